From an optimization exercise on the open Yosys and OpenROAD flow, aimed at small area; shortcuts taken in it are not production practice.
In this exercise RTL edits were held to simulation tests only and were not proved equivalent to the original.
Runs are listed by start time; runs that overlapped did not see each other's results, and the first one shown may already differ from the original design.
The series may have gaps, and a smaller design here may also do less where the tests do not look.

[flow/run.sh]
#!/bin/bash
# synth_recipe.tcl (not shown) runs the flow's synth.tcl, then flattens the netlist and writes it again
# the make line also repeats each setting of config.mk as NAME=value (left out here)
make -C /OpenROAD-flow-scripts/flow DESIGN_CONFIG=/design/flow/config.mk WORK_HOME=/design/flow/orfs CLKGATE_MAP_FILE= SYNTH_SCRIPT=/design/flow/synth_recipe.tcl finish
[flow/config.mk]
export PLATFORM = sky130hd
export DESIGN_NAME = butterfly
export DESIGN_NICKNAME = butterfly
export VERILOG_FILES = /design/flow/design.v
export SDC_FILE = /design/flow/constraint.sdc
export NUM_CORES = 4
export LEC_CHECK = 0
export ABC_AREA = 1
export CAP_MARGIN = 20
export CORE_MARGIN = 2
export CORE_UTILIZATION = 40
export SLEW_MARGIN = 20
export SYNTH_HIERARCHICAL = 1
export SYNTH_MINIMUM_KEEP_SIZE = 0
[flow/constraint.sdc]
create_clock -name core_clock -period 7.0 [get_ports {clk_data}]
set_input_delay 1.4000 -clock core_clock [delete_from_list [all_inputs] [get_ports {clk_data}]]
set_output_delay 1.4000 -clock core_clock [all_outputs]
set_load 0.01 [all_outputs]
[flow/design.v]
`timescale 1ns / 1ps
module mult_butterfly (
    input CLK,
    input signed [15: 0] A,
    input signed [15: 0] B,
    output signed [31: 0] P
    );
    localparam STAGES = 8;
    reg signed [15: 0] a_r;
    reg signed [15: 0] b_r;
    reg signed [31: 0] p_r [0: STAGES - 2];
    integer i;
    always @(posedge CLK) begin
        a_r <= A;
        b_r <= B;
        p_r[0] <= a_r * b_r;
        for (i = 1; i <= STAGES - 2; i = i + 1) begin
            p_r[i] <= p_r[i-1];
        end
    end
    assign P = p_r[STAGES - 2];
endmodule
module butterfly #(
    parameter DATA_WIDTH = 16
)(
    input clk_data,
    input rst,
    input en,
    input signed [DATA_WIDTH - 1: 0] xp_real,
    input signed [DATA_WIDTH - 1: 0] xp_imag,
    input signed [DATA_WIDTH - 1: 0] xq_real,
    input signed [DATA_WIDTH - 1: 0] xq_imag,
    input signed [DATA_WIDTH - 1: 0] factor_real,
    input signed [DATA_WIDTH - 1: 0] factor_imag,
    output valid,
    output signed [DATA_WIDTH - 1: 0] yp_real,
    output signed [DATA_WIDTH - 1: 0] yp_imag,
    output signed [DATA_WIDTH - 1: 0] yq_real,
    output signed [DATA_WIDTH - 1: 0] yq_imag
    );
    wire fr_one0 = factor_real[0] ^ 1'b0;
    wire fr_two0 = (factor_real[1] & ~factor_real[0] & ~1'b0) | (~factor_real[1] & factor_real[0] & 1'b0);
    wire fr_neg0 = factor_real[1];
    wire pp1 = (fr_one0 & xq_real[0]) ^ fr_neg0;
    wire pp2 = ((fr_one0 & xq_real[1]) | (fr_two0 & xq_real[0])) ^ fr_neg0;
    wire pp3 = ((fr_one0 & xq_real[2]) | (fr_two0 & xq_real[1])) ^ fr_neg0;
    wire pp4 = ((fr_one0 & xq_real[3]) | (fr_two0 & xq_real[2])) ^ fr_neg0;
    wire pp5 = ((fr_one0 & xq_real[4]) | (fr_two0 & xq_real[3])) ^ fr_neg0;
    wire pp6 = ((fr_one0 & xq_real[5]) | (fr_two0 & xq_real[4])) ^ fr_neg0;
    wire pp7 = ((fr_one0 & xq_real[6]) | (fr_two0 & xq_real[5])) ^ fr_neg0;
    wire pp8 = ((fr_one0 & xq_real[7]) | (fr_two0 & xq_real[6])) ^ fr_neg0;
    wire pp9 = ((fr_one0 & xq_real[8]) | (fr_two0 & xq_real[7])) ^ fr_neg0;
    wire pp10 = ((fr_one0 & xq_real[9]) | (fr_two0 & xq_real[8])) ^ fr_neg0;
    wire pp11 = ((fr_one0 & xq_real[10]) | (fr_two0 & xq_real[9])) ^ fr_neg0;
    wire pp12 = ((fr_one0 & xq_real[11]) | (fr_two0 & xq_real[10])) ^ fr_neg0;
    wire pp13 = ((fr_one0 & xq_real[12]) | (fr_two0 & xq_real[11])) ^ fr_neg0;
    wire pp14 = ((fr_one0 & xq_real[13]) | (fr_two0 & xq_real[12])) ^ fr_neg0;
    wire pp15 = ((fr_one0 & xq_real[14]) | (fr_two0 & xq_real[13])) ^ fr_neg0;
    wire pp16 = ((fr_one0 & xq_real[15]) | (fr_two0 & xq_real[14])) ^ fr_neg0;
    wire pp17 = ((fr_one0 & xq_real[15]) | (fr_two0 & xq_real[15])) ^ fr_neg0;
    wire ppn18 = ~pp17;
    wire fr_one1 = factor_real[2] ^ factor_real[1];
    wire fr_two1 = (factor_real[3] & ~factor_real[2] & ~factor_real[1]) | (~factor_real[3] & factor_real[2] & factor_real[1]);
    wire fr_neg1 = factor_real[3];
    wire pp19 = (fr_one1 & xq_real[0]) ^ fr_neg1;
    wire pp20 = ((fr_one1 & xq_real[1]) | (fr_two1 & xq_real[0])) ^ fr_neg1;
    wire pp21 = ((fr_one1 & xq_real[2]) | (fr_two1 & xq_real[1])) ^ fr_neg1;
    wire pp22 = ((fr_one1 & xq_real[3]) | (fr_two1 & xq_real[2])) ^ fr_neg1;
    wire pp23 = ((fr_one1 & xq_real[4]) | (fr_two1 & xq_real[3])) ^ fr_neg1;
    wire pp24 = ((fr_one1 & xq_real[5]) | (fr_two1 & xq_real[4])) ^ fr_neg1;
    wire pp25 = ((fr_one1 & xq_real[6]) | (fr_two1 & xq_real[5])) ^ fr_neg1;
    wire pp26 = ((fr_one1 & xq_real[7]) | (fr_two1 & xq_real[6])) ^ fr_neg1;
    wire pp27 = ((fr_one1 & xq_real[8]) | (fr_two1 & xq_real[7])) ^ fr_neg1;
    wire pp28 = ((fr_one1 & xq_real[9]) | (fr_two1 & xq_real[8])) ^ fr_neg1;
    wire pp29 = ((fr_one1 & xq_real[10]) | (fr_two1 & xq_real[9])) ^ fr_neg1;
    wire pp30 = ((fr_one1 & xq_real[11]) | (fr_two1 & xq_real[10])) ^ fr_neg1;
    wire pp31 = ((fr_one1 & xq_real[12]) | (fr_two1 & xq_real[11])) ^ fr_neg1;
    wire pp32 = ((fr_one1 & xq_real[13]) | (fr_two1 & xq_real[12])) ^ fr_neg1;
    wire pp33 = ((fr_one1 & xq_real[14]) | (fr_two1 & xq_real[13])) ^ fr_neg1;
    wire pp34 = ((fr_one1 & xq_real[15]) | (fr_two1 & xq_real[14])) ^ fr_neg1;
    wire pp35 = ((fr_one1 & xq_real[15]) | (fr_two1 & xq_real[15])) ^ fr_neg1;
    wire ppn36 = ~pp35;
    wire fr_one2 = factor_real[4] ^ factor_real[3];
    wire fr_two2 = (factor_real[5] & ~factor_real[4] & ~factor_real[3]) | (~factor_real[5] & factor_real[4] & factor_real[3]);
    wire fr_neg2 = factor_real[5];
    wire pp37 = (fr_one2 & xq_real[0]) ^ fr_neg2;
    wire pp38 = ((fr_one2 & xq_real[1]) | (fr_two2 & xq_real[0])) ^ fr_neg2;
    wire pp39 = ((fr_one2 & xq_real[2]) | (fr_two2 & xq_real[1])) ^ fr_neg2;
    wire pp40 = ((fr_one2 & xq_real[3]) | (fr_two2 & xq_real[2])) ^ fr_neg2;
    wire pp41 = ((fr_one2 & xq_real[4]) | (fr_two2 & xq_real[3])) ^ fr_neg2;
    wire pp42 = ((fr_one2 & xq_real[5]) | (fr_two2 & xq_real[4])) ^ fr_neg2;
    wire pp43 = ((fr_one2 & xq_real[6]) | (fr_two2 & xq_real[5])) ^ fr_neg2;
    wire pp44 = ((fr_one2 & xq_real[7]) | (fr_two2 & xq_real[6])) ^ fr_neg2;
    wire pp45 = ((fr_one2 & xq_real[8]) | (fr_two2 & xq_real[7])) ^ fr_neg2;
    wire pp46 = ((fr_one2 & xq_real[9]) | (fr_two2 & xq_real[8])) ^ fr_neg2;
    wire pp47 = ((fr_one2 & xq_real[10]) | (fr_two2 & xq_real[9])) ^ fr_neg2;
    wire pp48 = ((fr_one2 & xq_real[11]) | (fr_two2 & xq_real[10])) ^ fr_neg2;
    wire pp49 = ((fr_one2 & xq_real[12]) | (fr_two2 & xq_real[11])) ^ fr_neg2;
    wire pp50 = ((fr_one2 & xq_real[13]) | (fr_two2 & xq_real[12])) ^ fr_neg2;
    wire pp51 = ((fr_one2 & xq_real[14]) | (fr_two2 & xq_real[13])) ^ fr_neg2;
    wire pp52 = ((fr_one2 & xq_real[15]) | (fr_two2 & xq_real[14])) ^ fr_neg2;
    wire pp53 = ((fr_one2 & xq_real[15]) | (fr_two2 & xq_real[15])) ^ fr_neg2;
    wire ppn54 = ~pp53;
    wire fr_one3 = factor_real[6] ^ factor_real[5];
    wire fr_two3 = (factor_real[7] & ~factor_real[6] & ~factor_real[5]) | (~factor_real[7] & factor_real[6] & factor_real[5]);
    wire fr_neg3 = factor_real[7];
    wire pp55 = (fr_one3 & xq_real[0]) ^ fr_neg3;
    wire pp56 = ((fr_one3 & xq_real[1]) | (fr_two3 & xq_real[0])) ^ fr_neg3;
    wire pp57 = ((fr_one3 & xq_real[2]) | (fr_two3 & xq_real[1])) ^ fr_neg3;
    wire pp58 = ((fr_one3 & xq_real[3]) | (fr_two3 & xq_real[2])) ^ fr_neg3;
    wire pp59 = ((fr_one3 & xq_real[4]) | (fr_two3 & xq_real[3])) ^ fr_neg3;
    wire pp60 = ((fr_one3 & xq_real[5]) | (fr_two3 & xq_real[4])) ^ fr_neg3;
    wire pp61 = ((fr_one3 & xq_real[6]) | (fr_two3 & xq_real[5])) ^ fr_neg3;
    wire pp62 = ((fr_one3 & xq_real[7]) | (fr_two3 & xq_real[6])) ^ fr_neg3;
    wire pp63 = ((fr_one3 & xq_real[8]) | (fr_two3 & xq_real[7])) ^ fr_neg3;
    wire pp64 = ((fr_one3 & xq_real[9]) | (fr_two3 & xq_real[8])) ^ fr_neg3;
    wire pp65 = ((fr_one3 & xq_real[10]) | (fr_two3 & xq_real[9])) ^ fr_neg3;
    wire pp66 = ((fr_one3 & xq_real[11]) | (fr_two3 & xq_real[10])) ^ fr_neg3;
    wire pp67 = ((fr_one3 & xq_real[12]) | (fr_two3 & xq_real[11])) ^ fr_neg3;
    wire pp68 = ((fr_one3 & xq_real[13]) | (fr_two3 & xq_real[12])) ^ fr_neg3;
    wire pp69 = ((fr_one3 & xq_real[14]) | (fr_two3 & xq_real[13])) ^ fr_neg3;
    wire pp70 = ((fr_one3 & xq_real[15]) | (fr_two3 & xq_real[14])) ^ fr_neg3;
    wire pp71 = ((fr_one3 & xq_real[15]) | (fr_two3 & xq_real[15])) ^ fr_neg3;
    wire ppn72 = ~pp71;
    wire fr_one4 = factor_real[8] ^ factor_real[7];
    wire fr_two4 = (factor_real[9] & ~factor_real[8] & ~factor_real[7]) | (~factor_real[9] & factor_real[8] & factor_real[7]);
    wire fr_neg4 = factor_real[9];
    wire pp73 = (fr_one4 & xq_real[0]) ^ fr_neg4;
    wire pp74 = ((fr_one4 & xq_real[1]) | (fr_two4 & xq_real[0])) ^ fr_neg4;
    wire pp75 = ((fr_one4 & xq_real[2]) | (fr_two4 & xq_real[1])) ^ fr_neg4;
    wire pp76 = ((fr_one4 & xq_real[3]) | (fr_two4 & xq_real[2])) ^ fr_neg4;
    wire pp77 = ((fr_one4 & xq_real[4]) | (fr_two4 & xq_real[3])) ^ fr_neg4;
    wire pp78 = ((fr_one4 & xq_real[5]) | (fr_two4 & xq_real[4])) ^ fr_neg4;
    wire pp79 = ((fr_one4 & xq_real[6]) | (fr_two4 & xq_real[5])) ^ fr_neg4;
    wire pp80 = ((fr_one4 & xq_real[7]) | (fr_two4 & xq_real[6])) ^ fr_neg4;
    wire pp81 = ((fr_one4 & xq_real[8]) | (fr_two4 & xq_real[7])) ^ fr_neg4;
    wire pp82 = ((fr_one4 & xq_real[9]) | (fr_two4 & xq_real[8])) ^ fr_neg4;
    wire pp83 = ((fr_one4 & xq_real[10]) | (fr_two4 & xq_real[9])) ^ fr_neg4;
    wire pp84 = ((fr_one4 & xq_real[11]) | (fr_two4 & xq_real[10])) ^ fr_neg4;
    wire pp85 = ((fr_one4 & xq_real[12]) | (fr_two4 & xq_real[11])) ^ fr_neg4;
    wire pp86 = ((fr_one4 & xq_real[13]) | (fr_two4 & xq_real[12])) ^ fr_neg4;
    wire pp87 = ((fr_one4 & xq_real[14]) | (fr_two4 & xq_real[13])) ^ fr_neg4;
    wire pp88 = ((fr_one4 & xq_real[15]) | (fr_two4 & xq_real[14])) ^ fr_neg4;
    wire pp89 = ((fr_one4 & xq_real[15]) | (fr_two4 & xq_real[15])) ^ fr_neg4;
    wire ppn90 = ~pp89;
    wire fr_one5 = factor_real[10] ^ factor_real[9];
    wire fr_two5 = (factor_real[11] & ~factor_real[10] & ~factor_real[9]) | (~factor_real[11] & factor_real[10] & factor_real[9]);
    wire fr_neg5 = factor_real[11];
    wire pp91 = (fr_one5 & xq_real[0]) ^ fr_neg5;
    wire pp92 = ((fr_one5 & xq_real[1]) | (fr_two5 & xq_real[0])) ^ fr_neg5;
    wire pp93 = ((fr_one5 & xq_real[2]) | (fr_two5 & xq_real[1])) ^ fr_neg5;
    wire pp94 = ((fr_one5 & xq_real[3]) | (fr_two5 & xq_real[2])) ^ fr_neg5;
    wire pp95 = ((fr_one5 & xq_real[4]) | (fr_two5 & xq_real[3])) ^ fr_neg5;
    wire pp96 = ((fr_one5 & xq_real[5]) | (fr_two5 & xq_real[4])) ^ fr_neg5;
    wire pp97 = ((fr_one5 & xq_real[6]) | (fr_two5 & xq_real[5])) ^ fr_neg5;
    wire pp98 = ((fr_one5 & xq_real[7]) | (fr_two5 & xq_real[6])) ^ fr_neg5;
    wire pp99 = ((fr_one5 & xq_real[8]) | (fr_two5 & xq_real[7])) ^ fr_neg5;
    wire pp100 = ((fr_one5 & xq_real[9]) | (fr_two5 & xq_real[8])) ^ fr_neg5;
    wire pp101 = ((fr_one5 & xq_real[10]) | (fr_two5 & xq_real[9])) ^ fr_neg5;
    wire pp102 = ((fr_one5 & xq_real[11]) | (fr_two5 & xq_real[10])) ^ fr_neg5;
    wire pp103 = ((fr_one5 & xq_real[12]) | (fr_two5 & xq_real[11])) ^ fr_neg5;
    wire pp104 = ((fr_one5 & xq_real[13]) | (fr_two5 & xq_real[12])) ^ fr_neg5;
    wire pp105 = ((fr_one5 & xq_real[14]) | (fr_two5 & xq_real[13])) ^ fr_neg5;
    wire pp106 = ((fr_one5 & xq_real[15]) | (fr_two5 & xq_real[14])) ^ fr_neg5;
    wire pp107 = ((fr_one5 & xq_real[15]) | (fr_two5 & xq_real[15])) ^ fr_neg5;
    wire ppn108 = ~pp107;
    wire fr_one6 = factor_real[12] ^ factor_real[11];
    wire fr_two6 = (factor_real[13] & ~factor_real[12] & ~factor_real[11]) | (~factor_real[13] & factor_real[12] & factor_real[11]);
    wire fr_neg6 = factor_real[13];
    wire pp109 = (fr_one6 & xq_real[0]) ^ fr_neg6;
    wire pp110 = ((fr_one6 & xq_real[1]) | (fr_two6 & xq_real[0])) ^ fr_neg6;
    wire pp111 = ((fr_one6 & xq_real[2]) | (fr_two6 & xq_real[1])) ^ fr_neg6;
    wire pp112 = ((fr_one6 & xq_real[3]) | (fr_two6 & xq_real[2])) ^ fr_neg6;
    wire pp113 = ((fr_one6 & xq_real[4]) | (fr_two6 & xq_real[3])) ^ fr_neg6;
    wire pp114 = ((fr_one6 & xq_real[5]) | (fr_two6 & xq_real[4])) ^ fr_neg6;
    wire pp115 = ((fr_one6 & xq_real[6]) | (fr_two6 & xq_real[5])) ^ fr_neg6;
    wire pp116 = ((fr_one6 & xq_real[7]) | (fr_two6 & xq_real[6])) ^ fr_neg6;
    wire pp117 = ((fr_one6 & xq_real[8]) | (fr_two6 & xq_real[7])) ^ fr_neg6;
    wire pp118 = ((fr_one6 & xq_real[9]) | (fr_two6 & xq_real[8])) ^ fr_neg6;
    wire pp119 = ((fr_one6 & xq_real[10]) | (fr_two6 & xq_real[9])) ^ fr_neg6;
    wire pp120 = ((fr_one6 & xq_real[11]) | (fr_two6 & xq_real[10])) ^ fr_neg6;
    wire pp121 = ((fr_one6 & xq_real[12]) | (fr_two6 & xq_real[11])) ^ fr_neg6;
    wire pp122 = ((fr_one6 & xq_real[13]) | (fr_two6 & xq_real[12])) ^ fr_neg6;
    wire pp123 = ((fr_one6 & xq_real[14]) | (fr_two6 & xq_real[13])) ^ fr_neg6;
    wire pp124 = ((fr_one6 & xq_real[15]) | (fr_two6 & xq_real[14])) ^ fr_neg6;
    wire pp125 = ((fr_one6 & xq_real[15]) | (fr_two6 & xq_real[15])) ^ fr_neg6;
    wire ppn126 = ~pp125;
    wire fr_one7 = factor_real[14] ^ factor_real[13];
    wire fr_two7 = (factor_real[15] & ~factor_real[14] & ~factor_real[13]) | (~factor_real[15] & factor_real[14] & factor_real[13]);
    wire fr_neg7 = factor_real[15];
    wire pp127 = (fr_one7 & xq_real[0]) ^ fr_neg7;
    wire pp128 = ((fr_one7 & xq_real[1]) | (fr_two7 & xq_real[0])) ^ fr_neg7;
    wire pp129 = ((fr_one7 & xq_real[2]) | (fr_two7 & xq_real[1])) ^ fr_neg7;
    wire pp130 = ((fr_one7 & xq_real[3]) | (fr_two7 & xq_real[2])) ^ fr_neg7;
    wire pp131 = ((fr_one7 & xq_real[4]) | (fr_two7 & xq_real[3])) ^ fr_neg7;
    wire pp132 = ((fr_one7 & xq_real[5]) | (fr_two7 & xq_real[4])) ^ fr_neg7;
    wire pp133 = ((fr_one7 & xq_real[6]) | (fr_two7 & xq_real[5])) ^ fr_neg7;
    wire pp134 = ((fr_one7 & xq_real[7]) | (fr_two7 & xq_real[6])) ^ fr_neg7;
    wire pp135 = ((fr_one7 & xq_real[8]) | (fr_two7 & xq_real[7])) ^ fr_neg7;
    wire pp136 = ((fr_one7 & xq_real[9]) | (fr_two7 & xq_real[8])) ^ fr_neg7;
    wire pp137 = ((fr_one7 & xq_real[10]) | (fr_two7 & xq_real[9])) ^ fr_neg7;
    wire pp138 = ((fr_one7 & xq_real[11]) | (fr_two7 & xq_real[10])) ^ fr_neg7;
    wire pp139 = ((fr_one7 & xq_real[12]) | (fr_two7 & xq_real[11])) ^ fr_neg7;
    wire pp140 = ((fr_one7 & xq_real[13]) | (fr_two7 & xq_real[12])) ^ fr_neg7;
    wire pp141 = ((fr_one7 & xq_real[14]) | (fr_two7 & xq_real[13])) ^ fr_neg7;
    wire pp142 = ((fr_one7 & xq_real[15]) | (fr_two7 & xq_real[14])) ^ fr_neg7;
    wire pp143 = ((fr_one7 & xq_real[15]) | (fr_two7 & xq_real[15])) ^ fr_neg7;
    wire ppn144 = ~pp143;
    wire fin_one0 = factor_imag[0] ^ 1'b0;
    wire fin_two0 = (factor_imag[1] & ~factor_imag[0] & ~1'b0) | (~factor_imag[1] & factor_imag[0] & 1'b0);
    wire fin_neg0 = ~factor_imag[1];
    wire pp145 = (fin_one0 & xq_imag[0]) ^ fin_neg0;
    wire pp146 = ((fin_one0 & xq_imag[1]) | (fin_two0 & xq_imag[0])) ^ fin_neg0;
    wire pp147 = ((fin_one0 & xq_imag[2]) | (fin_two0 & xq_imag[1])) ^ fin_neg0;
    wire pp148 = ((fin_one0 & xq_imag[3]) | (fin_two0 & xq_imag[2])) ^ fin_neg0;
    wire pp149 = ((fin_one0 & xq_imag[4]) | (fin_two0 & xq_imag[3])) ^ fin_neg0;
    wire pp150 = ((fin_one0 & xq_imag[5]) | (fin_two0 & xq_imag[4])) ^ fin_neg0;
    wire pp151 = ((fin_one0 & xq_imag[6]) | (fin_two0 & xq_imag[5])) ^ fin_neg0;
    wire pp152 = ((fin_one0 & xq_imag[7]) | (fin_two0 & xq_imag[6])) ^ fin_neg0;
    wire pp153 = ((fin_one0 & xq_imag[8]) | (fin_two0 & xq_imag[7])) ^ fin_neg0;
    wire pp154 = ((fin_one0 & xq_imag[9]) | (fin_two0 & xq_imag[8])) ^ fin_neg0;
    wire pp155 = ((fin_one0 & xq_imag[10]) | (fin_two0 & xq_imag[9])) ^ fin_neg0;
    wire pp156 = ((fin_one0 & xq_imag[11]) | (fin_two0 & xq_imag[10])) ^ fin_neg0;
    wire pp157 = ((fin_one0 & xq_imag[12]) | (fin_two0 & xq_imag[11])) ^ fin_neg0;
    wire pp158 = ((fin_one0 & xq_imag[13]) | (fin_two0 & xq_imag[12])) ^ fin_neg0;
    wire pp159 = ((fin_one0 & xq_imag[14]) | (fin_two0 & xq_imag[13])) ^ fin_neg0;
    wire pp160 = ((fin_one0 & xq_imag[15]) | (fin_two0 & xq_imag[14])) ^ fin_neg0;
    wire pp161 = ((fin_one0 & xq_imag[15]) | (fin_two0 & xq_imag[15])) ^ fin_neg0;
    wire ppn162 = ~pp161;
    wire fin_one1 = factor_imag[2] ^ factor_imag[1];
    wire fin_two1 = (factor_imag[3] & ~factor_imag[2] & ~factor_imag[1]) | (~factor_imag[3] & factor_imag[2] & factor_imag[1]);
    wire fin_neg1 = ~factor_imag[3];
    wire pp163 = (fin_one1 & xq_imag[0]) ^ fin_neg1;
    wire pp164 = ((fin_one1 & xq_imag[1]) | (fin_two1 & xq_imag[0])) ^ fin_neg1;
    wire pp165 = ((fin_one1 & xq_imag[2]) | (fin_two1 & xq_imag[1])) ^ fin_neg1;
    wire pp166 = ((fin_one1 & xq_imag[3]) | (fin_two1 & xq_imag[2])) ^ fin_neg1;
    wire pp167 = ((fin_one1 & xq_imag[4]) | (fin_two1 & xq_imag[3])) ^ fin_neg1;
    wire pp168 = ((fin_one1 & xq_imag[5]) | (fin_two1 & xq_imag[4])) ^ fin_neg1;
    wire pp169 = ((fin_one1 & xq_imag[6]) | (fin_two1 & xq_imag[5])) ^ fin_neg1;
    wire pp170 = ((fin_one1 & xq_imag[7]) | (fin_two1 & xq_imag[6])) ^ fin_neg1;
    wire pp171 = ((fin_one1 & xq_imag[8]) | (fin_two1 & xq_imag[7])) ^ fin_neg1;
    wire pp172 = ((fin_one1 & xq_imag[9]) | (fin_two1 & xq_imag[8])) ^ fin_neg1;
    wire pp173 = ((fin_one1 & xq_imag[10]) | (fin_two1 & xq_imag[9])) ^ fin_neg1;
    wire pp174 = ((fin_one1 & xq_imag[11]) | (fin_two1 & xq_imag[10])) ^ fin_neg1;
    wire pp175 = ((fin_one1 & xq_imag[12]) | (fin_two1 & xq_imag[11])) ^ fin_neg1;
    wire pp176 = ((fin_one1 & xq_imag[13]) | (fin_two1 & xq_imag[12])) ^ fin_neg1;
    wire pp177 = ((fin_one1 & xq_imag[14]) | (fin_two1 & xq_imag[13])) ^ fin_neg1;
    wire pp178 = ((fin_one1 & xq_imag[15]) | (fin_two1 & xq_imag[14])) ^ fin_neg1;
    wire pp179 = ((fin_one1 & xq_imag[15]) | (fin_two1 & xq_imag[15])) ^ fin_neg1;
    wire ppn180 = ~pp179;
    wire fin_one2 = factor_imag[4] ^ factor_imag[3];
    wire fin_two2 = (factor_imag[5] & ~factor_imag[4] & ~factor_imag[3]) | (~factor_imag[5] & factor_imag[4] & factor_imag[3]);
    wire fin_neg2 = ~factor_imag[5];
    wire pp181 = (fin_one2 & xq_imag[0]) ^ fin_neg2;
    wire pp182 = ((fin_one2 & xq_imag[1]) | (fin_two2 & xq_imag[0])) ^ fin_neg2;
    wire pp183 = ((fin_one2 & xq_imag[2]) | (fin_two2 & xq_imag[1])) ^ fin_neg2;
    wire pp184 = ((fin_one2 & xq_imag[3]) | (fin_two2 & xq_imag[2])) ^ fin_neg2;
    wire pp185 = ((fin_one2 & xq_imag[4]) | (fin_two2 & xq_imag[3])) ^ fin_neg2;
    wire pp186 = ((fin_one2 & xq_imag[5]) | (fin_two2 & xq_imag[4])) ^ fin_neg2;
    wire pp187 = ((fin_one2 & xq_imag[6]) | (fin_two2 & xq_imag[5])) ^ fin_neg2;
    wire pp188 = ((fin_one2 & xq_imag[7]) | (fin_two2 & xq_imag[6])) ^ fin_neg2;
    wire pp189 = ((fin_one2 & xq_imag[8]) | (fin_two2 & xq_imag[7])) ^ fin_neg2;
    wire pp190 = ((fin_one2 & xq_imag[9]) | (fin_two2 & xq_imag[8])) ^ fin_neg2;
    wire pp191 = ((fin_one2 & xq_imag[10]) | (fin_two2 & xq_imag[9])) ^ fin_neg2;
    wire pp192 = ((fin_one2 & xq_imag[11]) | (fin_two2 & xq_imag[10])) ^ fin_neg2;
    wire pp193 = ((fin_one2 & xq_imag[12]) | (fin_two2 & xq_imag[11])) ^ fin_neg2;
    wire pp194 = ((fin_one2 & xq_imag[13]) | (fin_two2 & xq_imag[12])) ^ fin_neg2;
    wire pp195 = ((fin_one2 & xq_imag[14]) | (fin_two2 & xq_imag[13])) ^ fin_neg2;
    wire pp196 = ((fin_one2 & xq_imag[15]) | (fin_two2 & xq_imag[14])) ^ fin_neg2;
    wire pp197 = ((fin_one2 & xq_imag[15]) | (fin_two2 & xq_imag[15])) ^ fin_neg2;
    wire ppn198 = ~pp197;
    wire fin_one3 = factor_imag[6] ^ factor_imag[5];
    wire fin_two3 = (factor_imag[7] & ~factor_imag[6] & ~factor_imag[5]) | (~factor_imag[7] & factor_imag[6] & factor_imag[5]);
    wire fin_neg3 = ~factor_imag[7];
    wire pp199 = (fin_one3 & xq_imag[0]) ^ fin_neg3;
    wire pp200 = ((fin_one3 & xq_imag[1]) | (fin_two3 & xq_imag[0])) ^ fin_neg3;
    wire pp201 = ((fin_one3 & xq_imag[2]) | (fin_two3 & xq_imag[1])) ^ fin_neg3;
    wire pp202 = ((fin_one3 & xq_imag[3]) | (fin_two3 & xq_imag[2])) ^ fin_neg3;
    wire pp203 = ((fin_one3 & xq_imag[4]) | (fin_two3 & xq_imag[3])) ^ fin_neg3;
    wire pp204 = ((fin_one3 & xq_imag[5]) | (fin_two3 & xq_imag[4])) ^ fin_neg3;
    wire pp205 = ((fin_one3 & xq_imag[6]) | (fin_two3 & xq_imag[5])) ^ fin_neg3;
    wire pp206 = ((fin_one3 & xq_imag[7]) | (fin_two3 & xq_imag[6])) ^ fin_neg3;
    wire pp207 = ((fin_one3 & xq_imag[8]) | (fin_two3 & xq_imag[7])) ^ fin_neg3;
    wire pp208 = ((fin_one3 & xq_imag[9]) | (fin_two3 & xq_imag[8])) ^ fin_neg3;
    wire pp209 = ((fin_one3 & xq_imag[10]) | (fin_two3 & xq_imag[9])) ^ fin_neg3;
    wire pp210 = ((fin_one3 & xq_imag[11]) | (fin_two3 & xq_imag[10])) ^ fin_neg3;
    wire pp211 = ((fin_one3 & xq_imag[12]) | (fin_two3 & xq_imag[11])) ^ fin_neg3;
    wire pp212 = ((fin_one3 & xq_imag[13]) | (fin_two3 & xq_imag[12])) ^ fin_neg3;
    wire pp213 = ((fin_one3 & xq_imag[14]) | (fin_two3 & xq_imag[13])) ^ fin_neg3;
    wire pp214 = ((fin_one3 & xq_imag[15]) | (fin_two3 & xq_imag[14])) ^ fin_neg3;
    wire pp215 = ((fin_one3 & xq_imag[15]) | (fin_two3 & xq_imag[15])) ^ fin_neg3;
    wire ppn216 = ~pp215;
    wire fin_one4 = factor_imag[8] ^ factor_imag[7];
    wire fin_two4 = (factor_imag[9] & ~factor_imag[8] & ~factor_imag[7]) | (~factor_imag[9] & factor_imag[8] & factor_imag[7]);
    wire fin_neg4 = ~factor_imag[9];
    wire pp217 = (fin_one4 & xq_imag[0]) ^ fin_neg4;
    wire pp218 = ((fin_one4 & xq_imag[1]) | (fin_two4 & xq_imag[0])) ^ fin_neg4;
    wire pp219 = ((fin_one4 & xq_imag[2]) | (fin_two4 & xq_imag[1])) ^ fin_neg4;
    wire pp220 = ((fin_one4 & xq_imag[3]) | (fin_two4 & xq_imag[2])) ^ fin_neg4;
    wire pp221 = ((fin_one4 & xq_imag[4]) | (fin_two4 & xq_imag[3])) ^ fin_neg4;
    wire pp222 = ((fin_one4 & xq_imag[5]) | (fin_two4 & xq_imag[4])) ^ fin_neg4;
    wire pp223 = ((fin_one4 & xq_imag[6]) | (fin_two4 & xq_imag[5])) ^ fin_neg4;
    wire pp224 = ((fin_one4 & xq_imag[7]) | (fin_two4 & xq_imag[6])) ^ fin_neg4;
    wire pp225 = ((fin_one4 & xq_imag[8]) | (fin_two4 & xq_imag[7])) ^ fin_neg4;
    wire pp226 = ((fin_one4 & xq_imag[9]) | (fin_two4 & xq_imag[8])) ^ fin_neg4;
    wire pp227 = ((fin_one4 & xq_imag[10]) | (fin_two4 & xq_imag[9])) ^ fin_neg4;
    wire pp228 = ((fin_one4 & xq_imag[11]) | (fin_two4 & xq_imag[10])) ^ fin_neg4;
    wire pp229 = ((fin_one4 & xq_imag[12]) | (fin_two4 & xq_imag[11])) ^ fin_neg4;
    wire pp230 = ((fin_one4 & xq_imag[13]) | (fin_two4 & xq_imag[12])) ^ fin_neg4;
    wire pp231 = ((fin_one4 & xq_imag[14]) | (fin_two4 & xq_imag[13])) ^ fin_neg4;
    wire pp232 = ((fin_one4 & xq_imag[15]) | (fin_two4 & xq_imag[14])) ^ fin_neg4;
    wire pp233 = ((fin_one4 & xq_imag[15]) | (fin_two4 & xq_imag[15])) ^ fin_neg4;
    wire ppn234 = ~pp233;
    wire fin_one5 = factor_imag[10] ^ factor_imag[9];
    wire fin_two5 = (factor_imag[11] & ~factor_imag[10] & ~factor_imag[9]) | (~factor_imag[11] & factor_imag[10] & factor_imag[9]);
    wire fin_neg5 = ~factor_imag[11];
    wire pp235 = (fin_one5 & xq_imag[0]) ^ fin_neg5;
    wire pp236 = ((fin_one5 & xq_imag[1]) | (fin_two5 & xq_imag[0])) ^ fin_neg5;
    wire pp237 = ((fin_one5 & xq_imag[2]) | (fin_two5 & xq_imag[1])) ^ fin_neg5;
    wire pp238 = ((fin_one5 & xq_imag[3]) | (fin_two5 & xq_imag[2])) ^ fin_neg5;
    wire pp239 = ((fin_one5 & xq_imag[4]) | (fin_two5 & xq_imag[3])) ^ fin_neg5;
    wire pp240 = ((fin_one5 & xq_imag[5]) | (fin_two5 & xq_imag[4])) ^ fin_neg5;
    wire pp241 = ((fin_one5 & xq_imag[6]) | (fin_two5 & xq_imag[5])) ^ fin_neg5;
    wire pp242 = ((fin_one5 & xq_imag[7]) | (fin_two5 & xq_imag[6])) ^ fin_neg5;
    wire pp243 = ((fin_one5 & xq_imag[8]) | (fin_two5 & xq_imag[7])) ^ fin_neg5;
    wire pp244 = ((fin_one5 & xq_imag[9]) | (fin_two5 & xq_imag[8])) ^ fin_neg5;
    wire pp245 = ((fin_one5 & xq_imag[10]) | (fin_two5 & xq_imag[9])) ^ fin_neg5;
    wire pp246 = ((fin_one5 & xq_imag[11]) | (fin_two5 & xq_imag[10])) ^ fin_neg5;
    wire pp247 = ((fin_one5 & xq_imag[12]) | (fin_two5 & xq_imag[11])) ^ fin_neg5;
    wire pp248 = ((fin_one5 & xq_imag[13]) | (fin_two5 & xq_imag[12])) ^ fin_neg5;
    wire pp249 = ((fin_one5 & xq_imag[14]) | (fin_two5 & xq_imag[13])) ^ fin_neg5;
    wire pp250 = ((fin_one5 & xq_imag[15]) | (fin_two5 & xq_imag[14])) ^ fin_neg5;
    wire pp251 = ((fin_one5 & xq_imag[15]) | (fin_two5 & xq_imag[15])) ^ fin_neg5;
    wire ppn252 = ~pp251;
    wire fin_one6 = factor_imag[12] ^ factor_imag[11];
    wire fin_two6 = (factor_imag[13] & ~factor_imag[12] & ~factor_imag[11]) | (~factor_imag[13] & factor_imag[12] & factor_imag[11]);
    wire fin_neg6 = ~factor_imag[13];
    wire pp253 = (fin_one6 & xq_imag[0]) ^ fin_neg6;
    wire pp254 = ((fin_one6 & xq_imag[1]) | (fin_two6 & xq_imag[0])) ^ fin_neg6;
    wire pp255 = ((fin_one6 & xq_imag[2]) | (fin_two6 & xq_imag[1])) ^ fin_neg6;
    wire pp256 = ((fin_one6 & xq_imag[3]) | (fin_two6 & xq_imag[2])) ^ fin_neg6;
    wire pp257 = ((fin_one6 & xq_imag[4]) | (fin_two6 & xq_imag[3])) ^ fin_neg6;
    wire pp258 = ((fin_one6 & xq_imag[5]) | (fin_two6 & xq_imag[4])) ^ fin_neg6;
    wire pp259 = ((fin_one6 & xq_imag[6]) | (fin_two6 & xq_imag[5])) ^ fin_neg6;
    wire pp260 = ((fin_one6 & xq_imag[7]) | (fin_two6 & xq_imag[6])) ^ fin_neg6;
    wire pp261 = ((fin_one6 & xq_imag[8]) | (fin_two6 & xq_imag[7])) ^ fin_neg6;
    wire pp262 = ((fin_one6 & xq_imag[9]) | (fin_two6 & xq_imag[8])) ^ fin_neg6;
    wire pp263 = ((fin_one6 & xq_imag[10]) | (fin_two6 & xq_imag[9])) ^ fin_neg6;
    wire pp264 = ((fin_one6 & xq_imag[11]) | (fin_two6 & xq_imag[10])) ^ fin_neg6;
    wire pp265 = ((fin_one6 & xq_imag[12]) | (fin_two6 & xq_imag[11])) ^ fin_neg6;
    wire pp266 = ((fin_one6 & xq_imag[13]) | (fin_two6 & xq_imag[12])) ^ fin_neg6;
    wire pp267 = ((fin_one6 & xq_imag[14]) | (fin_two6 & xq_imag[13])) ^ fin_neg6;
    wire pp268 = ((fin_one6 & xq_imag[15]) | (fin_two6 & xq_imag[14])) ^ fin_neg6;
    wire pp269 = ((fin_one6 & xq_imag[15]) | (fin_two6 & xq_imag[15])) ^ fin_neg6;
    wire ppn270 = ~pp269;
    wire fin_one7 = factor_imag[14] ^ factor_imag[13];
    wire fin_two7 = (factor_imag[15] & ~factor_imag[14] & ~factor_imag[13]) | (~factor_imag[15] & factor_imag[14] & factor_imag[13]);
    wire fin_neg7 = ~factor_imag[15];
    wire pp271 = (fin_one7 & xq_imag[0]) ^ fin_neg7;
    wire pp272 = ((fin_one7 & xq_imag[1]) | (fin_two7 & xq_imag[0])) ^ fin_neg7;
    wire pp273 = ((fin_one7 & xq_imag[2]) | (fin_two7 & xq_imag[1])) ^ fin_neg7;
    wire pp274 = ((fin_one7 & xq_imag[3]) | (fin_two7 & xq_imag[2])) ^ fin_neg7;
    wire pp275 = ((fin_one7 & xq_imag[4]) | (fin_two7 & xq_imag[3])) ^ fin_neg7;
    wire pp276 = ((fin_one7 & xq_imag[5]) | (fin_two7 & xq_imag[4])) ^ fin_neg7;
    wire pp277 = ((fin_one7 & xq_imag[6]) | (fin_two7 & xq_imag[5])) ^ fin_neg7;
    wire pp278 = ((fin_one7 & xq_imag[7]) | (fin_two7 & xq_imag[6])) ^ fin_neg7;
    wire pp279 = ((fin_one7 & xq_imag[8]) | (fin_two7 & xq_imag[7])) ^ fin_neg7;
    wire pp280 = ((fin_one7 & xq_imag[9]) | (fin_two7 & xq_imag[8])) ^ fin_neg7;
    wire pp281 = ((fin_one7 & xq_imag[10]) | (fin_two7 & xq_imag[9])) ^ fin_neg7;
    wire pp282 = ((fin_one7 & xq_imag[11]) | (fin_two7 & xq_imag[10])) ^ fin_neg7;
    wire pp283 = ((fin_one7 & xq_imag[12]) | (fin_two7 & xq_imag[11])) ^ fin_neg7;
    wire pp284 = ((fin_one7 & xq_imag[13]) | (fin_two7 & xq_imag[12])) ^ fin_neg7;
    wire pp285 = ((fin_one7 & xq_imag[14]) | (fin_two7 & xq_imag[13])) ^ fin_neg7;
    wire pp286 = ((fin_one7 & xq_imag[15]) | (fin_two7 & xq_imag[14])) ^ fin_neg7;
    wire pp287 = ((fin_one7 & xq_imag[15]) | (fin_two7 & xq_imag[15])) ^ fin_neg7;
    wire ppn288 = ~pp287;
    wire xs289 = ~xp_real[15];
    wire res290, rec291;
    bfly_fa u_res290 (.a(pp1), .b(fr_neg0), .c(pp145), .s(res290), .co(rec291));
    wire res292, rec293;
    bfly_ha u_res292 (.a(pp2), .b(pp146), .s(res292), .co(rec293));
    wire res294, rec295;
    bfly_fa u_res294 (.a(pp3), .b(pp19), .c(fr_neg1), .s(res294), .co(rec295));
    wire res296, rec297;
    bfly_fa u_res296 (.a(pp147), .b(pp163), .c(fin_neg1), .s(res296), .co(rec297));
    wire res298, rec299;
    bfly_ha u_res298 (.a(rec293), .b(res294), .s(res298), .co(rec299));
    wire res300, rec301;
    bfly_fa u_res300 (.a(pp4), .b(pp20), .c(pp148), .s(res300), .co(rec301));
    wire res302, rec303;
    bfly_fa u_res302 (.a(pp164), .b(rec295), .c(rec297), .s(res302), .co(rec303));
    wire res304, rec305;
    bfly_ha u_res304 (.a(res300), .b(rec299), .s(res304), .co(rec305));
    wire res306, rec307;
    bfly_fa u_res306 (.a(pp5), .b(pp21), .c(pp37), .s(res306), .co(rec307));
    wire res308, rec309;
    bfly_fa u_res308 (.a(fr_neg2), .b(pp149), .c(pp165), .s(res308), .co(rec309));
    wire res310, rec311;
    bfly_fa u_res310 (.a(pp181), .b(fin_neg2), .c(rec301), .s(res310), .co(rec311));
    wire res312, rec313;
    bfly_fa u_res312 (.a(res306), .b(res308), .c(rec303), .s(res312), .co(rec313));
    wire res314, rec315;
    bfly_ha u_res314 (.a(res310), .b(rec305), .s(res314), .co(rec315));
    wire res316, rec317;
    bfly_fa u_res316 (.a(pp6), .b(pp22), .c(pp38), .s(res316), .co(rec317));
    wire res318, rec319;
    bfly_fa u_res318 (.a(pp150), .b(pp166), .c(pp182), .s(res318), .co(rec319));
    wire res320, rec321;
    bfly_fa u_res320 (.a(rec307), .b(rec309), .c(res316), .s(res320), .co(rec321));
    wire res322, rec323;
    bfly_fa u_res322 (.a(res318), .b(rec311), .c(res320), .s(res322), .co(rec323));
    wire res324, rec325;
    bfly_ha u_res324 (.a(rec315), .b(rec313), .s(res324), .co(rec325));
    wire res326, rec327;
    bfly_fa u_res326 (.a(pp7), .b(pp23), .c(pp39), .s(res326), .co(rec327));
    wire res328, rec329;
    bfly_fa u_res328 (.a(pp55), .b(fr_neg3), .c(pp151), .s(res328), .co(rec329));
    wire res330, rec331;
    bfly_fa u_res330 (.a(pp167), .b(pp183), .c(pp199), .s(res330), .co(rec331));
    wire res332, rec333;
    bfly_fa u_res332 (.a(fin_neg3), .b(rec317), .c(rec319), .s(res332), .co(rec333));
    wire res334, rec335;
    bfly_fa u_res334 (.a(res326), .b(res328), .c(res330), .s(res334), .co(rec335));
    wire res336, rec337;
    bfly_fa u_res336 (.a(rec321), .b(res332), .c(res334), .s(res336), .co(rec337));
    wire res338, rec339;
    bfly_ha u_res338 (.a(rec323), .b(res336), .s(res338), .co(rec339));
    wire res340, rec341;
    bfly_fa u_res340 (.a(pp8), .b(pp24), .c(pp40), .s(res340), .co(rec341));
    wire res342, rec343;
    bfly_fa u_res342 (.a(pp56), .b(pp152), .c(pp168), .s(res342), .co(rec343));
    wire res344, rec345;
    bfly_fa u_res344 (.a(pp184), .b(pp200), .c(rec327), .s(res344), .co(rec345));
    wire res346, rec347;
    bfly_fa u_res346 (.a(rec329), .b(rec331), .c(res340), .s(res346), .co(rec347));
    wire res348, rec349;
    bfly_fa u_res348 (.a(res342), .b(rec333), .c(rec335), .s(res348), .co(rec349));
    wire res350, rec351;
    bfly_fa u_res350 (.a(res344), .b(res346), .c(rec337), .s(res350), .co(rec351));
    wire res352, rec353;
    bfly_ha u_res352 (.a(res348), .b(rec339), .s(res352), .co(rec353));
    wire res354, rec355;
    bfly_fa u_res354 (.a(pp9), .b(pp25), .c(pp41), .s(res354), .co(rec355));
    wire res356, rec357;
    bfly_fa u_res356 (.a(pp57), .b(pp73), .c(fr_neg4), .s(res356), .co(rec357));
    wire res358, rec359;
    bfly_fa u_res358 (.a(pp153), .b(pp169), .c(pp185), .s(res358), .co(rec359));
    wire res360, rec361;
    bfly_fa u_res360 (.a(pp201), .b(pp217), .c(fin_neg4), .s(res360), .co(rec361));
    wire res362, rec363;
    bfly_fa u_res362 (.a(rec341), .b(rec343), .c(res354), .s(res362), .co(rec363));
    wire res364, rec365;
    bfly_fa u_res364 (.a(res356), .b(res358), .c(res360), .s(res364), .co(rec365));
    wire res366, rec367;
    bfly_fa u_res366 (.a(rec345), .b(rec347), .c(res362), .s(res366), .co(rec367));
    wire res368, rec369;
    bfly_fa u_res368 (.a(res364), .b(rec349), .c(res366), .s(res368), .co(rec369));
    wire res370, rec371;
    bfly_ha u_res370 (.a(rec351), .b(rec353), .s(res370), .co(rec371));
    wire res372, rec373;
    bfly_fa u_res372 (.a(pp10), .b(pp26), .c(pp42), .s(res372), .co(rec373));
    wire res374, rec375;
    bfly_fa u_res374 (.a(pp58), .b(pp74), .c(pp154), .s(res374), .co(rec375));
    wire res376, rec377;
    bfly_fa u_res376 (.a(pp170), .b(pp186), .c(pp202), .s(res376), .co(rec377));
    wire res378, rec379;
    bfly_fa u_res378 (.a(pp218), .b(rec355), .c(rec357), .s(res378), .co(rec379));
    wire res380, rec381;
    bfly_fa u_res380 (.a(rec359), .b(rec361), .c(res372), .s(res380), .co(rec381));
    wire res382, rec383;
    bfly_fa u_res382 (.a(res374), .b(res376), .c(rec363), .s(res382), .co(rec383));
    wire res384, rec385;
    bfly_fa u_res384 (.a(rec365), .b(res378), .c(res380), .s(res384), .co(rec385));
    wire res386, rec387;
    bfly_fa u_res386 (.a(rec367), .b(res382), .c(res384), .s(res386), .co(rec387));
    wire res388, rec389;
    bfly_ha u_res388 (.a(rec369), .b(res386), .s(res388), .co(rec389));
    wire res390, rec391;
    bfly_fa u_res390 (.a(pp11), .b(pp27), .c(pp43), .s(res390), .co(rec391));
    wire res392, rec393;
    bfly_fa u_res392 (.a(pp59), .b(pp75), .c(pp91), .s(res392), .co(rec393));
    wire res394, rec395;
    bfly_fa u_res394 (.a(fr_neg5), .b(pp155), .c(pp171), .s(res394), .co(rec395));
    wire res396, rec397;
    bfly_fa u_res396 (.a(pp187), .b(pp203), .c(pp219), .s(res396), .co(rec397));
    wire res398, rec399;
    bfly_fa u_res398 (.a(pp235), .b(fin_neg5), .c(rec373), .s(res398), .co(rec399));
    wire res400, rec401;
    bfly_fa u_res400 (.a(rec375), .b(rec377), .c(res390), .s(res400), .co(rec401));
    wire res402, rec403;
    bfly_fa u_res402 (.a(res392), .b(res394), .c(res396), .s(res402), .co(rec403));
    wire res404, rec405;
    bfly_fa u_res404 (.a(rec379), .b(rec381), .c(res398), .s(res404), .co(rec405));
    wire res406, rec407;
    bfly_fa u_res406 (.a(res400), .b(res402), .c(rec383), .s(res406), .co(rec407));
    wire res408, rec409;
    bfly_fa u_res408 (.a(rec385), .b(res404), .c(res406), .s(res408), .co(rec409));
    wire res410, rec411;
    bfly_ha u_res410 (.a(rec387), .b(rec389), .s(res410), .co(rec411));
    wire res412, rec413;
    bfly_fa u_res412 (.a(pp12), .b(pp28), .c(pp44), .s(res412), .co(rec413));
    wire res414, rec415;
    bfly_fa u_res414 (.a(pp60), .b(pp76), .c(pp92), .s(res414), .co(rec415));
    wire res416, rec417;
    bfly_fa u_res416 (.a(pp156), .b(pp172), .c(pp188), .s(res416), .co(rec417));
    wire res418, rec419;
    bfly_fa u_res418 (.a(pp204), .b(pp220), .c(pp236), .s(res418), .co(rec419));
    wire res420, rec421;
    bfly_fa u_res420 (.a(rec391), .b(rec393), .c(rec395), .s(res420), .co(rec421));
    wire res422, rec423;
    bfly_fa u_res422 (.a(rec397), .b(res412), .c(res414), .s(res422), .co(rec423));
    wire res424, rec425;
    bfly_fa u_res424 (.a(res416), .b(res418), .c(rec399), .s(res424), .co(rec425));
    wire res426, rec427;
    bfly_fa u_res426 (.a(rec401), .b(rec403), .c(res420), .s(res426), .co(rec427));
    wire res428, rec429;
    bfly_fa u_res428 (.a(res422), .b(rec405), .c(res424), .s(res428), .co(rec429));
    wire res430, rec431;
    bfly_fa u_res430 (.a(res426), .b(rec407), .c(res428), .s(res430), .co(rec431));
    wire res432, rec433;
    bfly_ha u_res432 (.a(rec409), .b(res430), .s(res432), .co(rec433));
    wire res434, rec435;
    bfly_fa u_res434 (.a(pp13), .b(pp29), .c(pp45), .s(res434), .co(rec435));
    wire res436, rec437;
    bfly_fa u_res436 (.a(pp61), .b(pp77), .c(pp93), .s(res436), .co(rec437));
    wire res438, rec439;
    bfly_fa u_res438 (.a(pp109), .b(fr_neg6), .c(pp157), .s(res438), .co(rec439));
    wire res440, rec441;
    bfly_fa u_res440 (.a(pp173), .b(pp189), .c(pp205), .s(res440), .co(rec441));
    wire res442, rec443;
    bfly_fa u_res442 (.a(pp221), .b(pp237), .c(pp253), .s(res442), .co(rec443));
    wire res444, rec445;
    bfly_fa u_res444 (.a(fin_neg6), .b(rec413), .c(rec415), .s(res444), .co(rec445));
    wire res446, rec447;
    bfly_fa u_res446 (.a(rec417), .b(rec419), .c(res434), .s(res446), .co(rec447));
    wire res448, rec449;
    bfly_fa u_res448 (.a(res436), .b(res438), .c(res440), .s(res448), .co(rec449));
    wire res450, rec451;
    bfly_fa u_res450 (.a(res442), .b(rec421), .c(rec423), .s(res450), .co(rec451));
    wire res452, rec453;
    bfly_fa u_res452 (.a(res444), .b(res446), .c(res448), .s(res452), .co(rec453));
    wire res454, rec455;
    bfly_fa u_res454 (.a(rec425), .b(rec427), .c(res450), .s(res454), .co(rec455));
    wire res456, rec457;
    bfly_fa u_res456 (.a(res452), .b(rec429), .c(res454), .s(res456), .co(rec457));
    wire res458, rec459;
    bfly_ha u_res458 (.a(rec431), .b(res456), .s(res458), .co(rec459));
    wire res460, rec461;
    bfly_fa u_res460 (.a(pp14), .b(pp30), .c(pp46), .s(res460), .co(rec461));
    wire res462, rec463;
    bfly_fa u_res462 (.a(pp62), .b(pp78), .c(pp94), .s(res462), .co(rec463));
    wire res464, rec465;
    bfly_fa u_res464 (.a(pp110), .b(pp158), .c(pp174), .s(res464), .co(rec465));
    wire res466, rec467;
    bfly_fa u_res466 (.a(pp190), .b(pp206), .c(pp222), .s(res466), .co(rec467));
    wire res468, rec469;
    bfly_fa u_res468 (.a(pp238), .b(pp254), .c(xp_real[0]), .s(res468), .co(rec469));
    wire res470, rec471;
    bfly_fa u_res470 (.a(rec435), .b(rec437), .c(rec439), .s(res470), .co(rec471));
    wire res472, rec473;
    bfly_fa u_res472 (.a(rec441), .b(rec443), .c(res460), .s(res472), .co(rec473));
    wire res474, rec475;
    bfly_fa u_res474 (.a(res462), .b(res464), .c(res466), .s(res474), .co(rec475));
    wire res476, rec477;
    bfly_fa u_res476 (.a(res468), .b(rec445), .c(rec447), .s(res476), .co(rec477));
    wire res478, rec479;
    bfly_fa u_res478 (.a(rec449), .b(res470), .c(res472), .s(res478), .co(rec479));
    wire res480, rec481;
    bfly_fa u_res480 (.a(res474), .b(rec451), .c(rec453), .s(res480), .co(rec481));
    wire res482, rec483;
    bfly_fa u_res482 (.a(res476), .b(res478), .c(rec455), .s(res482), .co(rec483));
    wire res484, rec485;
    bfly_fa u_res484 (.a(res480), .b(rec457), .c(res482), .s(res484), .co(rec485));
    wire res486, rec487;
    bfly_fa u_res486 (.a(pp15), .b(pp31), .c(pp47), .s(res486), .co(rec487));
    wire res488, rec489;
    bfly_fa u_res488 (.a(pp63), .b(pp79), .c(pp95), .s(res488), .co(rec489));
    wire res490, rec491;
    bfly_fa u_res490 (.a(pp111), .b(pp127), .c(fr_neg7), .s(res490), .co(rec491));
    wire res492, rec493;
    bfly_fa u_res492 (.a(pp159), .b(pp175), .c(pp191), .s(res492), .co(rec493));
    wire res494, rec495;
    bfly_fa u_res494 (.a(pp207), .b(pp223), .c(pp239), .s(res494), .co(rec495));
    wire res496, rec497;
    bfly_fa u_res496 (.a(pp255), .b(pp271), .c(fin_neg7), .s(res496), .co(rec497));
    wire res498, rec499;
    bfly_fa u_res498 (.a(xp_real[1]), .b(rec461), .c(rec463), .s(res498), .co(rec499));
    wire res500, rec501;
    bfly_fa u_res500 (.a(rec465), .b(rec467), .c(rec469), .s(res500), .co(rec501));
    wire res502, rec503;
    bfly_fa u_res502 (.a(res486), .b(res488), .c(res490), .s(res502), .co(rec503));
    wire res504, rec505;
    bfly_fa u_res504 (.a(res492), .b(res494), .c(res496), .s(res504), .co(rec505));
    wire res506, rec507;
    bfly_fa u_res506 (.a(rec471), .b(rec473), .c(rec475), .s(res506), .co(rec507));
    wire res508, rec509;
    bfly_fa u_res508 (.a(res498), .b(res500), .c(res502), .s(res508), .co(rec509));
    wire res510, rec511;
    bfly_fa u_res510 (.a(res504), .b(rec477), .c(rec479), .s(res510), .co(rec511));
    wire res512, rec513;
    bfly_fa u_res512 (.a(res506), .b(res508), .c(rec481), .s(res512), .co(rec513));
    wire res514, rec515;
    bfly_fa u_res514 (.a(res510), .b(rec483), .c(res512), .s(res514), .co(rec515));
    wire res516, rec517;
    bfly_fa u_res516 (.a(pp16), .b(pp32), .c(pp48), .s(res516), .co(rec517));
    wire res518, rec519;
    bfly_fa u_res518 (.a(pp64), .b(pp80), .c(pp96), .s(res518), .co(rec519));
    wire res520, rec521;
    bfly_fa u_res520 (.a(pp112), .b(pp128), .c(pp160), .s(res520), .co(rec521));
    wire res522, rec523;
    bfly_fa u_res522 (.a(pp176), .b(pp192), .c(pp208), .s(res522), .co(rec523));
    wire res524, rec525;
    bfly_fa u_res524 (.a(pp224), .b(pp240), .c(pp256), .s(res524), .co(rec525));
    wire res526, rec527;
    bfly_fa u_res526 (.a(pp272), .b(xp_real[2]), .c(rec487), .s(res526), .co(rec527));
    wire res528, rec529;
    bfly_fa u_res528 (.a(rec489), .b(rec491), .c(rec493), .s(res528), .co(rec529));
    wire res530, rec531;
    bfly_fa u_res530 (.a(rec495), .b(rec497), .c(res516), .s(res530), .co(rec531));
    wire res532, rec533;
    bfly_fa u_res532 (.a(res518), .b(res520), .c(res522), .s(res532), .co(rec533));
    wire res534, rec535;
    bfly_fa u_res534 (.a(res524), .b(rec499), .c(rec501), .s(res534), .co(rec535));
    wire res536, rec537;
    bfly_fa u_res536 (.a(rec503), .b(rec505), .c(res526), .s(res536), .co(rec537));
    wire res538, rec539;
    bfly_fa u_res538 (.a(res528), .b(res530), .c(res532), .s(res538), .co(rec539));
    wire res540, rec541;
    bfly_fa u_res540 (.a(rec507), .b(res534), .c(rec509), .s(res540), .co(rec541));
    wire res542, rec543;
    bfly_fa u_res542 (.a(res536), .b(res538), .c(rec511), .s(res542), .co(rec543));
    wire res544, rec545;
    bfly_fa u_res544 (.a(res540), .b(rec513), .c(res542), .s(res544), .co(rec545));
    wire res546, rec547;
    bfly_fa u_res546 (.a(ppn18), .b(pp33), .c(pp49), .s(res546), .co(rec547));
    wire res548, rec549;
    bfly_fa u_res548 (.a(pp65), .b(pp81), .c(pp97), .s(res548), .co(rec549));
    wire res550, rec551;
    bfly_fa u_res550 (.a(pp113), .b(pp129), .c(ppn162), .s(res550), .co(rec551));
    wire res552, rec553;
    bfly_fa u_res552 (.a(pp177), .b(pp193), .c(pp209), .s(res552), .co(rec553));
    wire res554, rec555;
    bfly_fa u_res554 (.a(pp225), .b(pp241), .c(pp257), .s(res554), .co(rec555));
    wire res556, rec557;
    bfly_fa u_res556 (.a(pp273), .b(xp_real[3]), .c(rec517), .s(res556), .co(rec557));
    wire res558, rec559;
    bfly_fa u_res558 (.a(rec519), .b(rec521), .c(rec523), .s(res558), .co(rec559));
    wire res560, rec561;
    bfly_fa u_res560 (.a(rec525), .b(res546), .c(res548), .s(res560), .co(rec561));
    wire res562, rec563;
    bfly_fa u_res562 (.a(res550), .b(res552), .c(res554), .s(res562), .co(rec563));
    wire res564, rec565;
    bfly_fa u_res564 (.a(rec527), .b(rec529), .c(rec531), .s(res564), .co(rec565));
    wire res566, rec567;
    bfly_fa u_res566 (.a(rec533), .b(res556), .c(res558), .s(res566), .co(rec567));
    wire res568, rec569;
    bfly_fa u_res568 (.a(res560), .b(res562), .c(rec535), .s(res568), .co(rec569));
    wire res570, rec571;
    bfly_fa u_res570 (.a(rec537), .b(rec539), .c(res564), .s(res570), .co(rec571));
    wire res572, rec573;
    bfly_fa u_res572 (.a(res566), .b(res568), .c(rec541), .s(res572), .co(rec573));
    wire res574, rec575;
    bfly_fa u_res574 (.a(res570), .b(rec543), .c(res572), .s(res574), .co(rec575));
    wire res576 = ~(pp34 ^ pp50);
    wire rec577 = pp34 | pp50;
    wire res578, rec579;
    bfly_fa u_res578 (.a(pp66), .b(pp82), .c(pp98), .s(res578), .co(rec579));
    wire res580, rec581;
    bfly_fa u_res580 (.a(pp114), .b(pp130), .c(pp178), .s(res580), .co(rec581));
    wire res582, rec583;
    bfly_fa u_res582 (.a(pp194), .b(pp210), .c(pp226), .s(res582), .co(rec583));
    wire res584, rec585;
    bfly_fa u_res584 (.a(pp242), .b(pp258), .c(pp274), .s(res584), .co(rec585));
    wire res586, rec587;
    bfly_fa u_res586 (.a(xp_real[4]), .b(res576), .c(rec547), .s(res586), .co(rec587));
    wire res588, rec589;
    bfly_fa u_res588 (.a(rec549), .b(rec551), .c(rec553), .s(res588), .co(rec589));
    wire res590, rec591;
    bfly_fa u_res590 (.a(rec555), .b(res578), .c(res580), .s(res590), .co(rec591));
    wire res592, rec593;
    bfly_fa u_res592 (.a(res582), .b(res584), .c(rec557), .s(res592), .co(rec593));
    wire res594, rec595;
    bfly_fa u_res594 (.a(rec559), .b(rec561), .c(rec563), .s(res594), .co(rec595));
    wire res596, rec597;
    bfly_fa u_res596 (.a(res586), .b(res588), .c(res590), .s(res596), .co(rec597));
    wire res598, rec599;
    bfly_fa u_res598 (.a(rec565), .b(rec567), .c(res592), .s(res598), .co(rec599));
    wire res600, rec601;
    bfly_fa u_res600 (.a(res594), .b(res596), .c(rec569), .s(res600), .co(rec601));
    wire res602, rec603;
    bfly_fa u_res602 (.a(rec571), .b(res598), .c(res600), .s(res602), .co(rec603));
    wire res604, rec605;
    bfly_ha u_res604 (.a(rec573), .b(res602), .s(res604), .co(rec605));
    wire res606 = ~(ppn36 ^ pp51);
    wire rec607 = ppn36 | pp51;
    wire res608, rec609;
    bfly_fa u_res608 (.a(pp67), .b(pp83), .c(pp99), .s(res608), .co(rec609));
    wire res610, rec611;
    bfly_fa u_res610 (.a(pp115), .b(pp131), .c(ppn180), .s(res610), .co(rec611));
    wire res612, rec613;
    bfly_fa u_res612 (.a(pp195), .b(pp211), .c(pp227), .s(res612), .co(rec613));
    wire res614, rec615;
    bfly_fa u_res614 (.a(pp243), .b(pp259), .c(pp275), .s(res614), .co(rec615));
    wire res616, rec617;
    bfly_fa u_res616 (.a(xp_real[5]), .b(rec577), .c(res606), .s(res616), .co(rec617));
    wire res618, rec619;
    bfly_fa u_res618 (.a(rec579), .b(rec581), .c(rec583), .s(res618), .co(rec619));
    wire res620, rec621;
    bfly_fa u_res620 (.a(rec585), .b(res608), .c(res610), .s(res620), .co(rec621));
    wire res622, rec623;
    bfly_fa u_res622 (.a(res612), .b(res614), .c(res616), .s(res622), .co(rec623));
    wire res624, rec625;
    bfly_fa u_res624 (.a(rec587), .b(rec589), .c(rec591), .s(res624), .co(rec625));
    wire res626, rec627;
    bfly_fa u_res626 (.a(res618), .b(res620), .c(res622), .s(res626), .co(rec627));
    wire res628, rec629;
    bfly_fa u_res628 (.a(rec593), .b(rec595), .c(rec597), .s(res628), .co(rec629));
    wire res630, rec631;
    bfly_fa u_res630 (.a(res624), .b(res626), .c(rec599), .s(res630), .co(rec631));
    wire res632, rec633;
    bfly_fa u_res632 (.a(res628), .b(rec601), .c(res630), .s(res632), .co(rec633));
    wire res634, rec635;
    bfly_ha u_res634 (.a(rec603), .b(res632), .s(res634), .co(rec635));
    wire res636, rec637;
    bfly_fa u_res636 (.a(pp52), .b(pp68), .c(pp84), .s(res636), .co(rec637));
    wire res638, rec639;
    bfly_fa u_res638 (.a(pp100), .b(pp116), .c(pp132), .s(res638), .co(rec639));
    wire res640, rec641;
    bfly_fa u_res640 (.a(pp196), .b(pp212), .c(pp228), .s(res640), .co(rec641));
    wire res642, rec643;
    bfly_fa u_res642 (.a(pp244), .b(pp260), .c(pp276), .s(res642), .co(rec643));
    wire res644, rec645;
    bfly_fa u_res644 (.a(xp_real[6]), .b(rec607), .c(rec609), .s(res644), .co(rec645));
    wire res646, rec647;
    bfly_fa u_res646 (.a(rec611), .b(rec613), .c(rec615), .s(res646), .co(rec647));
    wire res648, rec649;
    bfly_fa u_res648 (.a(res636), .b(res638), .c(res640), .s(res648), .co(rec649));
    wire res650, rec651;
    bfly_fa u_res650 (.a(res642), .b(rec617), .c(rec619), .s(res650), .co(rec651));
    wire res652, rec653;
    bfly_fa u_res652 (.a(rec621), .b(res644), .c(res646), .s(res652), .co(rec653));
    wire res654, rec655;
    bfly_fa u_res654 (.a(res648), .b(rec623), .c(rec625), .s(res654), .co(rec655));
    wire res656, rec657;
    bfly_fa u_res656 (.a(res650), .b(res652), .c(rec627), .s(res656), .co(rec657));
    wire res658, rec659;
    bfly_fa u_res658 (.a(rec629), .b(res654), .c(res656), .s(res658), .co(rec659));
    wire res660, rec661;
    bfly_fa u_res660 (.a(rec631), .b(res658), .c(rec633), .s(res660), .co(rec661));
    wire res662 = ~(ppn54 ^ pp69);
    wire rec663 = ppn54 | pp69;
    wire res664, rec665;
    bfly_fa u_res664 (.a(pp85), .b(pp101), .c(pp117), .s(res664), .co(rec665));
    wire res666, rec667;
    bfly_fa u_res666 (.a(pp133), .b(ppn198), .c(pp213), .s(res666), .co(rec667));
    wire res668, rec669;
    bfly_fa u_res668 (.a(pp229), .b(pp245), .c(pp261), .s(res668), .co(rec669));
    wire res670, rec671;
    bfly_fa u_res670 (.a(pp277), .b(xp_real[7]), .c(res662), .s(res670), .co(rec671));
    wire res672, rec673;
    bfly_fa u_res672 (.a(rec637), .b(rec639), .c(rec641), .s(res672), .co(rec673));
    wire res674, rec675;
    bfly_fa u_res674 (.a(rec643), .b(res664), .c(res666), .s(res674), .co(rec675));
    wire res676, rec677;
    bfly_fa u_res676 (.a(res668), .b(res670), .c(rec645), .s(res676), .co(rec677));
    wire res678, rec679;
    bfly_fa u_res678 (.a(rec647), .b(rec649), .c(res672), .s(res678), .co(rec679));
    wire res680, rec681;
    bfly_fa u_res680 (.a(res674), .b(rec651), .c(rec653), .s(res680), .co(rec681));
    wire res682, rec683;
    bfly_fa u_res682 (.a(res676), .b(res678), .c(rec655), .s(res682), .co(rec683));
    wire res684, rec685;
    bfly_fa u_res684 (.a(res680), .b(rec657), .c(res682), .s(res684), .co(rec685));
    wire res686, rec687;
    bfly_ha u_res686 (.a(rec659), .b(res684), .s(res686), .co(rec687));
    wire res688, rec689;
    bfly_fa u_res688 (.a(pp70), .b(pp86), .c(pp102), .s(res688), .co(rec689));
    wire res690, rec691;
    bfly_fa u_res690 (.a(pp118), .b(pp134), .c(pp214), .s(res690), .co(rec691));
    wire res692, rec693;
    bfly_fa u_res692 (.a(pp230), .b(pp246), .c(pp262), .s(res692), .co(rec693));
    wire res694, rec695;
    bfly_fa u_res694 (.a(pp278), .b(xp_real[8]), .c(rec663), .s(res694), .co(rec695));
    wire res696, rec697;
    bfly_fa u_res696 (.a(rec665), .b(rec667), .c(rec669), .s(res696), .co(rec697));
    wire res698, rec699;
    bfly_fa u_res698 (.a(res688), .b(res690), .c(res692), .s(res698), .co(rec699));
    wire res700, rec701;
    bfly_fa u_res700 (.a(rec671), .b(res694), .c(rec673), .s(res700), .co(rec701));
    wire res702, rec703;
    bfly_fa u_res702 (.a(rec675), .b(res696), .c(res698), .s(res702), .co(rec703));
    wire res704, rec705;
    bfly_fa u_res704 (.a(rec677), .b(rec679), .c(res700), .s(res704), .co(rec705));
    wire res706, rec707;
    bfly_fa u_res706 (.a(res702), .b(rec681), .c(res704), .s(res706), .co(rec707));
    wire res708, rec709;
    bfly_fa u_res708 (.a(rec683), .b(res706), .c(rec685), .s(res708), .co(rec709));
    wire res710 = ~(ppn72 ^ pp87);
    wire rec711 = ppn72 | pp87;
    wire res712, rec713;
    bfly_fa u_res712 (.a(pp103), .b(pp119), .c(pp135), .s(res712), .co(rec713));
    wire res714, rec715;
    bfly_fa u_res714 (.a(ppn216), .b(pp231), .c(pp247), .s(res714), .co(rec715));
    wire res716, rec717;
    bfly_fa u_res716 (.a(pp263), .b(pp279), .c(xp_real[9]), .s(res716), .co(rec717));
    wire res718, rec719;
    bfly_fa u_res718 (.a(res710), .b(rec689), .c(rec691), .s(res718), .co(rec719));
    wire res720, rec721;
    bfly_fa u_res720 (.a(rec693), .b(res712), .c(res714), .s(res720), .co(rec721));
    wire res722, rec723;
    bfly_fa u_res722 (.a(res716), .b(rec695), .c(rec697), .s(res722), .co(rec723));
    wire res724, rec725;
    bfly_fa u_res724 (.a(rec699), .b(res718), .c(res720), .s(res724), .co(rec725));
    wire res726, rec727;
    bfly_fa u_res726 (.a(rec701), .b(res722), .c(rec703), .s(res726), .co(rec727));
    wire res728, rec729;
    bfly_fa u_res728 (.a(res724), .b(rec705), .c(res726), .s(res728), .co(rec729));
    wire res730, rec731;
    bfly_ha u_res730 (.a(rec707), .b(res728), .s(res730), .co(rec731));
    wire res732, rec733;
    bfly_fa u_res732 (.a(pp88), .b(pp104), .c(pp120), .s(res732), .co(rec733));
    wire res734, rec735;
    bfly_fa u_res734 (.a(pp136), .b(pp232), .c(pp248), .s(res734), .co(rec735));
    wire res736, rec737;
    bfly_fa u_res736 (.a(pp264), .b(pp280), .c(xp_real[10]), .s(res736), .co(rec737));
    wire res738, rec739;
    bfly_fa u_res738 (.a(rec711), .b(rec713), .c(rec715), .s(res738), .co(rec739));
    wire res740, rec741;
    bfly_fa u_res740 (.a(rec717), .b(res732), .c(res734), .s(res740), .co(rec741));
    wire res742, rec743;
    bfly_fa u_res742 (.a(res736), .b(rec719), .c(rec721), .s(res742), .co(rec743));
    wire res744, rec745;
    bfly_fa u_res744 (.a(res738), .b(res740), .c(rec723), .s(res744), .co(rec745));
    wire res746, rec747;
    bfly_fa u_res746 (.a(rec725), .b(res742), .c(res744), .s(res746), .co(rec747));
    wire res748, rec749;
    bfly_fa u_res748 (.a(rec727), .b(res746), .c(rec729), .s(res748), .co(rec749));
    wire res750 = ~(ppn90 ^ pp105);
    wire rec751 = ppn90 | pp105;
    wire res752, rec753;
    bfly_fa u_res752 (.a(pp121), .b(pp137), .c(ppn234), .s(res752), .co(rec753));
    wire res754, rec755;
    bfly_fa u_res754 (.a(pp249), .b(pp265), .c(pp281), .s(res754), .co(rec755));
    wire res756, rec757;
    bfly_fa u_res756 (.a(xp_real[11]), .b(res750), .c(rec733), .s(res756), .co(rec757));
    wire res758, rec759;
    bfly_fa u_res758 (.a(rec735), .b(rec737), .c(res752), .s(res758), .co(rec759));
    wire res760, rec761;
    bfly_fa u_res760 (.a(res754), .b(rec739), .c(rec741), .s(res760), .co(rec761));
    wire res762, rec763;
    bfly_fa u_res762 (.a(res756), .b(res758), .c(rec743), .s(res762), .co(rec763));
    wire res764, rec765;
    bfly_fa u_res764 (.a(res760), .b(rec745), .c(res762), .s(res764), .co(rec765));
    wire res766, rec767;
    bfly_ha u_res766 (.a(rec747), .b(res764), .s(res766), .co(rec767));
    wire res768, rec769;
    bfly_fa u_res768 (.a(pp106), .b(pp122), .c(pp138), .s(res768), .co(rec769));
    wire res770, rec771;
    bfly_fa u_res770 (.a(pp250), .b(pp266), .c(pp282), .s(res770), .co(rec771));
    wire res772, rec773;
    bfly_fa u_res772 (.a(xp_real[12]), .b(rec751), .c(rec753), .s(res772), .co(rec773));
    wire res774, rec775;
    bfly_fa u_res774 (.a(rec755), .b(res768), .c(res770), .s(res774), .co(rec775));
    wire res776, rec777;
    bfly_fa u_res776 (.a(rec757), .b(rec759), .c(res772), .s(res776), .co(rec777));
    wire res778, rec779;
    bfly_fa u_res778 (.a(res774), .b(rec761), .c(res776), .s(res778), .co(rec779));
    wire res780, rec781;
    bfly_fa u_res780 (.a(rec763), .b(res778), .c(rec765), .s(res780), .co(rec781));
    wire res782 = ~(ppn108 ^ pp123);
    wire rec783 = ppn108 | pp123;
    wire res784, rec785;
    bfly_fa u_res784 (.a(pp139), .b(ppn252), .c(pp267), .s(res784), .co(rec785));
    wire res786, rec787;
    bfly_fa u_res786 (.a(pp283), .b(xp_real[13]), .c(res782), .s(res786), .co(rec787));
    wire res788, rec789;
    bfly_fa u_res788 (.a(rec769), .b(rec771), .c(res784), .s(res788), .co(rec789));
    wire res790, rec791;
    bfly_fa u_res790 (.a(res786), .b(rec773), .c(rec775), .s(res790), .co(rec791));
    wire res792, rec793;
    bfly_fa u_res792 (.a(res788), .b(rec777), .c(res790), .s(res792), .co(rec793));
    wire res794, rec795;
    bfly_ha u_res794 (.a(rec779), .b(res792), .s(res794), .co(rec795));
    wire res796, rec797;
    bfly_fa u_res796 (.a(pp124), .b(pp140), .c(pp268), .s(res796), .co(rec797));
    wire res798, rec799;
    bfly_fa u_res798 (.a(pp284), .b(xp_real[14]), .c(rec783), .s(res798), .co(rec799));
    wire res800, rec801;
    bfly_fa u_res800 (.a(rec785), .b(res796), .c(rec787), .s(res800), .co(rec801));
    wire res802, rec803;
    bfly_fa u_res802 (.a(res798), .b(rec789), .c(res800), .s(res802), .co(rec803));
    wire res804, rec805;
    bfly_fa u_res804 (.a(rec791), .b(res802), .c(rec793), .s(res804), .co(rec805));
    wire res806, rec807;
    bfly_fa u_res806 (.a(ppn126), .b(pp141), .c(ppn270), .s(res806), .co(rec807));
    wire res808, rec809;
    bfly_fa u_res808 (.a(pp285), .b(xs289), .c(rec797), .s(res808), .co(rec809));
    wire res810, rec811;
    bfly_fa u_res810 (.a(res806), .b(rec799), .c(res808), .s(res810), .co(rec811));
    wire res812, rec813;
    bfly_fa u_res812 (.a(rec801), .b(res810), .c(rec803), .s(res812), .co(rec813));
    wire res814, rec815;
    bfly_fa u_res814 (.a(pp142), .b(pp286), .c(rec807), .s(res814), .co(rec815));
    wire res816, rec817;
    bfly_fa u_res816 (.a(rec809), .b(res814), .c(rec811), .s(res816), .co(rec817));
    wire res818 = ~(ppn144 ^ ppn288);
    wire rec819 = ppn144 | ppn288;
    wire res820, rec821;
    bfly_ha u_res820 (.a(res818), .b(rec815), .s(res820), .co(rec821));
    wire [20:0] re_a = {1'b1, 1'b1, rec819, res820, res816, res812, rec795, res794, rec767, res766, rec731, res730, rec687, res686, rec635, rec605, rec575, rec545, rec515, rec485, rec459};
    wire [20:0] re_b = {1'b0, 1'b0, rec821, rec817, rec813, rec805, res804, rec781, res780, rec749, res748, rec709, res708, rec661, res660, res634, res604, res574, res544, res514, res484};
    wire [12:0] re_la = {rec433, rec411, res408, rec371, res368, res350, rec325, res322, res314, res302, res296, res292, fin_neg0};
    wire [12:0] re_lb = {res458, res432, res410, res388, res370, res352, res338, res324, res312, res304, res298, rec291, res290};
    wire [12:0] re_lx = re_la ^ re_lb;
    wire [12:0] re_lo = re_la | re_lb;
    wire [12:0] re_lg = re_la & re_lb;
    wire re_z = (re_lx == {re_lo[11:0], 1'b0});
    wire re_G822 = re_lg[1] | (re_lo[1] & re_lg[0]);
    wire re_P823 = re_lo[1] & re_lo[0];
    wire re_G824 = re_lg[3] | (re_lo[3] & re_lg[2]);
    wire re_P825 = re_lo[3] & re_lo[2];
    wire re_G826 = re_lg[5] | (re_lo[5] & re_lg[4]);
    wire re_P827 = re_lo[5] & re_lo[4];
    wire re_G828 = re_lg[7] | (re_lo[7] & re_lg[6]);
    wire re_P829 = re_lo[7] & re_lo[6];
    wire re_G830 = re_lg[9] | (re_lo[9] & re_lg[8]);
    wire re_P831 = re_lo[9] & re_lo[8];
    wire re_G832 = re_lg[11] | (re_lo[11] & re_lg[10]);
    wire re_P833 = re_lo[11] & re_lo[10];
    wire re_G834 = re_G824 | (re_P825 & re_G822);
    wire re_P835 = re_P825 & re_P823;
    wire re_G836 = re_G828 | (re_P829 & re_G826);
    wire re_P837 = re_P829 & re_P827;
    wire re_G838 = re_G832 | (re_P833 & re_G830);
    wire re_P839 = re_P833 & re_P831;
    wire re_G840 = re_G836 | (re_P837 & re_G834);
    wire re_P841 = re_P837 & re_P835;
    wire re_G842 = re_lg[12] | (re_lo[12] & re_G838);
    wire re_P843 = re_lo[12] & re_P839;
    wire re_G844 = re_G842 | (re_P843 & re_G840);
    wire re_P845 = re_P843 & re_P841;
    wire re_c13 = re_G844;
    wire fi_one0 = factor_imag[0] ^ 1'b0;
    wire fi_two0 = (factor_imag[1] & ~factor_imag[0] & ~1'b0) | (~factor_imag[1] & factor_imag[0] & 1'b0);
    wire fi_neg0 = factor_imag[1];
    wire pp846 = (fi_one0 & xq_real[0]) ^ fi_neg0;
    wire pp847 = ((fi_one0 & xq_real[1]) | (fi_two0 & xq_real[0])) ^ fi_neg0;
    wire pp848 = ((fi_one0 & xq_real[2]) | (fi_two0 & xq_real[1])) ^ fi_neg0;
    wire pp849 = ((fi_one0 & xq_real[3]) | (fi_two0 & xq_real[2])) ^ fi_neg0;
    wire pp850 = ((fi_one0 & xq_real[4]) | (fi_two0 & xq_real[3])) ^ fi_neg0;
    wire pp851 = ((fi_one0 & xq_real[5]) | (fi_two0 & xq_real[4])) ^ fi_neg0;
    wire pp852 = ((fi_one0 & xq_real[6]) | (fi_two0 & xq_real[5])) ^ fi_neg0;
    wire pp853 = ((fi_one0 & xq_real[7]) | (fi_two0 & xq_real[6])) ^ fi_neg0;
    wire pp854 = ((fi_one0 & xq_real[8]) | (fi_two0 & xq_real[7])) ^ fi_neg0;
    wire pp855 = ((fi_one0 & xq_real[9]) | (fi_two0 & xq_real[8])) ^ fi_neg0;
    wire pp856 = ((fi_one0 & xq_real[10]) | (fi_two0 & xq_real[9])) ^ fi_neg0;
    wire pp857 = ((fi_one0 & xq_real[11]) | (fi_two0 & xq_real[10])) ^ fi_neg0;
    wire pp858 = ((fi_one0 & xq_real[12]) | (fi_two0 & xq_real[11])) ^ fi_neg0;
    wire pp859 = ((fi_one0 & xq_real[13]) | (fi_two0 & xq_real[12])) ^ fi_neg0;
    wire pp860 = ((fi_one0 & xq_real[14]) | (fi_two0 & xq_real[13])) ^ fi_neg0;
    wire pp861 = ((fi_one0 & xq_real[15]) | (fi_two0 & xq_real[14])) ^ fi_neg0;
    wire pp862 = ((fi_one0 & xq_real[15]) | (fi_two0 & xq_real[15])) ^ fi_neg0;
    wire ppn863 = ~pp862;
    wire fi_one1 = factor_imag[2] ^ factor_imag[1];
    wire fi_two1 = (factor_imag[3] & ~factor_imag[2] & ~factor_imag[1]) | (~factor_imag[3] & factor_imag[2] & factor_imag[1]);
    wire fi_neg1 = factor_imag[3];
    wire pp864 = (fi_one1 & xq_real[0]) ^ fi_neg1;
    wire pp865 = ((fi_one1 & xq_real[1]) | (fi_two1 & xq_real[0])) ^ fi_neg1;
    wire pp866 = ((fi_one1 & xq_real[2]) | (fi_two1 & xq_real[1])) ^ fi_neg1;
    wire pp867 = ((fi_one1 & xq_real[3]) | (fi_two1 & xq_real[2])) ^ fi_neg1;
    wire pp868 = ((fi_one1 & xq_real[4]) | (fi_two1 & xq_real[3])) ^ fi_neg1;
    wire pp869 = ((fi_one1 & xq_real[5]) | (fi_two1 & xq_real[4])) ^ fi_neg1;
    wire pp870 = ((fi_one1 & xq_real[6]) | (fi_two1 & xq_real[5])) ^ fi_neg1;
    wire pp871 = ((fi_one1 & xq_real[7]) | (fi_two1 & xq_real[6])) ^ fi_neg1;
    wire pp872 = ((fi_one1 & xq_real[8]) | (fi_two1 & xq_real[7])) ^ fi_neg1;
    wire pp873 = ((fi_one1 & xq_real[9]) | (fi_two1 & xq_real[8])) ^ fi_neg1;
    wire pp874 = ((fi_one1 & xq_real[10]) | (fi_two1 & xq_real[9])) ^ fi_neg1;
    wire pp875 = ((fi_one1 & xq_real[11]) | (fi_two1 & xq_real[10])) ^ fi_neg1;
    wire pp876 = ((fi_one1 & xq_real[12]) | (fi_two1 & xq_real[11])) ^ fi_neg1;
    wire pp877 = ((fi_one1 & xq_real[13]) | (fi_two1 & xq_real[12])) ^ fi_neg1;
    wire pp878 = ((fi_one1 & xq_real[14]) | (fi_two1 & xq_real[13])) ^ fi_neg1;
    wire pp879 = ((fi_one1 & xq_real[15]) | (fi_two1 & xq_real[14])) ^ fi_neg1;
    wire pp880 = ((fi_one1 & xq_real[15]) | (fi_two1 & xq_real[15])) ^ fi_neg1;
    wire ppn881 = ~pp880;
    wire fi_one2 = factor_imag[4] ^ factor_imag[3];
    wire fi_two2 = (factor_imag[5] & ~factor_imag[4] & ~factor_imag[3]) | (~factor_imag[5] & factor_imag[4] & factor_imag[3]);
    wire fi_neg2 = factor_imag[5];
    wire pp882 = (fi_one2 & xq_real[0]) ^ fi_neg2;
    wire pp883 = ((fi_one2 & xq_real[1]) | (fi_two2 & xq_real[0])) ^ fi_neg2;
    wire pp884 = ((fi_one2 & xq_real[2]) | (fi_two2 & xq_real[1])) ^ fi_neg2;
    wire pp885 = ((fi_one2 & xq_real[3]) | (fi_two2 & xq_real[2])) ^ fi_neg2;
    wire pp886 = ((fi_one2 & xq_real[4]) | (fi_two2 & xq_real[3])) ^ fi_neg2;
    wire pp887 = ((fi_one2 & xq_real[5]) | (fi_two2 & xq_real[4])) ^ fi_neg2;
    wire pp888 = ((fi_one2 & xq_real[6]) | (fi_two2 & xq_real[5])) ^ fi_neg2;
    wire pp889 = ((fi_one2 & xq_real[7]) | (fi_two2 & xq_real[6])) ^ fi_neg2;
    wire pp890 = ((fi_one2 & xq_real[8]) | (fi_two2 & xq_real[7])) ^ fi_neg2;
    wire pp891 = ((fi_one2 & xq_real[9]) | (fi_two2 & xq_real[8])) ^ fi_neg2;
    wire pp892 = ((fi_one2 & xq_real[10]) | (fi_two2 & xq_real[9])) ^ fi_neg2;
    wire pp893 = ((fi_one2 & xq_real[11]) | (fi_two2 & xq_real[10])) ^ fi_neg2;
    wire pp894 = ((fi_one2 & xq_real[12]) | (fi_two2 & xq_real[11])) ^ fi_neg2;
    wire pp895 = ((fi_one2 & xq_real[13]) | (fi_two2 & xq_real[12])) ^ fi_neg2;
    wire pp896 = ((fi_one2 & xq_real[14]) | (fi_two2 & xq_real[13])) ^ fi_neg2;
    wire pp897 = ((fi_one2 & xq_real[15]) | (fi_two2 & xq_real[14])) ^ fi_neg2;
    wire pp898 = ((fi_one2 & xq_real[15]) | (fi_two2 & xq_real[15])) ^ fi_neg2;
    wire ppn899 = ~pp898;
    wire fi_one3 = factor_imag[6] ^ factor_imag[5];
    wire fi_two3 = (factor_imag[7] & ~factor_imag[6] & ~factor_imag[5]) | (~factor_imag[7] & factor_imag[6] & factor_imag[5]);
    wire fi_neg3 = factor_imag[7];
    wire pp900 = (fi_one3 & xq_real[0]) ^ fi_neg3;
    wire pp901 = ((fi_one3 & xq_real[1]) | (fi_two3 & xq_real[0])) ^ fi_neg3;
    wire pp902 = ((fi_one3 & xq_real[2]) | (fi_two3 & xq_real[1])) ^ fi_neg3;
    wire pp903 = ((fi_one3 & xq_real[3]) | (fi_two3 & xq_real[2])) ^ fi_neg3;
    wire pp904 = ((fi_one3 & xq_real[4]) | (fi_two3 & xq_real[3])) ^ fi_neg3;
    wire pp905 = ((fi_one3 & xq_real[5]) | (fi_two3 & xq_real[4])) ^ fi_neg3;
    wire pp906 = ((fi_one3 & xq_real[6]) | (fi_two3 & xq_real[5])) ^ fi_neg3;
    wire pp907 = ((fi_one3 & xq_real[7]) | (fi_two3 & xq_real[6])) ^ fi_neg3;
    wire pp908 = ((fi_one3 & xq_real[8]) | (fi_two3 & xq_real[7])) ^ fi_neg3;
    wire pp909 = ((fi_one3 & xq_real[9]) | (fi_two3 & xq_real[8])) ^ fi_neg3;
    wire pp910 = ((fi_one3 & xq_real[10]) | (fi_two3 & xq_real[9])) ^ fi_neg3;
    wire pp911 = ((fi_one3 & xq_real[11]) | (fi_two3 & xq_real[10])) ^ fi_neg3;
    wire pp912 = ((fi_one3 & xq_real[12]) | (fi_two3 & xq_real[11])) ^ fi_neg3;
    wire pp913 = ((fi_one3 & xq_real[13]) | (fi_two3 & xq_real[12])) ^ fi_neg3;
    wire pp914 = ((fi_one3 & xq_real[14]) | (fi_two3 & xq_real[13])) ^ fi_neg3;
    wire pp915 = ((fi_one3 & xq_real[15]) | (fi_two3 & xq_real[14])) ^ fi_neg3;
    wire pp916 = ((fi_one3 & xq_real[15]) | (fi_two3 & xq_real[15])) ^ fi_neg3;
    wire ppn917 = ~pp916;
    wire fi_one4 = factor_imag[8] ^ factor_imag[7];
    wire fi_two4 = (factor_imag[9] & ~factor_imag[8] & ~factor_imag[7]) | (~factor_imag[9] & factor_imag[8] & factor_imag[7]);
    wire fi_neg4 = factor_imag[9];
    wire pp918 = (fi_one4 & xq_real[0]) ^ fi_neg4;
    wire pp919 = ((fi_one4 & xq_real[1]) | (fi_two4 & xq_real[0])) ^ fi_neg4;
    wire pp920 = ((fi_one4 & xq_real[2]) | (fi_two4 & xq_real[1])) ^ fi_neg4;
    wire pp921 = ((fi_one4 & xq_real[3]) | (fi_two4 & xq_real[2])) ^ fi_neg4;
    wire pp922 = ((fi_one4 & xq_real[4]) | (fi_two4 & xq_real[3])) ^ fi_neg4;
    wire pp923 = ((fi_one4 & xq_real[5]) | (fi_two4 & xq_real[4])) ^ fi_neg4;
    wire pp924 = ((fi_one4 & xq_real[6]) | (fi_two4 & xq_real[5])) ^ fi_neg4;
    wire pp925 = ((fi_one4 & xq_real[7]) | (fi_two4 & xq_real[6])) ^ fi_neg4;
    wire pp926 = ((fi_one4 & xq_real[8]) | (fi_two4 & xq_real[7])) ^ fi_neg4;
    wire pp927 = ((fi_one4 & xq_real[9]) | (fi_two4 & xq_real[8])) ^ fi_neg4;
    wire pp928 = ((fi_one4 & xq_real[10]) | (fi_two4 & xq_real[9])) ^ fi_neg4;
    wire pp929 = ((fi_one4 & xq_real[11]) | (fi_two4 & xq_real[10])) ^ fi_neg4;
    wire pp930 = ((fi_one4 & xq_real[12]) | (fi_two4 & xq_real[11])) ^ fi_neg4;
    wire pp931 = ((fi_one4 & xq_real[13]) | (fi_two4 & xq_real[12])) ^ fi_neg4;
    wire pp932 = ((fi_one4 & xq_real[14]) | (fi_two4 & xq_real[13])) ^ fi_neg4;
    wire pp933 = ((fi_one4 & xq_real[15]) | (fi_two4 & xq_real[14])) ^ fi_neg4;
    wire pp934 = ((fi_one4 & xq_real[15]) | (fi_two4 & xq_real[15])) ^ fi_neg4;
    wire ppn935 = ~pp934;
    wire fi_one5 = factor_imag[10] ^ factor_imag[9];
    wire fi_two5 = (factor_imag[11] & ~factor_imag[10] & ~factor_imag[9]) | (~factor_imag[11] & factor_imag[10] & factor_imag[9]);
    wire fi_neg5 = factor_imag[11];
    wire pp936 = (fi_one5 & xq_real[0]) ^ fi_neg5;
    wire pp937 = ((fi_one5 & xq_real[1]) | (fi_two5 & xq_real[0])) ^ fi_neg5;
    wire pp938 = ((fi_one5 & xq_real[2]) | (fi_two5 & xq_real[1])) ^ fi_neg5;
    wire pp939 = ((fi_one5 & xq_real[3]) | (fi_two5 & xq_real[2])) ^ fi_neg5;
    wire pp940 = ((fi_one5 & xq_real[4]) | (fi_two5 & xq_real[3])) ^ fi_neg5;
    wire pp941 = ((fi_one5 & xq_real[5]) | (fi_two5 & xq_real[4])) ^ fi_neg5;
    wire pp942 = ((fi_one5 & xq_real[6]) | (fi_two5 & xq_real[5])) ^ fi_neg5;
    wire pp943 = ((fi_one5 & xq_real[7]) | (fi_two5 & xq_real[6])) ^ fi_neg5;
    wire pp944 = ((fi_one5 & xq_real[8]) | (fi_two5 & xq_real[7])) ^ fi_neg5;
    wire pp945 = ((fi_one5 & xq_real[9]) | (fi_two5 & xq_real[8])) ^ fi_neg5;
    wire pp946 = ((fi_one5 & xq_real[10]) | (fi_two5 & xq_real[9])) ^ fi_neg5;
    wire pp947 = ((fi_one5 & xq_real[11]) | (fi_two5 & xq_real[10])) ^ fi_neg5;
    wire pp948 = ((fi_one5 & xq_real[12]) | (fi_two5 & xq_real[11])) ^ fi_neg5;
    wire pp949 = ((fi_one5 & xq_real[13]) | (fi_two5 & xq_real[12])) ^ fi_neg5;
    wire pp950 = ((fi_one5 & xq_real[14]) | (fi_two5 & xq_real[13])) ^ fi_neg5;
    wire pp951 = ((fi_one5 & xq_real[15]) | (fi_two5 & xq_real[14])) ^ fi_neg5;
    wire pp952 = ((fi_one5 & xq_real[15]) | (fi_two5 & xq_real[15])) ^ fi_neg5;
    wire ppn953 = ~pp952;
    wire fi_one6 = factor_imag[12] ^ factor_imag[11];
    wire fi_two6 = (factor_imag[13] & ~factor_imag[12] & ~factor_imag[11]) | (~factor_imag[13] & factor_imag[12] & factor_imag[11]);
    wire fi_neg6 = factor_imag[13];
    wire pp954 = (fi_one6 & xq_real[0]) ^ fi_neg6;
    wire pp955 = ((fi_one6 & xq_real[1]) | (fi_two6 & xq_real[0])) ^ fi_neg6;
    wire pp956 = ((fi_one6 & xq_real[2]) | (fi_two6 & xq_real[1])) ^ fi_neg6;
    wire pp957 = ((fi_one6 & xq_real[3]) | (fi_two6 & xq_real[2])) ^ fi_neg6;
    wire pp958 = ((fi_one6 & xq_real[4]) | (fi_two6 & xq_real[3])) ^ fi_neg6;
    wire pp959 = ((fi_one6 & xq_real[5]) | (fi_two6 & xq_real[4])) ^ fi_neg6;
    wire pp960 = ((fi_one6 & xq_real[6]) | (fi_two6 & xq_real[5])) ^ fi_neg6;
    wire pp961 = ((fi_one6 & xq_real[7]) | (fi_two6 & xq_real[6])) ^ fi_neg6;
    wire pp962 = ((fi_one6 & xq_real[8]) | (fi_two6 & xq_real[7])) ^ fi_neg6;
    wire pp963 = ((fi_one6 & xq_real[9]) | (fi_two6 & xq_real[8])) ^ fi_neg6;
    wire pp964 = ((fi_one6 & xq_real[10]) | (fi_two6 & xq_real[9])) ^ fi_neg6;
    wire pp965 = ((fi_one6 & xq_real[11]) | (fi_two6 & xq_real[10])) ^ fi_neg6;
    wire pp966 = ((fi_one6 & xq_real[12]) | (fi_two6 & xq_real[11])) ^ fi_neg6;
    wire pp967 = ((fi_one6 & xq_real[13]) | (fi_two6 & xq_real[12])) ^ fi_neg6;
    wire pp968 = ((fi_one6 & xq_real[14]) | (fi_two6 & xq_real[13])) ^ fi_neg6;
    wire pp969 = ((fi_one6 & xq_real[15]) | (fi_two6 & xq_real[14])) ^ fi_neg6;
    wire pp970 = ((fi_one6 & xq_real[15]) | (fi_two6 & xq_real[15])) ^ fi_neg6;
    wire ppn971 = ~pp970;
    wire fi_one7 = factor_imag[14] ^ factor_imag[13];
    wire fi_two7 = (factor_imag[15] & ~factor_imag[14] & ~factor_imag[13]) | (~factor_imag[15] & factor_imag[14] & factor_imag[13]);
    wire fi_neg7 = factor_imag[15];
    wire pp972 = (fi_one7 & xq_real[0]) ^ fi_neg7;
    wire pp973 = ((fi_one7 & xq_real[1]) | (fi_two7 & xq_real[0])) ^ fi_neg7;
    wire pp974 = ((fi_one7 & xq_real[2]) | (fi_two7 & xq_real[1])) ^ fi_neg7;
    wire pp975 = ((fi_one7 & xq_real[3]) | (fi_two7 & xq_real[2])) ^ fi_neg7;
    wire pp976 = ((fi_one7 & xq_real[4]) | (fi_two7 & xq_real[3])) ^ fi_neg7;
    wire pp977 = ((fi_one7 & xq_real[5]) | (fi_two7 & xq_real[4])) ^ fi_neg7;
    wire pp978 = ((fi_one7 & xq_real[6]) | (fi_two7 & xq_real[5])) ^ fi_neg7;
    wire pp979 = ((fi_one7 & xq_real[7]) | (fi_two7 & xq_real[6])) ^ fi_neg7;
    wire pp980 = ((fi_one7 & xq_real[8]) | (fi_two7 & xq_real[7])) ^ fi_neg7;
    wire pp981 = ((fi_one7 & xq_real[9]) | (fi_two7 & xq_real[8])) ^ fi_neg7;
    wire pp982 = ((fi_one7 & xq_real[10]) | (fi_two7 & xq_real[9])) ^ fi_neg7;
    wire pp983 = ((fi_one7 & xq_real[11]) | (fi_two7 & xq_real[10])) ^ fi_neg7;
    wire pp984 = ((fi_one7 & xq_real[12]) | (fi_two7 & xq_real[11])) ^ fi_neg7;
    wire pp985 = ((fi_one7 & xq_real[13]) | (fi_two7 & xq_real[12])) ^ fi_neg7;
    wire pp986 = ((fi_one7 & xq_real[14]) | (fi_two7 & xq_real[13])) ^ fi_neg7;
    wire pp987 = ((fi_one7 & xq_real[15]) | (fi_two7 & xq_real[14])) ^ fi_neg7;
    wire pp988 = ((fi_one7 & xq_real[15]) | (fi_two7 & xq_real[15])) ^ fi_neg7;
    wire ppn989 = ~pp988;
    wire pp990 = (fr_one0 & xq_imag[0]) ^ fr_neg0;
    wire pp991 = ((fr_one0 & xq_imag[1]) | (fr_two0 & xq_imag[0])) ^ fr_neg0;
    wire pp992 = ((fr_one0 & xq_imag[2]) | (fr_two0 & xq_imag[1])) ^ fr_neg0;
    wire pp993 = ((fr_one0 & xq_imag[3]) | (fr_two0 & xq_imag[2])) ^ fr_neg0;
    wire pp994 = ((fr_one0 & xq_imag[4]) | (fr_two0 & xq_imag[3])) ^ fr_neg0;
    wire pp995 = ((fr_one0 & xq_imag[5]) | (fr_two0 & xq_imag[4])) ^ fr_neg0;
    wire pp996 = ((fr_one0 & xq_imag[6]) | (fr_two0 & xq_imag[5])) ^ fr_neg0;
    wire pp997 = ((fr_one0 & xq_imag[7]) | (fr_two0 & xq_imag[6])) ^ fr_neg0;
    wire pp998 = ((fr_one0 & xq_imag[8]) | (fr_two0 & xq_imag[7])) ^ fr_neg0;
    wire pp999 = ((fr_one0 & xq_imag[9]) | (fr_two0 & xq_imag[8])) ^ fr_neg0;
    wire pp1000 = ((fr_one0 & xq_imag[10]) | (fr_two0 & xq_imag[9])) ^ fr_neg0;
    wire pp1001 = ((fr_one0 & xq_imag[11]) | (fr_two0 & xq_imag[10])) ^ fr_neg0;
    wire pp1002 = ((fr_one0 & xq_imag[12]) | (fr_two0 & xq_imag[11])) ^ fr_neg0;
    wire pp1003 = ((fr_one0 & xq_imag[13]) | (fr_two0 & xq_imag[12])) ^ fr_neg0;
    wire pp1004 = ((fr_one0 & xq_imag[14]) | (fr_two0 & xq_imag[13])) ^ fr_neg0;
    wire pp1005 = ((fr_one0 & xq_imag[15]) | (fr_two0 & xq_imag[14])) ^ fr_neg0;
    wire pp1006 = ((fr_one0 & xq_imag[15]) | (fr_two0 & xq_imag[15])) ^ fr_neg0;
    wire ppn1007 = ~pp1006;
    wire pp1008 = (fr_one1 & xq_imag[0]) ^ fr_neg1;
    wire pp1009 = ((fr_one1 & xq_imag[1]) | (fr_two1 & xq_imag[0])) ^ fr_neg1;
    wire pp1010 = ((fr_one1 & xq_imag[2]) | (fr_two1 & xq_imag[1])) ^ fr_neg1;
    wire pp1011 = ((fr_one1 & xq_imag[3]) | (fr_two1 & xq_imag[2])) ^ fr_neg1;
    wire pp1012 = ((fr_one1 & xq_imag[4]) | (fr_two1 & xq_imag[3])) ^ fr_neg1;
    wire pp1013 = ((fr_one1 & xq_imag[5]) | (fr_two1 & xq_imag[4])) ^ fr_neg1;
    wire pp1014 = ((fr_one1 & xq_imag[6]) | (fr_two1 & xq_imag[5])) ^ fr_neg1;
    wire pp1015 = ((fr_one1 & xq_imag[7]) | (fr_two1 & xq_imag[6])) ^ fr_neg1;
    wire pp1016 = ((fr_one1 & xq_imag[8]) | (fr_two1 & xq_imag[7])) ^ fr_neg1;
    wire pp1017 = ((fr_one1 & xq_imag[9]) | (fr_two1 & xq_imag[8])) ^ fr_neg1;
    wire pp1018 = ((fr_one1 & xq_imag[10]) | (fr_two1 & xq_imag[9])) ^ fr_neg1;
    wire pp1019 = ((fr_one1 & xq_imag[11]) | (fr_two1 & xq_imag[10])) ^ fr_neg1;
    wire pp1020 = ((fr_one1 & xq_imag[12]) | (fr_two1 & xq_imag[11])) ^ fr_neg1;
    wire pp1021 = ((fr_one1 & xq_imag[13]) | (fr_two1 & xq_imag[12])) ^ fr_neg1;
    wire pp1022 = ((fr_one1 & xq_imag[14]) | (fr_two1 & xq_imag[13])) ^ fr_neg1;
    wire pp1023 = ((fr_one1 & xq_imag[15]) | (fr_two1 & xq_imag[14])) ^ fr_neg1;
    wire pp1024 = ((fr_one1 & xq_imag[15]) | (fr_two1 & xq_imag[15])) ^ fr_neg1;
    wire ppn1025 = ~pp1024;
    wire pp1026 = (fr_one2 & xq_imag[0]) ^ fr_neg2;
    wire pp1027 = ((fr_one2 & xq_imag[1]) | (fr_two2 & xq_imag[0])) ^ fr_neg2;
    wire pp1028 = ((fr_one2 & xq_imag[2]) | (fr_two2 & xq_imag[1])) ^ fr_neg2;
    wire pp1029 = ((fr_one2 & xq_imag[3]) | (fr_two2 & xq_imag[2])) ^ fr_neg2;
    wire pp1030 = ((fr_one2 & xq_imag[4]) | (fr_two2 & xq_imag[3])) ^ fr_neg2;
    wire pp1031 = ((fr_one2 & xq_imag[5]) | (fr_two2 & xq_imag[4])) ^ fr_neg2;
    wire pp1032 = ((fr_one2 & xq_imag[6]) | (fr_two2 & xq_imag[5])) ^ fr_neg2;
    wire pp1033 = ((fr_one2 & xq_imag[7]) | (fr_two2 & xq_imag[6])) ^ fr_neg2;
    wire pp1034 = ((fr_one2 & xq_imag[8]) | (fr_two2 & xq_imag[7])) ^ fr_neg2;
    wire pp1035 = ((fr_one2 & xq_imag[9]) | (fr_two2 & xq_imag[8])) ^ fr_neg2;
    wire pp1036 = ((fr_one2 & xq_imag[10]) | (fr_two2 & xq_imag[9])) ^ fr_neg2;
    wire pp1037 = ((fr_one2 & xq_imag[11]) | (fr_two2 & xq_imag[10])) ^ fr_neg2;
    wire pp1038 = ((fr_one2 & xq_imag[12]) | (fr_two2 & xq_imag[11])) ^ fr_neg2;
    wire pp1039 = ((fr_one2 & xq_imag[13]) | (fr_two2 & xq_imag[12])) ^ fr_neg2;
    wire pp1040 = ((fr_one2 & xq_imag[14]) | (fr_two2 & xq_imag[13])) ^ fr_neg2;
    wire pp1041 = ((fr_one2 & xq_imag[15]) | (fr_two2 & xq_imag[14])) ^ fr_neg2;
    wire pp1042 = ((fr_one2 & xq_imag[15]) | (fr_two2 & xq_imag[15])) ^ fr_neg2;
    wire ppn1043 = ~pp1042;
    wire pp1044 = (fr_one3 & xq_imag[0]) ^ fr_neg3;
    wire pp1045 = ((fr_one3 & xq_imag[1]) | (fr_two3 & xq_imag[0])) ^ fr_neg3;
    wire pp1046 = ((fr_one3 & xq_imag[2]) | (fr_two3 & xq_imag[1])) ^ fr_neg3;
    wire pp1047 = ((fr_one3 & xq_imag[3]) | (fr_two3 & xq_imag[2])) ^ fr_neg3;
    wire pp1048 = ((fr_one3 & xq_imag[4]) | (fr_two3 & xq_imag[3])) ^ fr_neg3;
    wire pp1049 = ((fr_one3 & xq_imag[5]) | (fr_two3 & xq_imag[4])) ^ fr_neg3;
    wire pp1050 = ((fr_one3 & xq_imag[6]) | (fr_two3 & xq_imag[5])) ^ fr_neg3;
    wire pp1051 = ((fr_one3 & xq_imag[7]) | (fr_two3 & xq_imag[6])) ^ fr_neg3;
    wire pp1052 = ((fr_one3 & xq_imag[8]) | (fr_two3 & xq_imag[7])) ^ fr_neg3;
    wire pp1053 = ((fr_one3 & xq_imag[9]) | (fr_two3 & xq_imag[8])) ^ fr_neg3;
    wire pp1054 = ((fr_one3 & xq_imag[10]) | (fr_two3 & xq_imag[9])) ^ fr_neg3;
    wire pp1055 = ((fr_one3 & xq_imag[11]) | (fr_two3 & xq_imag[10])) ^ fr_neg3;
    wire pp1056 = ((fr_one3 & xq_imag[12]) | (fr_two3 & xq_imag[11])) ^ fr_neg3;
    wire pp1057 = ((fr_one3 & xq_imag[13]) | (fr_two3 & xq_imag[12])) ^ fr_neg3;
    wire pp1058 = ((fr_one3 & xq_imag[14]) | (fr_two3 & xq_imag[13])) ^ fr_neg3;
    wire pp1059 = ((fr_one3 & xq_imag[15]) | (fr_two3 & xq_imag[14])) ^ fr_neg3;
    wire pp1060 = ((fr_one3 & xq_imag[15]) | (fr_two3 & xq_imag[15])) ^ fr_neg3;
    wire ppn1061 = ~pp1060;
    wire pp1062 = (fr_one4 & xq_imag[0]) ^ fr_neg4;
    wire pp1063 = ((fr_one4 & xq_imag[1]) | (fr_two4 & xq_imag[0])) ^ fr_neg4;
    wire pp1064 = ((fr_one4 & xq_imag[2]) | (fr_two4 & xq_imag[1])) ^ fr_neg4;
    wire pp1065 = ((fr_one4 & xq_imag[3]) | (fr_two4 & xq_imag[2])) ^ fr_neg4;
    wire pp1066 = ((fr_one4 & xq_imag[4]) | (fr_two4 & xq_imag[3])) ^ fr_neg4;
    wire pp1067 = ((fr_one4 & xq_imag[5]) | (fr_two4 & xq_imag[4])) ^ fr_neg4;
    wire pp1068 = ((fr_one4 & xq_imag[6]) | (fr_two4 & xq_imag[5])) ^ fr_neg4;
    wire pp1069 = ((fr_one4 & xq_imag[7]) | (fr_two4 & xq_imag[6])) ^ fr_neg4;
    wire pp1070 = ((fr_one4 & xq_imag[8]) | (fr_two4 & xq_imag[7])) ^ fr_neg4;
    wire pp1071 = ((fr_one4 & xq_imag[9]) | (fr_two4 & xq_imag[8])) ^ fr_neg4;
    wire pp1072 = ((fr_one4 & xq_imag[10]) | (fr_two4 & xq_imag[9])) ^ fr_neg4;
    wire pp1073 = ((fr_one4 & xq_imag[11]) | (fr_two4 & xq_imag[10])) ^ fr_neg4;
    wire pp1074 = ((fr_one4 & xq_imag[12]) | (fr_two4 & xq_imag[11])) ^ fr_neg4;
    wire pp1075 = ((fr_one4 & xq_imag[13]) | (fr_two4 & xq_imag[12])) ^ fr_neg4;
    wire pp1076 = ((fr_one4 & xq_imag[14]) | (fr_two4 & xq_imag[13])) ^ fr_neg4;
    wire pp1077 = ((fr_one4 & xq_imag[15]) | (fr_two4 & xq_imag[14])) ^ fr_neg4;
    wire pp1078 = ((fr_one4 & xq_imag[15]) | (fr_two4 & xq_imag[15])) ^ fr_neg4;
    wire ppn1079 = ~pp1078;
    wire pp1080 = (fr_one5 & xq_imag[0]) ^ fr_neg5;
    wire pp1081 = ((fr_one5 & xq_imag[1]) | (fr_two5 & xq_imag[0])) ^ fr_neg5;
    wire pp1082 = ((fr_one5 & xq_imag[2]) | (fr_two5 & xq_imag[1])) ^ fr_neg5;
    wire pp1083 = ((fr_one5 & xq_imag[3]) | (fr_two5 & xq_imag[2])) ^ fr_neg5;
    wire pp1084 = ((fr_one5 & xq_imag[4]) | (fr_two5 & xq_imag[3])) ^ fr_neg5;
    wire pp1085 = ((fr_one5 & xq_imag[5]) | (fr_two5 & xq_imag[4])) ^ fr_neg5;
    wire pp1086 = ((fr_one5 & xq_imag[6]) | (fr_two5 & xq_imag[5])) ^ fr_neg5;
    wire pp1087 = ((fr_one5 & xq_imag[7]) | (fr_two5 & xq_imag[6])) ^ fr_neg5;
    wire pp1088 = ((fr_one5 & xq_imag[8]) | (fr_two5 & xq_imag[7])) ^ fr_neg5;
    wire pp1089 = ((fr_one5 & xq_imag[9]) | (fr_two5 & xq_imag[8])) ^ fr_neg5;
    wire pp1090 = ((fr_one5 & xq_imag[10]) | (fr_two5 & xq_imag[9])) ^ fr_neg5;
    wire pp1091 = ((fr_one5 & xq_imag[11]) | (fr_two5 & xq_imag[10])) ^ fr_neg5;
    wire pp1092 = ((fr_one5 & xq_imag[12]) | (fr_two5 & xq_imag[11])) ^ fr_neg5;
    wire pp1093 = ((fr_one5 & xq_imag[13]) | (fr_two5 & xq_imag[12])) ^ fr_neg5;
    wire pp1094 = ((fr_one5 & xq_imag[14]) | (fr_two5 & xq_imag[13])) ^ fr_neg5;
    wire pp1095 = ((fr_one5 & xq_imag[15]) | (fr_two5 & xq_imag[14])) ^ fr_neg5;
    wire pp1096 = ((fr_one5 & xq_imag[15]) | (fr_two5 & xq_imag[15])) ^ fr_neg5;
    wire ppn1097 = ~pp1096;
    wire pp1098 = (fr_one6 & xq_imag[0]) ^ fr_neg6;
    wire pp1099 = ((fr_one6 & xq_imag[1]) | (fr_two6 & xq_imag[0])) ^ fr_neg6;
    wire pp1100 = ((fr_one6 & xq_imag[2]) | (fr_two6 & xq_imag[1])) ^ fr_neg6;
    wire pp1101 = ((fr_one6 & xq_imag[3]) | (fr_two6 & xq_imag[2])) ^ fr_neg6;
    wire pp1102 = ((fr_one6 & xq_imag[4]) | (fr_two6 & xq_imag[3])) ^ fr_neg6;
    wire pp1103 = ((fr_one6 & xq_imag[5]) | (fr_two6 & xq_imag[4])) ^ fr_neg6;
    wire pp1104 = ((fr_one6 & xq_imag[6]) | (fr_two6 & xq_imag[5])) ^ fr_neg6;
    wire pp1105 = ((fr_one6 & xq_imag[7]) | (fr_two6 & xq_imag[6])) ^ fr_neg6;
    wire pp1106 = ((fr_one6 & xq_imag[8]) | (fr_two6 & xq_imag[7])) ^ fr_neg6;
    wire pp1107 = ((fr_one6 & xq_imag[9]) | (fr_two6 & xq_imag[8])) ^ fr_neg6;
    wire pp1108 = ((fr_one6 & xq_imag[10]) | (fr_two6 & xq_imag[9])) ^ fr_neg6;
    wire pp1109 = ((fr_one6 & xq_imag[11]) | (fr_two6 & xq_imag[10])) ^ fr_neg6;
    wire pp1110 = ((fr_one6 & xq_imag[12]) | (fr_two6 & xq_imag[11])) ^ fr_neg6;
    wire pp1111 = ((fr_one6 & xq_imag[13]) | (fr_two6 & xq_imag[12])) ^ fr_neg6;
    wire pp1112 = ((fr_one6 & xq_imag[14]) | (fr_two6 & xq_imag[13])) ^ fr_neg6;
    wire pp1113 = ((fr_one6 & xq_imag[15]) | (fr_two6 & xq_imag[14])) ^ fr_neg6;
    wire pp1114 = ((fr_one6 & xq_imag[15]) | (fr_two6 & xq_imag[15])) ^ fr_neg6;
    wire ppn1115 = ~pp1114;
    wire pp1116 = (fr_one7 & xq_imag[0]) ^ fr_neg7;
    wire pp1117 = ((fr_one7 & xq_imag[1]) | (fr_two7 & xq_imag[0])) ^ fr_neg7;
    wire pp1118 = ((fr_one7 & xq_imag[2]) | (fr_two7 & xq_imag[1])) ^ fr_neg7;
    wire pp1119 = ((fr_one7 & xq_imag[3]) | (fr_two7 & xq_imag[2])) ^ fr_neg7;
    wire pp1120 = ((fr_one7 & xq_imag[4]) | (fr_two7 & xq_imag[3])) ^ fr_neg7;
    wire pp1121 = ((fr_one7 & xq_imag[5]) | (fr_two7 & xq_imag[4])) ^ fr_neg7;
    wire pp1122 = ((fr_one7 & xq_imag[6]) | (fr_two7 & xq_imag[5])) ^ fr_neg7;
    wire pp1123 = ((fr_one7 & xq_imag[7]) | (fr_two7 & xq_imag[6])) ^ fr_neg7;
    wire pp1124 = ((fr_one7 & xq_imag[8]) | (fr_two7 & xq_imag[7])) ^ fr_neg7;
    wire pp1125 = ((fr_one7 & xq_imag[9]) | (fr_two7 & xq_imag[8])) ^ fr_neg7;
    wire pp1126 = ((fr_one7 & xq_imag[10]) | (fr_two7 & xq_imag[9])) ^ fr_neg7;
    wire pp1127 = ((fr_one7 & xq_imag[11]) | (fr_two7 & xq_imag[10])) ^ fr_neg7;
    wire pp1128 = ((fr_one7 & xq_imag[12]) | (fr_two7 & xq_imag[11])) ^ fr_neg7;
    wire pp1129 = ((fr_one7 & xq_imag[13]) | (fr_two7 & xq_imag[12])) ^ fr_neg7;
    wire pp1130 = ((fr_one7 & xq_imag[14]) | (fr_two7 & xq_imag[13])) ^ fr_neg7;
    wire pp1131 = ((fr_one7 & xq_imag[15]) | (fr_two7 & xq_imag[14])) ^ fr_neg7;
    wire pp1132 = ((fr_one7 & xq_imag[15]) | (fr_two7 & xq_imag[15])) ^ fr_neg7;
    wire ppn1133 = ~pp1132;
    wire xs1134 = ~xp_imag[15];
    wire ims1135, imc1136;
    bfly_fa u_ims1135 (.a(pp846), .b(fi_neg0), .c(pp990), .s(ims1135), .co(imc1136));
    wire ims1137, imc1138;
    bfly_ha u_ims1137 (.a(pp847), .b(pp991), .s(ims1137), .co(imc1138));
    wire ims1139, imc1140;
    bfly_fa u_ims1139 (.a(pp848), .b(pp864), .c(fi_neg1), .s(ims1139), .co(imc1140));
    wire ims1141, imc1142;
    bfly_fa u_ims1141 (.a(pp992), .b(pp1008), .c(fr_neg1), .s(ims1141), .co(imc1142));
    wire ims1143, imc1144;
    bfly_ha u_ims1143 (.a(imc1138), .b(ims1139), .s(ims1143), .co(imc1144));
    wire ims1145, imc1146;
    bfly_fa u_ims1145 (.a(pp849), .b(pp865), .c(pp993), .s(ims1145), .co(imc1146));
    wire ims1147, imc1148;
    bfly_fa u_ims1147 (.a(pp1009), .b(imc1140), .c(imc1142), .s(ims1147), .co(imc1148));
    wire ims1149, imc1150;
    bfly_ha u_ims1149 (.a(ims1145), .b(imc1144), .s(ims1149), .co(imc1150));
    wire ims1151, imc1152;
    bfly_fa u_ims1151 (.a(pp850), .b(pp866), .c(pp882), .s(ims1151), .co(imc1152));
    wire ims1153, imc1154;
    bfly_fa u_ims1153 (.a(fi_neg2), .b(pp994), .c(pp1010), .s(ims1153), .co(imc1154));
    wire ims1155, imc1156;
    bfly_fa u_ims1155 (.a(pp1026), .b(fr_neg2), .c(imc1146), .s(ims1155), .co(imc1156));
    wire ims1157, imc1158;
    bfly_fa u_ims1157 (.a(ims1151), .b(ims1153), .c(imc1148), .s(ims1157), .co(imc1158));
    wire ims1159, imc1160;
    bfly_ha u_ims1159 (.a(ims1155), .b(imc1150), .s(ims1159), .co(imc1160));
    wire ims1161, imc1162;
    bfly_fa u_ims1161 (.a(pp851), .b(pp867), .c(pp883), .s(ims1161), .co(imc1162));
    wire ims1163, imc1164;
    bfly_fa u_ims1163 (.a(pp995), .b(pp1011), .c(pp1027), .s(ims1163), .co(imc1164));
    wire ims1165, imc1166;
    bfly_fa u_ims1165 (.a(imc1152), .b(imc1154), .c(ims1161), .s(ims1165), .co(imc1166));
    wire ims1167, imc1168;
    bfly_fa u_ims1167 (.a(ims1163), .b(imc1156), .c(ims1165), .s(ims1167), .co(imc1168));
    wire ims1169, imc1170;
    bfly_ha u_ims1169 (.a(imc1160), .b(imc1158), .s(ims1169), .co(imc1170));
    wire ims1171, imc1172;
    bfly_fa u_ims1171 (.a(pp852), .b(pp868), .c(pp884), .s(ims1171), .co(imc1172));
    wire ims1173, imc1174;
    bfly_fa u_ims1173 (.a(pp900), .b(fi_neg3), .c(pp996), .s(ims1173), .co(imc1174));
    wire ims1175, imc1176;
    bfly_fa u_ims1175 (.a(pp1012), .b(pp1028), .c(pp1044), .s(ims1175), .co(imc1176));
    wire ims1177, imc1178;
    bfly_fa u_ims1177 (.a(fr_neg3), .b(imc1162), .c(imc1164), .s(ims1177), .co(imc1178));
    wire ims1179, imc1180;
    bfly_fa u_ims1179 (.a(ims1171), .b(ims1173), .c(ims1175), .s(ims1179), .co(imc1180));
    wire ims1181, imc1182;
    bfly_fa u_ims1181 (.a(imc1166), .b(ims1177), .c(ims1179), .s(ims1181), .co(imc1182));
    wire ims1183, imc1184;
    bfly_ha u_ims1183 (.a(imc1168), .b(ims1181), .s(ims1183), .co(imc1184));
    wire ims1185, imc1186;
    bfly_fa u_ims1185 (.a(pp853), .b(pp869), .c(pp885), .s(ims1185), .co(imc1186));
    wire ims1187, imc1188;
    bfly_fa u_ims1187 (.a(pp901), .b(pp997), .c(pp1013), .s(ims1187), .co(imc1188));
    wire ims1189, imc1190;
    bfly_fa u_ims1189 (.a(pp1029), .b(pp1045), .c(imc1172), .s(ims1189), .co(imc1190));
    wire ims1191, imc1192;
    bfly_fa u_ims1191 (.a(imc1174), .b(imc1176), .c(ims1185), .s(ims1191), .co(imc1192));
    wire ims1193, imc1194;
    bfly_fa u_ims1193 (.a(ims1187), .b(imc1178), .c(imc1180), .s(ims1193), .co(imc1194));
    wire ims1195, imc1196;
    bfly_fa u_ims1195 (.a(ims1189), .b(ims1191), .c(imc1182), .s(ims1195), .co(imc1196));
    wire ims1197, imc1198;
    bfly_ha u_ims1197 (.a(ims1193), .b(imc1184), .s(ims1197), .co(imc1198));
    wire ims1199, imc1200;
    bfly_fa u_ims1199 (.a(pp854), .b(pp870), .c(pp886), .s(ims1199), .co(imc1200));
    wire ims1201, imc1202;
    bfly_fa u_ims1201 (.a(pp902), .b(pp918), .c(fi_neg4), .s(ims1201), .co(imc1202));
    wire ims1203, imc1204;
    bfly_fa u_ims1203 (.a(pp998), .b(pp1014), .c(pp1030), .s(ims1203), .co(imc1204));
    wire ims1205, imc1206;
    bfly_fa u_ims1205 (.a(pp1046), .b(pp1062), .c(fr_neg4), .s(ims1205), .co(imc1206));
    wire ims1207, imc1208;
    bfly_fa u_ims1207 (.a(imc1186), .b(imc1188), .c(ims1199), .s(ims1207), .co(imc1208));
    wire ims1209, imc1210;
    bfly_fa u_ims1209 (.a(ims1201), .b(ims1203), .c(ims1205), .s(ims1209), .co(imc1210));
    wire ims1211, imc1212;
    bfly_fa u_ims1211 (.a(imc1190), .b(imc1192), .c(ims1207), .s(ims1211), .co(imc1212));
    wire ims1213, imc1214;
    bfly_fa u_ims1213 (.a(ims1209), .b(imc1194), .c(ims1211), .s(ims1213), .co(imc1214));
    wire ims1215, imc1216;
    bfly_ha u_ims1215 (.a(imc1196), .b(imc1198), .s(ims1215), .co(imc1216));
    wire ims1217, imc1218;
    bfly_fa u_ims1217 (.a(pp855), .b(pp871), .c(pp887), .s(ims1217), .co(imc1218));
    wire ims1219, imc1220;
    bfly_fa u_ims1219 (.a(pp903), .b(pp919), .c(pp999), .s(ims1219), .co(imc1220));
    wire ims1221, imc1222;
    bfly_fa u_ims1221 (.a(pp1015), .b(pp1031), .c(pp1047), .s(ims1221), .co(imc1222));
    wire ims1223, imc1224;
    bfly_fa u_ims1223 (.a(pp1063), .b(imc1200), .c(imc1202), .s(ims1223), .co(imc1224));
    wire ims1225, imc1226;
    bfly_fa u_ims1225 (.a(imc1204), .b(imc1206), .c(ims1217), .s(ims1225), .co(imc1226));
    wire ims1227, imc1228;
    bfly_fa u_ims1227 (.a(ims1219), .b(ims1221), .c(imc1208), .s(ims1227), .co(imc1228));
    wire ims1229, imc1230;
    bfly_fa u_ims1229 (.a(imc1210), .b(ims1223), .c(ims1225), .s(ims1229), .co(imc1230));
    wire ims1231, imc1232;
    bfly_fa u_ims1231 (.a(imc1212), .b(ims1227), .c(ims1229), .s(ims1231), .co(imc1232));
    wire ims1233, imc1234;
    bfly_ha u_ims1233 (.a(imc1214), .b(ims1231), .s(ims1233), .co(imc1234));
    wire ims1235, imc1236;
    bfly_fa u_ims1235 (.a(pp856), .b(pp872), .c(pp888), .s(ims1235), .co(imc1236));
    wire ims1237, imc1238;
    bfly_fa u_ims1237 (.a(pp904), .b(pp920), .c(pp936), .s(ims1237), .co(imc1238));
    wire ims1239, imc1240;
    bfly_fa u_ims1239 (.a(fi_neg5), .b(pp1000), .c(pp1016), .s(ims1239), .co(imc1240));
    wire ims1241, imc1242;
    bfly_fa u_ims1241 (.a(pp1032), .b(pp1048), .c(pp1064), .s(ims1241), .co(imc1242));
    wire ims1243, imc1244;
    bfly_fa u_ims1243 (.a(pp1080), .b(fr_neg5), .c(imc1218), .s(ims1243), .co(imc1244));
    wire ims1245, imc1246;
    bfly_fa u_ims1245 (.a(imc1220), .b(imc1222), .c(ims1235), .s(ims1245), .co(imc1246));
    wire ims1247, imc1248;
    bfly_fa u_ims1247 (.a(ims1237), .b(ims1239), .c(ims1241), .s(ims1247), .co(imc1248));
    wire ims1249, imc1250;
    bfly_fa u_ims1249 (.a(imc1224), .b(imc1226), .c(ims1243), .s(ims1249), .co(imc1250));
    wire ims1251, imc1252;
    bfly_fa u_ims1251 (.a(ims1245), .b(ims1247), .c(imc1228), .s(ims1251), .co(imc1252));
    wire ims1253, imc1254;
    bfly_fa u_ims1253 (.a(imc1230), .b(ims1249), .c(ims1251), .s(ims1253), .co(imc1254));
    wire ims1255, imc1256;
    bfly_ha u_ims1255 (.a(imc1232), .b(imc1234), .s(ims1255), .co(imc1256));
    wire ims1257, imc1258;
    bfly_fa u_ims1257 (.a(pp857), .b(pp873), .c(pp889), .s(ims1257), .co(imc1258));
    wire ims1259, imc1260;
    bfly_fa u_ims1259 (.a(pp905), .b(pp921), .c(pp937), .s(ims1259), .co(imc1260));
    wire ims1261, imc1262;
    bfly_fa u_ims1261 (.a(pp1001), .b(pp1017), .c(pp1033), .s(ims1261), .co(imc1262));
    wire ims1263, imc1264;
    bfly_fa u_ims1263 (.a(pp1049), .b(pp1065), .c(pp1081), .s(ims1263), .co(imc1264));
    wire ims1265, imc1266;
    bfly_fa u_ims1265 (.a(imc1236), .b(imc1238), .c(imc1240), .s(ims1265), .co(imc1266));
    wire ims1267, imc1268;
    bfly_fa u_ims1267 (.a(imc1242), .b(ims1257), .c(ims1259), .s(ims1267), .co(imc1268));
    wire ims1269, imc1270;
    bfly_fa u_ims1269 (.a(ims1261), .b(ims1263), .c(imc1244), .s(ims1269), .co(imc1270));
    wire ims1271, imc1272;
    bfly_fa u_ims1271 (.a(imc1246), .b(imc1248), .c(ims1265), .s(ims1271), .co(imc1272));
    wire ims1273, imc1274;
    bfly_fa u_ims1273 (.a(ims1267), .b(imc1250), .c(ims1269), .s(ims1273), .co(imc1274));
    wire ims1275, imc1276;
    bfly_fa u_ims1275 (.a(ims1271), .b(imc1252), .c(ims1273), .s(ims1275), .co(imc1276));
    wire ims1277, imc1278;
    bfly_ha u_ims1277 (.a(imc1254), .b(ims1275), .s(ims1277), .co(imc1278));
    wire ims1279, imc1280;
    bfly_fa u_ims1279 (.a(pp858), .b(pp874), .c(pp890), .s(ims1279), .co(imc1280));
    wire ims1281, imc1282;
    bfly_fa u_ims1281 (.a(pp906), .b(pp922), .c(pp938), .s(ims1281), .co(imc1282));
    wire ims1283, imc1284;
    bfly_fa u_ims1283 (.a(pp954), .b(fi_neg6), .c(pp1002), .s(ims1283), .co(imc1284));
    wire ims1285, imc1286;
    bfly_fa u_ims1285 (.a(pp1018), .b(pp1034), .c(pp1050), .s(ims1285), .co(imc1286));
    wire ims1287, imc1288;
    bfly_fa u_ims1287 (.a(pp1066), .b(pp1082), .c(pp1098), .s(ims1287), .co(imc1288));
    wire ims1289, imc1290;
    bfly_fa u_ims1289 (.a(fr_neg6), .b(imc1258), .c(imc1260), .s(ims1289), .co(imc1290));
    wire ims1291, imc1292;
    bfly_fa u_ims1291 (.a(imc1262), .b(imc1264), .c(ims1279), .s(ims1291), .co(imc1292));
    wire ims1293, imc1294;
    bfly_fa u_ims1293 (.a(ims1281), .b(ims1283), .c(ims1285), .s(ims1293), .co(imc1294));
    wire ims1295, imc1296;
    bfly_fa u_ims1295 (.a(ims1287), .b(imc1266), .c(imc1268), .s(ims1295), .co(imc1296));
    wire ims1297, imc1298;
    bfly_fa u_ims1297 (.a(ims1289), .b(ims1291), .c(ims1293), .s(ims1297), .co(imc1298));
    wire ims1299, imc1300;
    bfly_fa u_ims1299 (.a(imc1270), .b(imc1272), .c(ims1295), .s(ims1299), .co(imc1300));
    wire ims1301, imc1302;
    bfly_fa u_ims1301 (.a(ims1297), .b(imc1274), .c(ims1299), .s(ims1301), .co(imc1302));
    wire ims1303, imc1304;
    bfly_ha u_ims1303 (.a(imc1276), .b(ims1301), .s(ims1303), .co(imc1304));
    wire ims1305, imc1306;
    bfly_fa u_ims1305 (.a(pp859), .b(pp875), .c(pp891), .s(ims1305), .co(imc1306));
    wire ims1307, imc1308;
    bfly_fa u_ims1307 (.a(pp907), .b(pp923), .c(pp939), .s(ims1307), .co(imc1308));
    wire ims1309, imc1310;
    bfly_fa u_ims1309 (.a(pp955), .b(pp1003), .c(pp1019), .s(ims1309), .co(imc1310));
    wire ims1311, imc1312;
    bfly_fa u_ims1311 (.a(pp1035), .b(pp1051), .c(pp1067), .s(ims1311), .co(imc1312));
    wire ims1313, imc1314;
    bfly_fa u_ims1313 (.a(pp1083), .b(pp1099), .c(xp_imag[0]), .s(ims1313), .co(imc1314));
    wire ims1315, imc1316;
    bfly_fa u_ims1315 (.a(imc1280), .b(imc1282), .c(imc1284), .s(ims1315), .co(imc1316));
    wire ims1317, imc1318;
    bfly_fa u_ims1317 (.a(imc1286), .b(imc1288), .c(ims1305), .s(ims1317), .co(imc1318));
    wire ims1319, imc1320;
    bfly_fa u_ims1319 (.a(ims1307), .b(ims1309), .c(ims1311), .s(ims1319), .co(imc1320));
    wire ims1321, imc1322;
    bfly_fa u_ims1321 (.a(ims1313), .b(imc1290), .c(imc1292), .s(ims1321), .co(imc1322));
    wire ims1323, imc1324;
    bfly_fa u_ims1323 (.a(imc1294), .b(ims1315), .c(ims1317), .s(ims1323), .co(imc1324));
    wire ims1325, imc1326;
    bfly_fa u_ims1325 (.a(ims1319), .b(imc1296), .c(imc1298), .s(ims1325), .co(imc1326));
    wire ims1327, imc1328;
    bfly_fa u_ims1327 (.a(ims1321), .b(ims1323), .c(imc1300), .s(ims1327), .co(imc1328));
    wire ims1329, imc1330;
    bfly_fa u_ims1329 (.a(ims1325), .b(imc1302), .c(ims1327), .s(ims1329), .co(imc1330));
    wire ims1331, imc1332;
    bfly_fa u_ims1331 (.a(pp860), .b(pp876), .c(pp892), .s(ims1331), .co(imc1332));
    wire ims1333, imc1334;
    bfly_fa u_ims1333 (.a(pp908), .b(pp924), .c(pp940), .s(ims1333), .co(imc1334));
    wire ims1335, imc1336;
    bfly_fa u_ims1335 (.a(pp956), .b(pp972), .c(fi_neg7), .s(ims1335), .co(imc1336));
    wire ims1337, imc1338;
    bfly_fa u_ims1337 (.a(pp1004), .b(pp1020), .c(pp1036), .s(ims1337), .co(imc1338));
    wire ims1339, imc1340;
    bfly_fa u_ims1339 (.a(pp1052), .b(pp1068), .c(pp1084), .s(ims1339), .co(imc1340));
    wire ims1341, imc1342;
    bfly_fa u_ims1341 (.a(pp1100), .b(pp1116), .c(fr_neg7), .s(ims1341), .co(imc1342));
    wire ims1343, imc1344;
    bfly_fa u_ims1343 (.a(xp_imag[1]), .b(imc1306), .c(imc1308), .s(ims1343), .co(imc1344));
    wire ims1345, imc1346;
    bfly_fa u_ims1345 (.a(imc1310), .b(imc1312), .c(imc1314), .s(ims1345), .co(imc1346));
    wire ims1347, imc1348;
    bfly_fa u_ims1347 (.a(ims1331), .b(ims1333), .c(ims1335), .s(ims1347), .co(imc1348));
    wire ims1349, imc1350;
    bfly_fa u_ims1349 (.a(ims1337), .b(ims1339), .c(ims1341), .s(ims1349), .co(imc1350));
    wire ims1351, imc1352;
    bfly_fa u_ims1351 (.a(imc1316), .b(imc1318), .c(imc1320), .s(ims1351), .co(imc1352));
    wire ims1353, imc1354;
    bfly_fa u_ims1353 (.a(ims1343), .b(ims1345), .c(ims1347), .s(ims1353), .co(imc1354));
    wire ims1355, imc1356;
    bfly_fa u_ims1355 (.a(ims1349), .b(imc1322), .c(imc1324), .s(ims1355), .co(imc1356));
    wire ims1357, imc1358;
    bfly_fa u_ims1357 (.a(ims1351), .b(ims1353), .c(imc1326), .s(ims1357), .co(imc1358));
    wire ims1359, imc1360;
    bfly_fa u_ims1359 (.a(ims1355), .b(imc1328), .c(ims1357), .s(ims1359), .co(imc1360));
    wire ims1361, imc1362;
    bfly_fa u_ims1361 (.a(pp861), .b(pp877), .c(pp893), .s(ims1361), .co(imc1362));
    wire ims1363, imc1364;
    bfly_fa u_ims1363 (.a(pp909), .b(pp925), .c(pp941), .s(ims1363), .co(imc1364));
    wire ims1365, imc1366;
    bfly_fa u_ims1365 (.a(pp957), .b(pp973), .c(pp1005), .s(ims1365), .co(imc1366));
    wire ims1367, imc1368;
    bfly_fa u_ims1367 (.a(pp1021), .b(pp1037), .c(pp1053), .s(ims1367), .co(imc1368));
    wire ims1369, imc1370;
    bfly_fa u_ims1369 (.a(pp1069), .b(pp1085), .c(pp1101), .s(ims1369), .co(imc1370));
    wire ims1371, imc1372;
    bfly_fa u_ims1371 (.a(pp1117), .b(xp_imag[2]), .c(imc1332), .s(ims1371), .co(imc1372));
    wire ims1373, imc1374;
    bfly_fa u_ims1373 (.a(imc1334), .b(imc1336), .c(imc1338), .s(ims1373), .co(imc1374));
    wire ims1375, imc1376;
    bfly_fa u_ims1375 (.a(imc1340), .b(imc1342), .c(ims1361), .s(ims1375), .co(imc1376));
    wire ims1377, imc1378;
    bfly_fa u_ims1377 (.a(ims1363), .b(ims1365), .c(ims1367), .s(ims1377), .co(imc1378));
    wire ims1379, imc1380;
    bfly_fa u_ims1379 (.a(ims1369), .b(imc1344), .c(imc1346), .s(ims1379), .co(imc1380));
    wire ims1381, imc1382;
    bfly_fa u_ims1381 (.a(imc1348), .b(imc1350), .c(ims1371), .s(ims1381), .co(imc1382));
    wire ims1383, imc1384;
    bfly_fa u_ims1383 (.a(ims1373), .b(ims1375), .c(ims1377), .s(ims1383), .co(imc1384));
    wire ims1385, imc1386;
    bfly_fa u_ims1385 (.a(imc1352), .b(ims1379), .c(imc1354), .s(ims1385), .co(imc1386));
    wire ims1387, imc1388;
    bfly_fa u_ims1387 (.a(ims1381), .b(ims1383), .c(imc1356), .s(ims1387), .co(imc1388));
    wire ims1389, imc1390;
    bfly_fa u_ims1389 (.a(ims1385), .b(imc1358), .c(ims1387), .s(ims1389), .co(imc1390));
    wire ims1391, imc1392;
    bfly_fa u_ims1391 (.a(ppn863), .b(pp878), .c(pp894), .s(ims1391), .co(imc1392));
    wire ims1393, imc1394;
    bfly_fa u_ims1393 (.a(pp910), .b(pp926), .c(pp942), .s(ims1393), .co(imc1394));
    wire ims1395, imc1396;
    bfly_fa u_ims1395 (.a(pp958), .b(pp974), .c(ppn1007), .s(ims1395), .co(imc1396));
    wire ims1397, imc1398;
    bfly_fa u_ims1397 (.a(pp1022), .b(pp1038), .c(pp1054), .s(ims1397), .co(imc1398));
    wire ims1399, imc1400;
    bfly_fa u_ims1399 (.a(pp1070), .b(pp1086), .c(pp1102), .s(ims1399), .co(imc1400));
    wire ims1401, imc1402;
    bfly_fa u_ims1401 (.a(pp1118), .b(xp_imag[3]), .c(imc1362), .s(ims1401), .co(imc1402));
    wire ims1403, imc1404;
    bfly_fa u_ims1403 (.a(imc1364), .b(imc1366), .c(imc1368), .s(ims1403), .co(imc1404));
    wire ims1405, imc1406;
    bfly_fa u_ims1405 (.a(imc1370), .b(ims1391), .c(ims1393), .s(ims1405), .co(imc1406));
    wire ims1407, imc1408;
    bfly_fa u_ims1407 (.a(ims1395), .b(ims1397), .c(ims1399), .s(ims1407), .co(imc1408));
    wire ims1409, imc1410;
    bfly_fa u_ims1409 (.a(imc1372), .b(imc1374), .c(imc1376), .s(ims1409), .co(imc1410));
    wire ims1411, imc1412;
    bfly_fa u_ims1411 (.a(imc1378), .b(ims1401), .c(ims1403), .s(ims1411), .co(imc1412));
    wire ims1413, imc1414;
    bfly_fa u_ims1413 (.a(ims1405), .b(ims1407), .c(imc1380), .s(ims1413), .co(imc1414));
    wire ims1415, imc1416;
    bfly_fa u_ims1415 (.a(imc1382), .b(imc1384), .c(ims1409), .s(ims1415), .co(imc1416));
    wire ims1417, imc1418;
    bfly_fa u_ims1417 (.a(ims1411), .b(ims1413), .c(imc1386), .s(ims1417), .co(imc1418));
    wire ims1419, imc1420;
    bfly_fa u_ims1419 (.a(ims1415), .b(imc1388), .c(ims1417), .s(ims1419), .co(imc1420));
    wire ims1421 = ~(pp879 ^ pp895);
    wire imc1422 = pp879 | pp895;
    wire ims1423, imc1424;
    bfly_fa u_ims1423 (.a(pp911), .b(pp927), .c(pp943), .s(ims1423), .co(imc1424));
    wire ims1425, imc1426;
    bfly_fa u_ims1425 (.a(pp959), .b(pp975), .c(pp1023), .s(ims1425), .co(imc1426));
    wire ims1427, imc1428;
    bfly_fa u_ims1427 (.a(pp1039), .b(pp1055), .c(pp1071), .s(ims1427), .co(imc1428));
    wire ims1429, imc1430;
    bfly_fa u_ims1429 (.a(pp1087), .b(pp1103), .c(pp1119), .s(ims1429), .co(imc1430));
    wire ims1431, imc1432;
    bfly_fa u_ims1431 (.a(xp_imag[4]), .b(ims1421), .c(imc1392), .s(ims1431), .co(imc1432));
    wire ims1433, imc1434;
    bfly_fa u_ims1433 (.a(imc1394), .b(imc1396), .c(imc1398), .s(ims1433), .co(imc1434));
    wire ims1435, imc1436;
    bfly_fa u_ims1435 (.a(imc1400), .b(ims1423), .c(ims1425), .s(ims1435), .co(imc1436));
    wire ims1437, imc1438;
    bfly_fa u_ims1437 (.a(ims1427), .b(ims1429), .c(imc1402), .s(ims1437), .co(imc1438));
    wire ims1439, imc1440;
    bfly_fa u_ims1439 (.a(imc1404), .b(imc1406), .c(imc1408), .s(ims1439), .co(imc1440));
    wire ims1441, imc1442;
    bfly_fa u_ims1441 (.a(ims1431), .b(ims1433), .c(ims1435), .s(ims1441), .co(imc1442));
    wire ims1443, imc1444;
    bfly_fa u_ims1443 (.a(imc1410), .b(imc1412), .c(ims1437), .s(ims1443), .co(imc1444));
    wire ims1445, imc1446;
    bfly_fa u_ims1445 (.a(ims1439), .b(ims1441), .c(imc1414), .s(ims1445), .co(imc1446));
    wire ims1447, imc1448;
    bfly_fa u_ims1447 (.a(imc1416), .b(ims1443), .c(ims1445), .s(ims1447), .co(imc1448));
    wire ims1449, imc1450;
    bfly_ha u_ims1449 (.a(imc1418), .b(ims1447), .s(ims1449), .co(imc1450));
    wire ims1451 = ~(ppn881 ^ pp896);
    wire imc1452 = ppn881 | pp896;
    wire ims1453, imc1454;
    bfly_fa u_ims1453 (.a(pp912), .b(pp928), .c(pp944), .s(ims1453), .co(imc1454));
    wire ims1455, imc1456;
    bfly_fa u_ims1455 (.a(pp960), .b(pp976), .c(ppn1025), .s(ims1455), .co(imc1456));
    wire ims1457, imc1458;
    bfly_fa u_ims1457 (.a(pp1040), .b(pp1056), .c(pp1072), .s(ims1457), .co(imc1458));
    wire ims1459, imc1460;
    bfly_fa u_ims1459 (.a(pp1088), .b(pp1104), .c(pp1120), .s(ims1459), .co(imc1460));
    wire ims1461, imc1462;
    bfly_fa u_ims1461 (.a(xp_imag[5]), .b(imc1422), .c(ims1451), .s(ims1461), .co(imc1462));
    wire ims1463, imc1464;
    bfly_fa u_ims1463 (.a(imc1424), .b(imc1426), .c(imc1428), .s(ims1463), .co(imc1464));
    wire ims1465, imc1466;
    bfly_fa u_ims1465 (.a(imc1430), .b(ims1453), .c(ims1455), .s(ims1465), .co(imc1466));
    wire ims1467, imc1468;
    bfly_fa u_ims1467 (.a(ims1457), .b(ims1459), .c(ims1461), .s(ims1467), .co(imc1468));
    wire ims1469, imc1470;
    bfly_fa u_ims1469 (.a(imc1432), .b(imc1434), .c(imc1436), .s(ims1469), .co(imc1470));
    wire ims1471, imc1472;
    bfly_fa u_ims1471 (.a(ims1463), .b(ims1465), .c(ims1467), .s(ims1471), .co(imc1472));
    wire ims1473, imc1474;
    bfly_fa u_ims1473 (.a(imc1438), .b(imc1440), .c(imc1442), .s(ims1473), .co(imc1474));
    wire ims1475, imc1476;
    bfly_fa u_ims1475 (.a(ims1469), .b(ims1471), .c(imc1444), .s(ims1475), .co(imc1476));
    wire ims1477, imc1478;
    bfly_fa u_ims1477 (.a(ims1473), .b(imc1446), .c(ims1475), .s(ims1477), .co(imc1478));
    wire ims1479, imc1480;
    bfly_ha u_ims1479 (.a(imc1448), .b(ims1477), .s(ims1479), .co(imc1480));
    wire ims1481, imc1482;
    bfly_fa u_ims1481 (.a(pp897), .b(pp913), .c(pp929), .s(ims1481), .co(imc1482));
    wire ims1483, imc1484;
    bfly_fa u_ims1483 (.a(pp945), .b(pp961), .c(pp977), .s(ims1483), .co(imc1484));
    wire ims1485, imc1486;
    bfly_fa u_ims1485 (.a(pp1041), .b(pp1057), .c(pp1073), .s(ims1485), .co(imc1486));
    wire ims1487, imc1488;
    bfly_fa u_ims1487 (.a(pp1089), .b(pp1105), .c(pp1121), .s(ims1487), .co(imc1488));
    wire ims1489, imc1490;
    bfly_fa u_ims1489 (.a(xp_imag[6]), .b(imc1452), .c(imc1454), .s(ims1489), .co(imc1490));
    wire ims1491, imc1492;
    bfly_fa u_ims1491 (.a(imc1456), .b(imc1458), .c(imc1460), .s(ims1491), .co(imc1492));
    wire ims1493, imc1494;
    bfly_fa u_ims1493 (.a(ims1481), .b(ims1483), .c(ims1485), .s(ims1493), .co(imc1494));
    wire ims1495, imc1496;
    bfly_fa u_ims1495 (.a(ims1487), .b(imc1462), .c(imc1464), .s(ims1495), .co(imc1496));
    wire ims1497, imc1498;
    bfly_fa u_ims1497 (.a(imc1466), .b(ims1489), .c(ims1491), .s(ims1497), .co(imc1498));
    wire ims1499, imc1500;
    bfly_fa u_ims1499 (.a(ims1493), .b(imc1468), .c(imc1470), .s(ims1499), .co(imc1500));
    wire ims1501, imc1502;
    bfly_fa u_ims1501 (.a(ims1495), .b(ims1497), .c(imc1472), .s(ims1501), .co(imc1502));
    wire ims1503, imc1504;
    bfly_fa u_ims1503 (.a(imc1474), .b(ims1499), .c(ims1501), .s(ims1503), .co(imc1504));
    wire ims1505, imc1506;
    bfly_fa u_ims1505 (.a(imc1476), .b(ims1503), .c(imc1478), .s(ims1505), .co(imc1506));
    wire ims1507 = ~(ppn899 ^ pp914);
    wire imc1508 = ppn899 | pp914;
    wire ims1509, imc1510;
    bfly_fa u_ims1509 (.a(pp930), .b(pp946), .c(pp962), .s(ims1509), .co(imc1510));
    wire ims1511, imc1512;
    bfly_fa u_ims1511 (.a(pp978), .b(ppn1043), .c(pp1058), .s(ims1511), .co(imc1512));
    wire ims1513, imc1514;
    bfly_fa u_ims1513 (.a(pp1074), .b(pp1090), .c(pp1106), .s(ims1513), .co(imc1514));
    wire ims1515, imc1516;
    bfly_fa u_ims1515 (.a(pp1122), .b(xp_imag[7]), .c(ims1507), .s(ims1515), .co(imc1516));
    wire ims1517, imc1518;
    bfly_fa u_ims1517 (.a(imc1482), .b(imc1484), .c(imc1486), .s(ims1517), .co(imc1518));
    wire ims1519, imc1520;
    bfly_fa u_ims1519 (.a(imc1488), .b(ims1509), .c(ims1511), .s(ims1519), .co(imc1520));
    wire ims1521, imc1522;
    bfly_fa u_ims1521 (.a(ims1513), .b(ims1515), .c(imc1490), .s(ims1521), .co(imc1522));
    wire ims1523, imc1524;
    bfly_fa u_ims1523 (.a(imc1492), .b(imc1494), .c(ims1517), .s(ims1523), .co(imc1524));
    wire ims1525, imc1526;
    bfly_fa u_ims1525 (.a(ims1519), .b(imc1496), .c(imc1498), .s(ims1525), .co(imc1526));
    wire ims1527, imc1528;
    bfly_fa u_ims1527 (.a(ims1521), .b(ims1523), .c(imc1500), .s(ims1527), .co(imc1528));
    wire ims1529, imc1530;
    bfly_fa u_ims1529 (.a(ims1525), .b(imc1502), .c(ims1527), .s(ims1529), .co(imc1530));
    wire ims1531, imc1532;
    bfly_ha u_ims1531 (.a(imc1504), .b(ims1529), .s(ims1531), .co(imc1532));
    wire ims1533, imc1534;
    bfly_fa u_ims1533 (.a(pp915), .b(pp931), .c(pp947), .s(ims1533), .co(imc1534));
    wire ims1535, imc1536;
    bfly_fa u_ims1535 (.a(pp963), .b(pp979), .c(pp1059), .s(ims1535), .co(imc1536));
    wire ims1537, imc1538;
    bfly_fa u_ims1537 (.a(pp1075), .b(pp1091), .c(pp1107), .s(ims1537), .co(imc1538));
    wire ims1539, imc1540;
    bfly_fa u_ims1539 (.a(pp1123), .b(xp_imag[8]), .c(imc1508), .s(ims1539), .co(imc1540));
    wire ims1541, imc1542;
    bfly_fa u_ims1541 (.a(imc1510), .b(imc1512), .c(imc1514), .s(ims1541), .co(imc1542));
    wire ims1543, imc1544;
    bfly_fa u_ims1543 (.a(ims1533), .b(ims1535), .c(ims1537), .s(ims1543), .co(imc1544));
    wire ims1545, imc1546;
    bfly_fa u_ims1545 (.a(imc1516), .b(ims1539), .c(imc1518), .s(ims1545), .co(imc1546));
    wire ims1547, imc1548;
    bfly_fa u_ims1547 (.a(imc1520), .b(ims1541), .c(ims1543), .s(ims1547), .co(imc1548));
    wire ims1549, imc1550;
    bfly_fa u_ims1549 (.a(imc1522), .b(imc1524), .c(ims1545), .s(ims1549), .co(imc1550));
    wire ims1551, imc1552;
    bfly_fa u_ims1551 (.a(ims1547), .b(imc1526), .c(ims1549), .s(ims1551), .co(imc1552));
    wire ims1553, imc1554;
    bfly_fa u_ims1553 (.a(imc1528), .b(ims1551), .c(imc1530), .s(ims1553), .co(imc1554));
    wire ims1555 = ~(ppn917 ^ pp932);
    wire imc1556 = ppn917 | pp932;
    wire ims1557, imc1558;
    bfly_fa u_ims1557 (.a(pp948), .b(pp964), .c(pp980), .s(ims1557), .co(imc1558));
    wire ims1559, imc1560;
    bfly_fa u_ims1559 (.a(ppn1061), .b(pp1076), .c(pp1092), .s(ims1559), .co(imc1560));
    wire ims1561, imc1562;
    bfly_fa u_ims1561 (.a(pp1108), .b(pp1124), .c(xp_imag[9]), .s(ims1561), .co(imc1562));
    wire ims1563, imc1564;
    bfly_fa u_ims1563 (.a(ims1555), .b(imc1534), .c(imc1536), .s(ims1563), .co(imc1564));
    wire ims1565, imc1566;
    bfly_fa u_ims1565 (.a(imc1538), .b(ims1557), .c(ims1559), .s(ims1565), .co(imc1566));
    wire ims1567, imc1568;
    bfly_fa u_ims1567 (.a(ims1561), .b(imc1540), .c(imc1542), .s(ims1567), .co(imc1568));
    wire ims1569, imc1570;
    bfly_fa u_ims1569 (.a(imc1544), .b(ims1563), .c(ims1565), .s(ims1569), .co(imc1570));
    wire ims1571, imc1572;
    bfly_fa u_ims1571 (.a(imc1546), .b(ims1567), .c(imc1548), .s(ims1571), .co(imc1572));
    wire ims1573, imc1574;
    bfly_fa u_ims1573 (.a(ims1569), .b(imc1550), .c(ims1571), .s(ims1573), .co(imc1574));
    wire ims1575, imc1576;
    bfly_ha u_ims1575 (.a(imc1552), .b(ims1573), .s(ims1575), .co(imc1576));
    wire ims1577, imc1578;
    bfly_fa u_ims1577 (.a(pp933), .b(pp949), .c(pp965), .s(ims1577), .co(imc1578));
    wire ims1579, imc1580;
    bfly_fa u_ims1579 (.a(pp981), .b(pp1077), .c(pp1093), .s(ims1579), .co(imc1580));
    wire ims1581, imc1582;
    bfly_fa u_ims1581 (.a(pp1109), .b(pp1125), .c(xp_imag[10]), .s(ims1581), .co(imc1582));
    wire ims1583, imc1584;
    bfly_fa u_ims1583 (.a(imc1556), .b(imc1558), .c(imc1560), .s(ims1583), .co(imc1584));
    wire ims1585, imc1586;
    bfly_fa u_ims1585 (.a(imc1562), .b(ims1577), .c(ims1579), .s(ims1585), .co(imc1586));
    wire ims1587, imc1588;
    bfly_fa u_ims1587 (.a(ims1581), .b(imc1564), .c(imc1566), .s(ims1587), .co(imc1588));
    wire ims1589, imc1590;
    bfly_fa u_ims1589 (.a(ims1583), .b(ims1585), .c(imc1568), .s(ims1589), .co(imc1590));
    wire ims1591, imc1592;
    bfly_fa u_ims1591 (.a(imc1570), .b(ims1587), .c(ims1589), .s(ims1591), .co(imc1592));
    wire ims1593, imc1594;
    bfly_fa u_ims1593 (.a(imc1572), .b(ims1591), .c(imc1574), .s(ims1593), .co(imc1594));
    wire ims1595 = ~(ppn935 ^ pp950);
    wire imc1596 = ppn935 | pp950;
    wire ims1597, imc1598;
    bfly_fa u_ims1597 (.a(pp966), .b(pp982), .c(ppn1079), .s(ims1597), .co(imc1598));
    wire ims1599, imc1600;
    bfly_fa u_ims1599 (.a(pp1094), .b(pp1110), .c(pp1126), .s(ims1599), .co(imc1600));
    wire ims1601, imc1602;
    bfly_fa u_ims1601 (.a(xp_imag[11]), .b(ims1595), .c(imc1578), .s(ims1601), .co(imc1602));
    wire ims1603, imc1604;
    bfly_fa u_ims1603 (.a(imc1580), .b(imc1582), .c(ims1597), .s(ims1603), .co(imc1604));
    wire ims1605, imc1606;
    bfly_fa u_ims1605 (.a(ims1599), .b(imc1584), .c(imc1586), .s(ims1605), .co(imc1606));
    wire ims1607, imc1608;
    bfly_fa u_ims1607 (.a(ims1601), .b(ims1603), .c(imc1588), .s(ims1607), .co(imc1608));
    wire ims1609, imc1610;
    bfly_fa u_ims1609 (.a(ims1605), .b(imc1590), .c(ims1607), .s(ims1609), .co(imc1610));
    wire ims1611, imc1612;
    bfly_ha u_ims1611 (.a(imc1592), .b(ims1609), .s(ims1611), .co(imc1612));
    wire ims1613, imc1614;
    bfly_fa u_ims1613 (.a(pp951), .b(pp967), .c(pp983), .s(ims1613), .co(imc1614));
    wire ims1615, imc1616;
    bfly_fa u_ims1615 (.a(pp1095), .b(pp1111), .c(pp1127), .s(ims1615), .co(imc1616));
    wire ims1617, imc1618;
    bfly_fa u_ims1617 (.a(xp_imag[12]), .b(imc1596), .c(imc1598), .s(ims1617), .co(imc1618));
    wire ims1619, imc1620;
    bfly_fa u_ims1619 (.a(imc1600), .b(ims1613), .c(ims1615), .s(ims1619), .co(imc1620));
    wire ims1621, imc1622;
    bfly_fa u_ims1621 (.a(imc1602), .b(imc1604), .c(ims1617), .s(ims1621), .co(imc1622));
    wire ims1623, imc1624;
    bfly_fa u_ims1623 (.a(ims1619), .b(imc1606), .c(ims1621), .s(ims1623), .co(imc1624));
    wire ims1625, imc1626;
    bfly_fa u_ims1625 (.a(imc1608), .b(ims1623), .c(imc1610), .s(ims1625), .co(imc1626));
    wire ims1627 = ~(ppn953 ^ pp968);
    wire imc1628 = ppn953 | pp968;
    wire ims1629, imc1630;
    bfly_fa u_ims1629 (.a(pp984), .b(ppn1097), .c(pp1112), .s(ims1629), .co(imc1630));
    wire ims1631, imc1632;
    bfly_fa u_ims1631 (.a(pp1128), .b(xp_imag[13]), .c(ims1627), .s(ims1631), .co(imc1632));
    wire ims1633, imc1634;
    bfly_fa u_ims1633 (.a(imc1614), .b(imc1616), .c(ims1629), .s(ims1633), .co(imc1634));
    wire ims1635, imc1636;
    bfly_fa u_ims1635 (.a(ims1631), .b(imc1618), .c(imc1620), .s(ims1635), .co(imc1636));
    wire ims1637, imc1638;
    bfly_fa u_ims1637 (.a(ims1633), .b(imc1622), .c(ims1635), .s(ims1637), .co(imc1638));
    wire ims1639, imc1640;
    bfly_ha u_ims1639 (.a(imc1624), .b(ims1637), .s(ims1639), .co(imc1640));
    wire ims1641, imc1642;
    bfly_fa u_ims1641 (.a(pp969), .b(pp985), .c(pp1113), .s(ims1641), .co(imc1642));
    wire ims1643, imc1644;
    bfly_fa u_ims1643 (.a(pp1129), .b(xp_imag[14]), .c(imc1628), .s(ims1643), .co(imc1644));
    wire ims1645, imc1646;
    bfly_fa u_ims1645 (.a(imc1630), .b(ims1641), .c(imc1632), .s(ims1645), .co(imc1646));
    wire ims1647, imc1648;
    bfly_fa u_ims1647 (.a(ims1643), .b(imc1634), .c(ims1645), .s(ims1647), .co(imc1648));
    wire ims1649, imc1650;
    bfly_fa u_ims1649 (.a(imc1636), .b(ims1647), .c(imc1638), .s(ims1649), .co(imc1650));
    wire ims1651, imc1652;
    bfly_fa u_ims1651 (.a(ppn971), .b(pp986), .c(ppn1115), .s(ims1651), .co(imc1652));
    wire ims1653, imc1654;
    bfly_fa u_ims1653 (.a(pp1130), .b(xs1134), .c(imc1642), .s(ims1653), .co(imc1654));
    wire ims1655, imc1656;
    bfly_fa u_ims1655 (.a(ims1651), .b(imc1644), .c(ims1653), .s(ims1655), .co(imc1656));
    wire ims1657, imc1658;
    bfly_fa u_ims1657 (.a(imc1646), .b(ims1655), .c(imc1648), .s(ims1657), .co(imc1658));
    wire ims1659, imc1660;
    bfly_fa u_ims1659 (.a(pp987), .b(pp1131), .c(imc1652), .s(ims1659), .co(imc1660));
    wire ims1661, imc1662;
    bfly_fa u_ims1661 (.a(imc1654), .b(ims1659), .c(imc1656), .s(ims1661), .co(imc1662));
    wire ims1663 = ~(ppn989 ^ ppn1133);
    wire imc1664 = ppn989 | ppn1133;
    wire ims1665, imc1666;
    bfly_ha u_ims1665 (.a(ims1663), .b(imc1660), .s(ims1665), .co(imc1666));
    wire [20:0] im_a = {1'b1, 1'b1, imc1664, ims1665, ims1661, ims1657, imc1640, ims1639, imc1612, ims1611, imc1576, ims1575, imc1532, ims1531, imc1480, imc1450, imc1420, imc1390, imc1360, imc1330, imc1304};
    wire [20:0] im_b = {1'b0, 1'b0, imc1666, imc1662, imc1658, imc1650, ims1649, imc1626, ims1625, imc1594, ims1593, imc1554, ims1553, imc1506, ims1505, ims1479, ims1449, ims1419, ims1389, ims1359, ims1329};
    wire [12:0] im_la = {imc1278, imc1256, ims1253, imc1216, ims1213, ims1195, imc1170, ims1167, ims1159, ims1147, ims1141, ims1137, fr_neg0};
    wire [12:0] im_lb = {ims1303, ims1277, ims1255, ims1233, ims1215, ims1197, ims1183, ims1169, ims1157, ims1149, ims1143, imc1136, ims1135};
    wire [12:0] im_lx = im_la ^ im_lb;
    wire [12:0] im_lo = im_la | im_lb;
    wire [12:0] im_lg = im_la & im_lb;
    wire im_z = (im_lx == {im_lo[11:0], 1'b0});
    wire im_G1667 = im_lg[1] | (im_lo[1] & im_lg[0]);
    wire im_P1668 = im_lo[1] & im_lo[0];
    wire im_G1669 = im_lg[3] | (im_lo[3] & im_lg[2]);
    wire im_P1670 = im_lo[3] & im_lo[2];
    wire im_G1671 = im_lg[5] | (im_lo[5] & im_lg[4]);
    wire im_P1672 = im_lo[5] & im_lo[4];
    wire im_G1673 = im_lg[7] | (im_lo[7] & im_lg[6]);
    wire im_P1674 = im_lo[7] & im_lo[6];
    wire im_G1675 = im_lg[9] | (im_lo[9] & im_lg[8]);
    wire im_P1676 = im_lo[9] & im_lo[8];
    wire im_G1677 = im_lg[11] | (im_lo[11] & im_lg[10]);
    wire im_P1678 = im_lo[11] & im_lo[10];
    wire im_G1679 = im_G1669 | (im_P1670 & im_G1667);
    wire im_P1680 = im_P1670 & im_P1668;
    wire im_G1681 = im_G1673 | (im_P1674 & im_G1671);
    wire im_P1682 = im_P1674 & im_P1672;
    wire im_G1683 = im_G1677 | (im_P1678 & im_G1675);
    wire im_P1684 = im_P1678 & im_P1676;
    wire im_G1685 = im_G1681 | (im_P1682 & im_G1679);
    wire im_P1686 = im_P1682 & im_P1680;
    wire im_G1687 = im_lg[12] | (im_lo[12] & im_G1683);
    wire im_P1688 = im_lo[12] & im_P1684;
    wire im_G1689 = im_G1687 | (im_P1688 & im_G1685);
    wire im_P1690 = im_P1688 & im_P1686;
    wire im_c13 = im_G1689;
    reg v1, v2;
    always @(posedge clk_data) begin
        v1 <= en & ~rst;
        v2 <= v1 & ~rst;
    end
    assign valid = v2;
    reg [20:0] re_ar, re_br; reg re_cr, re_zr; reg [15:0] re_xp;
    always @(posedge clk_data) begin
        re_ar <= re_a; re_br <= re_b; re_cr <= re_c13; re_zr <= re_z; re_xp <= xp_real;
    end
    wire [21:0] re_hs = {re_ar, 1'b1} + {re_br, re_cr};
    wire [20:0] re_h = re_hs[21:1];
    wire [21:0] re_qs = {{4{re_xp[15]}}, re_xp, 1'b0, 1'b1} + {~re_h, re_zr};
    wire [20:0] re_q = re_qs[21:1];
    reg [20:0] im_ar, im_br; reg im_cr, im_zr; reg [15:0] im_xp;
    always @(posedge clk_data) begin
        im_ar <= im_a; im_br <= im_b; im_cr <= im_c13; im_zr <= im_z; im_xp <= xp_imag;
    end
    wire [21:0] im_hs = {im_ar, 1'b1} + {im_br, im_cr};
    wire [20:0] im_h = im_hs[21:1];
    wire [21:0] im_qs = {{4{im_xp[15]}}, im_xp, 1'b0, 1'b1} + {~im_h, im_zr};
    wire [20:0] im_q = im_qs[21:1];
    assign yp_real = {re_h[20], re_h[14:0]};
    assign yp_imag = {im_h[20], im_h[14:0]};
    assign yq_real = {re_q[20], re_q[14:0]};
    assign yq_imag = {im_q[20], im_q[14:0]};
endmodule
module bfly_fa (input a, input b, input c, output s, output co);
    assign s = a ^ b ^ c;
    assign co = (a & b) | (a & c) | (b & c);
endmodule
module bfly_ha (input a, input b, output s, output co);
    assign s = a ^ b;
    assign co = a & b;
endmodule
==> results of run 1 <==
==> synthesized netlist by cell type (4+ instances only) <==
| master | instances |
|---|---|
| xor2_1 | 551 |
| fa_1 | 482 |
| o22ai_1 | 428 |
| nand2_1 | 331 |
| inv_1 | 273 |
| ha_1 | 182 |
| nor2_1 | 124 |
| dfxtp_1 | 114 |
| buf_2 | 96 |
| clkbuf_1 | 81 |
| a21oi_1 | 78 |
| o22ai_2 | 69 |
| nand3_1 | 67 |
| buf_1 | 48 |
| o21ai_0 | 41 |
| inv_2 | 30 |
| xnor2_1 | 22 |
| buf_6 | 16 |
| nand4_1 | 16 |
| nor3_1 | 16 |
| o21ai_1 | 16 |
| o21bai_1 | 13 |
| nor2_2 | 12 |
| a31oi_1 | 8 |
| buf_4 | 7 |
| a21o_1 | 6 |
| nor2_4 | 6 |
| nor4_1 | 6 |
| a221oi_1 | 4 |
==> cell type report <==
type                    count  share of cell area (%)
clock buffers              18                    1.34
clock inverters            14                   0.511
inverters                 305                    3.57
multi-input cells        2495                    74.7
flip-flops and latches    114                    7.11
well taps                 940                    3.66
repair buffers            335                    9.14
==> layer usage <==
metal,share of wire (%),up-vias
met5,0.013,-
met4,6.4,2
met3,8.1,299
met2,46,1306
met1,40,12100
li1,-,10700
==> final timing paths <==
path                  startpoint    end  slack [ns]  cells after the start
setup reg to reg              v1     v2        6.54                      2
hold reg to reg               v1     v2        0.40                      2
hold / removal                v1     v2        0.40                      2
setup / recovery  factor_real[4]  re_zr        0.71                     18
==> registers in the layout, indices dropped and copies added, names as in the netlist, 16 cells and up <==
register / count
im_ar: 19
im_br: 19
re_ar: 19
re_br: 19
im_xp: 16
re_xp: 16
==> modules after synthesis, one instance, submodules excluded <==
module,area [µm²],flops+latches
bfly_fa,20.0,0
bfly_ha,12.5,0
butterfly,18500,114
==> critical path, delay by kind of cell <==
kind	cells	cell delay, ns
buf+inv	3	1.01
fa+ha+maj	7	3.01
simple gates	5	0.80
compound gates	1	0.17
xor+xnor	2	0.33
==> cells by family after synthesis <==
| logic type | Yosys count |
|---|---|
| compound gates | 669 |
| flops | 114 |
| xor+xnor | 573 |
| fa+ha+maj | 664 |
| simple gates | 589 |
| buf+inv | 553 |
==> per-stage QoR <==
stage	setup slack, ns	cells
final	0.714	4221
after global routing	0.540	4221
after CTS	0.767	4221
after detailed placement	0.292	4189
after global placement	0.363	4189
after floorplan	1.17	3162
==> impl_metrics.tcl, run 1 <==
set metrics [dict create \
    final_common_cell "xor2_1" \
    crit_path_end_kind "flip-flop" \
    wl_per_cell_um 24.6 \
    slowest_stage "fa_1" \
    met3_usage_pct 5.44 \
    synthMuxAreaShare_pct 0 \
    fin_skew_ns 0.0000510 \
    globalplace.congestion 0.965 \
    synth-compound-area-share_pct 15.7 \
    start_util_pct 40.5 \
    core_area_um2 70400 \
    syn_nets 3925 \
    clock_latency_ns 0.47 \
    yosysWarnings 7 \
    synthCells 3162 \
    num_antenna_cells 0 \
    fmax_mhz 159 \
    busiest_layer "met2" \
    synth_cell_types 38 \
    ctsResizeCount 0 \
    die_w_um 271 \
    synth_edf_count 0 \
    grt_pass1_vias 25100 \
    required_ns 7.43 \
    grt_max_degree 33 \
    num_rows 97 \
    grtUsageMet1_pct 36.0 \
    ys_seq_area_share_pct 8.00 \
    final-setup-viol-count 0 \
    cts-root-buf "clkbuf_16" \
    crit_type "primary input to flip-flop" \
    postCtsSetupBuffers 0 \
    slowest_delay_ns 0.58 \
    cts_tree "built" \
    wl_um 104000 \
    synth_simple_gate_area_share_pct 8.69 \
    die_h_um 271 \
    port-buffer-count 163 \
    area_growth_pct 12.5 \
    synthTopCellsByArea "fa_1 (34%), xor2_1 (17%), o22ai_1 (9.4%)" \
    fin_area_um2 32100 \
    fin_crit_ns 6.29 \
    overflow 0 \
    grt_use_total_pct 28.5 \
    status "finished clean" \
    critPathLaunchType "primary input" \
    cts.sinks 114 \
    ys_ff_latch 114 \
    slew-limit-headroom_pct 32.5 \
    drt-pass1-iter-count 8 \
    place_area_um2 31500 \
    cts_buffers 17 \
    grt_first_pass_wirelength_um 158000 \
    cap_violations 0 \
    tightest_slew_ns 1.01 \
    grtUsageMet2_pct 45.8 \
    tns_ns 0 \
    fp.dieArea_um2 73500 \
    drt_iter0_markers 2439 \
    slew_viol_final 0 \
    hold_viol 0 \
    io_pins 164 \
    synth-adder-area-share_pct 41.8 \
    multi_input_area_um2 24000 \
    ys.flop_type "dfxtp_1" \
    cts.clk_slew.worst_paths_ns 0.07 \
    synth-async-reset-ratio_pct 0 \
    hpwl_um 83700 \
    crit_path_frequent_cell "fa_1" \
    fin_crit_sh_pct 89.8 \
    yosys.area_share.xor_xnor_pct 17.6 \
    synth_area_per_cell_um2 9.03 \
    h-tree-depth 4 \
    syn_area_um2 28500 \
    final_util_pct 45.6 \
    cp_max_fo 21 \
    final_cell_mix "xor2_1 (551), fa_1 (482), o22ai_1 (428), nand2_1 (331), inv_1 (273)" \
    clock_path_buffers 2 \
    nets 4031 \
    vias 24400 \
    hold_slack_ns 0.400 \
    rsz0062_at_grt "no" \
    ff_latch_area_um2 2280 \
    n_fill_cell 6896 \
    drtAntennaViolNets 0 \
    synth.top_cell.area_share_pct 33.8 \
    synth_top_family_by_area "adder cells" \
    viasPerCell 5.79 \
    drc 0 \
    yosys.area.top_type "fa_1" \
    layout-drive-gt1-share_pct 10.5 \
    antenna_found_initial 2 \
    hp-class "flip-flop to flip-flop" \
    holdBufCountCts 0 \
    arrival_ns 6.71 \
    path_cells "clkdlybuf4s50_1, nor2_1, nor2_2, inv_2, o22ai_1, xor2_1, fa_1, fa_1, fa_1, fa_1, fa_1, ha_1, inv_1, ha_1, xnor2_1, nor3_1, nand4_1, nor2_1" \
]
Power of run 1 is not shown: the default activity estimate is doubtful for this run.
--- run 2: outline of the changes from run 1 ---
flow/design.v: 1855 -> 1791 lines; modules unchanged: 3
  butterfly: edited, 1825 -> 1761 lines, shown in part
==> module butterfly as of run 2, first 34 of 1761 lines <==
module butterfly #(
    parameter DATA_WIDTH = 16
)(
    input clk_data,
    input rst,
    input en,
    input signed [DATA_WIDTH - 1: 0] xp_real,
    input signed [DATA_WIDTH - 1: 0] xp_imag,
    input signed [DATA_WIDTH - 1: 0] xq_real,
    input signed [DATA_WIDTH - 1: 0] xq_imag,
    input signed [DATA_WIDTH - 1: 0] factor_real,
    input signed [DATA_WIDTH - 1: 0] factor_imag,
    output valid,
    output signed [DATA_WIDTH - 1: 0] yp_real,
    output signed [DATA_WIDTH - 1: 0] yp_imag,
    output signed [DATA_WIDTH - 1: 0] yq_real,
    output signed [DATA_WIDTH - 1: 0] yq_imag
    );
    wire fr_one0 = factor_real[0] ^ 1'b0;
    wire fr_two0 = (factor_real[1] & ~factor_real[0] & ~1'b0) | (~factor_real[1] & factor_real[0] & 1'b0);
    wire fr_neg0 = factor_real[1];
    wire pp1 = (fr_one0 & xq_real[0]) ^ fr_neg0;
    wire pp2 = ((fr_one0 & xq_real[1]) | (fr_two0 & xq_real[0])) ^ fr_neg0;
    wire pp3 = ((fr_one0 & xq_real[2]) | (fr_two0 & xq_real[1])) ^ fr_neg0;
    wire pp4 = ((fr_one0 & xq_real[3]) | (fr_two0 & xq_real[2])) ^ fr_neg0;
    wire pp5 = ((fr_one0 & xq_real[4]) | (fr_two0 & xq_real[3])) ^ fr_neg0;
    wire pp6 = ((fr_one0 & xq_real[5]) | (fr_two0 & xq_real[4])) ^ fr_neg0;
    wire pp7 = ((fr_one0 & xq_real[6]) | (fr_two0 & xq_real[5])) ^ fr_neg0;
    wire pp8 = ((fr_one0 & xq_real[7]) | (fr_two0 & xq_real[6])) ^ fr_neg0;
    wire pp9 = ((fr_one0 & xq_real[8]) | (fr_two0 & xq_real[7])) ^ fr_neg0;
    wire pp10 = ((fr_one0 & xq_real[9]) | (fr_two0 & xq_real[8])) ^ fr_neg0;
    wire pp11 = ((fr_one0 & xq_real[10]) | (fr_two0 & xq_real[9])) ^ fr_neg0;
    wire pp12 = ((fr_one0 & xq_real[11]) | (fr_two0 & xq_real[10])) ^ fr_neg0;
    wire pp13 = ((fr_one0 & xq_real[12]) | (fr_two0 & xq_real[11])) ^ fr_neg0;
==> run 2 against run 1 <==
- still clean
- critical endpoint is now re_h[15]
- first-iteration DRC count grew 29%
- critical path depth grew 8
- synthesized cell count grew 6.6%
==> impl_metrics.tcl, run 2 <==
set metrics [dict create \
    status "finished clean" \
    synth_cell_types 41 \
    cts_tree "built" \
    fp.dieArea_um2 73300 \
    synth_area_per_cell_um2 8.45 \
    syn_area_um2 28500 \
    antenna_found_initial 4 \
    synth_top_family_by_area "adder cells" \
    holdBufCountCts 0 \
    hpwl_um 98000 \
    crit_buf_inv 8 \
    h-tree-depth 3 \
    synth_edf_count 0 \
    viasPerCell 5.73 \
    crit_path_frequent_cell "fa_1" \
    fmax_mhz 145 \
    num_rows 97 \
    wl_per_cell_um 24.5 \
    overflow 0 \
    globalplace.congestion 1.04 \
    grt_use_total_pct 31.2 \
    final_cell_mix "xor2_1 (515), buf_4 (471), fa_1 (447), nand2_1 (440), o22ai_1 (398)" \
    synth-adder-area-share_pct 40.7 \
    reg2reg_from "v1" \
    grt_max_degree 35 \
    fin_skew_ns 0.00000963 \
    tns_ns 0 \
    nets 4549 \
    slowest_stage "fa_1" \
    synthTopCellsByArea "fa_1 (34%), xor2_1 (16%), o22ai_1 (8.9%)" \
    die_w_um 271 \
    slew-limit-headroom_pct 30.1 \
    syn_nets 4109 \
    grt_pass1_vias 26800 \
    core_area_um2 70300 \
    tightest_slew_ns 1.05 \
    hp-class "flip-flop to flip-flop" \
    ys_seq_area_share_pct 5.48 \
    slew_viol_final 0 \
    synth_simple_gate_area_share_pct 11.9 \
    die_h_um 271 \
    yosys.area.top_type "fa_1" \
    grt_first_pass_wirelength_um 171000 \
    crit_family "adder cells" \
    reg2reg_depth 2 \
    drt-pass1-iter-count 6 \
    arrival_ns 7.16 \
    cts.sinks 78 \
    cap_violations 0 \
    final-setup-viol-count 0 \
    wl_um 116000 \
    drt_iter0_markers 3142 \
    crit_type "primary input to flip-flop" \
    clock_path_buffers 2 \
    ys_top_cells_by_count "xor2_1 (516), fa_1 (482), nand2_1 (454), o22ai_1 (407), inv_1 (235)" \
    drtAntennaViolNets 0 \
    synth-async-reset-ratio_pct 0 \
    slowest_delay_ns 0.52 \
    crit_start "factor_imag[9]" \
    synthMuxAreaShare_pct 0 \
    critical_path_depth 26 \
    crit_path_end_kind "flip-flop" \
    ys_ff_latch 78 \
    io_pins 164 \
    final_common_cell "xor2_1" \
    synth.top_cell.area_share_pct 33.9 \
    min_path_cells 2 \
    cts.clk_slew.worst_paths_ns 0.08 \
    layout-drive-gt1-share_pct 22.7 \
    n_fill_cell 6623 \
    area_growth_pct 26.4 \
    synth-compound-area-share_pct 17.1 \
    clock_latency_ns 0.38 \
    synth.most_common_cell "xor2_1" \
    cp_max_fo 8 \
    start_util_pct 40.5 \
    required_ns 7.29 \
    min_from "v1" \
    fin_crit_ns 6.88 \
    yosysWarnings 7 \
    critPathLaunchType "primary input" \
    drc 0 \
    yosys.area_share.xor_xnor_pct 16.1 \
    ys.flop_type "dfxtp_1" \
    cts-root-buf "clkbuf_16" \
    top_regs "im_h x21, re_h x21" \
    synthCells 3372 \
    cts_buffers 9 \
    port-buffer-count 163 \
    fin_crit_sh_pct 98.2 \
    vias 27300 \
    rsz0062_at_grt "yes" \
    hold_viol 0 \
]
## run 2: kinds of logic (layout without fill, tap and decap cells)
family,Yosys count,in the layout
buffers and inverters,564,1009
flip-flops,78,78
adder cells (fa/ha/maj),638,638
AND/OR/NAND/NOR,809,809
XOR/XNOR,522,522
other,0,3
AO/OA/AOI/OAI,761,761
## run 2: through the flow
stage | setup WS (ns) | instance area [µm²] | cells | util [%] | hold WS, ns
floorplan | 0.370 | 28500 | 3372 | - | 0.388
global placement | -0.554 | 34700 | 4727 | 49.3 | 0.393
detailed placement | -0.530 | 34700 | 4727 | 49.3 | 0.401
CTS | 0.0122 | 35000 | 4743 | 49.8 | 0.412
global route | -0.0214 | 36000 | 4759 | 51.2 | 0.438
finish | 0.124 | 36000 | 4760 | 51.2 | 0.408
## run 2: layout make-up
type                       instances  area (µm²)  share of cell area [%]
clock buffer                      10         229                   0.636
antenna                            3        7.51                  0.0209
inverter                         281        1080                    2.99
tap                              940        1180                    3.27
multi-input combinational       2730       25300                    70.3
clock inverter                     6        70.1                   0.195
sequential                        78        1560                    4.34
timing repair buffer             712        6590                    18.3
## run 2: worst reg2reg max path, stage by stage, from the launching register on
cell and delay [ns]:
dfxtp_1 0.30, inv_1 0.04, nor2_1 0.03
## run 2: modules after synthesis, one instance, submodules excluded
module | flip-flops and latches | cells inside | area (µm²) | times used
bfly_fa | 0 | 1 | 20.0 | 480
bfly_ha | 0 | 1 | 12.5 | 38
butterfly | 78 | 2854 | 18400 | 1
## run 2: final timing paths
kind | endpoint | slack, ns
setup / recovery | re_h[15] | 0.12
hold / removal | v2 | 0.41
setup reg to reg | v2 | 6.53
hold reg to reg | v2 | 0.41
## run 2: what timing repair did
action                                  4_1_cts  5_1_grt
pin swaps                                     0       56
resized for setup                             8      207
gates cloned                                  0        1
buffers inserted                              0       13
endpoints found under the setup margin       18       40
## run 2: per-layer routing
metal / track usage, % / wire length [µm] / vias up
met1: 44.0 / 49600 / 13300
met2: 45.7 / 49300 / 1572
met4: 12.9 / 5420 / 2
li1: - / - / 12100
met3: 7.33 / 12000 / 246
met5: 0 / 11 / -
Power of run 2 is left out: the tool's default activity adds up to more than one toggle a clock period on the data nets, which glitch-free logic cannot reach.
==> inputs of run 3 (changes only) <==
==> flow/design.v: back to that of run 1 <==
--- a/flow/config.mk
+++ b/flow/config.mk
@@ -7,8 +7,8 @@
 export LEC_CHECK = 0
 export ABC_AREA = 1
-export CAP_MARGIN = 20
+export CAP_MARGIN = 0
 export CORE_MARGIN = 2
 export CORE_UTILIZATION = 40
-export SLEW_MARGIN = 20
+export SLEW_MARGIN = 0
 export SYNTH_HIERARCHICAL = 1
 export SYNTH_MINIMUM_KEEP_SIZE = 0
==> run 3 against run 2 <==
- hold slack worse by 0.0085 ns
- clock-buffer cell count rose by 8
- die area grew 0.21%
- cell count is 11% lower
- via count decreased by 10%
- synthesized area is 0.22% higher
- critical path depth fell by 8
- core utilization decreased by 5.6 points
- setup slack better by 0.59 ns
==> impl_metrics.tcl, run 3 <==
set metrics [dict create \
    fin_skew_ns 0.0000510 \
    drtAntennaViolNets 0 \
    hold_viol 0 \
    grt_pass1_vias 25100 \
    crit_path_frequent_cell "fa_1" \
    antenna_found_initial 2 \
    slowest_delay_ns 0.58 \
    critPathLaunchType "primary input" \
    syn_nets 3925 \
    start_util_pct 40.5 \
    grt_use_total_pct 28.5 \
    cts.sinks 114 \
    num_antenna_cells 0 \
    ff_latch_area_um2 2280 \
    fin_crit_sh_pct 89.8 \
    required_ns 7.43 \
    synth_area_per_cell_um2 9.03 \
    hp-class "flip-flop to flip-flop" \
    min_path_cells 2 \
    yosysWarnings 7 \
    wl_per_cell_um 24.6 \
    clock_path_buffers 2 \
    ys.flop_type "dfxtp_1" \
    ys_seq_area_share_pct 8.00 \
    vias 24400 \
    layout-drive-gt1-share_pct 10.5 \
    crit_path_end_kind "flip-flop" \
    ys_top_cells_by_count "xor2_1 (551), fa_1 (482), o22ai_1 (428), nand2_1 (331), inv_1 (273)" \
    tns_ns 0 \
    slew-limit-headroom_pct 32.5 \
    port-buffer-count 163 \
    cp_max_fo 21 \
    crit_type "primary input to flip-flop" \
    worst_slack_ns 0.714 \
    h-tree-depth 4 \
    path_cells "clkdlybuf4s50_1, nor2_1, nor2_2, inv_2, o22ai_1, xor2_1, fa_1, fa_1, fa_1, fa_1, fa_1, ha_1, inv_1, ha_1, xnor2_1, nor3_1, nand4_1, nor2_1" \
    nets 4031 \
    viasPerCell 5.79 \
    clock_latency_ns 0.47 \
    fmax_mhz 159 \
    drt-pass1-iter-count 8 \
    num_rows 97 \
    final_cell_mix "xor2_1 (551), fa_1 (482), o22ai_1 (428), nand2_1 (331), inv_1 (273)" \
    fin_crit_ns 6.29 \
    slew_viol_final 0 \
    globalplace.congestion 0.965 \
    cts-root-buf "clkbuf_16" \
    synth-async-reset-ratio_pct 0 \
    synth.top_cell.area_share_pct 33.8 \
    yosys.area.top_type "fa_1" \
    tightest_slew_ns 1.01 \
    hpwl_um 83700 \
    die_h_um 271 \
    reg2reg_depth 2 \
    synthTopCellsByArea "fa_1 (34%), xor2_1 (17%), o22ai_1 (9.4%)" \
    cap_violations 0 \
    postCtsSetupBuffers 0 \
    synth_edf_count 0 \
    status "finished clean" \
    drt_iter0_markers 2439 \
    slowest_stage "fa_1" \
    cts_tree "built" \
    hold_slack_ns 0.400 \
    final_common_cell "xor2_1" \
    synth.most_common_cell "xor2_1" \
    die_w_um 271 \
    area_growth_pct 12.5 \
    grt_max_degree 33 \
    io_pins 164 \
    cts.clk_slew.worst_paths_ns 0.07 \
    final-setup-viol-count 0 \
    grt_first_pass_wirelength_um 158000 \
    drc 0 \
    synthCells 3162 \
    rsz0062_at_grt "no" \
    fp.dieArea_um2 73500 \
    ctsResizeCount 0 \
    arrival_ns 6.71 \
    ys_ff_latch 114 \
    syn_area_um2 28500 \
    core_area_um2 70400 \
    pre_cts_slack_ns 0.292 \
    holdBufCountCts 0 \
    synth_cell_types 38 \
    wl_um 104000 \
    overflow 0 \
    multi_input_area_um2 24000 \
    cts_buffers 17 \
    n_fill_cell 6896 \
]
[run 3: changes by cell type after synthesis, moves of 35 or more]
cell      change
a21oi_1      -62
inv_1        +38
nor2_1       -71
o21ai_0      -48
xor2_1       +35
clkbuf_1     -44
nand2_1     -123
buf_1        +35
dfxtp_1      +36
[run 3: kinds of logic (layout without fill, tap and decap cells)]
group                      count (synthesis)  in the layout  share of synthesized area (%)
adders and majority gates                664            664                           41.8
DFF                                      114            114                           8.00
AOI/OAI and AO/OA                        669            669                           15.7
and+or+nand+nor                          589            589                           8.69
xor gates and xnor gates                 573            573                           17.6
buffers and inverters                    553            672                           8.21
[run 3: routing by layer]
layer	GRT usage [%]	share of wire [%]	wire, µm	vias up
li1	-	-	-	10700
met1	36.0	40	41100	12100
met2	45.8	46	47700	1306
met3	5.44	8.1	8410	299
met4	16.5	6.4	6630	2
met5	0	0.013	14	-
[run 3: cell type report]
class | count | area share [%]
clock buffer | 18 | 1.34
sequential | 114 | 7.11
tap | 940 | 3.66
multi-input combinational | 2495 | 74.7
clock inverter | 14 | 0.511
timing repair buffer | 335 | 9.14
inverter | 305 | 3.57
[run 3: path summary, 6_finish.rpt]
| check | startpoint | to | slack [ns] |
|---|---|---|---|
| worst max-delay path | factor_real[4] | re_zr | 0.71 |
| worst min-delay path | v1 | v2 | 0.40 |
| worst max register to register | v1 | v2 | 6.54 |
| worst min register to register | v1 | v2 | 0.40 |
[run 3: worst max-delay path: cells and delay by family]
kind,cells,cell delay (ns)
AO/OA/AOI/OAI,1,0.17
XOR/XNOR,2,0.33
adder cells (fa/ha/maj),7,3.01
buffers and inverters,3,1.01
AND/OR/NAND/NOR,5,0.80
[run 3: per-module statistics from Yosys (local to each module, per instance)]
module	cells	flops+latches	cell area, µm²	times used
bfly_fa	1	0	20.0	480
bfly_ha	1	0	12.5	38
butterfly	2644	114	18500	1
[run 3: metrics by stage]
step | area (µm²) | utilization, % | std cells
2_1_floorplan | 28500 | - | 3162
3_3_place_gp | 31500 | 44.8 | 4189
3_5_place_dp | 31500 | 44.8 | 4189
4_1_cts | 32100 | 45.6 | 4221
5_1_grt | 32100 | 45.6 | 4221
6_report | 32100 | 45.6 | 4221
Power of run 3 is not shown: the default activity estimate is doubtful for this run.
==> inputs of run 4 (changes only) <==
--- a/flow/config.mk
+++ b/flow/config.mk
@@ -10,4 +10,6 @@
 export CORE_MARGIN = 2
 export CORE_UTILIZATION = 40
+export CTS_BUF_LIST = sky130_fd_sc_hd__clkbuf_8
+export CTS_CLUSTER_SIZE = 30
 export SLEW_MARGIN = 0
 export SYNTH_HIERARCHICAL = 1
==> run 4 against run 3 <==
- die area unchanged
- cell count about the same
- clock skew about the same
- non-clock buffer count unchanged
- global-route usage about the same
- synthesized area unchanged
- clock-buffer cell count down 1
- first-iteration DRC count down 4.9%
- synthesized cell count unchanged
- critical endpoint unchanged
- highest routed layer unchanged
==> impl_metrics.tcl, run 4 <==
set metrics [dict create \
    status "finished clean" \
    crit_path_end_kind "flip-flop" \
    wl_per_cell_um 24.6 \
    fin_skew_ns 0.0000510 \
    tightest_slew_ns 1.01 \
    yosys.area.top_type "fa_1" \
    ys_ff_latch 114 \
    hp-class "flip-flop to flip-flop" \
    tns_ns 0 \
    final_common_cell "xor2_1" \
    clock_latency_ns 0.53 \
    viasPerCell 5.79 \
    die_h_um 271 \
    slowest_delay_ns 0.58 \
    drc 0 \
    cap_violations 0 \
    rsz0062_at_grt "no" \
    core_area_um2 70400 \
    cts_buffers 17 \
    io_pins 164 \
    arrival_ns 6.72 \
    grt_pass1_vias 25100 \
    synth.top_cell.area_share_pct 33.8 \
    postCtsSetupBuffers 0 \
    crit_path_frequent_cell "fa_1" \
    grt_max_degree 33 \
    synth-async-reset-ratio_pct 0 \
    clock_path_buffers 2 \
    num_rows 97 \
    crit_type "primary input to flip-flop" \
    fin_crit_ns 6.23 \
    cts-root-buf "clkbuf_8" \
    critPathLaunchType "primary input" \
    crit_buf_inv 3 \
    cts.clk_slew.worst_paths_ns 0.10 \
    grt_use_total_pct 28.5 \
    h-tree-depth 4 \
    synth_cell_types 38 \
    final-setup-viol-count 0 \
    area_growth_pct 11.8 \
    cp_max_fo 21 \
    start_util_pct 40.5 \
    fp.dieArea_um2 73500 \
    n_fill_cell 6924 \
    slew-limit-headroom_pct 32.9 \
    synthCells 3162 \
    slowest_stage "fa_1" \
    overflow 0 \
    hold_viol 0 \
    ys_seq_area_share_pct 8.00 \
    grt_first_pass_wirelength_um 158000 \
    globalplace.congestion 0.965 \
    fin_crit_sh_pct 89.0 \
    vias 24400 \
    crit_family "adder cells" \
    syn_nets 3925 \
    drt-pass1-iter-count 6 \
    ys_top_cells_by_count "xor2_1 (551), fa_1 (482), o22ai_1 (428), nand2_1 (331), inv_1 (273)" \
    synthTopCellsByArea "fa_1 (34%), xor2_1 (17%), o22ai_1 (9.4%)" \
    holdBufCountCts 0 \
    synth.most_common_cell "xor2_1" \
    fmax_mhz 161 \
    ys.flop_type "dfxtp_1" \
    hpwl_um 83700 \
    drtAntennaViolNets 0 \
    cts_tree "built" \
    layout-drive-gt1-share_pct 10.5 \
    antenna_found_initial 3 \
    synth_edf_count 0 \
    ctsResizeCount 0 \
    drt_iter0_markers 2319 \
    wl_um 104000 \
    die_w_um 271 \
    cts.sinks 114 \
    syn_area_um2 28500 \
    path_cells "clkdlybuf4s50_1, nor2_1, nor2_2, inv_2, o22ai_1, xor2_1, fa_1, fa_1, fa_1, fa_1, fa_1, ha_1, inv_1, ha_1, xnor2_1, nor3_1, nand4_1, nor2_1" \
    synth_area_per_cell_um2 9.03 \
    final_cell_mix "xor2_1 (551), fa_1 (482), o22ai_1 (428), nand2_1 (331), inv_1 (274)" \
    port-buffer-count 163 \
    yosysWarnings 7 \
    required_ns 7.49 \
    nets 4031 \
    slew_viol_final 0 \
]
run 4: path summary, 6_finish.rpt:
check,from,to,slack [ns],cells past startpoint
setup / recovery,factor_real[4],re_zr,0.77,18
hold / removal,v1,v2,0.40,2
setup reg to reg,v1,v2,6.54,2
hold reg to reg,v1,v2,0.40,2
run 4: area by class of cell:
cell class,count,area (µm²),share of cell area [%]
multi-input combinational,2495,24000,75.1
timing repair buffer,335,2930,9.19
sequential,114,2280,7.15
tap,940,1180,3.69
inverter,305,1140,3.59
clock buffer,17,234,0.733
clock inverter,15,168,0.525
antenna,1,2.50,0.00784
run 4: cells by family (layout without fill, tap and decap cells):
logic type | Yosys count | count (layout) | share of synthesized area (%)
XOR/XNOR | 573 | 573 | 17.6
flip-flops | 114 | 114 | 8.00
other | 0 | 1 | 0
buffers and inverters | 553 | 672 | 8.21
AND/OR/NAND/NOR | 589 | 589 | 8.69
adder cells (fa/ha/maj) | 664 | 664 | 41.8
AO/OA/AOI/OAI | 669 | 669 | 15.7
run 4: stage by stage:
step / instances / util (%) / worst slack [ns] / area (µm²) / hold WS, ns
after global placement: 4189 / 44.8 / 0.363 / 31500 / 0.390
after floorplan: 3162 / - / 1.17 / 28500 / 0.388
after global routing: 4222 / 45.3 / 0.620 / 31900 / 0.443
final: 4222 / 45.3 / 0.771 / 31900 / 0.403
after CTS: 4221 / 45.3 / 0.855 / 31900 / 0.408
after detailed placement: 4189 / 44.8 / 0.292 / 31500 / 0.395
run 4: Yosys stat by module (local to each module, per instance):
module,flops+latches,copies in the design,cell area [µm²]
bfly_fa,0,480,20.0
bfly_ha,0,38,12.5
butterfly,114,1,18500
run 4: tightest hold or removal path: cells and delay by family (launching register included):
family                 cells  cell delay (ns)
buffers and inverters      1             0.04
and+or+nand+nor            1             0.03
DFF                        1             0.30
run 4: per-layer routing:
metal	wire, µm	global-route usage, %	up-vias
met2	47600	45.8	1337
met3	8290	5.18	298
met1	41400	36.1	12100
met5	14	0	-
met4	6680	16.5	2
li1	-	-	10700
Power of run 4 is not shown: the default activity estimate is doubtful for this run.
==> inputs of run 5 (changes only) <==
--- a/flow/design.v
+++ b/flow/design.v
@@ -908,6 +908,6 @@
     wire res820, rec821;
     bfly_ha u_res820 (.a(res818), .b(rec815), .s(res820), .co(rec821));
-    wire [20:0] re_a = {1'b1, 1'b1, rec819, res820, res816, res812, rec795, res794, rec767, res766, rec731, res730, rec687, res686, rec635, rec605, rec575, rec545, rec515, rec485, rec459};
-    wire [20:0] re_b = {1'b0, 1'b0, rec821, rec817, rec813, rec805, res804, rec781, res780, rec749, res748, rec709, res708, rec661, res660, res634, res604, res574, res544, res514, res484};
+    wire [19:0] re_a = {1'b1, rec819, res820, res816, res812, rec795, res794, rec767, res766, rec731, res730, rec687, res686, rec635, rec605, rec575, rec545, rec515, rec485, rec459};
+    wire [19:0] re_b = {1'b0, rec821, rec817, rec813, rec805, res804, rec781, res780, rec749, res748, rec709, res708, rec661, res660, res634, res604, res574, res544, res514, res484};
     wire [12:0] re_la = {rec433, rec411, res408, rec371, res368, res350, rec325, res322, res314, res302, res296, res292, fin_neg0};
     wire [12:0] re_lb = {res458, res432, res410, res388, res370, res352, res338, res324, res312, res304, res298, rec291, res290};
@@ -1786,6 +1786,6 @@
     wire ims1665, imc1666;
     bfly_ha u_ims1665 (.a(ims1663), .b(imc1660), .s(ims1665), .co(imc1666));
-    wire [20:0] im_a = {1'b1, 1'b1, imc1664, ims1665, ims1661, ims1657, imc1640, ims1639, imc1612, ims1611, imc1576, ims1575, imc1532, ims1531, imc1480, imc1450, imc1420, imc1390, imc1360, imc1330, imc1304};
-    wire [20:0] im_b = {1'b0, 1'b0, imc1666, imc1662, imc1658, imc1650, ims1649, imc1626, ims1625, imc1594, ims1593, imc1554, ims1553, imc1506, ims1505, ims1479, ims1449, ims1419, ims1389, ims1359, ims1329};
+    wire [19:0] im_a = {1'b1, imc1664, ims1665, ims1661, ims1657, imc1640, ims1639, imc1612, ims1611, imc1576, ims1575, imc1532, ims1531, imc1480, imc1450, imc1420, imc1390, imc1360, imc1330, imc1304};
+    wire [19:0] im_b = {1'b0, imc1666, imc1662, imc1658, imc1650, ims1649, imc1626, ims1625, imc1594, ims1593, imc1554, ims1553, imc1506, ims1505, ims1479, ims1449, ims1419, ims1389, ims1359, ims1329};
     wire [12:0] im_la = {imc1278, imc1256, ims1253, imc1216, ims1213, ims1195, imc1170, ims1167, ims1159, ims1147, ims1141, ims1137, fr_neg0};
     wire [12:0] im_lb = {ims1303, ims1277, ims1255, ims1233, ims1215, ims1197, ims1183, ims1169, ims1157, ims1149, ims1143, imc1136, ims1135};
@@ -1825,24 +1825,588 @@
     end
     assign valid = v2;
-    reg [20:0] re_ar, re_br; reg re_cr, re_zr; reg [15:0] re_xp;
+    reg [19:0] re_ar, re_br; reg re_cr, re_zr; reg [15:0] re_xp;
     always @(posedge clk_data) begin
         re_ar <= re_a; re_br <= re_b; re_cr <= re_c13; re_zr <= re_z; re_xp <= xp_real;
     end
-    wire [21:0] re_hs = {re_ar, 1'b1} + {re_br, re_cr};
-    wire [20:0] re_h = re_hs[21:1];
-    wire [21:0] re_qs = {{4{re_xp[15]}}, re_xp, 1'b0, 1'b1} + {~re_h, re_zr};
-    wire [20:0] re_q = re_qs[21:1];
-    reg [20:0] im_ar, im_br; reg im_cr, im_zr; reg [15:0] im_xp;
+    wire [19:0] re_x2 = {{3{re_xp[15]}}, re_xp, 1'b0};
+    wire re_hg1691 = re_ar[0] & re_br[0];
+    wire re_hp1692 = re_ar[0] ^ re_br[0];
+    wire re_hg1693 = re_ar[1] & re_br[1];
+    wire re_hp1694 = re_ar[1] ^ re_br[1];
+    wire re_hg1695 = re_ar[2] & re_br[2];
+    wire re_hp1696 = re_ar[2] ^ re_br[2];
+    wire re_hg1697 = re_ar[3] & re_br[3];
+    wire re_hp1698 = re_ar[3] ^ re_br[3];
+    wire re_hg1699 = re_ar[4] & re_br[4];
+    wire re_hp1700 = re_ar[4] ^ re_br[4];
+    wire re_hg1701 = re_ar[5] & re_br[5];
+    wire re_hp1702 = re_ar[5] ^ re_br[5];
+    wire re_hg1703 = re_ar[6] & re_br[6];
+    wire re_hp1704 = re_ar[6] ^ re_br[6];
+    wire re_hg1705 = re_ar[7] & re_br[7];
+    wire re_hp1706 = re_ar[7] ^ re_br[7];
+    wire re_hg1707 = re_ar[8] & re_br[8];
+    wire re_hp1708 = re_ar[8] ^ re_br[8];
+    wire re_hg1709 = re_ar[9] & re_br[9];
+    wire re_hp1710 = re_ar[9] ^ re_br[9];
+    wire re_hg1711 = re_ar[10] & re_br[10];
+    wire re_hp1712 = re_ar[10] ^ re_br[10];
+    wire re_hg1713 = re_ar[11] & re_br[11];
+    wire re_hp1714 = re_ar[11] ^ re_br[11];
+    wire re_hg1715 = re_ar[12] & re_br[12];
+    wire re_hp1716 = re_ar[12] ^ re_br[12];
+    wire re_hg1717 = re_ar[13] & re_br[13];
+    wire re_hp1718 = re_ar[13] ^ re_br[13];
+    wire re_hg1719 = re_ar[14] & re_br[14];
+    wire re_hp1720 = re_ar[14] ^ re_br[14];
+    wire re_hg1721 = re_ar[15] & re_br[15];
+    wire re_hp1722 = re_ar[15] ^ re_br[15];
+    wire re_hg1723 = re_ar[16] & re_br[16];
+    wire re_hp1724 = re_ar[16] ^ re_br[16];
+    wire re_hg1725 = re_ar[17] & re_br[17];
+    wire re_hp1726 = re_ar[17] ^ re_br[17];
+    wire re_hg1727 = re_ar[18] & re_br[18];
+    wire re_hp1728 = re_ar[18] ^ re_br[18];
+    wire re_hg1729 = re_ar[19] & re_br[19];
+    wire re_hp1730 = re_ar[19] ^ re_br[19];
+    wire re_hg1731 = re_hg1691 | (re_hp1692 & re_cr);
+    wire re_hG1732 = re_hg1693 | (re_hp1694 & re_hg1731);
+    wire re_hP1733 = re_hp1694 & re_hp1692;
+    wire re_hG1734 = re_hg1697 | (re_hp1698 & re_hg1695);
+    wire re_hP1735 = re_hp1698 & re_hp1696;
+    wire re_hG1736 = re_hg1701 | (re_hp1702 & re_hg1699);
+    wire re_hP1737 = re_hp1702 & re_hp1700;
+    wire re_hG1738 = re_hg1705 | (re_hp1706 & re_hg1703);
+    wire re_hP1739 = re_hp1706 & re_hp1704;
+    wire re_hG1740 = re_hg1709 | (re_hp1710 & re_hg1707);
+    wire re_hP1741 = re_hp1710 & re_hp1708;
+    wire re_hG1742 = re_hg1713 | (re_hp1714 & re_hg1711);
+    wire re_hP1743 = re_hp1714 & re_hp1712;
+    wire re_hG1744 = re_hg1717 | (re_hp1718 & re_hg1715);
+    wire re_hP1745 = re_hp1718 & re_hp1716;
+    wire re_hG1746 = re_hg1721 | (re_hp1722 & re_hg1719);
+    wire re_hP1747 = re_hp1722 & re_hp1720;
+    wire re_hG1748 = re_hg1725 | (re_hp1726 & re_hg1723);
+    wire re_hP1749 = re_hp1726 & re_hp1724;
+    wire re_hG1750 = re_hg1729 | (re_hp1730 & re_hg1727);
+    wire re_hP1751 = re_hp1730 & re_hp1728;
+    wire re_hG1752 = re_hg1695 | (re_hp1696 & re_hG1732);
+    wire re_hP1753 = re_hp1696 & re_hP1733;
+    wire re_hG1754 = re_hG1734 | (re_hP1735 & re_hG1732);
+    wire re_hP1755 = re_hP1735 & re_hP1733;
+    wire re_hG1756 = re_hg1703 | (re_hp1704 & re_hG1736);
+    wire re_hP1757 = re_hp1704 & re_hP1737;
+    wire re_hG1758 = re_hG1738 | (re_hP1739 & re_hG1736);
+    wire re_hP1759 = re_hP1739 & re_hP1737;
+    wire re_hG1760 = re_hg1711 | (re_hp1712 & re_hG1740);
+    wire re_hP1761 = re_hp1712 & re_hP1741;
+    wire re_hG1762 = re_hG1742 | (re_hP1743 & re_hG1740);
+    wire re_hP1763 = re_hP1743 & re_hP1741;
+    wire re_hG1764 = re_hg1719 | (re_hp1720 & re_hG1744);
+    wire re_hP1765 = re_hp1720 & re_hP1745;
+    wire re_hG1766 = re_hG1746 | (re_hP1747 & re_hG1744);
+    wire re_hP1767 = re_hP1747 & re_hP1745;
+    wire re_hG1768 = re_hg1727 | (re_hp1728 & re_hG1748);
+    wire re_hP1769 = re_hp1728 & re_hP1749;
+    wire re_hG1770 = re_hG1750 | (re_hP1751 & re_hG1748);
+    wire re_hP1771 = re_hP1751 & re_hP1749;
+    wire re_hG1772 = re_hg1699 | (re_hp1700 & re_hG1754);
+    wire re_hP1773 = re_hp1700 & re_hP1755;
+    wire re_hG1774 = re_hG1736 | (re_hP1737 & re_hG1754);
+    wire re_hP1775 = re_hP1737 & re_hP1755;
+    wire re_hG1776 = re_hG1756 | (re_hP1757 & re_hG1754);
+    wire re_hP1777 = re_hP1757 & re_hP1755;
+    wire re_hG1778 = re_hG1758 | (re_hP1759 & re_hG1754);
+    wire re_hP1779 = re_hP1759 & re_hP1755;
+    wire re_hG1780 = re_hg1715 | (re_hp1716 & re_hG1762);
+    wire re_hP1781 = re_hp1716 & re_hP1763;
+    wire re_hG1782 = re_hG1744 | (re_hP1745 & re_hG1762);
+    wire re_hP1783 = re_hP1745 & re_hP1763;
+    wire re_hG1784 = re_hG1764 | (re_hP1765 & re_hG1762);
+    wire re_hP1785 = re_hP1765 & re_hP1763;
+    wire re_hG1786 = re_hG1766 | (re_hP1767 & re_hG1762);
+    wire re_hP1787 = re_hP1767 & re_hP1763;
+    wire re_hG1788 = re_hg1707 | (re_hp1708 & re_hG1778);
+    wire re_hP1789 = re_hp1708 & re_hP1779;
+    wire re_hG1790 = re_hG1740 | (re_hP1741 & re_hG1778);
+    wire re_hP1791 = re_hP1741 & re_hP1779;
+    wire re_hG1792 = re_hG1760 | (re_hP1761 & re_hG1778);
+    wire re_hP1793 = re_hP1761 & re_hP1779;
+    wire re_hG1794 = re_hG1762 | (re_hP1763 & re_hG1778);
+    wire re_hP1795 = re_hP1763 & re_hP1779;
+    wire re_hG1796 = re_hG1780 | (re_hP1781 & re_hG1778);
+    wire re_hP1797 = re_hP1781 & re_hP1779;
+    wire re_hG1798 = re_hG1782 | (re_hP1783 & re_hG1778);
+    wire re_hP1799 = re_hP1783 & re_hP1779;
+    wire re_hG1800 = re_hG1784 | (re_hP1785 & re_hG1778);
+    wire re_hP1801 = re_hP1785 & re_hP1779;
+    wire re_hG1802 = re_hG1786 | (re_hP1787 & re_hG1778);
+    wire re_hP1803 = re_hP1787 & re_hP1779;
+    wire re_hG1804 = re_hg1723 | (re_hp1724 & re_hG1802);
+    wire re_hP1805 = re_hp1724 & re_hP1803;
+    wire re_hG1806 = re_hG1748 | (re_hP1749 & re_hG1802);
+    wire re_hP1807 = re_hP1749 & re_hP1803;
+    wire re_hG1808 = re_hG1768 | (re_hP1769 & re_hG1802);
+    wire re_hP1809 = re_hP1769 & re_hP1803;
+    wire re_hG1810 = re_hG1770 | (re_hP1771 & re_hG1802);
+    wire re_hP1811 = re_hP1771 & re_hP1803;
+    wire re_hs1812 = re_hp1692 ^ re_cr;
+    wire re_hs1813 = re_hp1694 ^ re_hg1731;
+    wire re_hs1814 = re_hp1696 ^ re_hG1732;
+    wire re_hs1815 = re_hp1698 ^ re_hG1752;
+    wire re_hs1816 = re_hp1700 ^ re_hG1754;
+    wire re_hs1817 = re_hp1702 ^ re_hG1772;
+    wire re_hs1818 = re_hp1704 ^ re_hG1774;
+    wire re_hs1819 = re_hp1706 ^ re_hG1776;
+    wire re_hs1820 = re_hp1708 ^ re_hG1778;
+    wire re_hs1821 = re_hp1710 ^ re_hG1788;
+    wire re_hs1822 = re_hp1712 ^ re_hG1790;
+    wire re_hs1823 = re_hp1714 ^ re_hG1792;
+    wire re_hs1824 = re_hp1716 ^ re_hG1794;
+    wire re_hs1825 = re_hp1718 ^ re_hG1796;
+    wire re_hs1826 = re_hp1720 ^ re_hG1798;
+    wire re_hs1827 = re_hp1722 ^ re_hG1800;
+    wire re_hs1828 = re_hp1724 ^ re_hG1802;
+    wire re_hs1829 = re_hp1726 ^ re_hG1804;
+    wire re_hs1830 = re_hp1728 ^ re_hG1806;
+    wire re_hs1831 = re_hp1730 ^ re_hG1808;
+    wire [19:0] re_h = {re_hs1831, re_hs1830, re_hs1829, re_hs1828, re_hs1827, re_hs1826, re_hs1825, re_hs1824, re_hs1823, re_hs1822, re_hs1821, re_hs1820, re_hs1819, re_hs1818, re_hs1817, re_hs1816, re_hs1815, re_hs1814, re_hs1813, re_hs1812};
+    wire [19:0] re_hn = ~re_h;
+    wire re_qg1832 = re_x2[0] & re_hn[0];
+    wire re_qp1833 = re_x2[0] ^ re_hn[0];
+    wire re_qg1834 = re_x2[1] & re_hn[1];
+    wire re_qp1835 = re_x2[1] ^ re_hn[1];
+    wire re_qg1836 = re_x2[2] & re_hn[2];
+    wire re_qp1837 = re_x2[2] ^ re_hn[2];
+    wire re_qg1838 = re_x2[3] & re_hn[3];
+    wire re_qp1839 = re_x2[3] ^ re_hn[3];
+    wire re_qg1840 = re_x2[4] & re_hn[4];
+    wire re_qp1841 = re_x2[4] ^ re_hn[4];
+    wire re_qg1842 = re_x2[5] & re_hn[5];
+    wire re_qp1843 = re_x2[5] ^ re_hn[5];
+    wire re_qg1844 = re_x2[6] & re_hn[6];
+    wire re_qp1845 = re_x2[6] ^ re_hn[6];
+    wire re_qg1846 = re_x2[7] & re_hn[7];
+    wire re_qp1847 = re_x2[7] ^ re_hn[7];
+    wire re_qg1848 = re_x2[8] & re_hn[8];
+    wire re_qp1849 = re_x2[8] ^ re_hn[8];
+    wire re_qg1850 = re_x2[9] & re_hn[9];
+    wire re_qp1851 = re_x2[9] ^ re_hn[9];
+    wire re_qg1852 = re_x2[10] & re_hn[10];
+    wire re_qp1853 = re_x2[10] ^ re_hn[10];
+    wire re_qg1854 = re_x2[11] & re_hn[11];
+    wire re_qp1855 = re_x2[11] ^ re_hn[11];
+    wire re_qg1856 = re_x2[12] & re_hn[12];
+    wire re_qp1857 = re_x2[12] ^ re_hn[12];
+    wire re_qg1858 = re_x2[13] & re_hn[13];
+    wire re_qp1859 = re_x2[13] ^ re_hn[13];
+    wire re_qg1860 = re_x2[14] & re_hn[14];
+    wire re_qp1861 = re_x2[14] ^ re_hn[14];
+    wire re_qg1862 = re_x2[15] & re_hn[15];
+    wire re_qp1863 = re_x2[15] ^ re_hn[15];
+    wire re_qg1864 = re_x2[16] & re_hn[16];
+    wire re_qp1865 = re_x2[16] ^ re_hn[16];
+    wire re_qg1866 = re_x2[17] & re_hn[17];
+    wire re_qp1867 = re_x2[17] ^ re_hn[17];
+    wire re_qg1868 = re_x2[18] & re_hn[18];
+    wire re_qp1869 = re_x2[18] ^ re_hn[18];
+    wire re_qg1870 = re_x2[19] & re_hn[19];
+    wire re_qp1871 = re_x2[19] ^ re_hn[19];
+    wire re_qg1872 = re_qg1832 | (re_qp1833 & re_zr);
+    wire re_qG1873 = re_qg1834 | (re_qp1835 & re_qg1872);
+    wire re_qP1874 = re_qp1835 & re_qp1833;
+    wire re_qG1875 = re_qg1838 | (re_qp1839 & re_qg1836);
+    wire re_qP1876 = re_qp1839 & re_qp1837;
+    wire re_qG1877 = re_qg1842 | (re_qp1843 & re_qg1840);
+    wire re_qP1878 = re_qp1843 & re_qp1841;
+    wire re_qG1879 = re_qg1846 | (re_qp1847 & re_qg1844);
+    wire re_qP1880 = re_qp1847 & re_qp1845;
+    wire re_qG1881 = re_qg1850 | (re_qp1851 & re_qg1848);
+    wire re_qP1882 = re_qp1851 & re_qp1849;
+    wire re_qG1883 = re_qg1854 | (re_qp1855 & re_qg1852);
+    wire re_qP1884 = re_qp1855 & re_qp1853;
+    wire re_qG1885 = re_qg1858 | (re_qp1859 & re_qg1856);
+    wire re_qP1886 = re_qp1859 & re_qp1857;
+    wire re_qG1887 = re_qg1862 | (re_qp1863 & re_qg1860);
+    wire re_qP1888 = re_qp1863 & re_qp1861;
+    wire re_qG1889 = re_qg1866 | (re_qp1867 & re_qg1864);
+    wire re_qP1890 = re_qp1867 & re_qp1865;
+    wire re_qG1891 = re_qg1870 | (re_qp1871 & re_qg1868);
+    wire re_qP1892 = re_qp1871 & re_qp1869;
+    wire re_qG1893 = re_qg1836 | (re_qp1837 & re_qG1873);
+    wire re_qP1894 = re_qp1837 & re_qP1874;
+    wire re_qG1895 = re_qG1875 | (re_qP1876 & re_qG1873);
+    wire re_qP1896 = re_qP1876 & re_qP1874;
+    wire re_qG1897 = re_qg1844 | (re_qp1845 & re_qG1877);
+    wire re_qP1898 = re_qp1845 & re_qP1878;
+    wire re_qG1899 = re_qG1879 | (re_qP1880 & re_qG1877);
+    wire re_qP1900 = re_qP1880 & re_qP1878;
+    wire re_qG1901 = re_qg1852 | (re_qp1853 & re_qG1881);
+    wire re_qP1902 = re_qp1853 & re_qP1882;
+    wire re_qG1903 = re_qG1883 | (re_qP1884 & re_qG1881);
+    wire re_qP1904 = re_qP1884 & re_qP1882;
+    wire re_qG1905 = re_qg1860 | (re_qp1861 & re_qG1885);
+    wire re_qP1906 = re_qp1861 & re_qP1886;
+    wire re_qG1907 = re_qG1887 | (re_qP1888 & re_qG1885);
+    wire re_qP1908 = re_qP1888 & re_qP1886;
+    wire re_qG1909 = re_qg1868 | (re_qp1869 & re_qG1889);
+    wire re_qP1910 = re_qp1869 & re_qP1890;
+    wire re_qG1911 = re_qG1891 | (re_qP1892 & re_qG1889);
+    wire re_qP1912 = re_qP1892 & re_qP1890;
+    wire re_qG1913 = re_qg1840 | (re_qp1841 & re_qG1895);
+    wire re_qP1914 = re_qp1841 & re_qP1896;
+    wire re_qG1915 = re_qG1877 | (re_qP1878 & re_qG1895);
+    wire re_qP1916 = re_qP1878 & re_qP1896;
+    wire re_qG1917 = re_qG1897 | (re_qP1898 & re_qG1895);
+    wire re_qP1918 = re_qP1898 & re_qP1896;
+    wire re_qG1919 = re_qG1899 | (re_qP1900 & re_qG1895);
+    wire re_qP1920 = re_qP1900 & re_qP1896;
+    wire re_qG1921 = re_qg1856 | (re_qp1857 & re_qG1903);
+    wire re_qP1922 = re_qp1857 & re_qP1904;
+    wire re_qG1923 = re_qG1885 | (re_qP1886 & re_qG1903);
+    wire re_qP1924 = re_qP1886 & re_qP1904;
+    wire re_qG1925 = re_qG1905 | (re_qP1906 & re_qG1903);
+    wire re_qP1926 = re_qP1906 & re_qP1904;
+    wire re_qG1927 = re_qG1907 | (re_qP1908 & re_qG1903);
+    wire re_qP1928 = re_qP1908 & re_qP1904;
+    wire re_qG1929 = re_qg1848 | (re_qp1849 & re_qG1919);
+    wire re_qP1930 = re_qp1849 & re_qP1920;
+    wire re_qG1931 = re_qG1881 | (re_qP1882 & re_qG1919);
+    wire re_qP1932 = re_qP1882 & re_qP1920;
+    wire re_qG1933 = re_qG1901 | (re_qP1902 & re_qG1919);
+    wire re_qP1934 = re_qP1902 & re_qP1920;
+    wire re_qG1935 = re_qG1903 | (re_qP1904 & re_qG1919);
+    wire re_qP1936 = re_qP1904 & re_qP1920;
+    wire re_qG1937 = re_qG1921 | (re_qP1922 & re_qG1919);
+    wire re_qP1938 = re_qP1922 & re_qP1920;
+    wire re_qG1939 = re_qG1923 | (re_qP1924 & re_qG1919);
+    wire re_qP1940 = re_qP1924 & re_qP1920;
+    wire re_qG1941 = re_qG1925 | (re_qP1926 & re_qG1919);
+    wire re_qP1942 = re_qP1926 & re_qP1920;
+    wire re_qG1943 = re_qG1927 | (re_qP1928 & re_qG1919);
+    wire re_qP1944 = re_qP1928 & re_qP1920;
+    wire re_qG1945 = re_qg1864 | (re_qp1865 & re_qG1943);
+    wire re_qP1946 = re_qp1865 & re_qP1944;
+    wire re_qG1947 = re_qG1889 | (re_qP1890 & re_qG1943);
+    wire re_qP1948 = re_qP1890 & re_qP1944;
+    wire re_qG1949 = re_qG1909 | (re_qP1910 & re_qG1943);
+    wire re_qP1950 = re_qP1910 & re_qP1944;
+    wire re_qG1951 = re_qG1911 | (re_qP1912 & re_qG1943);
+    wire re_qP1952 = re_qP1912 & re_qP1944;
+    wire re_qs1953 = re_qp1833 ^ re_zr;
+    wire re_qs1954 = re_qp1835 ^ re_qg1872;
+    wire re_qs1955 = re_qp1837 ^ re_qG1873;
+    wire re_qs1956 = re_qp1839 ^ re_qG1893;
+    wire re_qs1957 = re_qp1841 ^ re_qG1895;
+    wire re_qs1958 = re_qp1843 ^ re_qG1913;
+    wire re_qs1959 = re_qp1845 ^ re_qG1915;
+    wire re_qs1960 = re_qp1847 ^ re_qG1917;
+    wire re_qs1961 = re_qp1849 ^ re_qG1919;
+    wire re_qs1962 = re_qp1851 ^ re_qG1929;
+    wire re_qs1963 = re_qp1853 ^ re_qG1931;
+    wire re_qs1964 = re_qp1855 ^ re_qG1933;
+    wire re_qs1965 = re_qp1857 ^ re_qG1935;
+    wire re_qs1966 = re_qp1859 ^ re_qG1937;
+    wire re_qs1967 = re_qp1861 ^ re_qG1939;
+    wire re_qs1968 = re_qp1863 ^ re_qG1941;
+    wire re_qs1969 = re_qp1865 ^ re_qG1943;
+    wire re_qs1970 = re_qp1867 ^ re_qG1945;
+    wire re_qs1971 = re_qp1869 ^ re_qG1947;
+    wire re_qs1972 = re_qp1871 ^ re_qG1949;
+    wire [19:0] re_q = {re_qs1972, re_qs1971, re_qs1970, re_qs1969, re_qs1968, re_qs1967, re_qs1966, re_qs1965, re_qs1964, re_qs1963, re_qs1962, re_qs1961, re_qs1960, re_qs1959, re_qs1958, re_qs1957, re_qs1956, re_qs1955, re_qs1954, re_qs1953};
+    reg [19:0] im_ar, im_br; reg im_cr, im_zr; reg [15:0] im_xp;
     always @(posedge clk_data) begin
         im_ar <= im_a; im_br <= im_b; im_cr <= im_c13; im_zr <= im_z; im_xp <= xp_imag;
     end
-    wire [21:0] im_hs = {im_ar, 1'b1} + {im_br, im_cr};
-    wire [20:0] im_h = im_hs[21:1];
-    wire [21:0] im_qs = {{4{im_xp[15]}}, im_xp, 1'b0, 1'b1} + {~im_h, im_zr};
-    wire [20:0] im_q = im_qs[21:1];
-    assign yp_real = {re_h[20], re_h[14:0]};
-    assign yp_imag = {im_h[20], im_h[14:0]};
-    assign yq_real = {re_q[20], re_q[14:0]};
-    assign yq_imag = {im_q[20], im_q[14:0]};
+    wire [19:0] im_x2 = {{3{im_xp[15]}}, im_xp, 1'b0};
+    wire im_hg1973 = im_ar[0] & im_br[0];
+    wire im_hp1974 = im_ar[0] ^ im_br[0];
+    wire im_hg1975 = im_ar[1] & im_br[1];
+    wire im_hp1976 = im_ar[1] ^ im_br[1];
+    wire im_hg1977 = im_ar[2] & im_br[2];
+    wire im_hp1978 = im_ar[2] ^ im_br[2];
+    wire im_hg1979 = im_ar[3] & im_br[3];
+    wire im_hp1980 = im_ar[3] ^ im_br[3];
+    wire im_hg1981 = im_ar[4] & im_br[4];
+    wire im_hp1982 = im_ar[4] ^ im_br[4];
+    wire im_hg1983 = im_ar[5] & im_br[5];
+    wire im_hp1984 = im_ar[5] ^ im_br[5];
+    wire im_hg1985 = im_ar[6] & im_br[6];
+    wire im_hp1986 = im_ar[6] ^ im_br[6];
+    wire im_hg1987 = im_ar[7] & im_br[7];
+    wire im_hp1988 = im_ar[7] ^ im_br[7];
+    wire im_hg1989 = im_ar[8] & im_br[8];
+    wire im_hp1990 = im_ar[8] ^ im_br[8];
+    wire im_hg1991 = im_ar[9] & im_br[9];
+    wire im_hp1992 = im_ar[9] ^ im_br[9];
+    wire im_hg1993 = im_ar[10] & im_br[10];
+    wire im_hp1994 = im_ar[10] ^ im_br[10];
+    wire im_hg1995 = im_ar[11] & im_br[11];
+    wire im_hp1996 = im_ar[11] ^ im_br[11];
+    wire im_hg1997 = im_ar[12] & im_br[12];
+    wire im_hp1998 = im_ar[12] ^ im_br[12];
+    wire im_hg1999 = im_ar[13] & im_br[13];
+    wire im_hp2000 = im_ar[13] ^ im_br[13];
+    wire im_hg2001 = im_ar[14] & im_br[14];
+    wire im_hp2002 = im_ar[14] ^ im_br[14];
+    wire im_hg2003 = im_ar[15] & im_br[15];
+    wire im_hp2004 = im_ar[15] ^ im_br[15];
+    wire im_hg2005 = im_ar[16] & im_br[16];
+    wire im_hp2006 = im_ar[16] ^ im_br[16];
+    wire im_hg2007 = im_ar[17] & im_br[17];
+    wire im_hp2008 = im_ar[17] ^ im_br[17];
+    wire im_hg2009 = im_ar[18] & im_br[18];
+    wire im_hp2010 = im_ar[18] ^ im_br[18];
+    wire im_hg2011 = im_ar[19] & im_br[19];
+    wire im_hp2012 = im_ar[19] ^ im_br[19];
+    wire im_hg2013 = im_hg1973 | (im_hp1974 & im_cr);
+    wire im_hG2014 = im_hg1975 | (im_hp1976 & im_hg2013);
+    wire im_hP2015 = im_hp1976 & im_hp1974;
+    wire im_hG2016 = im_hg1979 | (im_hp1980 & im_hg1977);
+    wire im_hP2017 = im_hp1980 & im_hp1978;
+    wire im_hG2018 = im_hg1983 | (im_hp1984 & im_hg1981);
+    wire im_hP2019 = im_hp1984 & im_hp1982;
+    wire im_hG2020 = im_hg1987 | (im_hp1988 & im_hg1985);
+    wire im_hP2021 = im_hp1988 & im_hp1986;
+    wire im_hG2022 = im_hg1991 | (im_hp1992 & im_hg1989);
+    wire im_hP2023 = im_hp1992 & im_hp1990;
+    wire im_hG2024 = im_hg1995 | (im_hp1996 & im_hg1993);
+    wire im_hP2025 = im_hp1996 & im_hp1994;
+    wire im_hG2026 = im_hg1999 | (im_hp2000 & im_hg1997);
+    wire im_hP2027 = im_hp2000 & im_hp1998;
+    wire im_hG2028 = im_hg2003 | (im_hp2004 & im_hg2001);
+    wire im_hP2029 = im_hp2004 & im_hp2002;
+    wire im_hG2030 = im_hg2007 | (im_hp2008 & im_hg2005);
+    wire im_hP2031 = im_hp2008 & im_hp2006;
+    wire im_hG2032 = im_hg2011 | (im_hp2012 & im_hg2009);
+    wire im_hP2033 = im_hp2012 & im_hp2010;
+    wire im_hG2034 = im_hg1977 | (im_hp1978 & im_hG2014);
+    wire im_hP2035 = im_hp1978 & im_hP2015;
+    wire im_hG2036 = im_hG2016 | (im_hP2017 & im_hG2014);
+    wire im_hP2037 = im_hP2017 & im_hP2015;
+    wire im_hG2038 = im_hg1985 | (im_hp1986 & im_hG2018);
+    wire im_hP2039 = im_hp1986 & im_hP2019;
+    wire im_hG2040 = im_hG2020 | (im_hP2021 & im_hG2018);
+    wire im_hP2041 = im_hP2021 & im_hP2019;
+    wire im_hG2042 = im_hg1993 | (im_hp1994 & im_hG2022);
+    wire im_hP2043 = im_hp1994 & im_hP2023;
+    wire im_hG2044 = im_hG2024 | (im_hP2025 & im_hG2022);
+    wire im_hP2045 = im_hP2025 & im_hP2023;
+    wire im_hG2046 = im_hg2001 | (im_hp2002 & im_hG2026);
+    wire im_hP2047 = im_hp2002 & im_hP2027;
+    wire im_hG2048 = im_hG2028 | (im_hP2029 & im_hG2026);
+    wire im_hP2049 = im_hP2029 & im_hP2027;
+    wire im_hG2050 = im_hg2009 | (im_hp2010 & im_hG2030);
+    wire im_hP2051 = im_hp2010 & im_hP2031;
+    wire im_hG2052 = im_hG2032 | (im_hP2033 & im_hG2030);
+    wire im_hP2053 = im_hP2033 & im_hP2031;
+    wire im_hG2054 = im_hg1981 | (im_hp1982 & im_hG2036);
+    wire im_hP2055 = im_hp1982 & im_hP2037;
+    wire im_hG2056 = im_hG2018 | (im_hP2019 & im_hG2036);
+    wire im_hP2057 = im_hP2019 & im_hP2037;
+    wire im_hG2058 = im_hG2038 | (im_hP2039 & im_hG2036);
+    wire im_hP2059 = im_hP2039 & im_hP2037;
+    wire im_hG2060 = im_hG2040 | (im_hP2041 & im_hG2036);
+    wire im_hP2061 = im_hP2041 & im_hP2037;
+    wire im_hG2062 = im_hg1997 | (im_hp1998 & im_hG2044);
+    wire im_hP2063 = im_hp1998 & im_hP2045;
+    wire im_hG2064 = im_hG2026 | (im_hP2027 & im_hG2044);
+    wire im_hP2065 = im_hP2027 & im_hP2045;
+    wire im_hG2066 = im_hG2046 | (im_hP2047 & im_hG2044);
+    wire im_hP2067 = im_hP2047 & im_hP2045;
+    wire im_hG2068 = im_hG2048 | (im_hP2049 & im_hG2044);
+    wire im_hP2069 = im_hP2049 & im_hP2045;
+    wire im_hG2070 = im_hg1989 | (im_hp1990 & im_hG2060);
+    wire im_hP2071 = im_hp1990 & im_hP2061;
+    wire im_hG2072 = im_hG2022 | (im_hP2023 & im_hG2060);
+    wire im_hP2073 = im_hP2023 & im_hP2061;
+    wire im_hG2074 = im_hG2042 | (im_hP2043 & im_hG2060);
+    wire im_hP2075 = im_hP2043 & im_hP2061;
+    wire im_hG2076 = im_hG2044 | (im_hP2045 & im_hG2060);
+    wire im_hP2077 = im_hP2045 & im_hP2061;
+    wire im_hG2078 = im_hG2062 | (im_hP2063 & im_hG2060);
+    wire im_hP2079 = im_hP2063 & im_hP2061;
+    wire im_hG2080 = im_hG2064 | (im_hP2065 & im_hG2060);
+    wire im_hP2081 = im_hP2065 & im_hP2061;
+    wire im_hG2082 = im_hG2066 | (im_hP2067 & im_hG2060);
+    wire im_hP2083 = im_hP2067 & im_hP2061;
+    wire im_hG2084 = im_hG2068 | (im_hP2069 & im_hG2060);
+    wire im_hP2085 = im_hP2069 & im_hP2061;
+    wire im_hG2086 = im_hg2005 | (im_hp2006 & im_hG2084);
+    wire im_hP2087 = im_hp2006 & im_hP2085;
+    wire im_hG2088 = im_hG2030 | (im_hP2031 & im_hG2084);
+    wire im_hP2089 = im_hP2031 & im_hP2085;
+    wire im_hG2090 = im_hG2050 | (im_hP2051 & im_hG2084);
+    wire im_hP2091 = im_hP2051 & im_hP2085;
+    wire im_hG2092 = im_hG2052 | (im_hP2053 & im_hG2084);
+    wire im_hP2093 = im_hP2053 & im_hP2085;
+    wire im_hs2094 = im_hp1974 ^ im_cr;
+    wire im_hs2095 = im_hp1976 ^ im_hg2013;
+    wire im_hs2096 = im_hp1978 ^ im_hG2014;
+    wire im_hs2097 = im_hp1980 ^ im_hG2034;
+    wire im_hs2098 = im_hp1982 ^ im_hG2036;
+    wire im_hs2099 = im_hp1984 ^ im_hG2054;
+    wire im_hs2100 = im_hp1986 ^ im_hG2056;
+    wire im_hs2101 = im_hp1988 ^ im_hG2058;
+    wire im_hs2102 = im_hp1990 ^ im_hG2060;
+    wire im_hs2103 = im_hp1992 ^ im_hG2070;
+    wire im_hs2104 = im_hp1994 ^ im_hG2072;
+    wire im_hs2105 = im_hp1996 ^ im_hG2074;
+    wire im_hs2106 = im_hp1998 ^ im_hG2076;
+    wire im_hs2107 = im_hp2000 ^ im_hG2078;
+    wire im_hs2108 = im_hp2002 ^ im_hG2080;
+    wire im_hs2109 = im_hp2004 ^ im_hG2082;
+    wire im_hs2110 = im_hp2006 ^ im_hG2084;
+    wire im_hs2111 = im_hp2008 ^ im_hG2086;
+    wire im_hs2112 = im_hp2010 ^ im_hG2088;
+    wire im_hs2113 = im_hp2012 ^ im_hG2090;
+    wire [19:0] im_h = {im_hs2113, im_hs2112, im_hs2111, im_hs2110, im_hs2109, im_hs2108, im_hs2107, im_hs2106, im_hs2105, im_hs2104, im_hs2103, im_hs2102, im_hs2101, im_hs2100, im_hs2099, im_hs2098, im_hs2097, im_hs2096, im_hs2095, im_hs2094};
+    wire [19:0] im_hn = ~im_h;
+    wire im_qg2114 = im_x2[0] & im_hn[0];
+    wire im_qp2115 = im_x2[0] ^ im_hn[0];
+    wire im_qg2116 = im_x2[1] & im_hn[1];
+    wire im_qp2117 = im_x2[1] ^ im_hn[1];
+    wire im_qg2118 = im_x2[2] & im_hn[2];
+    wire im_qp2119 = im_x2[2] ^ im_hn[2];
+    wire im_qg2120 = im_x2[3] & im_hn[3];
+    wire im_qp2121 = im_x2[3] ^ im_hn[3];
+    wire im_qg2122 = im_x2[4] & im_hn[4];
+    wire im_qp2123 = im_x2[4] ^ im_hn[4];
+    wire im_qg2124 = im_x2[5] & im_hn[5];
+    wire im_qp2125 = im_x2[5] ^ im_hn[5];
+    wire im_qg2126 = im_x2[6] & im_hn[6];
+    wire im_qp2127 = im_x2[6] ^ im_hn[6];
+    wire im_qg2128 = im_x2[7] & im_hn[7];
+    wire im_qp2129 = im_x2[7] ^ im_hn[7];
+    wire im_qg2130 = im_x2[8] & im_hn[8];
+    wire im_qp2131 = im_x2[8] ^ im_hn[8];
+    wire im_qg2132 = im_x2[9] & im_hn[9];
+    wire im_qp2133 = im_x2[9] ^ im_hn[9];
+    wire im_qg2134 = im_x2[10] & im_hn[10];
+    wire im_qp2135 = im_x2[10] ^ im_hn[10];
+    wire im_qg2136 = im_x2[11] & im_hn[11];
+    wire im_qp2137 = im_x2[11] ^ im_hn[11];
+    wire im_qg2138 = im_x2[12] & im_hn[12];
+    wire im_qp2139 = im_x2[12] ^ im_hn[12];
+    wire im_qg2140 = im_x2[13] & im_hn[13];
+    wire im_qp2141 = im_x2[13] ^ im_hn[13];
+    wire im_qg2142 = im_x2[14] & im_hn[14];
+    wire im_qp2143 = im_x2[14] ^ im_hn[14];
+    wire im_qg2144 = im_x2[15] & im_hn[15];
+    wire im_qp2145 = im_x2[15] ^ im_hn[15];
+    wire im_qg2146 = im_x2[16] & im_hn[16];
+    wire im_qp2147 = im_x2[16] ^ im_hn[16];
+    wire im_qg2148 = im_x2[17] & im_hn[17];
+    wire im_qp2149 = im_x2[17] ^ im_hn[17];
+    wire im_qg2150 = im_x2[18] & im_hn[18];
+    wire im_qp2151 = im_x2[18] ^ im_hn[18];
+    wire im_qg2152 = im_x2[19] & im_hn[19];
+    wire im_qp2153 = im_x2[19] ^ im_hn[19];
+    wire im_qg2154 = im_qg2114 | (im_qp2115 & im_zr);
+    wire im_qG2155 = im_qg2116 | (im_qp2117 & im_qg2154);
+    wire im_qP2156 = im_qp2117 & im_qp2115;
+    wire im_qG2157 = im_qg2120 | (im_qp2121 & im_qg2118);
+    wire im_qP2158 = im_qp2121 & im_qp2119;
+    wire im_qG2159 = im_qg2124 | (im_qp2125 & im_qg2122);
+    wire im_qP2160 = im_qp2125 & im_qp2123;
+    wire im_qG2161 = im_qg2128 | (im_qp2129 & im_qg2126);
+    wire im_qP2162 = im_qp2129 & im_qp2127;
+    wire im_qG2163 = im_qg2132 | (im_qp2133 & im_qg2130);
+    wire im_qP2164 = im_qp2133 & im_qp2131;
+    wire im_qG2165 = im_qg2136 | (im_qp2137 & im_qg2134);
+    wire im_qP2166 = im_qp2137 & im_qp2135;
+    wire im_qG2167 = im_qg2140 | (im_qp2141 & im_qg2138);
+    wire im_qP2168 = im_qp2141 & im_qp2139;
+    wire im_qG2169 = im_qg2144 | (im_qp2145 & im_qg2142);
+    wire im_qP2170 = im_qp2145 & im_qp2143;
+    wire im_qG2171 = im_qg2148 | (im_qp2149 & im_qg2146);
+    wire im_qP2172 = im_qp2149 & im_qp2147;
+    wire im_qG2173 = im_qg2152 | (im_qp2153 & im_qg2150);
+    wire im_qP2174 = im_qp2153 & im_qp2151;
+    wire im_qG2175 = im_qg2118 | (im_qp2119 & im_qG2155);
+    wire im_qP2176 = im_qp2119 & im_qP2156;
+    wire im_qG2177 = im_qG2157 | (im_qP2158 & im_qG2155);
+    wire im_qP2178 = im_qP2158 & im_qP2156;
+    wire im_qG2179 = im_qg2126 | (im_qp2127 & im_qG2159);
+    wire im_qP2180 = im_qp2127 & im_qP2160;
+    wire im_qG2181 = im_qG2161 | (im_qP2162 & im_qG2159);
+    wire im_qP2182 = im_qP2162 & im_qP2160;
+    wire im_qG2183 = im_qg2134 | (im_qp2135 & im_qG2163);
+    wire im_qP2184 = im_qp2135 & im_qP2164;
+    wire im_qG2185 = im_qG2165 | (im_qP2166 & im_qG2163);
+    wire im_qP2186 = im_qP2166 & im_qP2164;
+    wire im_qG2187 = im_qg2142 | (im_qp2143 & im_qG2167);
+    wire im_qP2188 = im_qp2143 & im_qP2168;
+    wire im_qG2189 = im_qG2169 | (im_qP2170 & im_qG2167);
+    wire im_qP2190 = im_qP2170 & im_qP2168;
+    wire im_qG2191 = im_qg2150 | (im_qp2151 & im_qG2171);
+    wire im_qP2192 = im_qp2151 & im_qP2172;
+    wire im_qG2193 = im_qG2173 | (im_qP2174 & im_qG2171);
+    wire im_qP2194 = im_qP2174 & im_qP2172;
+    wire im_qG2195 = im_qg2122 | (im_qp2123 & im_qG2177);
+    wire im_qP2196 = im_qp2123 & im_qP2178;
+    wire im_qG2197 = im_qG2159 | (im_qP2160 & im_qG2177);
+    wire im_qP2198 = im_qP2160 & im_qP2178;
+    wire im_qG2199 = im_qG2179 | (im_qP2180 & im_qG2177);
+    wire im_qP2200 = im_qP2180 & im_qP2178;
+    wire im_qG2201 = im_qG2181 | (im_qP2182 & im_qG2177);
+    wire im_qP2202 = im_qP2182 & im_qP2178;
+    wire im_qG2203 = im_qg2138 | (im_qp2139 & im_qG2185);
+    wire im_qP2204 = im_qp2139 & im_qP2186;
+    wire im_qG2205 = im_qG2167 | (im_qP2168 & im_qG2185);
+    wire im_qP2206 = im_qP2168 & im_qP2186;
+    wire im_qG2207 = im_qG2187 | (im_qP2188 & im_qG2185);
+    wire im_qP2208 = im_qP2188 & im_qP2186;
+    wire im_qG2209 = im_qG2189 | (im_qP2190 & im_qG2185);
+    wire im_qP2210 = im_qP2190 & im_qP2186;
+    wire im_qG2211 = im_qg2130 | (im_qp2131 & im_qG2201);
+    wire im_qP2212 = im_qp2131 & im_qP2202;
+    wire im_qG2213 = im_qG2163 | (im_qP2164 & im_qG2201);
+    wire im_qP2214 = im_qP2164 & im_qP2202;
+    wire im_qG2215 = im_qG2183 | (im_qP2184 & im_qG2201);
+    wire im_qP2216 = im_qP2184 & im_qP2202;
+    wire im_qG2217 = im_qG2185 | (im_qP2186 & im_qG2201);
+    wire im_qP2218 = im_qP2186 & im_qP2202;
+    wire im_qG2219 = im_qG2203 | (im_qP2204 & im_qG2201);
+    wire im_qP2220 = im_qP2204 & im_qP2202;
+    wire im_qG2221 = im_qG2205 | (im_qP2206 & im_qG2201);
+    wire im_qP2222 = im_qP2206 & im_qP2202;
+    wire im_qG2223 = im_qG2207 | (im_qP2208 & im_qG2201);
+    wire im_qP2224 = im_qP2208 & im_qP2202;
+    wire im_qG2225 = im_qG2209 | (im_qP2210 & im_qG2201);
+    wire im_qP2226 = im_qP2210 & im_qP2202;
+    wire im_qG2227 = im_qg2146 | (im_qp2147 & im_qG2225);
+    wire im_qP2228 = im_qp2147 & im_qP2226;
+    wire im_qG2229 = im_qG2171 | (im_qP2172 & im_qG2225);
+    wire im_qP2230 = im_qP2172 & im_qP2226;
+    wire im_qG2231 = im_qG2191 | (im_qP2192 & im_qG2225);
+    wire im_qP2232 = im_qP2192 & im_qP2226;
+    wire im_qG2233 = im_qG2193 | (im_qP2194 & im_qG2225);
+    wire im_qP2234 = im_qP2194 & im_qP2226;
+    wire im_qs2235 = im_qp2115 ^ im_zr;
+    wire im_qs2236 = im_qp2117 ^ im_qg2154;
+    wire im_qs2237 = im_qp2119 ^ im_qG2155;
+    wire im_qs2238 = im_qp2121 ^ im_qG2175;
+    wire im_qs2239 = im_qp2123 ^ im_qG2177;
+    wire im_qs2240 = im_qp2125 ^ im_qG2195;
+    wire im_qs2241 = im_qp2127 ^ im_qG2197;
+    wire im_qs2242 = im_qp2129 ^ im_qG2199;
+    wire im_qs2243 = im_qp2131 ^ im_qG2201;
+    wire im_qs2244 = im_qp2133 ^ im_qG2211;
+    wire im_qs2245 = im_qp2135 ^ im_qG2213;
+    wire im_qs2246 = im_qp2137 ^ im_qG2215;
+    wire im_qs2247 = im_qp2139 ^ im_qG2217;
+    wire im_qs2248 = im_qp2141 ^ im_qG2219;
+    wire im_qs2249 = im_qp2143 ^ im_qG2221;
+    wire im_qs2250 = im_qp2145 ^ im_qG2223;
+    wire im_qs2251 = im_qp2147 ^ im_qG2225;
+    wire im_qs2252 = im_qp2149 ^ im_qG2227;
+    wire im_qs2253 = im_qp2151 ^ im_qG2229;
+    wire im_qs2254 = im_qp2153 ^ im_qG2231;
+    wire [19:0] im_q = {im_qs2254, im_qs2253, im_qs2252, im_qs2251, im_qs2250, im_qs2249, im_qs2248, im_qs2247, im_qs2246, im_qs2245, im_qs2244, im_qs2243, im_qs2242, im_qs2241, im_qs2240, im_qs2239, im_qs2238, im_qs2237, im_qs2236, im_qs2235};
+    assign yp_real = {re_h[19], re_h[14:0]};
+    assign yp_imag = {im_h[19], im_h[14:0]};
+    assign yq_real = {re_q[19], re_q[14:0]};
+    assign yq_imag = {im_q[19], im_q[14:0]};
 endmodule
 module bfly_fa (input a, input b, input c, output s, output co);
--- a/flow/config.mk
+++ b/flow/config.mk
@@ -7,10 +7,10 @@
 export LEC_CHECK = 0
 export ABC_AREA = 1
-export CAP_MARGIN = 0
+export CAP_MARGIN = 20
 export CORE_MARGIN = 2
 export CORE_UTILIZATION = 40
 export CTS_BUF_LIST = sky130_fd_sc_hd__clkbuf_8
 export CTS_CLUSTER_SIZE = 30
-export SLEW_MARGIN = 0
+export SLEW_MARGIN = 20
 export SYNTH_HIERARCHICAL = 1
 export SYNTH_MINIMUM_KEEP_SIZE = 0
==> run 5 against run 4 <==
- still clean on timing, DRC and antenna
- cell area decreased by 4.7%
- non-clock buffer count shrank 5
- maximum frequency decreased by 0.41%
- core utilization is 0.92 points lower
- clock skew about the same
- global-route usage grew 0.17 points
- clock-buffer cell count increased by 2
- largest cell class unchanged
==> impl_metrics.tcl, run 5 <==
set metrics [dict create \
    ys_ff_latch 114 \
    slew_viol_final 0 \
    clock_path_buffers 2 \
    hp-class "flip-flop to flip-flop" \
    reg2reg_from "v1" \
    antenna_found_initial 5 \
    clock_latency_ns 0.53 \
    viasPerCell 5.77 \
    ctsResizeCount 0 \
    io_pins 164 \
    cts-root-buf "clkbuf_8" \
    synth_area_per_cell_um2 9.15 \
    synth.most_common_cell "xor2_1" \
    core_area_um2 68500 \
    ys_seq_area_share_pct 8.26 \
    drt_iter0_markers 2343 \
    cts_buffers 17 \
    grt_first_pass_wirelength_um 150000 \
    cap_violations 0 \
    crit_path_end_kind "flip-flop" \
    final_cell_mix "xor2_1 (516), fa_1 (500), o22ai_1 (447), inv_1 (280), nand2_1 (268)" \
    drt-pass1-iter-count 6 \
    wl_per_cell_um 25.3 \
    port-buffer-count 163 \
    synthCells 3019 \
    wl_um 99700 \
    synth_cell_types 42 \
    crit_end "re_zr" \
    postCtsSetupBuffers 0 \
    synth-async-reset-ratio_pct 0 \
    hpwl_um 78900 \
    status "finished clean" \
    vias 22700 \
    slowest_delay_ns 0.65 \
    yosysWarnings 7 \
    rsz0062_at_grt "no" \
    crit_path_frequent_cell "fa_1" \
    syn_area_um2 27600 \
    path_cells "clkdlybuf4s50_1, inv_1, o21ai_2, o22ai_1, xor2_1, fa_1, fa_1, fa_1, fa_1, fa_1, ha_1, inv_1, ha_1, o21ai_0, a221oi_1, nand3_1, nor2_1" \
    final_common_cell "xor2_1" \
    synthTopCellsByArea "fa_1 (36%), xor2_1 (16%), o22ai_1 (10%)" \
    drtAntennaViolNets 0 \
    holdBufCountCts 0 \
    nets 3817 \
    drc 0 \
    start_util_pct 40.4 \
    grt_pass1_vias 23500 \
    num_rows 96 \
    crit_type "primary input to flip-flop" \
    fin_skew_ns 0.0000313 \
    fp.dieArea_um2 71200 \
    overflow 0 \
    ys.flop_type "dfxtp_1" \
    cts.sinks 114 \
    die_h_um 267 \
    cp_max_fo 13 \
    area_growth_pct 10.0 \
    hold_viol 0 \
    grt_max_degree 50 \
    fin_crit_sh_pct 89.3 \
    synth.top_cell.area_share_pct 36.2 \
    crit_start "factor_imag[7]" \
    slew-limit-headroom_pct 31.1 \
    syn_nets 3792 \
    ys_top_cells_by_count "xor2_1 (516), fa_1 (500), o22ai_1 (447), inv_1 (280), nand2_1 (268)" \
    layout-drive-gt1-share_pct 8.41 \
    tns_ns 0 \
    ff2ff_setup_slack_ns 6.53 \
    synth_edf_count 0 \
    reg2reg_depth 2 \
    h-tree-depth 4 \
    grt_use_total_pct 28.7 \
    fmax_mhz 160 \
    fin_crit_ns 6.25 \
    arrival_ns 6.73 \
    critPathLaunchType "primary input" \
    cts.clk_slew.worst_paths_ns 0.08 \
    final-setup-viol-count 0 \
    globalplace.congestion 1.02 \
    r2r-end "v2" \
    required_ns 7.47 \
    yosys.area.top_type "fa_1" \
    slowest_stage "clkdlybuf4s50_1" \
    tightest_slew_ns 1.02 \
    die_w_um 267 \
    cts_tree "built" \
]
[run 5: cell families after synthesis]
| family | Yosys count | share of synthesized area, % |
|---|---|---|
| fa+ha+maj | 674 | 44.1 |
| compound gates | 625 | 13.9 |
| buf+inv | 613 | 10.2 |
| xor+xnor | 524 | 16.6 |
| simple gates | 469 | 6.98 |
| flops | 114 | 8.26 |
[run 5: per-layer routing]
layer	part of all wire, %	wire length (µm)	vias up	global-route usage [%]
met4	6.3	6260	2	16.0
met3	10	10300	320	7.65
li1	-	-	9906	-
met2	43	43100	1380	43.3
met1	40	39900	11100	37.3
met5	0.018	18	-	0
[run 5: modules after synthesis (local to each module, per instance)]
| module | cells | cell area (µm²) | flip-flops and latches |
|---|---|---|---|
| bfly_ha | 1 | 12.5 | 0 |
| bfly_fa | 1 | 20.0 | 0 |
| butterfly | 2501 | 17600 | 114 |
[run 5: layout make-up]
type | count | area [µm²]
fillers | 6786 | 38100
flip-flops and latches | 114 | 2280
multi-input cells | 2292 | 22600
clock inverters | 13 | 160
well taps | 882 | 1100
clock buffers | 19 | 262
repair buffers | 330 | 2910
diodes | 3 | 7.51
inverters | 289 | 1080
[run 5: worst min-delay path by stage]
stage	startpoint	end	slack (ns)	depth (start not counted)
floorplan	v1	v2	0.39	2
global placement	v1	v2	0.39	2
detailed placement	v1	v2	0.40	2
CTS	v1	v2	0.41	2
global route	v1	v2	0.43	2
finish	v1	v2	0.41	2
[run 5: critical path: cells and delay by family]
kind | cells | cell delay [ns]
and+or+nand+nor | 2 | 0.21
adders and majority gates | 7 | 3.02
xor gates and xnor gates | 1 | 0.20
buffers and inverters | 3 | 0.84
AOI/OAI and AO/OA | 4 | 1.05
[run 5: through the flow]
stage | setup WS (ns) | cell area, µm² | hold WS, ns | std cells | util, %
finish | 0.746 | 30400 | 0.409 | 3942 | 44.4
floorplan | 1.28 | 27600 | 0.388 | 3019 | -
global placement | 0.311 | 30000 | 0.394 | 3907 | 43.8
detailed placement | 0.254 | 30000 | 0.399 | 3907 | 43.8
global route | 0.557 | 30400 | 0.429 | 3942 | 44.4
CTS | 0.809 | 30400 | 0.412 | 3939 | 44.4
Power of run 5 is not shown: the default activity estimate is doubtful for this run.
==> inputs of run 6 (changes only) <==
==> flow/flow/run.sh (new file) <==
#!/bin/bash
# Standard layout, with the port buffers that buffer_ports inserts taken
# from the platform's smallest plain buffer, and timing-driven global
# placement using its resizing only virtually (to weight nets); the
# resizer's own repair steps after placement and after CTS size the design.
set -euo pipefail
export BUFFER_PORTS_ARGS="-buffer_cell sky130_fd_sc_hd__buf_1"
export GPL_KEEP_OVERFLOW=0
bash standard.sh > standard_flow.log 2>&1
==> flow/standard.sh (new file) <==
#!/bin/bash
# synth_recipe.tcl (not shown) runs the flow's synth.tcl, then flattens the netlist and writes it again
# the make line also repeats each setting of config.mk as NAME=value (left out here)
make -C /OpenROAD-flow-scripts/flow DESIGN_CONFIG=/design/flow/config.mk WORK_HOME=/design/flow/orfs CLKGATE_MAP_FILE= SYNTH_SCRIPT=/design/flow/synth_recipe.tcl "${@:-finish}"
--- a/flow/config.mk
+++ b/flow/config.mk
@@ -7,10 +7,10 @@
 export LEC_CHECK = 0
 export ABC_AREA = 1
-export CAP_MARGIN = 20
+export CAP_MARGIN = 0
 export CORE_MARGIN = 2
 export CORE_UTILIZATION = 40
 export CTS_BUF_LIST = sky130_fd_sc_hd__clkbuf_8
 export CTS_CLUSTER_SIZE = 30
-export SLEW_MARGIN = 20
+export SLEW_MARGIN = 0
 export SYNTH_HIERARCHICAL = 1
 export SYNTH_MINIMUM_KEEP_SIZE = 0
removed: flow/run.sh
==> run 6 against run 5 <==
- now fails the layout checks on capacitance limit, slew limit
- setup slack worse by 0.59 ns
- hold slack about the same
- cell count down 3.0%
- critical path type unchanged
==> impl_metrics.tcl, run 6 <==
set metrics [dict create \
    synth-async-reset-ratio_pct 0 \
    die_h_um 267 \
    slew-limit-headroom_pct -4.96 \
    clock_latency_ns 0.53 \
    fmax_mhz 146 \
    cp_max_fo 24 \
    slowest_stage "clkinvlp_4" \
    arrival_ns 7.26 \
    synthTopCellsByArea "fa_1 (36%), xor2_1 (16%), o22ai_1 (10%)" \
    top_layer "met5" \
    hpwl_um 69000 \
    viasPerCell 5.86 \
    grt_max_degree 40 \
    status "finished with violations" \
    globalplace.congestion 0.969 \
    crit_buf_inv 2 \
    die_w_um 267 \
    drtAntennaViolNets 0 \
    wl_met3_um 11200 \
    synth_cell_types 42 \
    layout-drive-gt1-share_pct 5.51 \
    final_common_cell "xor2_1" \
    synth_edf_count 0 \
    crit_path_frequent_cell "fa_1" \
    h-tree-depth 4 \
    crit_family "adder cells" \
    cts_tree "built" \
    reg2reg_from "v1" \
    antenna_found_initial 7 \
    crit_type "primary input to flip-flop" \
    r2r-end "v2" \
    grt_first_pass_wirelength_um 142000 \
    core_area_um2 68500 \
    slew_viol_final 64 \
    min_from "v1" \
    final_cells 3825 \
    critPathLaunchType "primary input" \
    cap_violations 4 \
    fp.dieArea_um2 71200 \
    syn_nets 3792 \
    drt_iter0_markers 2649 \
    reg2reg_depth 2 \
    io_pins 164 \
    grt_pass1_vias 22400 \
    dp_cells 3764 \
    nets 3699 \
    synth.top_cell.area_share_pct 36.2 \
    yosys.area.top_type "fa_1" \
    wl_um 95200 \
    min_path_cells 2 \
    fin_crit_sh_pct 97.8 \
    overflow 0 \
    hold_viol 0 \
    cts.sinks 114 \
    ys.flop_type "dfxtp_1" \
    required_ns 7.41 \
    ys_ff_latch 114 \
    drc 0 \
    cts_buffers 17 \
    ys_seq_area_share_pct 8.26 \
    routedLengthMet1_um 36700 \
    area_growth_pct 5.45 \
    path_cells "buf_2, nor2_1, nor2_1, clkinvlp_4, o22ai_1, xor2_1, fa_1, fa_1, fa_1, fa_1, fa_1, fa_1, fa_1" \
    ys_top_cells_by_count "xor2_1 (516), fa_1 (500), o22ai_1 (447), inv_1 (280), nand2_1 (268)" \
    hold_end "v2" \
    cts-root-buf "clkbuf_8" \
    wl_met2_um 40700 \
    final_cell_mix "xor2_1 (516), fa_1 (500), o22ai_1 (447), inv_1 (266), nand2_1 (263)" \
    cts.clk_slew.worst_paths_ns 0.08 \
    crit_path_end_kind "flip-flop" \
    synth.most_common_cell "xor2_1" \
    grt_use_total_pct 27.0 \
    fin_skew_ns 0.0000177 \
    slowest_delay_ns 0.65 \
    synthCells 3019 \
    hp-class "flip-flop to flip-flop" \
    wl_per_cell_um 24.9 \
    vias 22400 \
    tightest_slew_ns 1.57 \
    syn_area_um2 27600 \
    start_util_pct 40.4 \
    clock_path_buffers 2 \
    check.faults "capacitance limit, slew limit" \
    port-buffer-count 163 \
    drt-pass1-iter-count 6 \
    yosysWarnings 7 \
    num_rows 96 \
    synth_area_per_cell_um2 9.15 \
    fin_crit_ns 6.85 \
    final-setup-viol-count 0 \
    ff2ff_setup_slack_ns 6.53 \
    holdBufCountCts 0 \
]
run 6: cell count changes in the layout (fill, tap and decap cells not counted), sizes merged:
cell	delta
clkinv	+3
clkinvlp	+14
bufinv	+2
diode	+1
clkdlybuf4s15	+2
buf	+26
o21ai	+1
clkbuf	+1
clkdlybuf4s50	-155
inv	-12
run 6: per-stage QoR:
stage                     TNS (ns)  area, µm²  util, %  setup WS (ns)  hold WS, ns
after floorplan                  0      27600        -           1.28        0.388
after global placement     -212.75      27600     40.3          -3.66        0.392
after detailed placement    -31.38      28300     41.3          -1.13        0.398
after CTS                        0      28800     42.1         0.0468        0.413
after global routing      -0.00177      29100     42.6       -0.00177        0.424
final                            0      29100     42.6          0.152        0.409
run 6: worst max path at each step:
stage	from	to	cells after the start
3_5_place_dp	factor_imag[5]	re_zr	18
6_report	factor_imag[1]	im_br[6]	13
2_1_floorplan	factor_real[5]	re_zr	19
4_1_cts	factor_imag[7]	im_zr	17
5_1_grt	factor_imag[3]	im_cr	19
3_3_place_gp	factor_imag[11]	im_zr	16
run 6: per-layer routing:
metal	track usage, %	vias to the layer above
li1	-	9679
met1	35.0	10800
met2	40.0	1536
met3	7.60	335
met4	16.6	6
met5	0	-
run 6: area by class of cell:
cell class	instances	area, µm²
fill	6804	39300
multi-input combinational	2293	22700
sequential	114	2280
timing repair buffer	204	1420
inverter	289	1110
tap	882	1100
clock buffer	19	262
clock inverter	13	208
timing repair inverter	7	37.5
antenna	4	10.0
run 6: worst min-delay path, cell delays in order, from the launching register on:
cell	delay [ns]
dfxtp_1	0.30
inv_1	0.04
nor2_1	0.03
run 6: modules after synthesis, one instance, submodules excluded:
module     flops+latches  area (µm²)
bfly_fa                0        20.0
butterfly            114       17600
bfly_ha                0        12.5
run 6: cells by family (layout without fill, tap and decap cells):
kind of cell | after synthesis | in the layout | synth area share, %
AND/OR/NAND/NOR | 469 | 469 | 6.98
buffers and inverters | 613 | 532 | 10.2
adder cells (fa/ha/maj) | 674 | 674 | 44.1
other | 0 | 4 | 0
XOR/XNOR | 524 | 524 | 16.6
AO/OA/AOI/OAI | 625 | 626 | 13.9
flip-flops | 114 | 114 | 8.26
run 6: repair_timing:
| action | in CTS | in global routing |
|---|---|---|
| pin swaps | 1 | 0 |
| resized for setup | 8 | 9 |
| gates cloned | 4 | 4 |
| setup endpoints to repair | 21 | 4 |
| buffers inserted | 2 | 7 |
Power of run 6 is not shown: the default activity estimate is doubtful for this run.
==> inputs of run 7 (changes only) <==
--- a/flow/flow/run.sh
+++ b/flow/flow/run.sh
@@ -6,4 +6,4 @@
 set -euo pipefail
 export BUFFER_PORTS_ARGS="-buffer_cell sky130_fd_sc_hd__buf_1"
-export GPL_KEEP_OVERFLOW=0
+export GPL_KEEP_OVERFLOW=0.3
 bash standard.sh > standard_flow.log 2>&1
--- a/flow/config.mk
+++ b/flow/config.mk
@@ -7,10 +7,10 @@
 export LEC_CHECK = 0
 export ABC_AREA = 1
-export CAP_MARGIN = 0
+export CAP_MARGIN = 20
 export CORE_MARGIN = 2
 export CORE_UTILIZATION = 40
 export CTS_BUF_LIST = sky130_fd_sc_hd__clkbuf_8
 export CTS_CLUSTER_SIZE = 30
-export SLEW_MARGIN = 0
+export SLEW_MARGIN = 20
 export SYNTH_HIERARCHICAL = 1
 export SYNTH_MINIMUM_KEEP_SIZE = 0
==> run 7 against run 6 <==
- the run now finishes clean
- cell area increased by 3.9%
- register-to-register slack about the same
- die area unchanged
- clock skew about the same
- sequential share of layout area decreased by 0.30 points
- global-route usage increased by 1.1 points
- critical path depth increased by 5
- clock-buffer cell count decreased by 2
- critical path type unchanged
==> impl_metrics.tcl, run 7 <==
set metrics [dict create \
    status "finished clean" \
    globalplace.congestion 1.04 \
    num_rows 96 \
    crit_family "adder cells" \
    hp-class "flip-flop to flip-flop" \
    synth_area_per_cell_um2 9.15 \
    rsz0062_at_grt "no" \
    tightest_slew_ns 1.12 \
    fmax_mhz 170 \
    path_cells "clkbuf_2, buf_4, inv_1, o21ai_2, buf_12, o22ai_1, xor2_1, fa_1, fa_1, fa_1, fa_1, fa_1, ha_1, inv_1, ha_1, xor2_1, nand3_1, nor4_1" \
    syn_nets 3792 \
    grt_pass1_vias 23400 \
    multi_input_area_um2 22700 \
    fp.dieArea_um2 71200 \
    fin_crit_sh_pct 84.1 \
    critPathLaunchType "primary input" \
    hold_viol 0 \
    hpwl_um 78700 \
    cp_max_fo 18 \
    synthCells 3019 \
    syn_area_um2 27600 \
    area_growth_pct 9.60 \
    slew_viol_final 0 \
    clock_latency_ns 0.52 \
    synth_edf_count 0 \
    die_h_um 267 \
    die_w_um 267 \
    fin_skew_ns 0.0000225 \
    cts_buffers 17 \
    crit_path_end_kind "flip-flop" \
    synth-async-reset-ratio_pct 0 \
    cts_tree "built" \
    grt_max_degree 34 \
    tns_ns 0 \
    port-buffer-count 163 \
    worst_slack_ns 1.11 \
    arrival_ns 6.32 \
    ys_seq_area_share_pct 8.26 \
    final_common_cell "xor2_1" \
    crit_buf_inv 5 \
    final-setup-viol-count 0 \
    drtAntennaViolNets 0 \
    slew-limit-headroom_pct 24.6 \
    grt_use_total_pct 28.2 \
    crit_path_frequent_cell "fa_1" \
    ys_top_cells_by_count "xor2_1 (516), fa_1 (500), o22ai_1 (447), inv_1 (280), nand2_1 (268)" \
    ys.flop_type "dfxtp_1" \
    drt-pass1-iter-count 6 \
    ctsResizeCount 0 \
    cts.clk_slew.worst_paths_ns 0.08 \
    vias 23300 \
    clock_path_buffers 2 \
    n_fill_cell 6672 \
    io_pins 164 \
    start_util_pct 40.4 \
    cts.sinks 114 \
    cts-root-buf "clkbuf_8" \
    yosys.area.top_type "fa_1" \
    ff_latch_area_um2 2280 \
    antenna_found_initial 3 \
    cap_violations 0 \
    drt_iter0_markers 2495 \
    grt_first_pass_wirelength_um 147000 \
    postCtsSetupBuffers 0 \
    fin_crit_ns 5.89 \
    slowest_stage "fa_1" \
    pre_cts_slack_ns 0.646 \
    required_ns 7.44 \
    layout-drive-gt1-share_pct 11.2 \
    yosysWarnings 7 \
    synth_cell_types 42 \
    h-tree-depth 4 \
    crit_type "primary input to flip-flop" \
    synthTopCellsByArea "fa_1 (36%), xor2_1 (16%), o22ai_1 (10%)" \
    core_area_um2 68500 \
    nets 3909 \
    wl_per_cell_um 24.5 \
    synth.most_common_cell "xor2_1" \
    final_cell_mix "xor2_1 (516), fa_1 (500), o22ai_1 (447), inv_1 (277), nand2_1 (268)" \
    overflow 0 \
    holdBufCountCts 0 \
    viasPerCell 5.77 \
    drc 0 \
    ys_ff_latch 114 \
    wl_um 98800 \
    slowest_delay_ns 0.57 \
    synth.top_cell.area_share_pct 36.2 \
]
run 7: cell counts after synthesis:
Identical to the previous run, type by type.
run 7: layer usage:
metal | part of all wire [%] | vias up | track usage (%) | routed length [µm]
li1 | - | 10100 | - | -
met1 | 39 | 11300 | 36.2 | 38300
met2 | 43 | 1506 | 41.6 | 42000
met3 | 12 | 364 | 8.24 | 11500
met4 | 7.0 | 2 | 17.6 | 6870
met5 | 0.0081 | - | 0 | 8
run 7: logic make-up (layout without fill, tap and decap cells):
group,Yosys count,in the layout,synth area share (%)
AO/OA/AOI/OAI,625,625,13.9
AND/OR/NAND/NOR,469,469,6.98
buffers and inverters,613,743,10.2
other,0,2,0
adder cells (fa/ha/maj),674,674,44.1
XOR/XNOR,524,524,16.6
flip-flops,114,114,8.26
run 7: final cells by class:
cell class	instances	area share [%]
Clock inverter	15	0.533
Clock buffer	17	0.772
Antenna cell	2	0.0165
Tap cell	882	3.64
Sequential cell	114	7.53
Timing Repair Buffer	422	9.10
Inverter	289	3.58
Multi-Input combinational cell	2292	74.8
run 7: per-module statistics from Yosys, one instance, submodules excluded:
module,flip-flops and latches,area (µm²),cells inside
butterfly,114,17600,2501
bfly_fa,0,20.0,1
bfly_ha,0,12.5,1
run 7: through the flow:
step / instance area, µm² / utilization, % / instances / hold slack, ns
global route: 30300 / 44.2 / 4031 / 0.431
CTS: 30300 / 44.2 / 4031 / 0.414
floorplan: 27600 / - / 3019 / 0.388
finish: 30300 / 44.2 / 4033 / 0.409
global placement: 29900 / 43.7 / 3999 / 0.391
detailed placement: 29900 / 43.7 / 3999 / 0.399
run 7: worst register-to-register path, stage by stage, from the launching register on:
cell,delay (ns)
dfxtp_1,0.31
inv_1,0.04
nor2_1,0.03
run 7: worst paths after layout:
check / start / end / slack (ns) / cells after the start
worst max-delay path: factor_real[7] / im_zr / 1.11 / 18
worst min-delay path: v1 / v2 / 0.41 / 2
worst max register to register: v1 / v2 / 6.53 / 2
worst min register to register: v1 / v2 / 0.41 / 2
Power of run 7 is not shown: the default activity estimate is doubtful for this run.
==> inputs of run 8 (changes only) <==
--- a/flow/flow/run.sh
+++ b/flow/flow/run.sh
@@ -6,4 +6,4 @@
 set -euo pipefail
 export BUFFER_PORTS_ARGS="-buffer_cell sky130_fd_sc_hd__buf_1"
-export GPL_KEEP_OVERFLOW=0.3
+export GPL_KEEP_OVERFLOW=0
 bash standard.sh > standard_flow.log 2>&1
==> run 8 against run 7 <==
- still clean
- sequential cell count stayed put
- hold slack better by 0.0018 ns
- clock skew hardly changed
- setup slack worse by 0.95 ns
- critical path type unchanged
- critical endpoint is now re_zr
==> impl_metrics.tcl, run 8 <==
set metrics [dict create \
    crit_type "primary input to flip-flop" \
    worst_slack_ns 0.159 \
    drc 0 \
    syn_nets 3792 \
    fin_skew_ns 0.0000145 \
    overflow 0 \
    synth.top_cell.area_share_pct 36.2 \
    grt_first_pass_wirelength_um 141000 \
    vias 22300 \
    synthCells 3019 \
    grt_max_degree 40 \
    tns_ns 0 \
    pre_cts_slack_ns -0.263 \
    arrival_ns 7.32 \
    clock_latency_ns 0.54 \
    cts.sinks 114 \
    wl_per_cell_um 24.6 \
    io_pins 164 \
    nets 3679 \
    num_rows 96 \
    wl_um 93700 \
    ctsResizeCount 0 \
    layout-drive-gt1-share_pct 5.89 \
    grt_use_total_pct 26.8 \
    final_util_pct 42.4 \
    yosys.area.top_type "fa_1" \
    cts-root-buf "clkbuf_8" \
    clock_path_buffers 2 \
    hp-class "flip-flop to flip-flop" \
    synth_edf_count 0 \
    busiest_layer "met2" \
    syn_area_um2 27600 \
    area_growth_pct 4.96 \
    hold_slack_ns 0.411 \
    port-buffer-count 163 \
    ys_top_cells_by_count "xor2_1 (516), fa_1 (500), o22ai_1 (447), inv_1 (280), nand2_1 (268)" \
    synthTopCellsByArea "fa_1 (36%), xor2_1 (16%), o22ai_1 (10%)" \
    die_h_um 267 \
    tightest_slew_ns 1.22 \
    core_area_um2 68500 \
    fin_crit_sh_pct 97.7 \
    fp.dieArea_um2 71200 \
    met3_usage_pct 7.82 \
    fin_crit_ns 6.84 \
    n_fill_cell 6788 \
    antenna_found_initial 7 \
    hold_viol 0 \
    die_w_um 267 \
    drt-pass1-iter-count 7 \
    cap_violations 0 \
    cts.clk_slew.worst_paths_ns 0.08 \
    drt_iter0_markers 2509 \
    status "finished clean" \
    final_cell_mix "xor2_1 (516), fa_1 (500), o22ai_1 (447), nand2_1 (260), inv_1 (243)" \
    cts_tree "built" \
    synth.most_common_cell "xor2_1" \
    final-setup-viol-count 0 \
    required_ns 7.48 \
    globalplace.congestion 0.969 \
    final_common_cell "xor2_1" \
    ys_ff_latch 114 \
    synth_area_per_cell_um2 9.15 \
    drtAntennaViolNets 0 \
    grt_pass1_vias 22500 \
    ys.flop_type "dfxtp_1" \
    grtUsageMet2_pct 39.9 \
    synth-async-reset-ratio_pct 0 \
    critPathLaunchType "primary input" \
    hpwl_um 69500 \
    crit_path_end_kind "flip-flop" \
    cts_buffers 17 \
    yosysWarnings 7 \
    viasPerCell 5.84 \
    holdBufCountCts 0 \
    start_util_pct 40.4 \
    slew_viol_final 0 \
    ys_seq_area_share_pct 8.26 \
    grtUsageMet1_pct 34.6 \
    cp_max_fo 23 \
    fmax_mhz 146 \
    postCtsSetupBuffers 0 \
    rsz0062_at_grt "no" \
    slew-limit-headroom_pct 18.1 \
    synth_cell_types 42 \
    h-tree-depth 4 \
]
run 8: worst max-delay path, stage by stage:
cell and delay [ns]:
buf_1 0.53, clkinv_1 1.18, o22ai_1 0.47, xor2_1 0.25
fa_1 0.48, fa_1 0.41, fa_1 0.47, fa_1 0.52
fa_1 0.43, ha_1 0.33, inv_1 0.05, ha_1 0.28
o21ai_0 0.07, a221oi_1 0.21, nand3_1 0.11, nor2_1 0.11
run 8: final cells by class:
cell class,count,area [µm²],share of cell area [%]
clock buffers,19,262,0.901
repair buffers,192,1350,4.67
clock inverters,13,184,0.634
multi-input cells,2292,22700,78.3
flip-flops and latches,114,2280,7.87
inverters,289,1080,3.74
well taps,882,1100,3.80
diodes,8,20.0,0.0690
run 8: worst paths after layout:
check / from / end / slack [ns] / depth (start not counted)
min: v1 / v2 / 0.41 / 2
max reg2reg: v1 / v2 / 6.52 / 2
max: xq_real[0] / re_zr / 0.16 / 16
min reg2reg: v1 / v2 / 0.41 / 2
run 8: logic make-up (layout without fill, tap and decap cells):
logic type / Yosys count / in the layout / share of synthesized area [%]
buffers and inverters: 613 / 513 / 10.2
other: 0 / 8 / 0
XOR/XNOR: 524 / 524 / 16.6
flip-flops: 114 / 114 / 8.26
adder cells (fa/ha/maj): 674 / 674 / 44.1
AO/OA/AOI/OAI: 625 / 625 / 13.9
AND/OR/NAND/NOR: 469 / 469 / 6.98
run 8: modules after synthesis, one instance, submodules excluded:
module	cells	area, µm²	flip-flops and latches
bfly_fa	1	20.0	0
butterfly	2501	17600	114
bfly_ha	1	12.5	0
run 8: layer usage:
| layer | vias to the layer above | part of all wire, % |
|---|---|---|
| li1 | 9634 | - |
| met1 | 10800 | 39 |
| met2 | 1489 | 43 |
| met3 | 332 | 12 |
| met4 | 8 | 6.4 |
| met5 | - | 0.063 |
run 8: metrics by stage:
| stage | cell area, µm² | cells |
|---|---|---|
| after floorplan | 27600 | 3019 |
| after global placement | 27600 | 3740 |
| after detailed placement | 28500 | 3769 |
| after CTS | 29000 | 3801 |
| after global routing | 29000 | 3804 |
| final | 29000 | 3809 |
Power of run 8 is not shown: the default activity estimate is doubtful for this run.

static timing again, ports no longer ideal:
In the flow no input, the clock included, has a driving cell. The finished layouts below were timed again as built, in two steps. Step 1: set_driving_cell puts a clkbuf_16 on clk_data and a buf_2 on each other input, an assumption about the parent block. Step 2, shift: input delay + t, output delay - t, t = (earliest + latest rising clock arrival at the registers) / 2. This alone moves slack from input paths to output paths. Slacks: ideal / step 1 / step 2; pairs: ideal / step 1.
run	shift t [ns]	slack for setup (ns)	worst hold slack (ns)	worst setup path after step 2	pins driven straight from the clock port
run 1	0.534	0.714 / 0.709 / 0.176	0.400 / 0.400 / 0.400	input to register	1
run 2	0.446	0.124 / 0.166 / -0.280	0.408 / 0.408 / 0.408	input to register	1
run 3	0.534	0.714 / 0.709 / 0.176	0.400 / 0.400 / 0.400	input to register	1
run 4	0.592	0.771 / 0.724 / 0.132	0.403 / 0.403 / 0.403	input to register	1
run 5	0.579	0.746 / 0.734 / 0.155	0.409 / 0.409 / 0.409	input to register	1
run 6	0.591	0.152 / 0.126 / -0.465	0.409 / 0.409 / 0.409	input to register	1
run 7	0.580	1.112 / 1.133 / 0.553	0.409 / 0.409 / 0.409	input to register	1
run 8	0.595	0.159 / 0.146 / -0.448	0.411 / 0.411 / 0.411	input to register	1
For run 4, which loses most, drivers alone change the setup slack by -0.047 ns; drivers and shift together by -0.639 ns.
